This is an optimization exercise on Yosys and OpenROAD, whose aim is small area, not a production implementation. RTL that was checked went through simulation tests only; none was proved equivalent to the original. Order is by start time. A run may have started before the one above it ended, and the first run may already hold edits. Some runs may be left out. An edit can pass the tests and still lose a function that they never use. For runs 1 to 3, 15 and 17, only the layout was checked, not whether the RTL still works. No activity file was given, so power comes from the tool's default toggle rates. No driver is modelled on the clock port, so clocking that relies on it looks cheaper here than on a real chip.

==> flow/design.v <==
module sort #(
	parameter DATA_W = 32
)(
	input i_clk,
	input i_rst_n,
	input  [DATA_W*8-1:0] i_input,
	output [DATA_W*8-1:0] o_output
);
	wire [DATA_W-1:0] i_input_ [0:7];
	wire [DATA_W-1:0] stage_1  [0:7];
	wire [DATA_W-1:0] stage_2  [0:7];
	wire [DATA_W-1:0] stage_3  [0:7];
	wire [DATA_W-1:0] stage_4  [0:7];
	wire [DATA_W-1:0] stage_5  [0:7];
	wire [DATA_W-1:0] stage_6  [0:7];
	genvar i;
	for(i = 0; i < 8; i=i+1) begin
		assign i_input_[i] = i_input[(i+1)*DATA_W-1:i*DATA_W];
	end
	for(i = 0; i < 4; i=i+1) begin : t1
		if (i % 2 == 0) begin
			comparator #(
				.DATA_W(DATA_W)
			) u1 (
				.i_clk(i_clk),
				.i_rst_n(i_rst_n),
				.i_input_1(i_input_[2*i]),
				.i_input_2(i_input_[2*i+1]),
				.o_output_1(stage_1[2*i]),
				.o_output_2(stage_1[2*i+1])
			);
		end else begin
			comparator #(
				.DATA_W(DATA_W)
			) u1 (
				.i_clk(i_clk),
				.i_rst_n(i_rst_n),
				.i_input_1(i_input_[2*i]),
				.i_input_2(i_input_[2*i+1]),
				.o_output_1(stage_1[2*i+1]),
				.o_output_2(stage_1[2*i])
			);
		end
	end
	for(i = 0; i < 2; i=i+1) begin : t2
		comparator #(
			.DATA_W(DATA_W)
		) u2 (
			.i_clk(i_clk),
			.i_rst_n(i_rst_n),
			.i_input_1(stage_1[i]),
			.i_input_2(stage_1[i+2]),
			.o_output_1(stage_2[i]),
			.o_output_2(stage_2[i+2])
		);
	end
	for(i = 4; i < 6; i=i+1) begin : t3
		comparator #(
			.DATA_W(DATA_W)
		) u2 (
			.i_clk(i_clk),
			.i_rst_n(i_rst_n),
			.i_input_1(stage_1[i]),
			.i_input_2(stage_1[i+2]),
			.o_output_1(stage_2[i+2]),
			.o_output_2(stage_2[i])
		);
	end
	for(i = 0; i < 2; i=i+1) begin : t4
		comparator #(
			.DATA_W(DATA_W)
		) u3 (
			.i_clk(i_clk),
			.i_rst_n(i_rst_n),
			.i_input_1(stage_2[2*i]),
			.i_input_2(stage_2[2*i+1]),
			.o_output_1(stage_3[2*i]),
			.o_output_2(stage_3[2*i+1])
		);
	end
	for(i = 0; i < 2; i=i+1) begin : t5
		comparator #(
			.DATA_W(DATA_W)
		) u3 (
			.i_clk(i_clk),
			.i_rst_n(i_rst_n),
			.i_input_1(stage_2[4+2*i]),
			.i_input_2(stage_2[4+2*i+1]),
			.o_output_1(stage_3[4+2*i+1]),
			.o_output_2(stage_3[4+2*i])
		);
	end
	for(i = 0; i < 4; i=i+1) begin : t6
		comparator #(
			.DATA_W(DATA_W)
		) u4 (
			.i_clk(i_clk),
			.i_rst_n(i_rst_n),
			.i_input_1(stage_3[i]),
			.i_input_2(stage_3[i+4]),
			.o_output_1(stage_4[i]),
			.o_output_2(stage_4[i+4])
		);
	end
	for(i = 0; i < 2; i=i+1) begin : t7
		comparator #(
			.DATA_W(DATA_W)
		) u5 (
			.i_clk(i_clk),
			.i_rst_n(i_rst_n),
			.i_input_1(stage_4[i]),
			.i_input_2(stage_4[i+2]),
			.o_output_1(stage_5[i]),
			.o_output_2(stage_5[i+2])
		);
	end
	for(i = 4; i < 6; i=i+1) begin : t8
		comparator #(
			.DATA_W(DATA_W)
		) u5 (
			.i_clk(i_clk),
			.i_rst_n(i_rst_n),
			.i_input_1(stage_4[i]),
			.i_input_2(stage_4[i+2]),
			.o_output_1(stage_5[i]),
			.o_output_2(stage_5[i+2])
		);
	end
	for(i = 0; i < 8; i=i+2) begin : t9
		comparator #(
			.DATA_W(DATA_W)
		) u6 (
			.i_clk(i_clk),
			.i_rst_n(i_rst_n),
			.i_input_1(stage_5[i]),
			.i_input_2(stage_5[i+1]),
			.o_output_1(stage_6[i]),
			.o_output_2(stage_6[i+1])
		);
	end
	for(i = 0; i < 8; i=i+1)
		assign o_output[(i+1)*DATA_W-1:i*DATA_W] = stage_6[i];
endmodule
module comparator #(
	parameter DATA_W = 32
)(
	input               i_clk,
	input               i_rst_n,
	input  [DATA_W-1:0] i_input_1,
	input  [DATA_W-1:0] i_input_2,
	output [DATA_W-1:0] o_output_1,
	output [DATA_W-1:0] o_output_2
);
	reg [DATA_W-1:0] o_output_1_r, o_output_2_r;
	reg [DATA_W-1:0] o_output_1_w, o_output_2_w;
	assign o_output_1 = o_output_1_r;
	assign o_output_2 = o_output_2_r;
	always @(*) begin
		if (i_input_1 > i_input_2) begin
			o_output_1_w = i_input_2;
			o_output_2_w = i_input_1;
		end else begin
			o_output_1_w = i_input_1;
			o_output_2_w = i_input_2;
		end
	end
	always @(posedge i_clk or negedge i_rst_n) begin
		if (~i_rst_n) begin
			o_output_1_r <= 0;
			o_output_2_r <= 0;
		end else begin
			o_output_1_r <= o_output_1_w;
			o_output_2_r <= o_output_2_w;
		end
	end
endmodule
==> flow/run.sh <==
#!/bin/bash
# synth_recipe.tcl (not shown) runs the flow's synth.tcl, then flattens the netlist and writes it again
# the make line also repeats each setting of config.mk as NAME=value (left out here)
make -C /OpenROAD-flow-scripts/flow DESIGN_CONFIG=/design/flow/config.mk WORK_HOME=/design/flow/orfs CLKGATE_MAP_FILE= SYNTH_SCRIPT=/design/flow/synth_recipe.tcl finish
==> flow/config.mk <==
export PLATFORM = sky130hd
export DESIGN_NAME = sort
export DESIGN_NICKNAME = sort
export VERILOG_FILES = /design/flow/design.v
export SDC_FILE = /design/flow/constraint.sdc
export NUM_CORES = 4
export LEC_CHECK = 0
export CAP_MARGIN = 20
export CORE_MARGIN = 2
export CORE_UTILIZATION = 40
export SLEW_MARGIN = 20
==> flow/constraint.sdc <==
create_clock -name core_clock -period 4.0 [get_ports {i_clk}]
set_input_delay 0.8000 -clock core_clock [delete_from_list [all_inputs] [get_ports {i_clk}]]
set_output_delay 0.8000 -clock core_clock [all_outputs]
set_load 0.01 [all_outputs]
==> results.ini, run 1 <==
[routing]
wl_met2_um = 105000
routed_wirelength_um = 230000
wl_per_cell_um = 24.8
detail_route.vias_per_cell = 5.24
num_vias = 48500
postRouteAntennaNets = 0
remaining_design_rule_violation_count = 0
drt_pass1_iterations = 5
met3WireLength_um = 10600
route.layer.met1.wl_um = 108000
1st_iter_drt_viols = 3263
dr.max_layer_used = met4

[synthesis]
syn-cell-area_mm2 = 0.0766
synthesis.nets = 6958
synth_ff_type = dfrtp_1
syn-instance-count = 5932
ys_top_cells_by_area = dfrtp_1 (50%), mux2_2 (22%), ha_1 (13%), inv_1 (3.8%), a21oi_1 (2.0%)
synth-seq-cells = 1536
post-synth-top-count-cell = dfrtp_1
synthDominantAreaCellType = dfrtp_1
synth_seq_area_share_pct = 50.2
synth_top_cell_area_share_pct = 50.2
number_of_synthesized_flops_with_an_enable_pin = 0
async_sr_flop_fraction_pct = 100
yosys_warnings = 2
synth.cells.most_frequent = dfrtp_1 (1536), mux2_2 (1517), inv_1 (773)
synth.avg_cell_area_um2 = 12.9
yosys.cell_types.count = 40

[timing]
maxClockFrequency_ghz = 0.287
setup_repair_after_global_routing_missed_its_margin = false
finalClockSkew_ps = 34.7
final_max_slew_viol_count = 0
timing.final.crit_share_pct = 87.2
clock_period_minus_worst_slack_ps = 3490
worstMarginPinSlew_ps = 948
timing.slew.headroom_pct = 35.9
timing.setup.tns_ps = 0
report.final.setup_viol = 0
hold_viol = 0

[clock_tree]
clock_path_buffers = 3
htree_num_levels = 4
cts_sinks = 1536
clk-insertion-delay-late_ps = 820
cts_made_buffers = 169
cts_tree = done
clk_root_buffer_cell = clkbuf_16
clk_pin_slew_ps = 60
cts_post_setup_buffers_inserted = 0

[global_routing]
grt_remaining_overflow = 0
grtUsageTotal_pct = 23.7
wire_length_of_the_first_global_routing_pass_um = 336000
grt_pass1_vias = 49900
antenna_found_initial = 30
largest_net_degree_at_the_start_of_global_routing = 119

[power_and_ir_drop]
power.leakage_nw = 41.9
fin_total_pwr_mw = 86.2
power_switching_mw = 33.4
share_seq_of_total_power_pct = 33.7
cellPowerDensity_mw_per_mm2 = 948
pwr-share-clk_pct = 18.9
internal_power_mw = 52.8
comb_power_share_pct = 47.4
vdd_drop_max_mv = 0.632
sw_frac_of_total_pct = 38.7

[floorplan]
ioPinCount = 514
dieHeight_um = 442
fp-row-count = 160
floorplan.die.width_um = 442
std_cell_core_area_mm2 = 0.190
floorplan.die_area_mm2 = 0.195
floorplan.initialDensity_pct = 40.3

[setup_path]
r2r_end = t6[2].u4.o_output_1_r[25]$_DFF_PN0_
crit_start = t5[1].u3.o_output_2_r[7]$_DFF_PN0_
worst_setup_path_end_kind = flop
worstReg2RegStart = t5[1].u3.o_output_2_r[7]$_DFF_PN0_
reg2reg_setup_slack_ps = 510
crit_fanout = 64
cp_data_required_time_ps = 4660
worst_r2r_path_depth = 8
worst_ep_arrival_time_ps = 4150
startpoint_type = flop
setup.worst_path.class = flop to flop

[min_path]
hold_path.startpoint = t6[3].u4.o_output_2_r[5]$_DFF_PN0_
min_path_cells = 1
worst_hold_path.endpoint = t8[5].u5.o_output_2_r[5]$_DFF_PN0_
min-delay-path-class = flop to flop

[cells_and_area]
drive_above_1_share_pct = 29.1
syn2layout_area_growth_pct = 18.7
final.fill_count = 16900
num-nets-final = 7623

[placed_design]
finalWeightedCongestion = 0.950
buffer_ports.inserted = 513
hpwlAfterDp_um = 188000

[run_status]
run_status = no timing/DRC/antenna violations

[flow_run]
max_cap_violations = 0

-- placed cells by master, fill, tap and decap left out, types with 17 or more instances in the layout --
cell type	synthesis	routed
a211oi_1	36	36
a21boi_0	35	35
a21o_1	77	77
a21oi_1	313	313
and4_1	17	17
buf_12	0	32
buf_4	12	93
bufinv_16	0	20
clkbuf_1	0	17
clkbuf_16	0	170
clkbuf_8	0	28
clkdlybuf4s50_1	0	512
clkinv_2	0	31
clkinvlp_4	0	21
dfrtp_1	1536	1536
ha_1	768	768
inv_1	773	773
mux2_1	19	19
mux2_2	1517	1517
nand2_1	103	103
nand3_1	96	96
nand4_1	169	169
nor2_1	19	19
nor2b_1	21	21
nor3_1	41	41
nor4_1	36	34
o211ai_1	22	22
o21ai_0	91	91
-- power groups by stage --
stage	Combinational [mW]	Clock [mW]	Sequential, mW
3_5_place_dp	40.4	0	29.2
4_1_cts	40.9	16.7	28.9
5_1_grt	44.3	17.3	29.7
3_3_place_gp	39.8	0	29.1
6_report	40.8	16.3	29.0
2_1_floorplan	27.5	0	26.3
-- worst max-delay path by stage --
stage,endpoint,slack [ps],cells after the start
floorplan,t1[0].genblk1.u1.o_output_1_r[10]$_DFF_PN0_,1010,9
global placement,t1[2].genblk1.u1.o_output_2_r[30]$_DFF_PN0_,80,10
detailed placement,t1[2].genblk1.u1.o_output_1_r[4]$_DFF_PN0_,70,10
CTS,t6[2].u4.o_output_1_r[22]$_DFF_PN0_,620,8
global route,t6[2].u4.o_output_1_r[22]$_DFF_PN0_,510,8
finish,t6[2].u4.o_output_1_r[25]$_DFF_PN0_,510,8
-- cell families after synthesis --
| kind of cell | share of synthesized area [%] |
|---|---|
| multiplexers | 22.6 |
| flip-flops | 50.2 |
| buffers and inverters | 5.56 |
| adder cells (fa/ha/maj) | 12.5 |
| AO/OA/AOI/OAI | 5.32 |
| AND/OR/NAND/NOR | 3.79 |
-- metal layers --
layer	GRT usage, %	vias to the layer above
met5	0	-
met4	7.18	0
met3	3.22	338
met2	37.5	1171
met1	33.9	24800
li1	-	22300
-- area by class of cell --
class	count	area, um2	area share, %
repair buffers	639	6500	7.15
clock inverters	96	1200	1.32
flip-flops and latches	1536	38400	42.3
inverters	773	2900	3.19
clock buffers	215	4700	5.17
diodes	11	27.5	0.0303
multi-input cells	3478	34000	37.4
well taps	2511	3140	3.46
-- state kept, by name, indices dropped and copies added, names as in the netlist --
signal	cells
t2.u2.o_output_1_r	64
t1.genblk1.u1.o_output_1_r	128
t7.u5.o_output_1_r	64
t3.u2.o_output_1_r	64
t3.u2.o_output_2_r	64
t5.u3.o_output_2_r	64
t2.u2.o_output_2_r	64
t8.u5.o_output_2_r	64
t9.u6.o_output_2_r	128
t7.u5.o_output_2_r	64
t4.u3.o_output_1_r	64
t4.u3.o_output_2_r	64
t1.genblk1.u1.o_output_2_r	128
t9.u6.o_output_1_r	128
t6.u4.o_output_2_r	128
t5.u3.o_output_1_r	64
t6.u4.o_output_1_r	128
t8.u5.o_output_1_r	64
-- what timing repair did --
action / in CTS / in global routing
setup endpoints to repair: 0 / 0
hold endpoints to repair: 13 / 0
hold buffers: 1 / 0
gates resized for setup: 0 / 0
-- critical path, stage by stage (launching register included) --
cell,delay (ps)
dfrtp_1,570
inv_1,100
ha_1,320
a21oi_1,270
a211oi_1,130
or4_1,520
a22oi_2,140
buf_4,690
mux2_2,510
-- stage by stage --
stage          setup WS, ps  utilization, %  cells  cell area [um2]  hold WS, ps
2_1_floorplan          1010               -   5932            76600          475
6_report                512            47.8   9259            90900          528
5_1_grt                 513            47.8   9253            90900          543
3_5_place_dp           71.8            44.7   8936            85000          513
3_3_place_gp           77.7            44.7   8936            85000          512
4_1_cts                 615            47.8   9248            90900          531
==> inputs of run 2 (changes only) <==
==> flow/design.v (replaced) <==
module sort #(
	parameter DATA_W = 32
)(
	input i_clk,
	input i_rst_n,
	input  [DATA_W*8-1:0] i_input,
	output [DATA_W*8-1:0] o_output
);
	reg [6:1] vld;
	always @(posedge i_clk or negedge i_rst_n) begin
		if (~i_rst_n) vld <= 6'd0;
		else         vld <= {vld[5:1], 1'b1};
	end
	wire [31:0] c1_0_a = i_input[0 +: 32];
	wire [31:0] c1_0_b = i_input[32 +: 32];
	wire c1_0_gt = c1_0_a > c1_0_b;
	wire [31:0] c1_1_a = i_input[64 +: 32];
	wire [31:0] c1_1_b = i_input[96 +: 32];
	wire c1_1_gt = c1_1_a > c1_1_b;
	wire [31:0] c1_2_a = i_input[128 +: 32];
	wire [31:0] c1_2_b = i_input[160 +: 32];
	wire c1_2_gt = c1_2_a > c1_2_b;
	wire [31:0] c1_3_a = i_input[192 +: 32];
	wire [31:0] c1_3_b = i_input[224 +: 32];
	wire c1_3_gt = c1_3_a > c1_3_b;
	reg [31:0] r1 [0:7];
	reg [3:0] s1, ns1;
	always @(posedge i_clk) begin
		r1[0] <= i_input[0 +: 32];
		r1[1] <= i_input[32 +: 32];
		r1[2] <= i_input[64 +: 32];
		r1[3] <= i_input[96 +: 32];
		r1[4] <= i_input[128 +: 32];
		r1[5] <= i_input[160 +: 32];
		r1[6] <= i_input[192 +: 32];
		r1[7] <= i_input[224 +: 32];
		s1[0]  <= c1_0_gt;
		ns1[0] <= ~c1_0_gt;
		s1[1]  <= c1_1_gt;
		ns1[1] <= ~c1_1_gt;
		s1[2]  <= c1_2_gt;
		ns1[2] <= ~c1_2_gt;
		s1[3]  <= c1_3_gt;
		ns1[3] <= ~c1_3_gt;
	end
	wire [31:0] y1_0 = ~((r1[0] | {32{s1[0]}}) & (r1[1] | {32{ns1[0]}}));
	wire [31:0] y1_1 = ~((r1[1] | {32{s1[0]}}) & (r1[0] | {32{ns1[0]}}));
	wire [31:0] y1_2 = ~((r1[2] | {32{s1[1]}}) & (r1[3] | {32{ns1[1]}}));
	wire [31:0] y1_3 = ~((r1[3] | {32{s1[1]}}) & (r1[2] | {32{ns1[1]}}));
	wire [31:0] y1_4 = ~((r1[4] | {32{s1[2]}}) & (r1[5] | {32{ns1[2]}}));
	wire [31:0] y1_5 = ~((r1[5] | {32{s1[2]}}) & (r1[4] | {32{ns1[2]}}));
	wire [31:0] y1_6 = ~((r1[6] | {32{s1[3]}}) & (r1[7] | {32{ns1[3]}}));
	wire [31:0] y1_7 = ~((r1[7] | {32{s1[3]}}) & (r1[6] | {32{ns1[3]}}));
	wire [31:0] c2_0_a = ~y1_0;
	wire [31:0] c2_0_b = ~y1_2;
	wire c2_0_gt = c2_0_a > c2_0_b;
	wire [31:0] c2_1_a = ~y1_1;
	wire [31:0] c2_1_b = ~y1_3;
	wire c2_1_gt = c2_1_a > c2_1_b;
	wire [31:0] c2_2_a = ~y1_4;
	wire [31:0] c2_2_b = ~y1_6;
	wire c2_2_gt = c2_2_a > c2_2_b;
	wire [31:0] c2_3_a = ~y1_5;
	wire [31:0] c2_3_b = ~y1_7;
	wire c2_3_gt = c2_3_a > c2_3_b;
	reg [31:0] r2 [0:7];
	reg [3:0] s2, ns2;
	always @(posedge i_clk) begin
		r2[0] <= y1_0;
		r2[1] <= y1_1;
		r2[2] <= y1_2;
		r2[3] <= y1_3;
		r2[4] <= y1_4;
		r2[5] <= y1_5;
		r2[6] <= y1_6;
		r2[7] <= y1_7;
		s2[0]  <= c2_0_gt;
		ns2[0] <= ~c2_0_gt;
		s2[1]  <= c2_1_gt;
		ns2[1] <= ~c2_1_gt;
		s2[2]  <= c2_2_gt;
		ns2[2] <= ~c2_2_gt;
		s2[3]  <= c2_3_gt;
		ns2[3] <= ~c2_3_gt;
	end
	wire [31:0] y2_0 = ~((r2[0] | {32{s2[0]}}) & (r2[2] | {32{ns2[0]}}));
	wire [31:0] y2_2 = ~((r2[2] | {32{s2[0]}}) & (r2[0] | {32{ns2[0]}}));
	wire [31:0] y2_1 = ~((r2[1] | {32{s2[1]}}) & (r2[3] | {32{ns2[1]}}));
	wire [31:0] y2_3 = ~((r2[3] | {32{s2[1]}}) & (r2[1] | {32{ns2[1]}}));
	wire [31:0] y2_4 = ~((r2[4] | {32{s2[2]}}) & (r2[6] | {32{ns2[2]}}));
	wire [31:0] y2_6 = ~((r2[6] | {32{s2[2]}}) & (r2[4] | {32{ns2[2]}}));
	wire [31:0] y2_5 = ~((r2[5] | {32{s2[3]}}) & (r2[7] | {32{ns2[3]}}));
	wire [31:0] y2_7 = ~((r2[7] | {32{s2[3]}}) & (r2[5] | {32{ns2[3]}}));
	wire [31:0] c3_0_a = y2_1;
	wire [31:0] c3_0_b = y2_2;
	wire c3_0_gt = c3_0_a > c3_0_b;
	wire [31:0] c3_1_a = y2_5;
	wire [31:0] c3_1_b = y2_6;
	wire c3_1_gt = c3_1_a > c3_1_b;
	reg [31:0] r3 [0:7];
	reg [1:0] s3, ns3;
	always @(posedge i_clk) begin
		r3[0] <= y2_0;
		r3[1] <= y2_1;
		r3[2] <= y2_2;
		r3[3] <= y2_3;
		r3[4] <= y2_4;
		r3[5] <= y2_5;
		r3[6] <= y2_6;
		r3[7] <= y2_7;
		s3[0]  <= c3_0_gt;
		ns3[0] <= ~c3_0_gt;
		s3[1]  <= c3_1_gt;
		ns3[1] <= ~c3_1_gt;
	end
	wire [31:0] y3_1 = ~((r3[1] | {32{s3[0]}}) & (r3[2] | {32{ns3[0]}}));
	wire [31:0] y3_2 = ~((r3[2] | {32{s3[0]}}) & (r3[1] | {32{ns3[0]}}));
	wire [31:0] y3_5 = ~((r3[5] | {32{s3[1]}}) & (r3[6] | {32{ns3[1]}}));
	wire [31:0] y3_6 = ~((r3[6] | {32{s3[1]}}) & (r3[5] | {32{ns3[1]}}));
	wire [31:0] c4_0_a = r3[0];
	wire [31:0] c4_0_b = r3[4];
	wire c4_0_gt = c4_0_a > c4_0_b;
	wire [31:0] c4_1_a = ~y3_1;
	wire [31:0] c4_1_b = ~y3_5;
	wire c4_1_gt = c4_1_a > c4_1_b;
	wire [31:0] c4_2_a = ~y3_2;
	wire [31:0] c4_2_b = ~y3_6;
	wire c4_2_gt = c4_2_a > c4_2_b;
	wire [31:0] c4_3_a = r3[3];
	wire [31:0] c4_3_b = r3[7];
	wire c4_3_gt = c4_3_a > c4_3_b;
	reg [31:0] r4 [0:7];
	reg [3:0] s4, ns4;
	always @(posedge i_clk) begin
		r4[0] <= r3[0];
		r4[1] <= y3_1;
		r4[2] <= y3_2;
		r4[3] <= r3[3];
		r4[4] <= r3[4];
		r4[5] <= y3_5;
		r4[6] <= y3_6;
		r4[7] <= r3[7];
		s4[0]  <= c4_0_gt;
		ns4[0] <= ~c4_0_gt;
		s4[1]  <= c4_1_gt;
		ns4[1] <= ~c4_1_gt;
		s4[2]  <= c4_2_gt;
		ns4[2] <= ~c4_2_gt;
		s4[3]  <= c4_3_gt;
		ns4[3] <= ~c4_3_gt;
	end
	wire [31:0] y4_0 = ~((r4[0] | {32{s4[0]}}) & (r4[4] | {32{ns4[0]}}));
	wire [31:0] y4_4 = ~((r4[4] | {32{s4[0]}}) & (r4[0] | {32{ns4[0]}}));
	wire [31:0] y4_1 = ~((r4[1] | {32{s4[1]}}) & (r4[5] | {32{ns4[1]}}));
	wire [31:0] y4_5 = ~((r4[5] | {32{s4[1]}}) & (r4[1] | {32{ns4[1]}}));
	wire [31:0] y4_2 = ~((r4[2] | {32{s4[2]}}) & (r4[6] | {32{ns4[2]}}));
	wire [31:0] y4_6 = ~((r4[6] | {32{s4[2]}}) & (r4[2] | {32{ns4[2]}}));
	wire [31:0] y4_3 = ~((r4[3] | {32{s4[3]}}) & (r4[7] | {32{ns4[3]}}));
	wire [31:0] y4_7 = ~((r4[7] | {32{s4[3]}}) & (r4[3] | {32{ns4[3]}}));
	wire [31:0] c5_0_a = y4_2;
	wire [31:0] c5_0_b = ~y4_4;
	wire c5_0_gt = c5_0_a > c5_0_b;
	wire [31:0] c5_1_a = ~y4_3;
	wire [31:0] c5_1_b = y4_5;
	wire c5_1_gt = c5_1_a > c5_1_b;
	reg [31:0] r5 [0:7];
	reg [1:0] s5, ns5;
	always @(posedge i_clk) begin
		r5[0] <= y4_0;
		r5[1] <= y4_1;
		r5[2] <= y4_2;
		r5[3] <= y4_3;
		r5[4] <= y4_4;
		r5[5] <= y4_5;
		r5[6] <= y4_6;
		r5[7] <= y4_7;
		s5[0]  <= c5_0_gt;
		ns5[0] <= ~c5_0_gt;
		s5[1]  <= c5_1_gt;
		ns5[1] <= ~c5_1_gt;
	end
	wire [31:0] y5_2 = ~((r5[2] | {32{s5[0]}}) & ((~r5[4]) | {32{ns5[0]}}));
	wire [31:0] y5_4 = ~(((~r5[4]) | {32{s5[0]}}) & (r5[2] | {32{ns5[0]}}));
	wire [31:0] y5_3 = ~((r5[3] | {32{s5[1]}}) & ((~r5[5]) | {32{ns5[1]}}));
	wire [31:0] y5_5 = ~(((~r5[5]) | {32{s5[1]}}) & (r5[3] | {32{ns5[1]}}));
	wire [31:0] c6_0_a = r5[1];
	wire [31:0] c6_0_b = ~y5_2;
	wire c6_0_gt = c6_0_a > c6_0_b;
	wire [31:0] c6_1_a = y5_3;
	wire [31:0] c6_1_b = ~y5_4;
	wire c6_1_gt = c6_1_a > c6_1_b;
	wire [31:0] c6_2_a = y5_5;
	wire [31:0] c6_2_b = r5[6];
	wire c6_2_gt = c6_2_a > c6_2_b;
	reg [31:0] r6 [0:7];
	reg [2:0] s6, ns6;
	always @(posedge i_clk) begin
		r6[0] <= r5[0];
		r6[1] <= r5[1];
		r6[2] <= y5_2;
		r6[3] <= y5_3;
		r6[4] <= y5_4;
		r6[5] <= y5_5;
		r6[6] <= r5[6];
		r6[7] <= r5[7];
		s6[0]  <= c6_0_gt;
		ns6[0] <= ~c6_0_gt;
		s6[1]  <= c6_1_gt;
		ns6[1] <= ~c6_1_gt;
		s6[2]  <= c6_2_gt;
		ns6[2] <= ~c6_2_gt;
	end
	wire [2:0] sg6 = s6 | {3{~vld[6]}};
	wire [2:0] nsg6 = ns6 | {3{~vld[6]}};
	wire [2:0] sa6 = s6 & {3{vld[6]}};
	wire [2:0] nsa6 = ns6 & {3{vld[6]}};
	wire [31:0] y6_1 = ((~r6[2]) & {32{sa6[0]}}) | (r6[1] & {32{nsa6[0]}});
	wire [31:0] y6_2 = (r6[1] & {32{sa6[0]}}) | ((~r6[2]) & {32{nsa6[0]}});
	wire [31:0] y6_3 = ((~r6[4]) & {32{sa6[1]}}) | (r6[3] & {32{nsa6[1]}});
	wire [31:0] y6_4 = (r6[3] & {32{sa6[1]}}) | ((~r6[4]) & {32{nsa6[1]}});
	wire [31:0] y6_5 = (r6[6] & {32{sa6[2]}}) | (r6[5] & {32{nsa6[2]}});
	wire [31:0] y6_6 = (r6[5] & {32{sa6[2]}}) | (r6[6] & {32{nsa6[2]}});
	wire [31:0] y6_0 = ~(r6[0] | {32{~vld[6]}});
	wire [31:0] y6_7 = ~(r6[7] | {32{~vld[6]}});
	assign o_output[0 +: 32] = y6_0;
	assign o_output[32 +: 32] = y6_1;
	assign o_output[64 +: 32] = y6_2;
	assign o_output[96 +: 32] = y6_3;
	assign o_output[128 +: 32] = y6_4;
	assign o_output[160 +: 32] = y6_5;
	assign o_output[192 +: 32] = y6_6;
	assign o_output[224 +: 32] = y6_7;
endmodule
--- a/flow/config.mk
+++ b/flow/config.mk
@@ -5,6 +5,7 @@
 export SDC_FILE = /design/flow/constraint.sdc
 export NUM_CORES = 4
 export LEC_CHECK = 0
+export ABC_AREA = 1
 export CAP_MARGIN = 20
 export CORE_MARGIN = 2
 export CORE_UTILIZATION = 40
==> results.ini, run 2 <==
[floorplan]
dieHeight_um = 384
floorplan.initialDensity_pct = 40.2
fp-row-count = 139
floorplan.die_area_mm2 = 0.147
std_cell_core_area_mm2 = 0.143
ioPinCount = 514
floorplan.die.width_um = 384

[routing]
wl_per_cell_um = 22.8
routed_wirelength_um = 194000
num_vias = 44700
postRouteAntennaNets = 0
drt_pass1_iterations = 6
1st_iter_drt_viols = 3891
remaining_design_rule_violation_count = 0
detail_route.vias_per_cell = 5.24

[timing]
timing.slew.headroom_pct = 30.4
final_max_slew_viol_count = 0
hold_viol = 0
setup_repair_after_global_routing_missed_its_margin = false
layout_setup_ws_ps = 287
worstMarginPinSlew_ps = 1040
clock_period_minus_worst_slack_ps = 3710
maxClockFrequency_ghz = 0.269
hold-worst-slack_ps = 259
timing.final.crit_share_pct = 92.8
report.final.setup_viol = 0
timing.setup.tns_ps = 0
finalClockSkew_ps = 26.9

[clock_tree]
clk_root_buffer_cell = clkbuf_16
clock_path_buffers = 3
cts-hold-fix-buffers = 0
cts_tree = done
clk_pin_slew_ps = 60
cts_made_buffers = 161
htree_num_levels = 4
cts_sinks = 1580
clk-insertion-delay-late_ps = 800

[synthesis]
yosys.cell_types.count = 27
yosys_warnings = 7
post-synth-top-count-cell = dfxtp_1
synthesis.nets = 6894
synth.avg_cell_area_um2 = 9.58
number_of_synthesized_flops_with_an_enable_pin = 0
synthDominantAreaCellType = dfxtp_1
synth_top_cell_area_share_pct = 54.6
synth-seq-cells = 1580
syn-instance-count = 6028
synth.cells.most_frequent = dfxtp_1 (1574), o22ai_1 (1216), inv_1 (948)
ys_top_cells_by_area = dfxtp_1 (55%), ha_1 (13%), o22ai_1 (13%), inv_1 (6.2%), nand2_1 (4.4%)
synth_seq_area_share_pct = 54.8
async_sr_flop_fraction_pct = 0.380
synth_ff_type = dfxtp_1
syn-cell-area_mm2 = 0.0577

[cells_and_area]
num-nets-final = 7356
syn2layout_area_growth_pct = 21.4
layout_common_cells = dfxtp_1 (1542), o22ai_1 (1216), inv_1 (948)
post_layout_nonfiller_instances = 8538
most_common_cell_after_layout_fill_and_taps_aside = dfxtp_1
drive_above_1_share_pct = 5.42
utilization_pct = 48.9
final_cell_area_mm2 = 0.0701

[power_and_ir_drop]
vdd_drop_max_mv = 0.443
fin_total_pwr_mw = 67.0
sw_frac_of_total_pct = 39.8
share_seq_of_total_power_pct = 38.8
power.leakage_nw = 32.2
power_switching_mw = 26.7
pwr-share-clk_pct = 22.9
cellPowerDensity_mw_per_mm2 = 955
internal_power_mw = 40.3
comb_power_share_pct = 38.3

[placed_design]
placed_cell_area_mm2 = 0.0646
pre_cts_ws_ps = 760
hpwlAfterDp_um = 164000
finalWeightedCongestion = 0.985
buffer_ports.inserted = 513
place.detailed.instances = 8230

[min_path]
min-delay-path-class = primary input to async pin

[global_routing]
antenna_found_initial = 16
grtUsageTotal_pct = 25.8
grt_pass1_vias = 41200
wire_length_of_the_first_global_routing_pass_um = 276000
grt_remaining_overflow = 0
largest_net_degree_at_the_start_of_global_routing = 65

[setup_path]
crit_fanout = 40
list_of_cells_traversed_by_the_critical_path = nand2_2 > buf_4 > o22ai_1 > clkdlybuf4s50_1
worst_ep_arrival_time_ps = 2910
cp_data_required_time_ps = 3200
worst_setup_path_end_kind = primary output
cp.buffers_inverters = 2
startpoint_type = flop
worst_path_largest_cell_delay_ps = 570
setup.worst_path.class = flop to primary output
slowest_stage = dfrtp_2
cp_top_family = buffers and inverters

[flow_run]
max_cap_violations = 0

[run_status]
run_status = no timing/DRC/antenna violations

run 2: worst reg2reg max path: cells and delay by family, from the launching register on:
kind | cells | cell delay (ps)
AO/OA/AOI/OAI | 2 | 950
adder cells (fa/ha/maj) | 1 | 310
AND/OR/NAND/NOR | 4 | 840
flip-flops | 1 | 520
buffers and inverters | 1 | 110
run 2: cell type report:
type	count	area, um2
Tap cell	1903	2380
Timing Repair Buffer	566	5570
Clock inverter	70	875
Sequential cell	1580	31700
Multi-Input combinational cell	3232	21400
Antenna cell	15	37.5
Fill cell	13100	73400
Inverter	949	3560
Clock buffer	223	4610
run 2: worst paths after layout:
path                       cells after the start  slack (ps)              from                to
setup / recovery                               4         290  vld[6]$_DFF_PN0_      o_output[95]
hold / removal                                 1         260           i_rst_n  vld[5]$_DFF_PN0_
setup reg to reg                               8        1130    ns4[3]$_DFF_P_     s5[1]$_DFF_P_
hold reg to reg                                0         320  r5[0][9]$_DFF_P_  r6[0][9]$_DFF_P_
max in group asynchronous                      1        3500           i_rst_n  vld[6]$_DFF_PN0_
min in group core_clock                        0         320  r5[0][9]$_DFF_P_  r6[0][9]$_DFF_P_
run 2: kinds of logic after synthesis:
family	count (synthesis)	share of synthesized area (%)
AOI/OAI and AO/OA	1577	16.6
adders and majority gates	608	13.2
other	1	0.00649
DFF	1580	54.8
buffers and inverters	1216	8.20
and+or+nand+nor	1046	7.24
run 2: power groups by stage:
stage	clock, mW	combinational [mW]	sequential, mW
2_1_floorplan	0	15.9	23.5
3_3_place_gp	0	24.7	26.1
3_5_place_dp	0	25.2	26.2
4_1_cts	15.5	25.4	25.9
5_1_grt	16.2	28.1	26.6
6_report	15.3	25.6	26.0
run 2: what timing repair did:
action / in CTS / in global routing
cloned: 0 / 0
resized for setup: 0 / 6
setup buffers: 0 / 0
setup endpoints to repair: 49 / 129
run 2: layer usage:
| layer | vias up | global-route usage [%] | wire (um) |
|---|---|---|---|
| met1 | 21000 | 36.3 | 89800 |
| li1 | 21700 | - | - |
| met3 | 307 | 3.41 | 12900 |
| met4 | 2 | 10.5 | 8610 |
| met5 | - | 0 | 11 |
| met2 | 1681 | 39.8 | 83100 |
==> inputs of run 3 (changes only) <==
--- a/flow/design.v
+++ b/flow/design.v
@@ -6,6 +6,20 @@
 	input  [DATA_W*8-1:0] i_input,
 	output [DATA_W*8-1:0] o_output
 );
+	function gt32(input [31:0] a, input [31:0] b);
+		reg [31:0] g, e;
+		integer k, n;
+		begin
+			g = a & ~b;
+			e = a | ~b;
+			for (n = 16; n >= 1; n = n / 2)
+				for (k = 0; k < n; k = k + 1) begin
+					g[k] = g[2*k+1] | (e[2*k+1] & g[2*k]);
+					e[k] = e[2*k+1] & e[2*k];
+				end
+			gt32 = g[0];
+		end
+	endfunction
 	reg [6:1] vld;
 	always @(posedge i_clk or negedge i_rst_n) begin
 		if (~i_rst_n) vld <= 6'd0;
@@ -13,16 +27,16 @@
 	end
 	wire [31:0] c1_0_a = i_input[0 +: 32];
 	wire [31:0] c1_0_b = i_input[32 +: 32];
-	wire c1_0_gt = c1_0_a > c1_0_b;
+	wire c1_0_gt = gt32(c1_0_a, c1_0_b);
 	wire [31:0] c1_1_a = i_input[64 +: 32];
 	wire [31:0] c1_1_b = i_input[96 +: 32];
-	wire c1_1_gt = c1_1_a > c1_1_b;
+	wire c1_1_gt = gt32(c1_1_a, c1_1_b);
 	wire [31:0] c1_2_a = i_input[128 +: 32];
 	wire [31:0] c1_2_b = i_input[160 +: 32];
-	wire c1_2_gt = c1_2_a > c1_2_b;
+	wire c1_2_gt = gt32(c1_2_a, c1_2_b);
 	wire [31:0] c1_3_a = i_input[192 +: 32];
 	wire [31:0] c1_3_b = i_input[224 +: 32];
-	wire c1_3_gt = c1_3_a > c1_3_b;
+	wire c1_3_gt = gt32(c1_3_a, c1_3_b);
 	reg [31:0] r1 [0:7];
 	reg [3:0] s1, ns1;
 	always @(posedge i_clk) begin
@@ -53,16 +67,16 @@
 	wire [31:0] y1_7 = ~((r1[7] | {32{s1[3]}}) & (r1[6] | {32{ns1[3]}}));
 	wire [31:0] c2_0_a = ~y1_0;
 	wire [31:0] c2_0_b = ~y1_2;
-	wire c2_0_gt = c2_0_a > c2_0_b;
+	wire c2_0_gt = gt32(c2_0_a, c2_0_b);
 	wire [31:0] c2_1_a = ~y1_1;
 	wire [31:0] c2_1_b = ~y1_3;
-	wire c2_1_gt = c2_1_a > c2_1_b;
+	wire c2_1_gt = gt32(c2_1_a, c2_1_b);
 	wire [31:0] c2_2_a = ~y1_4;
 	wire [31:0] c2_2_b = ~y1_6;
-	wire c2_2_gt = c2_2_a > c2_2_b;
+	wire c2_2_gt = gt32(c2_2_a, c2_2_b);
 	wire [31:0] c2_3_a = ~y1_5;
 	wire [31:0] c2_3_b = ~y1_7;
-	wire c2_3_gt = c2_3_a > c2_3_b;
+	wire c2_3_gt = gt32(c2_3_a, c2_3_b);
 	reg [31:0] r2 [0:7];
 	reg [3:0] s2, ns2;
 	always @(posedge i_clk) begin
@@ -93,10 +107,10 @@
 	wire [31:0] y2_7 = ~((r2[7] | {32{s2[3]}}) & (r2[5] | {32{ns2[3]}}));
 	wire [31:0] c3_0_a = y2_1;
 	wire [31:0] c3_0_b = y2_2;
-	wire c3_0_gt = c3_0_a > c3_0_b;
+	wire c3_0_gt = gt32(c3_0_a, c3_0_b);
 	wire [31:0] c3_1_a = y2_5;
 	wire [31:0] c3_1_b = y2_6;
-	wire c3_1_gt = c3_1_a > c3_1_b;
+	wire c3_1_gt = gt32(c3_1_a, c3_1_b);
 	reg [31:0] r3 [0:7];
 	reg [1:0] s3, ns3;
 	always @(posedge i_clk) begin
@@ -119,16 +133,16 @@
 	wire [31:0] y3_6 = ~((r3[6] | {32{s3[1]}}) & (r3[5] | {32{ns3[1]}}));
 	wire [31:0] c4_0_a = r3[0];
 	wire [31:0] c4_0_b = r3[4];
-	wire c4_0_gt = c4_0_a > c4_0_b;
+	wire c4_0_gt = gt32(c4_0_a, c4_0_b);
 	wire [31:0] c4_1_a = ~y3_1;
 	wire [31:0] c4_1_b = ~y3_5;
-	wire c4_1_gt = c4_1_a > c4_1_b;
+	wire c4_1_gt = gt32(c4_1_a, c4_1_b);
 	wire [31:0] c4_2_a = ~y3_2;
 	wire [31:0] c4_2_b = ~y3_6;
-	wire c4_2_gt = c4_2_a > c4_2_b;
+	wire c4_2_gt = gt32(c4_2_a, c4_2_b);
 	wire [31:0] c4_3_a = r3[3];
 	wire [31:0] c4_3_b = r3[7];
-	wire c4_3_gt = c4_3_a > c4_3_b;
+	wire c4_3_gt = gt32(c4_3_a, c4_3_b);
 	reg [31:0] r4 [0:7];
 	reg [3:0] s4, ns4;
 	always @(posedge i_clk) begin
@@ -159,10 +173,10 @@
 	wire [31:0] y4_7 = ~((r4[7] | {32{s4[3]}}) & (r4[3] | {32{ns4[3]}}));
 	wire [31:0] c5_0_a = y4_2;
 	wire [31:0] c5_0_b = ~y4_4;
-	wire c5_0_gt = c5_0_a > c5_0_b;
+	wire c5_0_gt = gt32(c5_0_a, c5_0_b);
 	wire [31:0] c5_1_a = ~y4_3;
 	wire [31:0] c5_1_b = y4_5;
-	wire c5_1_gt = c5_1_a > c5_1_b;
+	wire c5_1_gt = gt32(c5_1_a, c5_1_b);
 	reg [31:0] r5 [0:7];
 	reg [1:0] s5, ns5;
 	always @(posedge i_clk) begin
@@ -185,13 +199,13 @@
 	wire [31:0] y5_5 = ~(((~r5[5]) | {32{s5[1]}}) & (r5[3] | {32{ns5[1]}}));
 	wire [31:0] c6_0_a = r5[1];
 	wire [31:0] c6_0_b = ~y5_2;
-	wire c6_0_gt = c6_0_a > c6_0_b;
+	wire c6_0_gt = gt32(c6_0_a, c6_0_b);
 	wire [31:0] c6_1_a = y5_3;
 	wire [31:0] c6_1_b = ~y5_4;
-	wire c6_1_gt = c6_1_a > c6_1_b;
+	wire c6_1_gt = gt32(c6_1_a, c6_1_b);
 	wire [31:0] c6_2_a = y5_5;
 	wire [31:0] c6_2_b = r5[6];
-	wire c6_2_gt = c6_2_a > c6_2_b;
+	wire c6_2_gt = gt32(c6_2_a, c6_2_b);
 	reg [31:0] r6 [0:7];
 	reg [2:0] s6, ns6;
 	always @(posedge i_clk) begin
==> flow/flow/run.sh (new file) <==
#!/bin/bash
# Own layout flow: the standard ORFS flow (standard.sh) with three changes:
#  - synthesis maps the logic with an area-oriented ABC script (flow/area.abc);
#    everything else in the synthesis, registers included, is the standard flow's own
#    (synth_recipe.tcl),
#  - port buffers use the smallest buffer cell,
#  - clock tree synthesis uses smaller clock buffers.
# Each tool's output is in orfs/logs/; make's output is in run_make.log.
set -euo pipefail
W=$(pwd)
cat > "$W/own_synth.tcl" <<EOT
# The standard flow's synthesis, with ABC's mapping script replaced
proc abc {args} {
  set i [lsearch -exact \$args -script]
  if {\$i >= 0} { lset args [expr {\$i + 1}] $W/flow/area.abc }
  yosys abc {*}\$args
}
source $W/synth_recipe.tcl
EOT
bash "$W/standard.sh" \
  "SYNTH_SCRIPT=$W/own_synth.tcl" \
  "BUFFER_PORTS_ARGS=-buffer_cell sky130_fd_sc_hd__buf_1" \
  finish > "$W/run_make.log" 2>&1
==> flow/flow/area.abc (new file) <==
strash
dch -f
amap
topo
==> flow/standard.sh (new file) <==
#!/bin/bash
# synth_recipe.tcl (not shown) runs the flow's synth.tcl, then flattens the netlist and writes it again
# the make line also repeats each setting of config.mk as NAME=value (left out here)
make -C /OpenROAD-flow-scripts/flow DESIGN_CONFIG=/design/flow/config.mk WORK_HOME=/design/flow/orfs CLKGATE_MAP_FILE= SYNTH_SCRIPT=/design/flow/synth_recipe.tcl "${@:-finish}"
--- a/flow/config.mk
+++ b/flow/config.mk
@@ -5,8 +5,8 @@
 export SDC_FILE = /design/flow/constraint.sdc
 export NUM_CORES = 4
 export LEC_CHECK = 0
-export ABC_AREA = 1
 export CAP_MARGIN = 20
 export CORE_MARGIN = 2
 export CORE_UTILIZATION = 40
+export CTS_BUF_LIST = sky130_fd_sc_hd__clkbuf_4 sky130_fd_sc_hd__clkbuf_8
 export SLEW_MARGIN = 20
removed: flow/run.sh
==> results.ini, run 3 <==
[power_and_ir_drop]
vdd_drop_max_mv = 0.449
cellPowerDensity_mw_per_mm2 = 988
power.leakage_nw = 23.7
fin_total_pwr_mw = 62.1

[clock_tree]
cts_sinks = 1580
htree_num_levels = 4
clk_root_buffer_cell = clkbuf_8
clk_pin_slew_ps = 60
cts_post_setup_buffers_inserted = 0
clock_path_buffers = 3
cts_made_buffers = 237
clk-insertion-delay-late_ps = 950
cts_tree = done

[min_path]
min-delay-path-class = primary input to flop
min_path_cells = 1
worst_hold_path.endpoint = r1[2][20]$_DFF_P_
hold_path.startpoint = i_input[84]

[synthesis]
synth_top_cell_area_share_pct = 62.9
async_sr_flop_fraction_pct = 0.380
post-synth-top-count-cell = dfxtp_1
synth_seq_area_share_pct = 63.2
syn-cell-area_mm2 = 0.0501
synth.avg_cell_area_um2 = 10.2
yosys_warnings = 7
synth_ff_type = dfxtp_1
ys_top_cells_by_area = dfxtp_1 (63%), o22ai_1 (16%), clkinv_1 (5.2%), nor2_1 (2.6%), o21ai_0 (1.0%)
number_of_synthesized_flops_with_an_enable_pin = 0
synthDominantAreaCellType = dfxtp_1
synth.cells.most_frequent = dfxtp_1 (1574), o22ai_1 (1244), clkinv_1 (691)
synth-seq-cells = 1580
yosys.cell_types.count = 49
synthesis.nets = 5151
syn-instance-count = 4893

[cells_and_area]
num-nets-final = 6228
drive_above_1_share_pct = 8.96
layout_common_cells = dfxtp_1 (1542), o22ai_1 (1244), clkinv_1 (690)
syn2layout_area_growth_pct = 25.5
final.fill_count = 11300
post_layout_nonfiller_instances = 7822
final_cell_area_mm2 = 0.0628
utilization_pct = 50.7
most_common_cell_after_layout_fill_and_taps_aside = dfxtp_1
multi_input_comb_area_mm2 = 0.0159
sequential_cell_area_mm2 = 0.0317

[timing]
maxClockFrequency_ghz = 0.264
setup_repair_after_global_routing_missed_its_margin = false
finalClockSkew_ps = 42.5
report.final.setup_viol = 0
final_max_slew_viol_count = 0
timing.slew.headroom_pct = 28.4
layout_setup_ws_ps = 214
hold_viol = 0
worstMarginPinSlew_ps = 1070
timing.final.crit_share_pct = 94.6
hold-worst-slack_ps = 70.8
clock_period_minus_worst_slack_ps = 3790
timing.setup.tns_ps = 0

[floorplan]
fp-row-count = 129
dieHeight_um = 358
floorplan.initialDensity_pct = 40.4
floorplan.die_area_mm2 = 0.128
ioPinCount = 514
floorplan.die.width_um = 358
std_cell_core_area_mm2 = 0.124

[setup_path]
worstReg2RegStart = ns2[3]$_DFF_P_
reg2reg_setup_slack_ps = 770
startpoint_type = flop
r2r_end = s3[1]$_DFF_P_
worst_setup_path_end_kind = primary output
worst_r2r_path_depth = 8
cp_data_required_time_ps = 3200
setup.worst_path.class = flop to primary output
crit_fanout = 37
worst_ep_arrival_time_ps = 2990

[routing]
detail_route.vias_per_cell = 5.41
num_vias = 42300
postRouteAntennaNets = 0
1st_iter_drt_viols = 3615
wl_per_cell_um = 21.1
routed_wirelength_um = 165000
drt_pass1_iterations = 7
remaining_design_rule_violation_count = 0

[placed_design]
pre_cts_ws_ps = 616
placed_cell_area_mm2 = 0.0548
finalWeightedCongestion = 0.944
place.detailed.instances = 7118
buffer_ports.inserted = 513
hpwlAfterDp_um = 130000

[run_status]
run_status = no timing/DRC/antenna violations

[global_routing]
grt_pass1_vias = 38800
largest_net_degree_at_the_start_of_global_routing = 65
grt_remaining_overflow = 0
wire_length_of_the_first_global_routing_pass_um = 237000
grtUsageTotal_pct = 24.8
antenna_found_initial = 28

[flow_run]
max_cap_violations = 0

==> run 3: cell count changes after synthesis, sizes merged, moves of 43 or more <==
cell | previous run | this run
a21oi | 266 | 95
buf | 214 | 0
clkbuf | 53 | 0
clkinv | 0 | 691
ha | 608 | 0
inv | 949 | 0
nand2 | 688 | 130
nand4 | 56 | 0
nor2 | 243 | 348
nor3 | 14 | 65
o21ai | 38 | 102
o22a | 0 | 43
or2 | 1 | 50
==> run 3: logic make-up after synthesis <==
| kind of cell | after synthesis | share of synthesized area, % |
|---|---|---|
| compound gates | 1868 | 24.7 |
| buf+inv | 691 | 5.18 |
| flops | 1580 | 63.2 |
| other cells | 1 | 0.00749 |
| simple gates | 753 | 6.85 |
==> run 3: power breakdown <==
| part | internal (mW) | switching, mW |
|---|---|---|
| Sequential | 22.0 | 4.31 |
| Clock | 8.44 | 6.21 |
| Combinational | 7.57 | 13.5 |
| Total | 38.1 | 24.1 |
==> run 3: cell type report <==
| cell class | instances | area share (%) |
|---|---|---|
| well taps | 1637 | 3.26 |
| inverters | 691 | 4.13 |
| clock inverters | 69 | 1.30 |
| diodes | 15 | 0.0597 |
| multi-input cells | 2622 | 25.2 |
| flip-flops and latches | 1580 | 50.4 |
| clock buffers | 370 | 7.45 |
| repair buffers | 838 | 8.14 |
==> run 3: worst max-delay path by stage <==
stage,start,to,slack (ps),cells after the start
6_report,vld[6]$_DFF_PN0_,o_output[93],210,4
5_1_grt,vld[6]$_DFF_PN0_,o_output[61],3,4
4_1_cts,vld[6]$_DFF_PN0_,o_output[97],100,4
3_5_place_dp,i_input[163],s1[2]$_DFF_P_,620,12
3_3_place_gp,i_input[163],s1[2]$_DFF_P_,610,12
2_1_floorplan,s4[1]$_DFF_P_,ns5[1]$_DFF_P_,880,10
==> run 3: what timing repair did <==
item / CTS / global route
resized for setup: 0 / 2
endpoints found under the hold margin: 255 / 0
hold buffers: 250 / 0
endpoints found under the setup margin: 0 / 1
==> run 3: metal layers <==
metal  vias to the layer above  global-route usage [%]  wire (um)
met5                         -                       0         18
met4                         4                    9.31       5400
met3                       313                    3.93      10700
met2                      1634                    38.1      71700
met1                     19800                    35.1      76900
li1                      20600                       -          -
==> run 3: worst max-delay path, stage by stage, from the launching register on <==
cell and delay (ps):
dfrtp_1 650, nand2_2 540, buf_4 420, o22ai_1 240, buf_1 180
==> inputs of run 4 (changes only) <==
==> flow/design.v (replaced) <==
module sort #(
	parameter DATA_W = 32
)(
	input i_clk,
	input i_rst_n,
	input  [DATA_W*8-1:0] i_input,
	output [DATA_W*8-1:0] o_output
);
	function gt32(input [31:0] a, input [31:0] b);
		reg [31:0] g, e;
		integer k, n;
		begin
			g = a & ~b;
			e = a | ~b;
			for (n = 16; n >= 1; n = n / 2)
				for (k = 0; k < n; k = k + 1) begin
					g[k] = g[2*k+1] | (e[2*k+1] & g[2*k]);
					e[k] = e[2*k+1] & e[2*k];
				end
			gt32 = g[0];
		end
	endfunction
	reg [6:1] vld;
	always @(posedge i_clk or negedge i_rst_n) begin
		if (~i_rst_n) vld <= 6'd0;
		else         vld <= {vld[5:1], 1'b1};
	end
	wire c1_0_gt = gt32(i_input[0 +: 32], i_input[32 +: 32]);   
	wire c1_1_gt = gt32(i_input[64 +: 32], i_input[96 +: 32]);   
	wire c1_2_gt = gt32(i_input[128 +: 32], i_input[160 +: 32]);   
	wire c1_3_gt = gt32(i_input[192 +: 32], i_input[224 +: 32]);   
	wire [31:0] y1_0 = ~((i_input[0 +: 32] | {32{c1_0_gt}}) & (i_input[32 +: 32] | {32{~c1_0_gt}}));
	wire [31:0] y1_1 = ~((i_input[32 +: 32] | {32{c1_0_gt}}) & (i_input[0 +: 32] | {32{~c1_0_gt}}));
	wire [31:0] y1_2 = ~((i_input[64 +: 32] | {32{c1_1_gt}}) & (i_input[96 +: 32] | {32{~c1_1_gt}}));
	wire [31:0] y1_3 = ~((i_input[96 +: 32] | {32{c1_1_gt}}) & (i_input[64 +: 32] | {32{~c1_1_gt}}));
	wire [31:0] y1_4 = ~((i_input[128 +: 32] | {32{c1_2_gt}}) & (i_input[160 +: 32] | {32{~c1_2_gt}}));
	wire [31:0] y1_5 = ~((i_input[160 +: 32] | {32{c1_2_gt}}) & (i_input[128 +: 32] | {32{~c1_2_gt}}));
	wire [31:0] y1_6 = ~((i_input[192 +: 32] | {32{c1_3_gt}}) & (i_input[224 +: 32] | {32{~c1_3_gt}}));
	wire [31:0] y1_7 = ~((i_input[224 +: 32] | {32{c1_3_gt}}) & (i_input[192 +: 32] | {32{~c1_3_gt}}));
	reg [31:0] r1 [0:7];
	always @(posedge i_clk) begin
		r1[0] <= y1_0;
		r1[1] <= y1_1;
		r1[2] <= y1_2;
		r1[3] <= y1_3;
		r1[4] <= y1_4;
		r1[5] <= y1_5;
		r1[6] <= y1_6;
		r1[7] <= y1_7;
	end
	wire c2_0_gt = gt32(~r1[0], ~r1[2]);   
	wire c2_1_gt = gt32(~r1[1], ~r1[3]);   
	wire c2_2_gt = gt32(~r1[4], ~r1[6]);   
	wire c2_3_gt = gt32(~r1[5], ~r1[7]);   
	wire [31:0] y2_0 = ~((r1[0] | {32{c2_0_gt}}) & (r1[2] | {32{~c2_0_gt}}));
	wire [31:0] y2_2 = ~((r1[2] | {32{c2_0_gt}}) & (r1[0] | {32{~c2_0_gt}}));
	wire [31:0] y2_1 = ~((r1[1] | {32{c2_1_gt}}) & (r1[3] | {32{~c2_1_gt}}));
	wire [31:0] y2_3 = ~((r1[3] | {32{c2_1_gt}}) & (r1[1] | {32{~c2_1_gt}}));
	wire [31:0] y2_4 = ~((r1[4] | {32{c2_2_gt}}) & (r1[6] | {32{~c2_2_gt}}));
	wire [31:0] y2_6 = ~((r1[6] | {32{c2_2_gt}}) & (r1[4] | {32{~c2_2_gt}}));
	wire [31:0] y2_5 = ~((r1[5] | {32{c2_3_gt}}) & (r1[7] | {32{~c2_3_gt}}));
	wire [31:0] y2_7 = ~((r1[7] | {32{c2_3_gt}}) & (r1[5] | {32{~c2_3_gt}}));
	reg [31:0] r2 [0:7];
	always @(posedge i_clk) begin
		r2[0] <= y2_0;
		r2[1] <= y2_1;
		r2[2] <= y2_2;
		r2[3] <= y2_3;
		r2[4] <= y2_4;
		r2[5] <= y2_5;
		r2[6] <= y2_6;
		r2[7] <= y2_7;
	end
	wire c3_0_gt = gt32(r2[1], r2[2]);   
	wire c3_1_gt = gt32(r2[5], r2[6]);   
	wire [31:0] y3_1 = ~((r2[1] | {32{c3_0_gt}}) & (r2[2] | {32{~c3_0_gt}}));
	wire [31:0] y3_2 = ~((r2[2] | {32{c3_0_gt}}) & (r2[1] | {32{~c3_0_gt}}));
	wire [31:0] y3_5 = ~((r2[5] | {32{c3_1_gt}}) & (r2[6] | {32{~c3_1_gt}}));
	wire [31:0] y3_6 = ~((r2[6] | {32{c3_1_gt}}) & (r2[5] | {32{~c3_1_gt}}));
	reg [31:0] r3 [0:7];
	always @(posedge i_clk) begin
		r3[0] <= r2[0];
		r3[1] <= y3_1;
		r3[2] <= y3_2;
		r3[3] <= r2[3];
		r3[4] <= r2[4];
		r3[5] <= y3_5;
		r3[6] <= y3_6;
		r3[7] <= r2[7];
	end
	wire c4_0_gt = gt32(r3[0], r3[4]);   
	wire c4_1_gt = gt32(~r3[1], ~r3[5]);   
	wire c4_2_gt = gt32(~r3[2], ~r3[6]);   
	wire c4_3_gt = gt32(r3[3], r3[7]);   
	wire [31:0] y4_0 = ~((r3[0] | {32{c4_0_gt}}) & (r3[4] | {32{~c4_0_gt}}));
	wire [31:0] y4_4 = ~((r3[4] | {32{c4_0_gt}}) & (r3[0] | {32{~c4_0_gt}}));
	wire [31:0] y4_1 = ~((r3[1] | {32{c4_1_gt}}) & (r3[5] | {32{~c4_1_gt}}));
	wire [31:0] y4_5 = ~((r3[5] | {32{c4_1_gt}}) & (r3[1] | {32{~c4_1_gt}}));
	wire [31:0] y4_2 = ~((r3[2] | {32{c4_2_gt}}) & (r3[6] | {32{~c4_2_gt}}));
	wire [31:0] y4_6 = ~((r3[6] | {32{c4_2_gt}}) & (r3[2] | {32{~c4_2_gt}}));
	wire [31:0] y4_3 = ~((r3[3] | {32{c4_3_gt}}) & (r3[7] | {32{~c4_3_gt}}));
	wire [31:0] y4_7 = ~((r3[7] | {32{c4_3_gt}}) & (r3[3] | {32{~c4_3_gt}}));
	reg [31:0] r4 [0:7];
	always @(posedge i_clk) begin
		r4[0] <= y4_0;
		r4[1] <= y4_1;
		r4[2] <= y4_2;
		r4[3] <= y4_3;
		r4[4] <= y4_4;
		r4[5] <= y4_5;
		r4[6] <= y4_6;
		r4[7] <= y4_7;
	end
	wire c5_0_gt = gt32(r4[2], ~r4[4]);   
	wire c5_1_gt = gt32(~r4[3], r4[5]);   
	wire [31:0] y5_2 = ~((r4[2] | {32{c5_0_gt}}) & ((~r4[4]) | {32{~c5_0_gt}}));
	wire [31:0] y5_4 = ~(((~r4[4]) | {32{c5_0_gt}}) & (r4[2] | {32{~c5_0_gt}}));
	wire [31:0] y5_3 = ~((r4[3] | {32{c5_1_gt}}) & ((~r4[5]) | {32{~c5_1_gt}}));
	wire [31:0] y5_5 = ~(((~r4[5]) | {32{c5_1_gt}}) & (r4[3] | {32{~c5_1_gt}}));
	reg [31:0] r5 [0:7];
	always @(posedge i_clk) begin
		r5[0] <= r4[0];
		r5[1] <= r4[1];
		r5[2] <= y5_2;
		r5[3] <= y5_3;
		r5[4] <= y5_4;
		r5[5] <= y5_5;
		r5[6] <= r4[6];
		r5[7] <= r4[7];
	end
	wire c6_0_gt = gt32(r5[1], ~r5[2]);   
	wire c6_1_gt = gt32(r5[3], ~r5[4]);   
	wire c6_2_gt = gt32(r5[5], r5[6]);   
	reg [31:0] r6 [0:7];
	always @(posedge i_clk) begin
		r6[0] <= r5[0];
		r6[1] <= r5[1];
		r6[2] <= r5[2];
		r6[3] <= r5[3];
		r6[4] <= r5[4];
		r6[5] <= r5[5];
		r6[6] <= r5[6];
		r6[7] <= r5[7];
	end
	reg [2:0] s6, ns6;
	always @(posedge i_clk or negedge i_rst_n) begin
		if (~i_rst_n) begin
			s6[0]  <= 1'b0;
			ns6[0] <= 1'b0;
			s6[1]  <= 1'b0;
			ns6[1] <= 1'b0;
			s6[2]  <= 1'b0;
			ns6[2] <= 1'b0;
		end else begin
			s6[0]  <= c6_0_gt & vld[5];
			ns6[0] <= ~c6_0_gt & vld[5];
			s6[1]  <= c6_1_gt & vld[5];
			ns6[1] <= ~c6_1_gt & vld[5];
			s6[2]  <= c6_2_gt & vld[5];
			ns6[2] <= ~c6_2_gt & vld[5];
		end
	end
	wire [31:0] y6_1 = ((~r6[2]) & {32{s6[0]}}) | (r6[1] & {32{ns6[0]}});
	wire [31:0] y6_2 = (r6[1] & {32{s6[0]}}) | ((~r6[2]) & {32{ns6[0]}});
	wire [31:0] y6_3 = ((~r6[4]) & {32{s6[1]}}) | (r6[3] & {32{ns6[1]}});
	wire [31:0] y6_4 = (r6[3] & {32{s6[1]}}) | ((~r6[4]) & {32{ns6[1]}});
	wire [31:0] y6_5 = (r6[6] & {32{s6[2]}}) | (r6[5] & {32{ns6[2]}});
	wire [31:0] y6_6 = (r6[5] & {32{s6[2]}}) | (r6[6] & {32{ns6[2]}});
	wire [31:0] y6_0 = ~(r6[0] | {32{~vld[6]}});
	wire [31:0] y6_7 = ~(r6[7] | {32{~vld[6]}});
	assign o_output[0 +: 32] = y6_0;
	assign o_output[32 +: 32] = y6_1;
	assign o_output[64 +: 32] = y6_2;
	assign o_output[96 +: 32] = y6_3;
	assign o_output[128 +: 32] = y6_4;
	assign o_output[160 +: 32] = y6_5;
	assign o_output[192 +: 32] = y6_6;
	assign o_output[224 +: 32] = y6_7;
endmodule
--- a/flow/flow/run.sh
+++ b/flow/flow/run.sh
@@ -4,7 +4,8 @@
 #    everything else in the synthesis, registers included, is the standard flow's own
 #    (synth_recipe.tcl),
 #  - port buffers use the smallest buffer cell,
-#  - clock tree synthesis uses smaller clock buffers.
+#  - clock tree synthesis clusters more sinks per leaf buffer and inserts no
+#    dummy loads.
 # Each tool's output is in orfs/logs/; make's output is in run_make.log.
 set -euo pipefail
 W=$(pwd)
@@ -20,4 +21,5 @@
 bash "$W/standard.sh" \
   "SYNTH_SCRIPT=$W/own_synth.tcl" \
   "BUFFER_PORTS_ARGS=-buffer_cell sky130_fd_sc_hd__buf_1" \
+  "CTS_ARGS=-sink_clustering_enable -repair_clock_nets -dont_use_dummy_load -buf_list sky130_fd_sc_hd__clkbuf_16 -sink_clustering_size 30 -sink_clustering_max_diameter 80" \
   finish > "$W/run_make.log" 2>&1
--- a/flow/config.mk
+++ b/flow/config.mk
@@ -8,5 +8,4 @@
 export CAP_MARGIN = 20
 export CORE_MARGIN = 2
 export CORE_UTILIZATION = 40
-export CTS_BUF_LIST = sky130_fd_sc_hd__clkbuf_4 sky130_fd_sc_hd__clkbuf_8
 export SLEW_MARGIN = 20
==> results.ini, run 4 <==
[setup_path]
startpoint_type = flop
slowest_stage = o31ai_1
crit_top_cell = clkinv_1
worst_path_largest_cell_delay_ps = 520
cp_top_family = compound AO/OA/AOI/OAI gates
crit_fanout = 43
setup.worst_path.class = flop to flop
worst_setup_path_end_kind = flop
cp_data_required_time_ps = 4480
list_of_cells_traversed_by_the_critical_path = clkinv_1 > a2111oi_0 > a211oi_1 > o31ai_1 > a31oi_1 > o21ai_4 > clkinv_1 > buf_12 > o22ai_1
cp.buffers_inverters = 3
reg2reg_setup_slack_ps = 390
worst_ep_arrival_time_ps = 4090

[synthesis]
synth_seq_area_share_pct = 63.0
synth_ff_type = dfxtp_1
synth-seq-cells = 1548
yosys_warnings = 7
combinational_family_with_the_most_area_after_synthesis = compound AO/OA/AOI/OAI gates
synth_simple_gate_area_share_pct = 6.98
ys_top_cells_by_area = dfxtp_1 (62%), o22ai_1 (15%), clkinv_1 (5.2%), nor2_1 (3.1%), a21oi_1 (1.6%)
synth.avg_cell_area_um2 = 10.2
number_of_synthesized_flops_with_an_enable_pin = 0
post_synthesis_share_of_cell_area_spent_on_full_adders_half_adders_and_majority_gates_pct = 0
synthXorXnorAreaFrac_pct = 0
syn-cell-area_mm2 = 0.0493
async_sr_flop_fraction_pct = 0.775
yosys.cell_types.count = 48
post_synth_mux_area_share_pct = 0
synthDominantAreaCellType = dfxtp_1
synthesis.nets = 5106
synth_top_cell_area_share_pct = 62.4
synth_compound_area_share_pct = 24.8
syn-instance-count = 4848
synth.cells.most_frequent = dfxtp_1 (1536), o22ai_1 (1182), clkinv_1 (679)
post-synth-top-count-cell = dfxtp_1

[placed_design]
finalWeightedCongestion = 0.966
place.detailed.instances = 7064
hpwlAfterDp_um = 136000
buffer_ports.inserted = 513
placed_cell_area_mm2 = 0.0546

[cells_and_area]
most_common_cell_after_layout_fill_and_taps_aside = dfxtp_1
syn2layout_area_growth_pct = 14.3
num-nets-final = 5766
layout_common_cells = dfxtp_1 (1514), o22ai_1 (1182), clkinv_1 (646)
post_layout_nonfiller_instances = 7145
final_cell_area_mm2 = 0.0563
utilization_pct = 46.2
drive_above_1_share_pct = 4.36

[global_routing]
grt_remaining_overflow = 0
wire_length_of_the_first_global_routing_pass_um = 239000
antenna_found_initial = 30
largest_net_degree_at_the_start_of_global_routing = 65
grt_pass1_vias = 36300
grtUsageTotal_pct = 25.7

[floorplan]
floorplan.die.width_um = 355
std_cell_core_area_mm2 = 0.122
fp-row-count = 128
floorplan.initialDensity_pct = 40.4
floorplan.die_area_mm2 = 0.126
dieHeight_um = 355
ioPinCount = 514

[timing]
final_max_slew_viol_count = 0
timing.setup.tns_ps = 0
clock_period_minus_worst_slack_ps = 3610
timing.final.crit_share_pct = 90.2
maxClockFrequency_ghz = 0.277
finalClockSkew_ps = 93.8
report.final.setup_viol = 0
hold_viol = 0
worstMarginPinSlew_ps = 1050
setup_repair_after_global_routing_missed_its_margin = false
hold-worst-slack_ps = 226
timing.slew.headroom_pct = 29.7

[clock_tree]
clk_pin_slew_ps = 110
htree_num_levels = 3
cts-hold-fix-buffers = 0
cts_post_setup_buffers_inserted = 0
postCtsResizedCells = 0
clk_root_buffer_cell = clkbuf_16
clock_path_buffers = 3
clk-insertion-delay-late_ps = 700
cts_sinks = 1548
cts_tree = done
cts_made_buffers = 67

[power_and_ir_drop]
vdd_drop_max_mv = 0.755
cellPowerDensity_mw_per_mm2 = 1110
power.leakage_nw = 20.4

[flow_run]
max_cap_violations = 0

[routing]
postRouteAntennaNets = 0
wl_per_cell_um = 23.6
drt_pass1_iterations = 7
num_vias = 40500
remaining_design_rule_violation_count = 0
routed_wirelength_um = 169000
detail_route.vias_per_cell = 5.66
1st_iter_drt_viols = 3908

[run_status]
run_status = no timing/DRC/antenna violations

[min_path]
min-delay-path-class = primary input to async pin

run 4: cell type report:
type                    count  area, um2
fillers                 11600      65700
clock buffers              67       1680
repair buffers            591       2810
diodes                     14       35.0
inverters                 679       2650
well taps                1625       2030
multi-input cells        2621      16000
flip-flops and latches   1548      31100
run 4: logic make-up after synthesis:
kind of cell	Yosys count
AO/OA/AOI/OAI	1858
buffers and inverters	679
flip-flops	1548
other	1
AND/OR/NAND/NOR	762
run 4: worst register-to-register path: cells and delay by family (launching register included):
| family | cells | cell delay (ps) |
|---|---|---|
| AOI/OAI and AO/OA | 6 | 2360 |
| buffers and inverters | 3 | 690 |
| DFF | 1 | 380 |
run 4: final timing paths:
kind                                         from                end  depth (start not counted)
max in group asynchronous                 i_rst_n    s6[2]$_DFF_PN0_                          1
worst min register to register  r5[7][19]$_DFF_P_  r6[7][19]$_DFF_P_                          0
worst min-delay path                      i_rst_n   vld[3]$_DFF_PN0_                          1
min in group core_clock         r5[7][19]$_DFF_P_  r6[7][19]$_DFF_P_                          0
worst max register to register   r3[0][2]$_DFF_P_   r4[4][7]$_DFF_P_                          9
worst max-delay path             r3[0][2]$_DFF_P_   r4[4][7]$_DFF_P_                          9
run 4: where the power goes:
group	leakage, nW	switching [mW]	internal [mW]	total (mW)
combinational	6.43	16.6	8.84	25.5
clock	0.826	4.57	3.03	7.59
sequential	13.1	6.18	23.0	29.2
run 4: per-layer routing:
| layer | routed length [um] | track usage, % | vias to the layer above |
|---|---|---|---|
| met4 | 6340 | 9.57 | 18 |
| li1 | - | - | 19400 |
| met1 | 74400 | 35.3 | 19200 |
| met2 | 76100 | 41.1 | 1574 |
| met5 | 118 | 0 | - |
| met3 | 11700 | 3.42 | 246 |
run 4: metrics by stage:
step	power (mW)	setup slack, ps
final	62.3	392
after global routing	65.5	272
after CTS	62.0	476
after detailed placement	54.5	-53.7
after global placement	54.2	-29.6
after floorplan	41.9	-1700
==> inputs of run 5 (changes only) <==
==> flow/flow/area.abc (replaced) <==
strash
&get -n
&syn2
&put
dc2
dch -f
amap
topo
--- a/flow/config.mk
+++ b/flow/config.mk
@@ -7,5 +7,6 @@
 export LEC_CHECK = 0
 export CAP_MARGIN = 20
 export CORE_MARGIN = 2
-export CORE_UTILIZATION = 40
+export CORE_UTILIZATION = 70
+export PLACE_DENSITY = 0.8
 export SLEW_MARGIN = 20
==> results.ini, run 5 <==
[synthesis]
syn-cell-area_mm2 = 0.0487
synthDominantAreaCellType = dfxtp_1
post-synth-top-count-cell = dfxtp_1
async_sr_flop_fraction_pct = 0.775
synth_seq_area_share_pct = 63.8
synth.avg_cell_area_um2 = 10.1
synth-seq-cells = 1548
ys_top_cells_by_area = dfxtp_1 (63%), o22ai_1 (16%), clkinv_1 (5.3%), nor2_1 (3.4%), a21oi_1 (1.3%)
synth_top_cell_area_share_pct = 63.1
synth_ff_type = dfxtp_1
yosys_warnings = 7
synth.cells.most_frequent = dfxtp_1 (1536), o22ai_1 (1242), clkinv_1 (690)
yosys.cell_types.count = 43
synthesis.nets = 5059
syn-instance-count = 4801
number_of_synthesized_flops_with_an_enable_pin = 0

[floorplan]
fp-row-count = 96
floorplan.die.width_um = 268
ioPinCount = 514
floorplan.initialDensity_pct = 70.9
dieHeight_um = 268

[run_status]
run_status = aborted with a tool error
last_flow_stage_reached = 5_1_grt
error = [ERROR GRT-0232] Routing congestion too high. Check the congestion heatmap in the GUI.

[timing]
repair-timing-grt-worst-ep = r1[1][4]$_DFF_P_/D
worstEndpointType = register input

[clock_tree]
clk_root_buffer_cell = clkbuf_16
clock_path_buffers = 3
cts_made_buffers = 58
cts_sinks = 1548
htree_num_levels = 2

[global_routing]
grtUsageTotal_pct = 85.7
grt_remaining_overflow = 313
largest_net_degree_at_the_start_of_global_routing = 65
antenna_found_initial = 90

[placed_design]
hpwlAfterDp_um = 106000
buffer_ports.inserted = 513
finalWeightedCongestion = 0.994
placed_cell_area_mm2 = 0.0540

-- run 5: changes by cell type after synthesis, moves of 24 or more --
cell and change:
a2111oi_0 -24, a211oi_1 +28, a21oi_1 -26, a221oi_1 -36, nand2_1 +43, nor2_1 +32
nor3_1 -48, o21a_1 +24, o22ai_1 +60
-- run 5: power groups by stage --
stage | clock [mW] | sequential (mW) | combinational [mW]
after floorplan | 0 | 25.5 | 12.9
after detailed placement | 0 | 27.5 | 20.0
after global placement | 0 | 27.2 | 19.4
after CTS | 6.89 | 27.4 | 23.2
-- run 5: repair_timing --
action / in CTS
endpoints found under the setup margin: 707
gates cloned: 33
hold buffers: 0
resized for setup: 307
buffers inserted: 30
pin swaps: 41
-- run 5: cells by family after synthesis --
| family | count (synthesis) | share of synthesized area (%) |
|---|---|---|
| AOI/OAI and AO/OA | 1841 | 24.6 |
| buffers and inverters | 690 | 5.32 |
| DFF | 1548 | 63.8 |
| other | 1 | 0.00770 |
| and+or+nand+nor | 721 | 6.29 |
-- run 5: metal layers --
layer,GRT usage [%],GRT overflow
met4,86.7,121
met3,77.3,24
met2,97.2,153
met5,52.6,6
met1,84.0,9
-- run 5: through the flow --
step | setup slack (ps) | std cells
after floorplan | -1240 | 4801
after global placement | -920 | 6450
after detailed placement | -1050 | 6450
after CTS | -175 | 6571
-- run 5: worst min path at each step --
stage                            from           endpoint
floorplan            r2[3][1]$_DFF_P_   r3[3][1]$_DFF_P_
global placement     r2[7][3]$_DFF_P_   r3[7][3]$_DFF_P_
detailed placement  r2[0][16]$_DFF_P_  r3[0][16]$_DFF_P_
CTS                           i_rst_n    s6[1]$_DFF_PN0_
==> inputs of run 6 (changes only) <==
--- a/flow/config.mk
+++ b/flow/config.mk
@@ -7,6 +7,5 @@
 export LEC_CHECK = 0
 export CAP_MARGIN = 20
 export CORE_MARGIN = 2
-export CORE_UTILIZATION = 70
-export PLACE_DENSITY = 0.8
+export CORE_UTILIZATION = 60
 export SLEW_MARGIN = 20
==> results.ini, run 6 <==
[run_status]
run_status = complete, but fails checks
failed_layout_checks = negative setup slack

[timing]
hold_viol = 0
setup_repair_after_global_routing_missed_its_margin = true
report.final.setup_viol = 578
hold-worst-slack_ps = 114
finalClockSkew_ps = 34.4
layout_setup_ws_ps = -350
timing.final.crit_share_pct = 109
timing.slew.headroom_pct = 27.7
clock_period_minus_worst_slack_ps = 4350
maxClockFrequency_ghz = 0.230
final_max_slew_viol_count = 0
worstMarginPinSlew_ps = 1080

[setup_path]
crit_fanout = 8
setup.worst_path.class = flop to flop
startpoint_type = flop
cp_data_required_time_ps = 4560
reg2reg_setup_slack_ps = -350
worst_setup_path_end_kind = flop
worst_ep_arrival_time_ps = 4910

[routing]
routed_wirelength_um = 173000
detail_route.vias_per_cell = 6.39
num_vias = 43900
1st_iter_drt_viols = 5412
drt_pass1_iterations = 10
wl_per_cell_um = 25.1
postRouteAntennaNets = 0
remaining_design_rule_violation_count = 0

[synthesis]
combinational_family_with_the_most_area_after_synthesis = compound AO/OA/AOI/OAI gates
synthXorXnorAreaFrac_pct = 0
synthDominantAreaCellType = dfxtp_1
synth-seq-cells = 1548
synth_ff_type = dfxtp_1
syn-instance-count = 4801
post-synth-top-count-cell = dfxtp_1
synth_top_cell_area_share_pct = 63.1
post_synth_mux_area_share_pct = 0
yosys.cell_types.count = 43
synth_simple_gate_area_share_pct = 6.29
synth.avg_cell_area_um2 = 10.1
number_of_synthesized_flops_with_an_enable_pin = 0
syn-cell-area_mm2 = 0.0487
async_sr_flop_fraction_pct = 0.775
yosys_warnings = 7
synth_compound_area_share_pct = 24.6
post_synthesis_share_of_cell_area_spent_on_full_adders_half_adders_and_majority_gates_pct = 0
synthesis.nets = 5059
synth.cells.most_frequent = dfxtp_1 (1536), o22ai_1 (1242), clkinv_1 (690)
synth_seq_area_share_pct = 63.8
ys_top_cells_by_area = dfxtp_1 (63%), o22ai_1 (16%), clkinv_1 (5.3%), nor2_1 (3.4%), a21oi_1 (1.3%)

[cells_and_area]
final.fill_count = 4863
syn2layout_area_growth_pct = 32.6
drive_above_1_share_pct = 19.0
most_common_cell_after_layout_fill_and_taps_aside = dfxtp_1
utilization_pct = 80.3
num-nets-final = 6060
layout_common_cells = dfxtp_1 (1516), o22ai_1 (818), clkinv_1 (655)

[placed_design]
buffer_ports.inserted = 513
hpwlAfterDp_um = 107000
pre_cts_ws_ps = -1070
finalWeightedCongestion = 0.997

[clock_tree]
htree_num_levels = 2
cts_made_buffers = 58
clk_pin_slew_ps = 110
clk_root_buffer_cell = clkbuf_16
clk-insertion-delay-late_ps = 690
cts_tree = done
clock_path_buffers = 3
cts_sinks = 1548
cts-hold-fix-buffers = 0

[floorplan]
floorplan.die_area_mm2 = 0.0835
std_cell_core_area_mm2 = 0.0804
floorplan.initialDensity_pct = 60.6
floorplan.die.width_um = 289
ioPinCount = 514
fp-row-count = 104
dieHeight_um = 289

[global_routing]
largest_net_degree_at_the_start_of_global_routing = 65
grt_pass1_vias = 36500
antenna_found_initial = 31
grt_remaining_overflow = 0
grtUsageTotal_pct = 33.7
wire_length_of_the_first_global_routing_pass_um = 213000

[flow_run]
max_cap_violations = 0

[power_and_ir_drop]
sw_frac_of_total_pct = 41.6
vdd_drop_max_mv = 0.717
share_seq_of_total_power_pct = 41.8
power_switching_mw = 28.2
cellPowerDensity_mw_per_mm2 = 1050
fin_total_pwr_mw = 67.7
comb_power_share_pct = 47.8
power.leakage_nw = 24.1
pwr-share-clk_pct = 10.4
internal_power_mw = 39.5

[min_path]
min-delay-path-class = primary input to async pin

-- run 6: cell counts after synthesis --
Identical to the previous run, type by type.
-- run 6: metal layers --
| layer | vias up | wire length (um) | GRT usage (%) |
|---|---|---|---|
| met2 | 2712 | 77500 | 52.1 |
| met5 | - | 197 | 0 |
| li1 | 19700 | - | - |
| met1 | 20800 | 66000 | 47.8 |
| met4 | 28 | 10400 | 11.2 |
| met3 | 627 | 18600 | 6.13 |
-- run 6: area by class of cell --
class	instances	area [um2]	area share, %
flip-flops and latches	1548	31100	48.1
multi-input cells	2563	19800	30.7
repair buffers	925	7760	12.0
inverters	690	2770	4.29
clock buffers	58	1450	2.25
well taps	1060	1330	2.05
repair inverters	16	314	0.486
diodes	10	25.0	0.0388
-- run 6: final timing paths --
kind / startpoint / end / cells after the start
max: r3[5][1]$_DFF_P_ / r4[1][6]$_DFF_P_ / 27
min: i_rst_n / s6[1]$_DFF_PN0_ / 1
max reg2reg: r3[5][1]$_DFF_P_ / r4[1][6]$_DFF_P_ / 27
min reg2reg: r2[7][17]$_DFF_P_ / r3[7][17]$_DFF_P_ / 0
max in group asynchronous: i_rst_n / s6[0]$_DFF_PN0_ / 1
min in group core_clock: r2[7][17]$_DFF_P_ / r3[7][17]$_DFF_P_ / 0
-- run 6: what timing repair did --
item                       CTS  global route
gates cloned                38            59
pin swaps                   63           115
setup endpoints to repair  558           980
resized for setup          338           676
setup buffers               35            56
-- run 6: power by group through the flow --
stage / Sequential, mW / Combinational [mW] / Clock [mW]
global placement: 27.3 / 20.3 / 0
finish: 28.3 / 32.3 / 7.06
floorplan: 25.5 / 12.9 / 0
global route: 28.8 / 33.8 / 7.59
detailed placement: 27.4 / 20.6 / 0
CTS: 27.3 / 24.7 / 7.00
-- run 6: logic make-up (layout without fill, tap and decap cells) --
| logic type | Yosys count | count (layout) |
|---|---|---|
| AO/OA/AOI/OAI | 1841 | 1841 |
| flip-flops | 1548 | 1548 |
| AND/OR/NAND/NOR | 721 | 721 |
| buffers and inverters | 690 | 1689 |
| other | 1 | 11 |
-- run 6: critical path: stages (launching register included) --
cell and delay (ps):
dfxtp_2 350, inv_2 40, nor2_1 80, a21oi_1 60, a211oi_2 190, a211oi_2 70
a21oi_1 140, o21ai_1 110, a221oi_2 280, a221oi_2 60, nor3_2 200, a221o_1 160
o221ai_2 110, o211a_1 180, nor3b_2 160, o211ai_1 130, o21a_1 170, a2111oi_4 320
buf_4 180, nand2_2 50, o21a_1 120, nor3_2 180, nand2_1 140, o21ai_4 110
buf_6 170, buf_12 140, clkbuf_16 200, o22ai_1 110
-- run 6: through the flow --
step | std cells | instance area [um2] | TNS, ps
after floorplan | 4801 | 49000 | -879280
after global placement | 6636 | 54700 | -190670
after detailed placement | 6636 | 54700 | -219500
after CTS | 6766 | 59300 | -7830
after global routing | 6862 | 64500 | -231290
final | 6870 | 64600 | -72530
==> inputs of run 7 (changes only) <==
--- a/flow/config.mk
+++ b/flow/config.mk
@@ -5,7 +5,7 @@
 export SDC_FILE = /design/flow/constraint.sdc
 export NUM_CORES = 4
 export LEC_CHECK = 0
-export CAP_MARGIN = 20
+export CAP_MARGIN = 5
 export CORE_MARGIN = 2
 export CORE_UTILIZATION = 60
-export SLEW_MARGIN = 20
+export SLEW_MARGIN = 5
==> results.ini, run 7 <==
[run_status]
run_status = complete, but fails checks
failed_layout_checks = negative setup slack

[global_routing]
grtUsageTotal_pct = 33.7
antenna_found_initial = 31
largest_net_degree_at_the_start_of_global_routing = 65
grt_pass1_vias = 36500
wire_length_of_the_first_global_routing_pass_um = 213000
grt_remaining_overflow = 0

[routing]
routed_wirelength_um = 173000
route.layer.met1.wl_um = 66200
remaining_design_rule_violation_count = 0
drt_pass1_iterations = 10
wl_per_cell_um = 25.1
postRouteAntennaNets = 0
wl_met2_um = 77600
detail_route.vias_per_cell = 6.38
met3WireLength_um = 18500
num_vias = 43800
1st_iter_drt_viols = 5517
dr.max_layer_used = met5

[synthesis]
yosys.cell_types.count = 43
syn-cell-area_mm2 = 0.0487
ys_top_cells_by_area = dfxtp_1 (63%), o22ai_1 (16%), clkinv_1 (5.3%), nor2_1 (3.4%), a21oi_1 (1.3%)
synth_top_cell_area_share_pct = 63.1
synthesis.nets = 5059
synth_ff_type = dfxtp_1
syn-instance-count = 4801
yosys_warnings = 7
synth.cells.most_frequent = dfxtp_1 (1536), o22ai_1 (1242), clkinv_1 (690)
post-synth-top-count-cell = dfxtp_1
synth_seq_area_share_pct = 63.8
synth.avg_cell_area_um2 = 10.1
synth-seq-cells = 1548
async_sr_flop_fraction_pct = 0.775
synthDominantAreaCellType = dfxtp_1
number_of_synthesized_flops_with_an_enable_pin = 0

[placed_design]
pre_cts_ws_ps = -1070
hpwlAfterDp_um = 107000
buffer_ports.inserted = 513
finalWeightedCongestion = 0.997

[timing]
setup_repair_after_global_routing_missed_its_margin = true
timing.final.crit_share_pct = 108
clock_period_minus_worst_slack_ps = 4330
report.final.setup_viol = 567
worstMarginPinSlew_ps = 1160
finalClockSkew_ps = 37.6
timing.slew.headroom_pct = 23.0
hold_viol = 0
maxClockFrequency_ghz = 0.231
layout_setup_ws_ps = -331
final_max_slew_viol_count = 0

[clock_tree]
clock_path_buffers = 3
clk_root_buffer_cell = clkbuf_16
cts_sinks = 1548
clk_pin_slew_ps = 110
cts_made_buffers = 58
cts_tree = done
clk-insertion-delay-late_ps = 690
htree_num_levels = 2
cts-hold-fix-buffers = 0

[floorplan]
ioPinCount = 514
fp-row-count = 104
dieHeight_um = 289
floorplan.initialDensity_pct = 60.6
std_cell_core_area_mm2 = 0.0804
floorplan.die_area_mm2 = 0.0835
floorplan.die.width_um = 289

[setup_path]
cp_data_required_time_ps = 4560
slowest_stage = dfxtp_2
worst_path_largest_cell_delay_ps = 350
worst_ep_arrival_time_ps = 4890
setup.worst_path.class = flop to flop
startpoint_type = flop
reg2reg_setup_slack_ps = -330
crit_fanout = 8
worst_setup_path_end_kind = flop

[cells_and_area]
drive_above_1_share_pct = 19.0
num-nets-final = 6059
most_common_cell_after_layout_fill_and_taps_aside = dfxtp_1
final.fill_count = 4866
utilization_pct = 80.3
syn2layout_area_growth_pct = 32.5
layout_common_cells = dfxtp_1 (1516), o22ai_1 (818), clkinv_1 (655)

[flow_run]
max_cap_violations = 0

[min_path]
min-delay-path-class = primary input to async pin

[power_and_ir_drop]
cellPowerDensity_mw_per_mm2 = 1050
power.leakage_nw = 24.1
vdd_drop_max_mv = 0.720

==> run 7: power by group <==
part | leakage (nW) | internal, mW | switching, mW
Sequential | 13.1 | 22.3 | 5.97
Combinational | 10.3 | 14.6 | 17.8
Clock | 0.715 | 2.61 | 4.46
Total | 24.1 | 39.5 | 28.2
==> run 7: what timing repair did <==
item	in CTS	in global routing
gates cloned	38	59
gates resized for setup	338	676
endpoints found under the setup margin	558	980
endpoints found under the hold margin	0	0
buffers inserted	35	56
pin swaps	63	115
==> run 7: through the flow <==
stage                     hold slack [ps]  setup TNS, ps  instance area [um2]  total power, mW  cells
after global routing                  158        -231290                64500             70.1   6861
final                                 107         -73470                64500             67.7   6869
after CTS                             103          -7830                59300             59.0   6766
after global placement                310        -190670                54700             47.6   6636
after floorplan                       310        -879280                49000             38.4   4801
after detailed placement              312        -219500                54700             48.1   6636
==> run 7: final timing paths <==
path	startpoint	cells after the start	end
min reg2reg	r2[7][17]$_DFF_P_	0	r3[7][17]$_DFF_P_
max reg2reg	r3[5][1]$_DFF_P_	27	r4[1][6]$_DFF_P_
max in group asynchronous	i_rst_n	1	s6[0]$_DFF_PN0_
min in group core_clock	r2[7][17]$_DFF_P_	0	r3[7][17]$_DFF_P_
min	i_rst_n	1	ns6[1]$_DFF_PN0_
max	r3[5][1]$_DFF_P_	27	r4[1][6]$_DFF_P_
==> run 7: layout make-up <==
class / count / area, um2 / area share [%]
Sequential cell: 1548 / 31100 / 48.2
Multi-Input combinational cell: 2563 / 19800 / 30.7
Timing Repair Buffer: 924 / 7740 / 12.0
Inverter: 690 / 2770 / 4.29
Clock buffer: 58 / 1450 / 2.25
Tap cell: 1060 / 1330 / 2.05
Timing Repair inverter: 16 / 314 / 0.487
Antenna cell: 10 / 25.0 / 0.0388
==> run 7: per-layer routing <==
metal / global-route usage [%] / up-vias
li1: - / 19700
met1: 47.8 / 20800
met2: 52.1 / 2669
met3: 6.13 / 608
met4: 11.2 / 28
met5: 0 / -
==> run 7: critical path: cells and delay by family (launching register included) <==
family	cells	cell delay [ps]
and+or+nand+nor	6	820
DFF	1	350
AOI/OAI and AO/OA	16	2330
buffers and inverters	5	730
==> run 7: logic make-up (layout without fill, tap and decap cells) <==
| family | count (synthesis) | in the layout | synth area share, % |
|---|---|---|---|
| flip-flops | 1548 | 1548 | 63.8 |
| other | 1 | 11 | 0.00770 |
| AND/OR/NAND/NOR | 721 | 721 | 6.29 |
| buffers and inverters | 690 | 1688 | 5.32 |
| AO/OA/AOI/OAI | 1841 | 1841 | 24.6 |
==> inputs of run 8 (changes only) <==
==> flow/flow/area.abc (replaced) <==
strash
dch -f
amap
topo
--- a/flow/config.mk
+++ b/flow/config.mk
@@ -5,7 +5,7 @@
 export SDC_FILE = /design/flow/constraint.sdc
 export NUM_CORES = 4
 export LEC_CHECK = 0
-export CAP_MARGIN = 5
+export CAP_MARGIN = 20
 export CORE_MARGIN = 2
 export CORE_UTILIZATION = 60
-export SLEW_MARGIN = 5
+export SLEW_MARGIN = 20
==> results.ini, run 8 <==
[run_status]
run_status = no timing/DRC/antenna violations

[synthesis]
syn-instance-count = 4848
yosys_warnings = 7
syn-cell-area_mm2 = 0.0493
synthDominantAreaCellType = dfxtp_1
yosys.cell_types.count = 48
async_sr_flop_fraction_pct = 0.775
ys_top_cells_by_area = dfxtp_1 (62%), o22ai_1 (15%), clkinv_1 (5.2%), nor2_1 (3.1%), a21oi_1 (1.6%)
post-synth-top-count-cell = dfxtp_1
synth.avg_cell_area_um2 = 10.2
synth.cells.most_frequent = dfxtp_1 (1536), o22ai_1 (1182), clkinv_1 (679)
synthesis.nets = 5106
synth_seq_area_share_pct = 63.0
number_of_synthesized_flops_with_an_enable_pin = 0
synth_top_cell_area_share_pct = 62.4
synth-seq-cells = 1548
synth_ff_type = dfxtp_1

[timing]
setup_repair_after_global_routing_missed_its_margin = false
timing.final.crit_share_pct = 88.4
hold-worst-slack_ps = 153
clock_period_minus_worst_slack_ps = 3540
timing.slew.headroom_pct = 30.5
layout_setup_ws_ps = 464
final_max_slew_viol_count = 0
hold_viol = 0
maxClockFrequency_ghz = 0.283
finalClockSkew_ps = 50.0
worstMarginPinSlew_ps = 1030
report.final.setup_viol = 0

[global_routing]
wire_length_of_the_first_global_routing_pass_um = 228000
antenna_found_initial = 30
grtUsageTotal_pct = 35.9
largest_net_degree_at_the_start_of_global_routing = 65
grt_pass1_vias = 36000
grt_remaining_overflow = 0

[setup_path]
crit_fanout = 27
worst_setup_path_end_kind = flop
worst_r2r_path_depth = 8
startpoint_type = flop
worst_path_largest_cell_delay_ps = 690
worstSetupEndpoint = r2[6][13]$_DFF_P_
cp_data_required_time_ps = 4530
crit_start = r1[6][29]$_DFF_P_
setup.worst_path.class = flop to flop
worst_ep_arrival_time_ps = 4060
worstReg2RegStart = r1[6][29]$_DFF_P_
slowest_stage = o22ai_1
r2r_end = r2[6][13]$_DFF_P_
reg2reg_setup_slack_ps = 460
list_of_cells_traversed_by_the_critical_path = clkinv_1 > a221oi_1 > o21ai_0 > a2111o_1 > a2111o_1 > o221ai_4 > clkinv_1 > o22ai_1

[power_and_ir_drop]
cellPowerDensity_mw_per_mm2 = 1110
sw_frac_of_total_pct = 44.4
pwr-share-clk_pct = 11.3
share_seq_of_total_power_pct = 47.7
comb_power_share_pct = 41.0
internal_power_mw = 34.2
fin_total_pwr_mw = 61.4
power_switching_mw = 27.3
power.leakage_nw = 20.1
vdd_drop_max_mv = 1.01

[routing]
drt_pass1_iterations = 8
wl_per_cell_um = 24.1
num_vias = 40900
1st_iter_drt_viols = 4116
postRouteAntennaNets = 0
routed_wirelength_um = 158000
remaining_design_rule_violation_count = 0
detail_route.vias_per_cell = 6.22

[floorplan]
ioPinCount = 514
std_cell_core_area_mm2 = 0.0817
dieHeight_um = 291
fp-row-count = 105
floorplan.die.width_um = 291
floorplan.die_area_mm2 = 0.0845
floorplan.initialDensity_pct = 60.3

[cells_and_area]
num-nets-final = 5745
utilization_pct = 67.5
layout_common_cells = dfxtp_1 (1514), o22ai_1 (1182), clkinv_1 (653)
syn2layout_area_growth_pct = 11.9
final_cell_area_mm2 = 0.0552
drive_above_1_share_pct = 3.83
most_common_cell_after_layout_fill_and_taps_aside = dfxtp_1

[clock_tree]
clk_root_buffer_cell = clkbuf_16
cts_sinks = 1548
clock_path_buffers = 3
clk-insertion-delay-late_ps = 700
postCtsResizedCells = 0
clk_pin_slew_ps = 110
cts-hold-fix-buffers = 0
cts_tree = done
cts_post_setup_buffers_inserted = 0
cts_made_buffers = 58
htree_num_levels = 2

[placed_design]
finalWeightedCongestion = 1.02
hpwlAfterDp_um = 127000
pre_cts_ws_ps = -28.3
buffer_ports.inserted = 513
placed_cell_area_mm2 = 0.0537

[flow_run]
max_cap_violations = 0

[min_path]
min-delay-path-class = primary input to async pin

[run 8: cell families (layout without fill, tap and decap cells)]
kind of cell	count (synthesis)	in the layout	share of synthesized area (%)
AO/OA/AOI/OAI	1858	1858	24.8
AND/OR/NAND/NOR	762	762	6.98
buffers and inverters	679	1316	5.17
flip-flops	1548	1548	63.0
other	1	15	0.00761
[run 8: stage by stage]
stage / TNS, ps / std cells
5_1_grt: 0 / 6562
2_1_floorplan: -774910 / 4848
3_5_place_dp: -56.9 / 6497
3_3_place_gp: 0 / 6497
4_1_cts: 0 / 6555
6_report: 0 / 6569
[run 8: worst min path at each step]
stage | start | to | slack (ps) | cells past startpoint
after floorplan | r2[3][6]$_DFF_P_ | r3[3][6]$_DFF_P_ | 310 | 0
after global placement | r5[7][15]$_DFF_P_ | r6[7][15]$_DFF_P_ | 310 | 0
after detailed placement | r2[3][24]$_DFF_P_ | r3[3][24]$_DFF_P_ | 310 | 0
after CTS | i_rst_n | s6[0]$_DFF_PN0_ | 160 | 1
after global routing | i_rst_n | s6[0]$_DFF_PN0_ | 200 | 1
final | i_rst_n | s6[0]$_DFF_PN0_ | 150 | 1
[run 8: worst max-delay path, delay by kind of cell (launching register included)]
| family | cells | cell delay (ps) |
|---|---|---|
| compound gates | 6 | 2200 |
| buf+inv | 2 | 780 |
| flops | 1 | 400 |
[run 8: power groups by stage]
stage	Clock [mW]	Sequential (mW)	Combinational, mW
5_1_grt	7.50	29.8	26.9
4_1_cts	6.98	29.0	24.6
2_1_floorplan	0	26.4	15.5
3_3_place_gp	0	29.3	24.2
3_5_place_dp	0	29.4	24.5
6_report	6.94	29.3	25.2
[run 8: layout make-up]
| type | count | area [um2] |
|---|---|---|
| Antenna cell | 14 | 35.0 |
| Clock buffer | 58 | 1450 |
| Fill cell | 6510 | 26600 |
| Inverter | 679 | 2650 |
| Multi-Input combinational cell | 2621 | 16000 |
| Sequential cell | 1548 | 31100 |
| Tap cell | 1070 | 1340 |
| Timing Repair Buffer | 579 | 2580 |
[run 8: metal layers]
layer | vias to the layer above | GRT usage, % | wire length [um] | part of all wire, %
li1 | 19300 | - | - | -
met1 | 19300 | 47.9 | 65300 | 41
met2 | 1880 | 58.2 | 71600 | 45
met3 | 356 | 6.27 | 13800 | 8.7
met4 | 26 | 14.5 | 7490 | 4.7
met5 | - | 0 | 154 | 0.097
==> inputs of run 9 (changes only) <==
--- a/flow/config.mk
+++ b/flow/config.mk
@@ -5,7 +5,7 @@
 export SDC_FILE = /design/flow/constraint.sdc
 export NUM_CORES = 4
 export LEC_CHECK = 0
-export CAP_MARGIN = 20
+export CAP_MARGIN = 5
 export CORE_MARGIN = 2
 export CORE_UTILIZATION = 60
-export SLEW_MARGIN = 20
+export SLEW_MARGIN = 5
==> results.ini, run 9 <==
[run_status]
run_status = no timing/DRC/antenna violations

[placed_design]
place.detailed.instances = 6497
placed_cell_area_mm2 = 0.0537
finalWeightedCongestion = 1.02
buffer_ports.inserted = 513
hpwlAfterDp_um = 127000

[clock_tree]
cts_sinks = 1548
cts-hold-fix-buffers = 0
clk_pin_slew_ps = 110
cts_post_setup_buffers_inserted = 0
clock_path_buffers = 3
cts_tree = done
clk_root_buffer_cell = clkbuf_16
htree_num_levels = 2
clk-insertion-delay-late_ps = 700
cts_made_buffers = 58
postCtsResizedCells = 0

[power_and_ir_drop]
fin_total_pwr_mw = 61.5
cellPowerDensity_mw_per_mm2 = 1110
power.leakage_nw = 20.1
vdd_drop_max_mv = 1.01

[cells_and_area]
most_common_cell_after_layout_fill_and_taps_aside = dfxtp_1
drive_above_1_share_pct = 3.83
num-nets-final = 5745
final_cell_area_mm2 = 0.0552
multi_input_comb_area_mm2 = 0.0160
final.fill_count = 6511
syn2layout_area_growth_pct = 11.9
layout_common_cells = dfxtp_1 (1514), o22ai_1 (1182), clkinv_1 (653)
post_layout_nonfiller_instances = 6569
sequential_cell_area_mm2 = 0.0311

[timing]
timing.slew.headroom_pct = 25.1
setup_repair_after_global_routing_missed_its_margin = false
report.final.setup_viol = 0
hold_viol = 0
finalClockSkew_ps = 49.7
maxClockFrequency_ghz = 0.282
final_max_slew_viol_count = 0
clock_period_minus_worst_slack_ps = 3540
worstMarginPinSlew_ps = 1120
timing.final.crit_share_pct = 88.5

[synthesis]
yosys_warnings = 7
synth.avg_cell_area_um2 = 10.2
synth.cells.most_frequent = dfxtp_1 (1536), o22ai_1 (1182), clkinv_1 (679)
yosys.cell_types.count = 48
synthDominantAreaCellType = dfxtp_1
syn-cell-area_mm2 = 0.0493
synth_top_cell_area_share_pct = 62.4
synth-seq-cells = 1548
async_sr_flop_fraction_pct = 0.775
synth_ff_type = dfxtp_1
synthesis.nets = 5106
synth_seq_area_share_pct = 63.0
ys_top_cells_by_area = dfxtp_1 (62%), o22ai_1 (15%), clkinv_1 (5.2%), nor2_1 (3.1%), a21oi_1 (1.6%)
syn-instance-count = 4848
post-synth-top-count-cell = dfxtp_1
number_of_synthesized_flops_with_an_enable_pin = 0

[routing]
detail_route.vias_per_cell = 6.22
num_vias = 40900
wl_per_cell_um = 24.1
1st_iter_drt_viols = 4116
drt_pass1_iterations = 6
routed_wirelength_um = 158000
remaining_design_rule_violation_count = 0
postRouteAntennaNets = 0

[setup_path]
setup.worst_path.class = flop to flop
startpoint_type = flop
worst_r2r_path_depth = 8
reg2reg_setup_slack_ps = 460
worst_ep_arrival_time_ps = 4070
crit_fanout = 27
cp_data_required_time_ps = 4530
worst_setup_path_end_kind = flop

[floorplan]
floorplan.die.width_um = 291
fp-row-count = 105
std_cell_core_area_mm2 = 0.0817
dieHeight_um = 291
floorplan.die_area_mm2 = 0.0845
ioPinCount = 514
floorplan.initialDensity_pct = 60.3

[global_routing]
wire_length_of_the_first_global_routing_pass_um = 228000
grt_remaining_overflow = 0
largest_net_degree_at_the_start_of_global_routing = 65
grtUsageTotal_pct = 35.9
antenna_found_initial = 30
grt_pass1_vias = 36000

[min_path]
min-delay-path-class = primary input to async pin

[flow_run]
max_cap_violations = 0

==> run 9: changes by cell type in the layout (fill, tap and decap cells not counted) <==
cell | before | now
inv_2 | 3 | 4
clkinv_2 | 18 | 17
==> run 9: logic make-up (layout without fill, tap and decap cells) <==
group	count (synthesis)	count (layout)	share of synthesized area, %
AO/OA/AOI/OAI	1858	1858	24.8
flip-flops	1548	1548	63.0
AND/OR/NAND/NOR	762	762	6.98
buffers and inverters	679	1316	5.17
other	1	15	0.00761
==> run 9: metrics by stage <==
| stage | hold WS [ps] | worst slack, ps | utilization [%] | TNS [ps] |
|---|---|---|---|---|
| after global placement | 309 | 46.6 | 65.7 | 0 |
| final | 154 | 459 | 67.5 | 0 |
| after detailed placement | 312 | -28.3 | 65.7 | -56.9 |
| after CTS | 164 | 505 | 67.5 | 0 |
| after floorplan | 310 | -1700 | - | -774910 |
| after global routing | 196 | 286 | 67.5 | 0 |
==> run 9: power breakdown <==
part | switching, mW | internal, mW
registers | 6.28 | 23.0
clock network | 4.34 | 2.61
logic | 16.7 | 8.52
==> run 9: area by class of cell <==
class	instances	share of cell area, %
flip-flops and latches	1548	56.3
well taps	1070	2.43
diodes	14	0.0635
inverters	679	4.80
clock buffers	58	2.63
multi-input cells	2621	29.1
repair buffers	579	4.68
==> run 9: final timing paths <==
kind,start,end
max,r1[6][29]$_DFF_P_,r2[6][13]$_DFF_P_
min,i_rst_n,s6[0]$_DFF_PN0_
max reg2reg,r1[6][29]$_DFF_P_,r2[6][13]$_DFF_P_
min reg2reg,r5[0][21]$_DFF_P_,r6[0][21]$_DFF_P_
max in group asynchronous,i_rst_n,s6[1]$_DFF_PN0_
min in group core_clock,r5[0][21]$_DFF_P_,r6[0][21]$_DFF_P_
==> run 9: per-layer routing <==
metal	global-route usage [%]	up-vias	share of wire, %
li1	-	19300	-
met1	47.9	19200	41
met2	58.2	1898	45
met3	6.27	367	8.7
met4	14.5	26	4.7
met5	0	-	0.097
==> run 9: worst max-delay path, cell delays in order, from the launching register on <==
cell and delay (ps):
dfxtp_1 400, clkinv_1 100, a221oi_1 330, o21ai_0 180, a2111o_1 430, a2111o_1 410
o221ai_4 160, clkinv_1 690, o22ai_1 690
==> inputs of run 10 (changes only) <==
--- a/flow/config.mk
+++ b/flow/config.mk
@@ -5,7 +5,8 @@
 export SDC_FILE = /design/flow/constraint.sdc
 export NUM_CORES = 4
 export LEC_CHECK = 0
-export CAP_MARGIN = 5
+export CAP_MARGIN = 20
 export CORE_MARGIN = 2
 export CORE_UTILIZATION = 60
-export SLEW_MARGIN = 5
+export GPL_TIMING_DRIVEN = 0
+export SLEW_MARGIN = 20
==> results.ini, run 10 <==
[run_status]
run_status = no timing/DRC/antenna violations

[floorplan]
floorplan.die_area_mm2 = 0.0845
floorplan.die.width_um = 291
fp-row-count = 105
dieHeight_um = 291
std_cell_core_area_mm2 = 0.0817
ioPinCount = 514
floorplan.initialDensity_pct = 60.3

[setup_path]
startpoint_type = flop
setup.worst_path.class = flop to flop
cp_data_required_time_ps = 4490
r2r_end = r4[6][9]$_DFF_P_
crit_fanout = 48
worst_r2r_path_depth = 14
worst_ep_arrival_time_ps = 4440
worstReg2RegStart = r3[2][7]$_DFF_P_
worst_setup_path_end_kind = flop
reg2reg_setup_slack_ps = 50

[cells_and_area]
num-nets-final = 5756
final_cell_area_mm2 = 0.0558
final.fill_count = 6419
multi_input_comb_area_mm2 = 0.0161
drive_above_1_share_pct = 4.55
layout_common_cells = dfxtp_1 (1514), o22ai_1 (1173), clkinv_1 (637)
utilization_pct = 68.3
sequential_cell_area_mm2 = 0.0311
most_common_cell_after_layout_fill_and_taps_aside = dfxtp_1
syn2layout_area_growth_pct = 13.2
post_layout_nonfiller_instances = 6580

[clock_tree]
cts_sinks = 1548
clk-insertion-delay-late_ps = 670
cts_tree = done
cts-hold-fix-buffers = 0
htree_num_levels = 2
clk_pin_slew_ps = 100
clock_path_buffers = 3
cts_made_buffers = 58
clk_root_buffer_cell = clkbuf_16

[routing]
routed_wirelength_um = 155000
remaining_design_rule_violation_count = 0
wl_per_cell_um = 23.6
num_vias = 40900
1st_iter_drt_viols = 4040
postRouteAntennaNets = 0
drt_pass1_iterations = 7
detail_route.vias_per_cell = 6.22

[placed_design]
buffer_ports.inserted = 513
place.detailed.instances = 6497
placed_cell_area_mm2 = 0.0541
finalWeightedCongestion = 1.01
hpwlAfterDp_um = 125000

[synthesis]
post_synth_mux_area_share_pct = 0
synthesis.nets = 5106
post-synth-top-count-cell = dfxtp_1
ys_top_cells_by_area = dfxtp_1 (62%), o22ai_1 (15%), clkinv_1 (5.2%), nor2_1 (3.1%), a21oi_1 (1.6%)
synth_ff_type = dfxtp_1
synth_simple_gate_area_share_pct = 6.98
synth_seq_area_share_pct = 63.0
synthDominantAreaCellType = dfxtp_1
number_of_synthesized_flops_with_an_enable_pin = 0
synth-seq-cells = 1548
yosys.cell_types.count = 48
synth.avg_cell_area_um2 = 10.2
syn-cell-area_mm2 = 0.0493
combinational_family_with_the_most_area_after_synthesis = compound AO/OA/AOI/OAI gates
synth.cells.most_frequent = dfxtp_1 (1536), o22ai_1 (1182), clkinv_1 (679)
async_sr_flop_fraction_pct = 0.775
post_synthesis_share_of_cell_area_spent_on_full_adders_half_adders_and_majority_gates_pct = 0
synth_top_cell_area_share_pct = 62.4
synthXorXnorAreaFrac_pct = 0
syn-instance-count = 4848
yosys_warnings = 7
synth_compound_area_share_pct = 24.8

[global_routing]
grt_remaining_overflow = 0
grt_pass1_vias = 35500
largest_net_degree_at_the_start_of_global_routing = 65
wire_length_of_the_first_global_routing_pass_um = 222000
grtUsageTotal_pct = 35.0
antenna_found_initial = 36

[timing]
final_max_slew_viol_count = 0
setup_repair_after_global_routing_missed_its_margin = false
finalClockSkew_ps = 24.0
timing.slew.headroom_pct = 24.1
maxClockFrequency_ghz = 0.253
worstMarginPinSlew_ps = 1120
report.final.setup_viol = 0
timing.final.crit_share_pct = 98.7
hold_viol = 0
clock_period_minus_worst_slack_ps = 3950

[power_and_ir_drop]
cellPowerDensity_mw_per_mm2 = 1120
power.leakage_nw = 20.4
vdd_drop_max_mv = 0.897

[min_path]
min-delay-path-class = primary input to async pin

[flow_run]
max_cap_violations = 0

## run 10: cell counts after synthesis
Identical to the previous run, type by type.
## run 10: timing repair
action	4_1_cts	5_1_grt
cloned	0	4
pin swaps	2	5
gates resized for setup	10	13
endpoints found under the setup margin	212	139
setup buffers	2	5
## run 10: metal layers
| layer | GRT usage (%) | vias to the layer above | share of wire [%] | wire [um] |
|---|---|---|---|---|
| met2 | 56.3 | 1926 | 46 | 70800 |
| met5 | 0 | - | 0.099 | 154 |
| met3 | 5.22 | 326 | 8.5 | 13100 |
| met1 | 47.0 | 19300 | 41 | 63600 |
| li1 | - | 19400 | - | - |
| met4 | 15.4 | 24 | 4.7 | 7260 |
## run 10: metrics by stage
step	setup TNS (ps)	hold WS [ps]	total power, mW	worst slack, ps
floorplan	-774910	310	41.9	-1700
global route	0	190	65.4	5.07
finish	0	161	62.8	52.9
CTS	0	158	61.7	35.0
detailed placement	-120120	312	54.9	-896
global placement	-2812500	310	52.5	-4780
## run 10: power breakdown
group / total (mW) / internal (mW) / switching (mW)
combinational: 26.9 / 9.31 / 17.6
clock: 6.92 / 2.61 / 4.32
sequential: 28.9 / 23.0 / 5.87
total: 62.8 / 35.0 / 27.8
## run 10: worst max path at each step
stage	endpoint	from	cells after the start	slack [ps]
after floorplan	r1[2][12]$_DFF_P_	i_input[109]	9	-1700
after global placement	r4[3][13]$_DFF_P_	r3[3][7]$_DFF_P_	8	-4780
after detailed placement	r1[2][7]$_DFF_P_	i_input[71]	13	-900
after CTS	r2[1][13]$_DFF_P_	r1[1][1]$_DFF_P_	10	30
after global routing	r2[5][13]$_DFF_P_	r1[5][1]$_DFF_P_	13	5
final	r4[6][9]$_DFF_P_	r3[2][7]$_DFF_P_	14	50
## run 10: cell type report
class,count,share of cell area [%]
Clock buffer,58,2.60
Inverter,679,4.82
Antenna cell,14,0.0628
Sequential cell,1548,55.7
Tap cell,1070,2.40
Timing Repair Buffer,586,5.49
Multi-Input combinational cell,2625,28.9
## run 10: critical path, stage by stage (launching register included)
cell and delay [ps]:
dfxtp_1 410, clkinv_1 120, nor2_1 150, a21oi_1 50
o21ai_0 110, nor2_1 90, a2111oi_2 520, or4_1 210
a311oi_2 160, nor3_4 410, buf_8 250, buf_8 200
clkinv_2 250, buf_12 270, o22ai_1 520
## run 10: kinds of logic after synthesis
family / Yosys count
compound gates: 1858
buf+inv: 679
flops: 1548
other cells: 1
simple gates: 762
==> inputs of run 11 (changes only) <==
--- a/flow/flow/run.sh
+++ b/flow/flow/run.sh
@@ -21,5 +21,5 @@
 bash "$W/standard.sh" \
   "SYNTH_SCRIPT=$W/own_synth.tcl" \
   "BUFFER_PORTS_ARGS=-buffer_cell sky130_fd_sc_hd__buf_1" \
-  "CTS_ARGS=-sink_clustering_enable -repair_clock_nets -dont_use_dummy_load -buf_list sky130_fd_sc_hd__clkbuf_16 -sink_clustering_size 30 -sink_clustering_max_diameter 80" \
+  "CTS_ARGS=-sink_clustering_enable -repair_clock_nets -dont_use_dummy_load -buf_list sky130_fd_sc_hd__clkbuf_16 -sink_clustering_size 32 -sink_clustering_max_diameter 100" \
   finish > "$W/run_make.log" 2>&1
--- a/flow/config.mk
+++ b/flow/config.mk
@@ -7,6 +7,5 @@
 export LEC_CHECK = 0
 export CAP_MARGIN = 20
 export CORE_MARGIN = 2
-export CORE_UTILIZATION = 60
-export GPL_TIMING_DRIVEN = 0
+export CORE_UTILIZATION = 65
 export SLEW_MARGIN = 20
==> results.ini, run 11 <==
[placed_design]
hpwlAfterDp_um = 124000
finalWeightedCongestion = 1.05
placed_cell_area_mm2 = 0.0535
pre_cts_ws_ps = 344
buffer_ports.inserted = 513

[timing]
timing.final.crit_share_pct = 88.1
hold-worst-slack_ps = 113
finalClockSkew_ps = 59.4
setup_repair_after_global_routing_missed_its_margin = false
worstMarginPinSlew_ps = 952
timing.slew.headroom_pct = 34.9
report.final.setup_viol = 0
hold_viol = 0
clock_period_minus_worst_slack_ps = 3520
layout_setup_ws_ps = 477
maxClockFrequency_ghz = 0.284
final_max_slew_viol_count = 0

[global_routing]
wire_length_of_the_first_global_routing_pass_um = 223000
antenna_found_initial = 26
grtUsageTotal_pct = 38.3
grt_pass1_vias = 36300
grt_remaining_overflow = 0
largest_net_degree_at_the_start_of_global_routing = 65

[min_path]
min-delay-path-class = primary input to async pin

[clock_tree]
postCtsResizedCells = 0
cts_tree = done
cts_post_setup_buffers_inserted = 0
cts_made_buffers = 54
cts-hold-fix-buffers = 0
clk_pin_slew_ps = 120
htree_num_levels = 2
clk_root_buffer_cell = clkbuf_16
clock_path_buffers = 3
cts_sinks = 1548
clk-insertion-delay-late_ps = 670

[synthesis]
synth.avg_cell_area_um2 = 10.2
ys_top_cells_by_area = dfxtp_1 (62%), o22ai_1 (15%), clkinv_1 (5.2%), nor2_1 (3.1%), a21oi_1 (1.6%)
synth-seq-cells = 1548
async_sr_flop_fraction_pct = 0.775
syn-instance-count = 4848
yosys.cell_types.count = 48
yosys_warnings = 7
synthesis.nets = 5106
synthDominantAreaCellType = dfxtp_1
synth_seq_area_share_pct = 63.0
post-synth-top-count-cell = dfxtp_1
syn-cell-area_mm2 = 0.0493
number_of_synthesized_flops_with_an_enable_pin = 0
synth_ff_type = dfxtp_1
synth.cells.most_frequent = dfxtp_1 (1536), o22ai_1 (1182), clkinv_1 (679)
synth_top_cell_area_share_pct = 62.4

[floorplan]
ioPinCount = 514
dieHeight_um = 279
floorplan.die_area_mm2 = 0.0780
fp-row-count = 100
std_cell_core_area_mm2 = 0.0747
floorplan.initialDensity_pct = 66.0
floorplan.die.width_um = 279

[setup_path]
worst_ep_arrival_time_ps = 4060
worst_path_largest_cell_delay_ps = 480
crit_top_cell = a2111oi_0
list_of_cells_traversed_by_the_critical_path = clkinv_1 > a21oi_1 > a21oi_1 > a2111oi_0 > a2111oi_0 > buf_4 > a2111oi_0 > nor4b_1 > o21ai_4 > clkinv_2 > buf_4 > o22ai_1
startpoint_type = flop
setup.worst_path.class = flop to flop
crit_fanout = 27
slowest_stage = dfxtp_1
worst_setup_path_end_kind = flop
cp_data_required_time_ps = 4540

[routing]
routed_wirelength_um = 155000
postRouteAntennaNets = 0
num_vias = 41500
detail_route.vias_per_cell = 6.42
1st_iter_drt_viols = 4729
wl_per_cell_um = 24.0
remaining_design_rule_violation_count = 0
drt_pass1_iterations = 7

[power_and_ir_drop]
pwr-share-clk_pct = 11.0
share_seq_of_total_power_pct = 47.5
power.leakage_nw = 20.0
cellPowerDensity_mw_per_mm2 = 1120
fin_total_pwr_mw = 61.3
sw_frac_of_total_pct = 44.7
vdd_drop_max_mv = 0.871
power_switching_mw = 27.4
comb_power_share_pct = 41.5
internal_power_mw = 33.9

[cells_and_area]
most_common_cell_after_layout_fill_and_taps_aside = dfxtp_1
final.fill_count = 5435
drive_above_1_share_pct = 3.67
utilization_pct = 73.5
syn2layout_area_growth_pct = 11.4
num-nets-final = 5736
layout_common_cells = dfxtp_1 (1514), o22ai_1 (1182), clkinv_1 (653)
final_cell_area_mm2 = 0.0549

[run_status]
run_status = no timing/DRC/antenna violations

[flow_run]
max_cap_violations = 0

-- run 11: worst paths after layout --
kind | to | slack [ps] | depth (start not counted) | start
max reg2reg | r3[6][27]$_DFF_P_ | 480 | 12 | r2[5][7]$_DFF_P_
min | s6[2]$_DFF_PN0_ | 110 | 1 | i_rst_n
max in group asynchronous | vld[3]$_DFF_PN0_ | 3490 | 1 | i_rst_n
min in group core_clock | r3[4][3]$_DFF_P_ | 330 | 0 | r2[4][3]$_DFF_P_
max | r3[6][27]$_DFF_P_ | 480 | 12 | r2[5][7]$_DFF_P_
min reg2reg | r3[4][3]$_DFF_P_ | 330 | 0 | r2[4][3]$_DFF_P_
-- run 11: cell families after synthesis --
| kind of cell | after synthesis | synth area share [%] |
|---|---|---|
| buf+inv | 679 | 5.17 |
| flops | 1548 | 63.0 |
| other cells | 1 | 0.00761 |
| compound gates | 1858 | 24.8 |
| simple gates | 762 | 6.98 |
-- run 11: power by group through the flow --
stage | combinational [mW] | clock, mW | sequential (mW)
5_1_grt | 27.1 | 7.28 | 29.6
2_1_floorplan | 15.5 | 0 | 26.4
3_3_place_gp | 24.2 | 0 | 28.9
6_report | 25.5 | 6.75 | 29.1
3_5_place_dp | 24.6 | 0 | 29.1
4_1_cts | 24.8 | 6.76 | 28.8
-- run 11: worst max-delay path, delay by kind of cell, from the launching register on --
kind / cells / cell delay, ps
AOI/OAI and AO/OA: 7 / 1750
buffers and inverters: 4 / 1000
DFF: 1 / 480
and+or+nand+nor: 1 / 170
-- run 11: final cells by class --
type	instances	area (um2)	area share, %
diodes	13	32.5	0.0593
inverters	679	2650	4.82
clock buffers	54	1350	2.46
multi-input cells	2621	16000	29.2
well taps	969	1210	2.21
repair buffers	574	2520	4.59
flip-flops and latches	1548	31100	56.6
-- run 11: per-layer routing --
metal  vias to the layer above  GRT usage, %  part of all wire, %
met5                         -             0                0.057
met4                        12          20.7                  6.1
met3                       384          5.43                  9.9
met2                      2286          60.9                   45
met1                     19500          50.9                   39
li1                      19300             -                    -
-- run 11: stage by stage --
| step | TNS [ps] | std cells |
|---|---|---|
| 5_1_grt | 0 | 6456 |
| 3_5_place_dp | 0 | 6391 |
| 4_1_cts | 0 | 6445 |
| 3_3_place_gp | 0 | 6391 |
| 6_report | 0 | 6458 |
| 2_1_floorplan | -774910 | 4848 |
==> inputs of run 12 (changes only) <==
--- a/flow/flow/run.sh
+++ b/flow/flow/run.sh
@@ -21,5 +21,5 @@
 bash "$W/standard.sh" \
   "SYNTH_SCRIPT=$W/own_synth.tcl" \
   "BUFFER_PORTS_ARGS=-buffer_cell sky130_fd_sc_hd__buf_1" \
-  "CTS_ARGS=-sink_clustering_enable -repair_clock_nets -dont_use_dummy_load -buf_list sky130_fd_sc_hd__clkbuf_16 -sink_clustering_size 32 -sink_clustering_max_diameter 100" \
+  "CTS_ARGS=-sink_clustering_enable -repair_clock_nets -dont_use_dummy_load -buf_list sky130_fd_sc_hd__clkbuf_16 -sink_clustering_size 30 -sink_clustering_max_diameter 80" \
   finish > "$W/run_make.log" 2>&1
==> flow/flow/area.abc (replaced) <==
strash
dc2 -b -l
dch -f
amap
topo
--- a/flow/config.mk
+++ b/flow/config.mk
@@ -7,5 +7,5 @@
 export LEC_CHECK = 0
 export CAP_MARGIN = 20
 export CORE_MARGIN = 2
-export CORE_UTILIZATION = 65
+export CORE_UTILIZATION = 60
 export SLEW_MARGIN = 20
==> results.ini, run 12 <==
[setup_path]
worstReg2RegStart = r2[1][13]$_DFF_P_
worst_setup_path_end_kind = flop
slowest_stage = clkinv_1
crit_top_cell = clkinv_1
cp_data_required_time_ps = 4580
worst_ep_arrival_time_ps = 4110
crit_start = r2[1][13]$_DFF_P_
startpoint_type = flop
setup.worst_path.class = flop to flop
worst_path_largest_cell_delay_ps = 560
crit_fanout = 40
list_of_cells_traversed_by_the_critical_path = clkinv_1 > a222oi_1 > nand2_1 > a221oi_1 > clkinv_1 > o21ai_0 > a31oi_1 > o221ai_4 > clkinv_1 > buf_12 > o22ai_1

[synthesis]
yosys.cell_types.count = 40
synth_seq_area_share_pct = 63.4
synth_ff_type = dfxtp_1
yosys_warnings = 7
syn-instance-count = 4728
post-synth-top-count-cell = dfxtp_1
synthesis.nets = 4986
async_sr_flop_fraction_pct = 0.775
synth-seq-cells = 1548
synth_top_cell_area_share_pct = 62.7
syn-cell-area_mm2 = 0.0490
ys_top_cells_by_area = dfxtp_1 (63%), o22ai_1 (17%), clkinv_1 (5.9%), nor2_1 (2.3%), a222oi_1 (2.1%)
number_of_synthesized_flops_with_an_enable_pin = 0
synth.avg_cell_area_um2 = 10.4
synthDominantAreaCellType = dfxtp_1
synth.cells.most_frequent = dfxtp_1 (1536), o22ai_1 (1361), clkinv_1 (771)

[placed_design]
finalWeightedCongestion = 0.953
hpwlAfterDp_um = 108000
buffer_ports.inserted = 513
placed_cell_area_mm2 = 0.0531

[timing]
clock_period_minus_worst_slack_ps = 3530
final_max_slew_viol_count = 0
hold_viol = 0
timing.slew.headroom_pct = 28.9
timing.final.crit_share_pct = 88.2
finalClockSkew_ps = 31.5
worstMarginPinSlew_ps = 1070
maxClockFrequency_ghz = 0.283
report.final.setup_viol = 0
timing.setup.tns_ps = 0
setup_repair_after_global_routing_missed_its_margin = false

[floorplan]
fp-row-count = 104
floorplan.die.width_um = 290
floorplan.initialDensity_pct = 60.7
dieHeight_um = 290
ioPinCount = 514
floorplan.die_area_mm2 = 0.0840
std_cell_core_area_mm2 = 0.0807

[cells_and_area]
final.fill_count = 6448
sequential_cell_area_mm2 = 0.0311
syn2layout_area_growth_pct = 11.5
num-nets-final = 5612
most_common_cell_after_layout_fill_and_taps_aside = dfxtp_1
utilization_pct = 67.7
layout_common_cells = dfxtp_1 (1532), o22ai_1 (1361), clkinv_1 (753)
multi_input_comb_area_mm2 = 0.0154
drive_above_1_share_pct = 2.90
final_cell_area_mm2 = 0.0546

[routing]
drt_pass1_iterations = 7
routed_wirelength_um = 137000
num_vias = 39300
detail_route.vias_per_cell = 6.12
postRouteAntennaNets = 0
wl_per_cell_um = 21.3
1st_iter_drt_viols = 4181
remaining_design_rule_violation_count = 0

[global_routing]
grt_remaining_overflow = 0
wire_length_of_the_first_global_routing_pass_um = 198000
grt_pass1_vias = 34000
grtUsageTotal_pct = 31.0
antenna_found_initial = 42
largest_net_degree_at_the_start_of_global_routing = 65

[power_and_ir_drop]
cellPowerDensity_mw_per_mm2 = 1120
power.leakage_nw = 20.0
vdd_drop_max_mv = 0.872

[clock_tree]
htree_num_levels = 2
clk-insertion-delay-late_ps = 670
clk_root_buffer_cell = clkbuf_16
cts_sinks = 1548
clock_path_buffers = 3
cts_made_buffers = 58
clk_pin_slew_ps = 110
cts_tree = done
cts_post_setup_buffers_inserted = 0
postCtsResizedCells = 0
cts-hold-fix-buffers = 0

[min_path]
min-delay-path-class = primary input to async pin

[flow_run]
max_cap_violations = 0

[run_status]
run_status = no timing/DRC/antenna violations

run 12: path summary, 6_finish.rpt:
kind,end,slack (ps),depth (start not counted)
max in group asynchronous,s6[0]$_DFF_PN0_,3470,1
setup / recovery,r3[2][1]$_DFF_P_,470,11
setup reg to reg,r3[2][1]$_DFF_P_,470,11
min in group core_clock,r5[7][26]$_DFF_P_,310,0
hold reg to reg,r5[7][26]$_DFF_P_,310,0
hold / removal,ns6[1]$_DFF_PN0_,120,1
run 12: power by group:
group | switching [mW] | internal [mW] | leakage, nW
sequential | 5.60 | 23.3 | 13.1
clock | 4.30 | 2.61 | 0.715
combinational | 16.3 | 9.09 | 6.19
run 12: final cells by class:
class                           count  area share [%]
Inverter                          771            5.40
Tap cell                         1060            2.43
Clock buffer                       58            2.66
Antenna cell                       15          0.0687
Sequential cell                  1548            56.8
Multi-Input combinational cell   2409            28.1
Timing Repair Buffer              566            4.48
run 12: metrics by stage:
step	total power, mW	std cells	hold slack, ps	worst slack, ps
5_1_grt	64.7	6421	145	152
3_5_place_dp	53.9	6353	312	512
3_3_place_gp	53.4	6353	310	578
6_report	61.2	6427	117	470
4_1_cts	60.7	6411	79.8	620
2_1_floorplan	43.6	4728	310	-1690
run 12: worst max-delay path, delay by kind of cell, from the launching register on:
family / cells / cell delay [ps]
buf+inv: 4 / 1230
simple gates: 1 / 160
compound gates: 6 / 1510
flops: 1 / 520
run 12: logic make-up (layout without fill, tap and decap cells):
logic type,after synthesis,count (layout),synth area share (%)
buffers and inverters,771,1395,5.91
AND/OR/NAND/NOR,467,467,3.83
other,1,16,0.00765
AO/OA/AOI/OAI,1941,1941,26.9
flip-flops,1548,1548,63.4
run 12: per-layer routing:
layer	global-route usage [%]	vias to the layer above	part of all wire (%)
met4	7.33	30	2.1
met5	0	-	0.15
met1	46.2	18500	46
met2	46.1	1508	42
li1	-	19100	-
met3	6.49	177	9.4
==> inputs of run 13 (changes only) <==
--- a/flow/flow/run.sh
+++ b/flow/flow/run.sh
@@ -21,5 +21,5 @@
 bash "$W/standard.sh" \
   "SYNTH_SCRIPT=$W/own_synth.tcl" \
   "BUFFER_PORTS_ARGS=-buffer_cell sky130_fd_sc_hd__buf_1" \
-  "CTS_ARGS=-sink_clustering_enable -repair_clock_nets -dont_use_dummy_load -buf_list sky130_fd_sc_hd__clkbuf_16 -sink_clustering_size 30 -sink_clustering_max_diameter 80" \
+  "CTS_ARGS=-sink_clustering_enable -repair_clock_nets -dont_use_dummy_load -buf_list sky130_fd_sc_hd__clkbuf_16 -sink_clustering_size 32 -sink_clustering_max_diameter 100" \
   finish > "$W/run_make.log" 2>&1
--- a/flow/config.mk
+++ b/flow/config.mk
@@ -7,5 +7,5 @@
 export LEC_CHECK = 0
 export CAP_MARGIN = 20
 export CORE_MARGIN = 2
-export CORE_UTILIZATION = 60
+export CORE_UTILIZATION = 65
 export SLEW_MARGIN = 20
==> results.ini, run 13 <==
[setup_path]
crit_fanout = 48
cp_data_required_time_ps = 4540
worst_setup_path_end_kind = flop
worst_ep_arrival_time_ps = 4010
setup.worst_path.class = flop to flop
startpoint_type = flop

[synthesis]
syn-instance-count = 4728
synth.cells.most_frequent = dfxtp_1 (1536), o22ai_1 (1361), clkinv_1 (771)
synth.avg_cell_area_um2 = 10.4
post-synth-top-count-cell = dfxtp_1
synthesis.nets = 4986
synth-seq-cells = 1548
number_of_synthesized_flops_with_an_enable_pin = 0
syn-cell-area_mm2 = 0.0490
synth_seq_area_share_pct = 63.4
yosys.cell_types.count = 40
synth_ff_type = dfxtp_1
async_sr_flop_fraction_pct = 0.775
ys_top_cells_by_area = dfxtp_1 (63%), o22ai_1 (17%), clkinv_1 (5.9%), nor2_1 (2.3%), a222oi_1 (2.1%)
synthDominantAreaCellType = dfxtp_1
yosys_warnings = 7
synth_top_cell_area_share_pct = 62.7

[cells_and_area]
final.fill_count = 5552
drive_above_1_share_pct = 2.64
post_layout_nonfiller_instances = 6323
most_common_cell_after_layout_fill_and_taps_aside = dfxtp_1
layout_common_cells = dfxtp_1 (1532), o22ai_1 (1361), clkinv_1 (753)
syn2layout_area_growth_pct = 10.9
num-nets-final = 5598

[power_and_ir_drop]
fin_total_pwr_mw = 60.8
cellPowerDensity_mw_per_mm2 = 1120
vdd_drop_max_mv = 1.77
power.leakage_nw = 19.9

[timing]
timing.setup.tns_ps = 0
timing.slew.headroom_pct = 28.6
finalClockSkew_ps = 50.2
hold-worst-slack_ps = 135
hold_viol = 0
worstMarginPinSlew_ps = 1070
timing.final.crit_share_pct = 86.6
final_max_slew_viol_count = 0
layout_setup_ws_ps = 537
report.final.setup_viol = 0
clock_period_minus_worst_slack_ps = 3460
setup_repair_after_global_routing_missed_its_margin = false
maxClockFrequency_ghz = 0.289

[clock_tree]
clk_root_buffer_cell = clkbuf_16
cts_tree = done
cts-hold-fix-buffers = 0
cts_made_buffers = 54
clk_pin_slew_ps = 120
cts_post_setup_buffers_inserted = 0
htree_num_levels = 2
clk-insertion-delay-late_ps = 660
clock_path_buffers = 3
cts_sinks = 1548
postCtsResizedCells = 0

[global_routing]
grtUsageTotal_pct = 33.1
grt_remaining_overflow = 0
antenna_found_initial = 49
grt_pass1_vias = 34300
wire_length_of_the_first_global_routing_pass_um = 197000
largest_net_degree_at_the_start_of_global_routing = 65

[floorplan]
floorplan.die.width_um = 279
std_cell_core_area_mm2 = 0.0746
dieHeight_um = 279
fp-row-count = 100
floorplan.die_area_mm2 = 0.0776
floorplan.initialDensity_pct = 65.7
ioPinCount = 514

[routing]
1st_iter_drt_viols = 4478
routed_wirelength_um = 135000
postRouteAntennaNets = 0
remaining_design_rule_violation_count = 0
num_vias = 39600
drt_pass1_iterations = 9
detail_route.vias_per_cell = 6.25
wl_per_cell_um = 21.3

[flow_run]
max_cap_violations = 0

[min_path]
min-delay-path-class = primary input to async pin

[run_status]
run_status = no timing/DRC/antenna violations

[placed_design]
hpwlAfterDp_um = 106000
finalWeightedCongestion = 0.950
buffer_ports.inserted = 513
pre_cts_ws_ps = 223
place.detailed.instances = 6251

run 13: worst max-delay path, cell delays in order (launching register included):
cell and delay [ps]:
dfxtp_1 440, clkinv_1 120, a22oi_1 190, a2111o_1 120, o21ai_0 110, a222oi_1 270, clkinv_1 190, a31oi_1 310
nor4b_1 100, buf_4 160, nor4_4 150, clkinv_1 480, buf_12 370, o22ai_1 310
run 13: report_power, final:
group	leakage [nW]	internal (mW)	switching, mW
clock network	0.666	2.44	4.25
registers	13.1	23.3	5.56
logic	6.15	9.03	16.2
run 13: cell families (layout without fill, tap and decap cells):
logic type             count (synthesis)  in the layout  synth area share, %
other                                  1             17              0.00765
and+or+nand+nor                      467            467                 3.83
buffers and inverters                771           1381                 5.91
DFF                                 1548           1548                 63.4
AOI/OAI and AO/OA                   1941           1941                 26.9
run 13: worst paths after layout:
check                                  start                 to  slack [ps]  cells past startpoint
min in group core_clock    r2[3][16]$_DFF_P_  r3[3][16]$_DFF_P_         320                      0
setup reg to reg            r1[4][1]$_DFF_P_   r2[6][5]$_DFF_P_         540                     13
setup / recovery            r1[4][1]$_DFF_P_   r2[6][5]$_DFF_P_         540                     13
hold / removal                       i_rst_n   vld[6]$_DFF_PN0_         130                      1
max in group asynchronous            i_rst_n   vld[4]$_DFF_PN0_        3440                      1
hold reg to reg            r2[3][16]$_DFF_P_  r3[3][16]$_DFF_P_         320                      0
run 13: layout make-up:
class	count	area, um2	area share (%)
tap	969	1210	2.23
sequential	1548	31100	57.1
inverter	771	2950	5.43
antenna	16	40.0	0.0736
clock buffer	54	1350	2.49
timing repair buffer	556	2390	4.39
multi-input combinational	2409	15400	28.3
run 13: layer usage:
layer  global-route usage [%]  vias up  wire length [um]
met3                     5.46      185             13900
met4                     8.17       22              3420
li1                         -    19100                 -
met1                     50.0    18500             60400
met5                        0        -               153
met2                     49.5     1799             56700
run 13: through the flow:
step | util [%] | instance area, um2
after detailed placement | 71.0 | 52900
after global placement | 71.0 | 52900
after CTS | 72.8 | 54300
after global routing | 72.9 | 54300
final | 72.9 | 54400
after floorplan | - | 49300
==> inputs of run 14 (changes only) <==
--- a/flow/flow/run.sh
+++ b/flow/flow/run.sh
@@ -21,5 +21,5 @@
 bash "$W/standard.sh" \
   "SYNTH_SCRIPT=$W/own_synth.tcl" \
   "BUFFER_PORTS_ARGS=-buffer_cell sky130_fd_sc_hd__buf_1" \
-  "CTS_ARGS=-sink_clustering_enable -repair_clock_nets -dont_use_dummy_load -buf_list sky130_fd_sc_hd__clkbuf_16 -sink_clustering_size 32 -sink_clustering_max_diameter 100" \
+  "CTS_ARGS=-sink_clustering_enable -repair_clock_nets -dont_use_dummy_load -buf_list sky130_fd_sc_hd__clkbuf_16 -sink_clustering_size 30 -sink_clustering_max_diameter 80" \
   finish > "$W/run_make.log" 2>&1
==> flow/flow/area.abc (replaced) <==
strash
dc2 -b -l
dc2 -b -l
dc2 -b -l
dch -f
amap
topo
--- a/flow/config.mk
+++ b/flow/config.mk
@@ -7,5 +7,5 @@
 export LEC_CHECK = 0
 export CAP_MARGIN = 20
 export CORE_MARGIN = 2
-export CORE_UTILIZATION = 65
+export CORE_UTILIZATION = 60
 export SLEW_MARGIN = 20
==> results.ini, run 14 <==
[run_status]
run_status = no timing/DRC/antenna violations

[cells_and_area]
num-nets-final = 5566
multi_input_comb_area_mm2 = 0.0152
sequential_cell_area_mm2 = 0.0311
drive_above_1_share_pct = 3.13
utilization_pct = 67.6
most_common_cell_after_layout_fill_and_taps_aside = dfxtp_1
final.fill_count = 6500
layout_common_cells = dfxtp_1 (1528), o22ai_1 (1366), clkinv_1 (760)
syn2layout_area_growth_pct = 11.4

[clock_tree]
cts_made_buffers = 58
postCtsResizedCells = 0
cts-hold-fix-buffers = 0
cts_post_setup_buffers_inserted = 0
cts_sinks = 1548
clk-insertion-delay-late_ps = 690
htree_num_levels = 2
clock_path_buffers = 3
cts_tree = done
clk_pin_slew_ps = 100
clk_root_buffer_cell = clkbuf_16

[global_routing]
antenna_found_initial = 38
grt_pass1_vias = 33700
grtUsageTotal_pct = 31.1
largest_net_degree_at_the_start_of_global_routing = 65
grt_remaining_overflow = 0
wire_length_of_the_first_global_routing_pass_um = 198000

[power_and_ir_drop]
power.leakage_nw = 19.9
vdd_drop_max_mv = 0.918
cellPowerDensity_mw_per_mm2 = 1110

[synthesis]
post-synth-top-count-cell = dfxtp_1
number_of_synthesized_flops_with_an_enable_pin = 0
synthesis.nets = 4942
synth.cells.most_frequent = dfxtp_1 (1536), o22ai_1 (1366), clkinv_1 (783)
synth-seq-cells = 1548
yosys.cell_types.count = 38
syn-instance-count = 4684
synth_ff_type = dfxtp_1
syn-cell-area_mm2 = 0.0488
synth_top_cell_area_share_pct = 63.0
yosys_warnings = 7
ys_top_cells_by_area = dfxtp_1 (63%), o22ai_1 (17%), clkinv_1 (6.0%), a222oi_1 (2.3%), nor2_1 (1.8%)
async_sr_flop_fraction_pct = 0.775
synthDominantAreaCellType = dfxtp_1
synth.avg_cell_area_um2 = 10.4
synth_seq_area_share_pct = 63.6

[routing]
routed_wirelength_um = 137000
postRouteAntennaNets = 0
num_vias = 39100
1st_iter_drt_viols = 4422
wl_per_cell_um = 21.4
remaining_design_rule_violation_count = 0
detail_route.vias_per_cell = 6.13
drt_pass1_iterations = 8

[timing]
hold-worst-slack_ps = 125
final_max_slew_viol_count = 0
report.final.setup_viol = 0
setup_repair_after_global_routing_missed_its_margin = false
worstMarginPinSlew_ps = 1070
timing.final.crit_share_pct = 86.4
maxClockFrequency_ghz = 0.289
clock_period_minus_worst_slack_ps = 3450
hold_viol = 0
finalClockSkew_ps = 43.5
timing.slew.headroom_pct = 28.5

[setup_path]
r2r_end = r5[4][0]$_DFF_P_
setup.worst_path.class = flop to flop
worst_setup_path_end_kind = flop
reg2reg_setup_slack_ps = 550
crit_start = r4[4][7]$_DFF_P_
worstReg2RegStart = r4[4][7]$_DFF_P_
worstSetupEndpoint = r5[4][0]$_DFF_P_
list_of_cells_traversed_by_the_critical_path = or2_0 > o21ai_0 > a21oi_1 > o21a_1 > a222oi_1 > clkinv_1 > a31oi_1 > nor4_1 > a2111oi_4 > clkinv_1 > buf_12 > o22ai_1
worst_ep_arrival_time_ps = 3990
startpoint_type = flop
worst_path_largest_cell_delay_ps = 490
worst_r2r_path_depth = 12
cp_data_required_time_ps = 4540
crit_top_cell = clkinv_1
slowest_stage = clkinv_1
crit_fanout = 48

[floorplan]
std_cell_core_area_mm2 = 0.0805
floorplan.die_area_mm2 = 0.0837
ioPinCount = 514
floorplan.die.width_um = 289
fp-row-count = 104
floorplan.initialDensity_pct = 60.6
dieHeight_um = 289

[placed_design]
buffer_ports.inserted = 513
finalWeightedCongestion = 0.967
hpwlAfterDp_um = 108000

[flow_run]
max_cap_violations = 0

[min_path]
min-delay-path-class = primary input to async pin

==> run 14: cell types whose count changed after synthesis, sizes merged, moves of 13 or more <==
cell	previous run	this run
nand2	121	142
a221oi	18	33
nor2	294	234
a21boi	20	7
o221ai	13	27
a21oi	66	53
==> run 14: cells by family (layout without fill, tap and decap cells) <==
logic type	Yosys count	count (layout)	synth area share, %
AOI/OAI and AO/OA	1929	1929	26.9
DFF	1548	1548	63.6
buffers and inverters	783	1405	6.02
and+or+nand+nor	423	423	3.49
other	1	15	0.00768
==> run 14: where the power goes <==
| part | internal [mW] | switching [mW] |
|---|---|---|
| Sequential | 23.3 | 6.04 |
| Clock | 2.60 | 4.30 |
| Combinational | 8.95 | 15.3 |
| Total | 34.8 | 25.6 |
==> run 14: how the worst min path moves through the flow <==
stage / from / end / cells past startpoint
floorplan: r2[4][1]$_DFF_P_ / r3[4][1]$_DFF_P_ / 0
global route: i_rst_n / vld[1]$_DFF_PN0_ / 1
CTS: i_rst_n / vld[5]$_DFF_PN0_ / 1
finish: i_rst_n / vld[2]$_DFF_PN0_ / 1
detailed placement: r2[0][22]$_DFF_P_ / r3[0][22]$_DFF_P_ / 0
global placement: r5[0][20]$_DFF_P_ / r6[0][20]$_DFF_P_ / 0
==> run 14: metrics by stage <==
stage,total power [mW],cells,setup WS (ps),area (um2),TNS [ps]
2_1_floorplan,43.5,4684,-1710,49100,-1209180
3_3_place_gp,52.7,6308,545,52900,0
3_5_place_dp,53.2,6308,489,52900,0
4_1_cts,60.0,6366,614,54400,0
5_1_grt,63.9,6374,274,54400,0
6_report,60.5,6380,546,54400,0
==> run 14: per-layer routing <==
layer	track usage, %	vias up	share of wire [%]
li1	-	18900	-
met1	46.3	18400	46
met2	46.9	1527	43
met3	6.39	176	9.7
met4	6.10	40	1.9
met5	0	-	0.19
==> run 14: cell type report <==
type                    count  share of cell area, %
well taps                1060                   2.44
diodes                     14                 0.0644
clock buffers              58                   2.67
multi-input cells        2353                   27.9
repair buffers            564                   4.40
inverters                 783                   5.43
flip-flops and latches   1548                   57.1
==> run 14: critical path: cells and delay by family (launching register included) <==
| kind | cells | cell delay [ps] |
|---|---|---|
| AO/OA/AOI/OAI | 7 | 1450 |
| buffers and inverters | 3 | 1040 |
| AND/OR/NAND/NOR | 2 | 420 |
| flip-flops | 1 | 380 |
==> inputs of run 15 (changes only) <==
--- a/flow/design.v
+++ b/flow/design.v
@@ -7,12 +7,18 @@
 	output [DATA_W*8-1:0] o_output
 );
 	function gt32(input [31:0] a, input [31:0] b);
-		reg [31:0] g, e;
+		reg [7:0] g, e;
+		reg c;
 		integer k, n;
 		begin
-			g = a & ~b;
-			e = a | ~b;
-			for (n = 16; n >= 1; n = n / 2)
+			for (k = 0; k < 8; k = k + 1) begin
+				c = 1'b0;
+				for (n = 0; n < 4; n = n + 1)
+					c = (a[4*k+n] & ~b[4*k+n]) | ((a[4*k+n] | ~b[4*k+n]) & c);
+				g[k] = c;
+				e[k] = &(a[4*k +: 4] | ~b[4*k +: 4]);
+			end
+			for (n = 4; n >= 1; n = n / 2)
 				for (k = 0; k < n; k = k + 1) begin
 					g[k] = g[2*k+1] | (e[2*k+1] & g[2*k]);
 					e[k] = e[2*k+1] & e[2*k];
==> flow/flow/area.abc (replaced) <==
strash
dc2 -b -l
dch -f
dc2 -b -l
dch -f
amap
topo
==> results.ini, run 15 <==
[cells_and_area]
syn2layout_area_growth_pct = 11.4
most_common_cell_after_layout_fill_and_taps_aside = dfxtp_1
layout_common_cells = dfxtp_1 (1527), o22ai_1 (1286), clkinv_1 (715)
num-nets-final = 5616
post_layout_nonfiller_instances = 6425
final_cell_area_mm2 = 0.0543
drive_above_1_share_pct = 3.02
final.fill_count = 6430

[timing]
clock_period_minus_worst_slack_ps = 3510
worstMarginPinSlew_ps = 1030
maxClockFrequency_ghz = 0.285
timing.setup.tns_ps = 0
report.final.setup_viol = 0
hold_viol = 0
timing.slew.headroom_pct = 31.0
final_max_slew_viol_count = 0
finalClockSkew_ps = 62.6
timing.final.crit_share_pct = 87.7
setup_repair_after_global_routing_missed_its_margin = false
hold-worst-slack_ps = 119

[setup_path]
worstReg2RegStart = r1[1][15]$_DFF_P_
crit_top_cell = clkinv_1
crit_start = r1[1][15]$_DFF_P_
worst_path_largest_cell_delay_ps = 610
worst_setup_path_end_kind = flop
cp_top_family = compound AO/OA/AOI/OAI gates
worst_ep_arrival_time_ps = 4020
cp_data_required_time_ps = 4510
crit_fanout = 33
list_of_cells_traversed_by_the_critical_path = clkinv_1 > o21ai_0 > clkinv_1 > a222oi_1 > o221ai_1 > a221oi_1 > a2111oi_0 > buf_4 > a21oi_4 > clkinv_2 > o22ai_1
slowest_stage = o22ai_1
cp.buffers_inverters = 4
startpoint_type = flop
setup.worst_path.class = flop to flop

[synthesis]
ys_top_cells_by_area = dfxtp_1 (63%), o22ai_1 (17%), clkinv_1 (5.7%), nor2_1 (2.2%), a222oi_1 (2.0%)
synth_seq_area_share_pct = 63.8
synth.cells.most_frequent = dfxtp_1 (1536), o22ai_1 (1288), clkinv_1 (739)
synth_ff_type = dfxtp_1
synth.avg_cell_area_um2 = 10.3
synth-seq-cells = 1548
yosys_warnings = 7
async_sr_flop_fraction_pct = 0.775
post-synth-top-count-cell = dfxtp_1
synthDominantAreaCellType = dfxtp_1
syn-instance-count = 4738
number_of_synthesized_flops_with_an_enable_pin = 0
syn-cell-area_mm2 = 0.0487
synthesis.nets = 4996
yosys.cell_types.count = 56
synth_top_cell_area_share_pct = 63.1

[clock_tree]
cts_made_buffers = 59
cts_post_setup_buffers_inserted = 0
clk-insertion-delay-late_ps = 680
cts-hold-fix-buffers = 0
cts_tree = done
htree_num_levels = 2
clk_pin_slew_ps = 100
clock_path_buffers = 3
cts_sinks = 1548
postCtsResizedCells = 0
clk_root_buffer_cell = clkbuf_16

[min_path]
min-delay-path-class = primary input to async pin

[placed_design]
finalWeightedCongestion = 0.984
hpwlAfterDp_um = 110000
place.detailed.instances = 6357
placed_cell_area_mm2 = 0.0528
buffer_ports.inserted = 513

[floorplan]
std_cell_core_area_mm2 = 0.0804
floorplan.die.width_um = 289
dieHeight_um = 289
ioPinCount = 514
floorplan.die_area_mm2 = 0.0835
fp-row-count = 104
floorplan.initialDensity_pct = 60.6

[routing]
postRouteAntennaNets = 0
num_vias = 39600
drt_pass1_iterations = 6
routed_wirelength_um = 139000
remaining_design_rule_violation_count = 0
1st_iter_drt_viols = 5004
detail_route.vias_per_cell = 6.17
wl_per_cell_um = 21.7

[power_and_ir_drop]
power.leakage_nw = 19.8
cellPowerDensity_mw_per_mm2 = 1070
vdd_drop_max_mv = 0.666

[global_routing]
grtUsageTotal_pct = 31.7
antenna_found_initial = 12
grt_pass1_vias = 33400
wire_length_of_the_first_global_routing_pass_um = 200000
grt_remaining_overflow = 0
largest_net_degree_at_the_start_of_global_routing = 66

[flow_run]
max_cap_violations = 0

[run_status]
run_status = no timing/DRC/antenna violations

-- run 15: cell count changes after synthesis, sizes merged, moves of 15 or more --
| cell | previous run | this run |
|---|---|---|
| a21o | 21 | 5 |
| a21oi | 53 | 90 |
| a221o | 43 | 10 |
| a221oi | 33 | 8 |
| clkinv | 783 | 739 |
| nand3 | 0 | 15 |
| nor2 | 234 | 290 |
| nor3 | 8 | 26 |
| o211ai | 12 | 31 |
| o21ai | 57 | 140 |
| o22a | 80 | 30 |
| o22ai | 1366 | 1288 |
| or2 | 12 | 27 |
-- run 15: worst paths after layout --
path,end,slack [ps],cells past startpoint
setup reg to reg,r2[1][1]$_DFF_P_,490,11
hold / removal,s6[1]$_DFF_PN0_,120,1
hold reg to reg,r5[0][28]$_DFF_P_,290,0
max in group asynchronous,ns6[0]$_DFF_PN0_,3460,1
setup / recovery,r2[1][1]$_DFF_P_,490,11
min in group core_clock,r5[0][28]$_DFF_P_,290,0
-- run 15: routing by layer --
layer | share of wire [%] | vias to the layer above | GRT usage, %
met5 | 0 | - | 0
met4 | 2.5 | 0 | 8.25
met3 | 9.2 | 179 | 3.49
met2 | 41 | 1856 | 46.0
met1 | 47 | 18600 | 50.1
li1 | - | 19000 | -
-- run 15: through the flow --
stage	setup WS (ps)	power, mW	utilization [%]
after detailed placement	260	50.5	65.6
after global routing	234	60.9	67.5
after floorplan	-1710	41.2	-
final	492	57.8	67.5
after global placement	249	50.1	65.6
after CTS	526	57.3	67.4
-- run 15: worst register-to-register path, cell delays in order (launching register included) --
cell       delay (ps)
dfxtp_1           380
clkinv_1           90
o21ai_0           250
clkinv_1          100
a222oi_1          340
o221ai_1          350
a221oi_1          430
a2111oi_0         110
buf_4             170
a21oi_4           120
clkinv_2          370
o22ai_1           640
-- run 15: cells by family (layout without fill, tap and decap cells) --
kind of cell / after synthesis / after routing / synth area share (%)
flip-flops: 1548 / 1548 / 63.8
AND/OR/NAND/NOR: 553 / 553 / 4.85
other: 1 / 10 / 0.00770
buffers and inverters: 739 / 1357 / 5.70
AO/OA/AOI/OAI: 1897 / 1897 / 25.7
-- run 15: where the power goes --
part	internal [mW]	total, mW	switching, mW
registers	22.9	28.6	5.69
logic	8.09	22.2	14.1
clock network	2.65	6.95	4.31
total	33.7	57.8	24.1
-- run 15: final cells by class --
cell class | count | area [um2] | share of cell area [%]
tap | 1060 | 1330 | 2.44
clock buffer | 59 | 1480 | 2.72
multi-input combinational | 2451 | 15100 | 27.9
timing repair buffer | 559 | 2410 | 4.44
antenna | 9 | 22.5 | 0.0415
sequential | 1548 | 31100 | 57.3
inverter | 739 | 2810 | 5.18
==> inputs of run 16 (changes only) <==
--- a/flow/design.v
+++ b/flow/design.v
@@ -7,18 +7,12 @@
 	output [DATA_W*8-1:0] o_output
 );
 	function gt32(input [31:0] a, input [31:0] b);
-		reg [7:0] g, e;
-		reg c;
+		reg [31:0] g, e;
 		integer k, n;
 		begin
-			for (k = 0; k < 8; k = k + 1) begin
-				c = 1'b0;
-				for (n = 0; n < 4; n = n + 1)
-					c = (a[4*k+n] & ~b[4*k+n]) | ((a[4*k+n] | ~b[4*k+n]) & c);
-				g[k] = c;
-				e[k] = &(a[4*k +: 4] | ~b[4*k +: 4]);
-			end
-			for (n = 4; n >= 1; n = n / 2)
+			g = a & ~b;
+			e = a | ~b;
+			for (n = 16; n >= 1; n = n / 2)
 				for (k = 0; k < n; k = k + 1) begin
 					g[k] = g[2*k+1] | (e[2*k+1] & g[2*k]);
 					e[k] = e[2*k+1] & e[2*k];
==> results.ini, run 16 <==
[min_path]
min-delay-path-class = primary input to async pin

[synthesis]
synth_top_cell_area_share_pct = 62.9
synth_seq_area_share_pct = 63.5
post-synth-top-count-cell = dfxtp_1
synthXorXnorAreaFrac_pct = 0
synth_compound_area_share_pct = 27.2
combinational_family_with_the_most_area_after_synthesis = compound AO/OA/AOI/OAI gates
post_synth_mux_area_share_pct = 0
async_sr_flop_fraction_pct = 0.775
synthDominantAreaCellType = dfxtp_1
synth.avg_cell_area_um2 = 10.5
number_of_synthesized_flops_with_an_enable_pin = 0
yosys_warnings = 7
ys_top_cells_by_area = dfxtp_1 (63%), o22ai_1 (17%), clkinv_1 (5.8%), a222oi_1 (2.1%), nor2_1 (2.0%)
synth.cells.most_frequent = dfxtp_1 (1536), o22ai_1 (1346), clkinv_1 (750)
synth_ff_type = dfxtp_1
synthesis.nets = 4915
yosys.cell_types.count = 39
synth_simple_gate_area_share_pct = 3.51
synth-seq-cells = 1548
syn-instance-count = 4657
syn-cell-area_mm2 = 0.0489
post_synthesis_share_of_cell_area_spent_on_full_adders_half_adders_and_majority_gates_pct = 0

[routing]
remaining_design_rule_violation_count = 0
routed_wirelength_um = 138000
wl_per_cell_um = 21.8
detail_route.vias_per_cell = 6.18
postRouteAntennaNets = 0
1st_iter_drt_viols = 4873
drt_pass1_iterations = 9
num_vias = 39100

[timing]
hold_viol = 0
clock_period_minus_worst_slack_ps = 3340
report.final.setup_viol = 0
finalClockSkew_ps = 35.3
timing.slew.headroom_pct = 32.3
worstMarginPinSlew_ps = 1020
final_max_slew_viol_count = 0
timing.final.crit_share_pct = 83.6
setup_repair_after_global_routing_missed_its_margin = false
maxClockFrequency_ghz = 0.299

[power_and_ir_drop]
comb_power_share_pct = 41.7
sw_frac_of_total_pct = 42.9
pwr-share-clk_pct = 11.3
internal_power_mw = 34.9
share_seq_of_total_power_pct = 47.0
power.leakage_nw = 19.9
power_switching_mw = 26.3
cellPowerDensity_mw_per_mm2 = 1130
vdd_drop_max_mv = 0.993

[floorplan]
ioPinCount = 514
std_cell_core_area_mm2 = 0.0805
dieHeight_um = 289
floorplan.die_area_mm2 = 0.0838
floorplan.initialDensity_pct = 60.7
floorplan.die.width_um = 289
fp-row-count = 104

[cells_and_area]
final.fill_count = 6362
drive_above_1_share_pct = 2.90
utilization_pct = 67.5
most_common_cell_after_layout_fill_and_taps_aside = dfxtp_1
final_cell_area_mm2 = 0.0543
syn2layout_area_growth_pct = 11.1
num-nets-final = 5531
layout_common_cells = dfxtp_1 (1529), o22ai_1 (1346), clkinv_1 (723)

[global_routing]
grt_pass1_vias = 33200
grtUsageTotal_pct = 31.6
antenna_found_initial = 15
grt_remaining_overflow = 0
wire_length_of_the_first_global_routing_pass_um = 200000
largest_net_degree_at_the_start_of_global_routing = 65

[placed_design]
buffer_ports.inserted = 513
placed_cell_area_mm2 = 0.0529
finalWeightedCongestion = 0.937
hpwlAfterDp_um = 110000

[setup_path]
worst_setup_path_end_kind = flop
crit_top_cell = o221a_1
startpoint_type = flop
reg2reg_setup_slack_ps = 660
setup.worst_path.class = flop to flop
worst_ep_arrival_time_ps = 3870
slowest_stage = clkinv_2
worst_path_largest_cell_delay_ps = 450
crit_fanout = 37
cp_data_required_time_ps = 4530
list_of_cells_traversed_by_the_critical_path = or2_0 > o221a_1 > o21ai_0 > a21oi_1 > o221ai_1 > o21bai_1 > o221a_1 > o221ai_4 > clkinv_2 > buf_4 > o22ai_1

[clock_tree]
postCtsResizedCells = 0
cts_tree = done
cts_made_buffers = 58
cts-hold-fix-buffers = 0
cts_sinks = 1548
clock_path_buffers = 3
clk_root_buffer_cell = clkbuf_16
cts_post_setup_buffers_inserted = 0
htree_num_levels = 2
clk-insertion-delay-late_ps = 670
clk_pin_slew_ps = 100

[run_status]
run_status = no timing/DRC/antenna violations

[flow_run]
max_cap_violations = 0

[run 16: cell count changes after synthesis, moves of 17 or more]
cell,before,now
nor2_1,290,262
a21o_1,5,38
o221a_1,3,20
o211ai_1,31,10
o22a_1,30,82
a221o_1,10,68
o21ai_0,140,44
a21oi_1,90,57
nand2_1,145,117
a31oi_1,24,3
o22ai_1,1288,1346
[run 16: logic make-up (layout without fill, tap and decap cells)]
family / Yosys count / in the layout
flops: 1548 / 1548
buf+inv: 750 / 1364
compound gates: 1930 / 1930
other cells: 1 / 3
simple gates: 428 / 428
[run 16: worst max-delay path: cells and delay by family, from the launching register on]
| kind | cells | cell delay [ps] |
|---|---|---|
| buf+inv | 2 | 830 |
| compound gates | 8 | 1750 |
| simple gates | 1 | 200 |
| flops | 1 | 410 |
[run 16: stage by stage]
stage | setup TNS [ps] | hold WS [ps] | std cells | setup slack [ps] | power [mW]
global placement | 0 | 310 | 6273 | 468 | 53.5
floorplan | -503610 | 310 | 4657 | -1800 | 43.7
CTS | 0 | 78.1 | 6331 | 707 | 60.7
global route | 0 | 133 | 6332 | 471 | 64.7
finish | 0 | 110 | 6333 | 655 | 61.2
detailed placement | 0 | 312 | 6273 | 420 | 54.0
[run 16: area by class of cell]
type	instances	area, um2	share of cell area [%]
Multi-Input combinational cell	2359	15300	28.2
Timing Repair Buffer	556	2300	4.23
Inverter	750	2880	5.30
Antenna cell	2	5.00	0.00921
Clock buffer	58	1450	2.67
Sequential cell	1548	31100	57.2
Tap cell	1060	1330	2.44
[run 16: metal layers]
layer	wire [um]	GRT usage [%]	vias up	part of all wire (%)
met2	57700	46.4	1807	42
met4	2970	7.22	0	2.2
met1	64600	49.5	18300	47
li1	-	-	18900	-
met5	0	0	-	0
met3	12900	3.85	150	9.3
[run 16: worst paths after layout]
check                                       start                 to  cells past startpoint
worst min-delay path                      i_rst_n   vld[5]$_DFF_PN0_                      1
worst max-delay path            r4[2][15]$_DFF_P_  r5[4][18]$_DFF_P_                     11
worst min register to register  r5[0][10]$_DFF_P_  r6[0][10]$_DFF_P_                      0
max in group asynchronous                 i_rst_n   ns6[0]$_DFF_PN0_                      1
min in group core_clock         r5[0][10]$_DFF_P_  r6[0][10]$_DFF_P_                      0
worst max register to register  r4[2][15]$_DFF_P_  r5[4][18]$_DFF_P_                     11
[run 16: power by group through the flow]
stage	sequential [mW]	clock [mW]	combinational, mW
floorplan	26.8	0	16.8
detailed placement	29.0	0	25.0
finish	28.8	6.91	25.5
global placement	28.8	0	24.6
CTS	28.6	7.00	25.1
global route	29.5	7.52	27.7
==> inputs of run 17 (changes only) <==
--- a/flow/design.v
+++ b/flow/design.v
@@ -7,12 +7,18 @@
 	output [DATA_W*8-1:0] o_output
 );
 	function gt32(input [31:0] a, input [31:0] b);
-		reg [31:0] g, e;
+		reg [7:0] g, e;
+		reg c;
 		integer k, n;
 		begin
-			g = a & ~b;
-			e = a | ~b;
-			for (n = 16; n >= 1; n = n / 2)
+			for (k = 0; k < 8; k = k + 1) begin
+				c = 1'b0;
+				for (n = 0; n < 4; n = n + 1)
+					c = (a[4*k+n] & ~b[4*k+n]) | ((a[4*k+n] | ~b[4*k+n]) & c);
+				g[k] = c;
+				e[k] = &(a[4*k +: 4] | ~b[4*k +: 4]);
+			end
+			for (n = 4; n >= 1; n = n / 2)
 				for (k = 0; k < n; k = k + 1) begin
 					g[k] = g[2*k+1] | (e[2*k+1] & g[2*k]);
 					e[k] = e[2*k+1] & e[2*k];
--- a/flow/config.mk
+++ b/flow/config.mk
@@ -7,5 +7,5 @@
 export LEC_CHECK = 0
 export CAP_MARGIN = 20
 export CORE_MARGIN = 2
-export CORE_UTILIZATION = 60
+export CORE_UTILIZATION = 65
 export SLEW_MARGIN = 20
==> results.ini, run 17 <==
[setup_path]
crit_fanout = 64
cp_data_required_time_ps = 4500
slowest_stage = a222oi_1
r2r_end = r2[6][3]$_DFF_P_
worst_setup_path_end_kind = flop
worst_path_largest_cell_delay_ps = 610
list_of_cells_traversed_by_the_critical_path = clkinv_1 > o22a_1 > a222oi_1 > clkinv_1 > a222oi_1 > nor2_1 > o211ai_1 > o21a_1 > o221ai_4 > clkinv_2 > o22ai_1
reg2reg_setup_slack_ps = 390
worstReg2RegStart = r1[4][2]$_DFF_P_
worst_ep_arrival_time_ps = 4110
startpoint_type = flop
setup.worst_path.class = flop to flop
worst_r2r_path_depth = 11

[global_routing]
wire_length_of_the_first_global_routing_pass_um = 201000
largest_net_degree_at_the_start_of_global_routing = 65
grt_pass1_vias = 34400
grt_remaining_overflow = 0
antenna_found_initial = 20
grtUsageTotal_pct = 33.9

[timing]
timing.slew.headroom_pct = 31.9
setup_repair_after_global_routing_missed_its_margin = false
report.final.setup_viol = 0
worstMarginPinSlew_ps = 1020
hold_viol = 0
maxClockFrequency_ghz = 0.277
final_max_slew_viol_count = 0
timing.final.crit_share_pct = 90.3
finalClockSkew_ps = 34.7
clock_period_minus_worst_slack_ps = 3610

[clock_tree]
clock_path_buffers = 3
htree_num_levels = 2
postCtsResizedCells = 0
cts_made_buffers = 58
clk-insertion-delay-late_ps = 670
clk_root_buffer_cell = clkbuf_16
cts_sinks = 1548
cts_post_setup_buffers_inserted = 0
cts_tree = done
cts-hold-fix-buffers = 0
clk_pin_slew_ps = 100

[power_and_ir_drop]
sw_frac_of_total_pct = 41.9
vdd_drop_max_mv = 0.884
cellPowerDensity_mw_per_mm2 = 1070
comb_power_share_pct = 39.2
pwr-share-clk_pct = 11.8
share_seq_of_total_power_pct = 49.0
power.leakage_nw = 19.8
internal_power_mw = 33.7
power_switching_mw = 24.3

[cells_and_area]
drive_above_1_share_pct = 3.01
num-nets-final = 5615
utilization_pct = 72.8
most_common_cell_after_layout_fill_and_taps_aside = dfxtp_1
final_cell_area_mm2 = 0.0541
layout_common_cells = dfxtp_1 (1527), o22ai_1 (1286), clkinv_1 (715)
syn2layout_area_growth_pct = 11.1

[run_status]
run_status = no timing/DRC/antenna violations

[placed_design]
finalWeightedCongestion = 1.04
buffer_ports.inserted = 513
placed_cell_area_mm2 = 0.0526
hpwlAfterDp_um = 108000

[floorplan]
dieHeight_um = 278
floorplan.initialDensity_pct = 65.5
ioPinCount = 514
floorplan.die.width_um = 278
fp-row-count = 100
floorplan.die_area_mm2 = 0.0771
std_cell_core_area_mm2 = 0.0743

[synthesis]
synth-seq-cells = 1548
synth_seq_area_share_pct = 63.8
syn-cell-area_mm2 = 0.0487
post-synth-top-count-cell = dfxtp_1
synthesis.nets = 4996
synth_top_cell_area_share_pct = 63.1
async_sr_flop_fraction_pct = 0.775
synth_ff_type = dfxtp_1
synthDominantAreaCellType = dfxtp_1
ys_top_cells_by_area = dfxtp_1 (63%), o22ai_1 (17%), clkinv_1 (5.7%), nor2_1 (2.2%), a222oi_1 (2.0%)
synth.avg_cell_area_um2 = 10.3
syn-instance-count = 4738
yosys_warnings = 7
synth.cells.most_frequent = dfxtp_1 (1536), o22ai_1 (1288), clkinv_1 (739)
yosys.cell_types.count = 56
number_of_synthesized_flops_with_an_enable_pin = 0

[flow_run]
max_cap_violations = 0

[routing]
1st_iter_drt_viols = 5193
routed_wirelength_um = 137000
drt_pass1_iterations = 6
postRouteAntennaNets = 0
remaining_design_rule_violation_count = 0
wl_per_cell_um = 21.6
detail_route.vias_per_cell = 6.28
num_vias = 39800

[min_path]
min-delay-path-class = primary input to async pin

run 17: cell count changes after synthesis, moves of 15 or more:
cell / delta
nand3_1: +15
nor2_1: +28
o22ai_1: -58
a31oi_1: +21
nor3_1: +15
a21oi_1: +33
o21ai_0: +96
a221o_1: -58
o221a_1: -17
o22a_1: -52
nand2_1: +28
a21o_1: -33
o211ai_1: +21
run 17: logic make-up after synthesis:
logic type | synth area share (%)
flip-flops | 63.8
other | 0.00770
AO/OA/AOI/OAI | 25.7
AND/OR/NAND/NOR | 4.85
buffers and inverters | 5.70
run 17: area by class of cell:
type | instances | area, um2
Clock buffer | 58 | 1450
Antenna cell | 9 | 22.5
Fill cell | 5474 | 20200
Timing Repair Buffer | 559 | 2390
Multi-Input combinational cell | 2451 | 15100
Inverter | 739 | 2810
Tap cell | 969 | 1210
Sequential cell | 1548 | 31100
run 17: critical path, delay by kind of cell (launching register included):
kind                   cells  cell delay, ps
AOI/OAI and AO/OA          7            2000
buffers and inverters      3             830
DFF                        1             460
and+or+nand+nor            1             120
run 17: power by group through the flow:
stage | Combinational (mW) | Clock [mW] | Sequential (mW)
after floorplan | 14.9 | 0 | 26.3
after global placement | 21.7 | 0 | 28.4
after detailed placement | 22.1 | 0 | 28.5
after CTS | 22.3 | 6.91 | 28.2
after global routing | 24.5 | 7.41 | 29.0
final | 22.8 | 6.85 | 28.4
run 17: worst max path at each step:
stage / startpoint / endpoint / slack, ps / cells past startpoint
finish: r1[4][2]$_DFF_P_ / r2[6][3]$_DFF_P_ / 390 / 11
CTS: r1[4][2]$_DFF_P_ / r2[6][3]$_DFF_P_ / 530 / 11
detailed placement: i_input[70] / r1[2][8]$_DFF_P_ / -40 / 10
floorplan: i_input[34] / r1[0][31]$_DFF_P_ / -1710 / 11
global route: r1[2][6]$_DFF_P_ / r2[0][18]$_DFF_P_ / 290 / 12
global placement: i_input[70] / r1[3][4]$_DFF_P_ / 170 / 10
run 17: layer usage:
metal | up-vias | wire length, um | global-route usage (%)
li1 | 19000 | - | -
met1 | 18500 | 60700 | 51.2
met2 | 2077 | 58400 | 51.3
met3 | 176 | 14600 | 5.01
met4 | 0 | 3340 | 8.25
met5 | - | 0 | 0
run 17: stage by stage:
| step | hold slack (ps) | cells | TNS (ps) | power (mW) | setup WS, ps |
|---|---|---|---|---|---|
| after floorplan | 310 | 4738 | -373510 | 41.2 | -1710 |
| after global placement | 310 | 6265 | 0 | 50.0 | 171 |
| after detailed placement | 312 | 6265 | -40.5 | 50.7 | -40.5 |
| after CTS | 120 | 6323 | 0 | 57.4 | 531 |
| after global routing | 161 | 6330 | 0 | 61.0 | 295 |
| final | 146 | 6333 | 0 | 58.0 | 389 |
==> inputs of run 18 (changes only) <==
--- a/flow/design.v
+++ b/flow/design.v
@@ -7,18 +7,18 @@
 	output [DATA_W*8-1:0] o_output
 );
 	function gt32(input [31:0] a, input [31:0] b);
-		reg [7:0] g, e;
+		reg [3:0] g, e;
 		reg c;
 		integer k, n;
 		begin
-			for (k = 0; k < 8; k = k + 1) begin
+			for (k = 0; k < 4; k = k + 1) begin
 				c = 1'b0;
-				for (n = 0; n < 4; n = n + 1)
-					c = (a[4*k+n] & ~b[4*k+n]) | ((a[4*k+n] | ~b[4*k+n]) & c);
+				for (n = 0; n < 8; n = n + 1)
+					c = (a[8*k+n] & ~b[8*k+n]) | ((a[8*k+n] | ~b[8*k+n]) & c);
 				g[k] = c;
-				e[k] = &(a[4*k +: 4] | ~b[4*k +: 4]);
+				e[k] = &(a[8*k +: 8] | ~b[8*k +: 8]);
 			end
-			for (n = 4; n >= 1; n = n / 2)
+			for (n = 2; n >= 1; n = n / 2)
 				for (k = 0; k < n; k = k + 1) begin
 					g[k] = g[2*k+1] | (e[2*k+1] & g[2*k]);
 					e[k] = e[2*k+1] & e[2*k];
--- a/flow/config.mk
+++ b/flow/config.mk
@@ -7,5 +7,5 @@
 export LEC_CHECK = 0
 export CAP_MARGIN = 20
 export CORE_MARGIN = 2
-export CORE_UTILIZATION = 65
+export CORE_UTILIZATION = 60
 export SLEW_MARGIN = 20
==> results.ini, run 18 <==
[timing]
layout_setup_ws_ps = 204
report.final.setup_viol = 0
clock_period_minus_worst_slack_ps = 3800
timing.final.crit_share_pct = 94.9
maxClockFrequency_ghz = 0.263
hold_viol = 0
final_max_slew_viol_count = 0
worstMarginPinSlew_ps = 1100
setup_repair_after_global_routing_missed_its_margin = false
timing.slew.headroom_pct = 26.8
finalClockSkew_ps = 38.6
hold-worst-slack_ps = 121

[power_and_ir_drop]
cellPowerDensity_mw_per_mm2 = 1020
internal_power_mw = 32.8
comb_power_share_pct = 37.5
vdd_drop_max_mv = 1.13
sw_frac_of_total_pct = 40.5
power_switching_mw = 22.3
fin_total_pwr_mw = 55.1
share_seq_of_total_power_pct = 50.0
pwr-share-clk_pct = 12.5
power.leakage_nw = 19.8

[floorplan]
floorplan.initialDensity_pct = 60.3
std_cell_core_area_mm2 = 0.0803
dieHeight_um = 288
floorplan.die.width_um = 288
fp-row-count = 104
floorplan.die_area_mm2 = 0.0830
ioPinCount = 514

[setup_path]
crit_start = r1[3][0]$_DFF_P_
worst_ep_arrival_time_ps = 4350
worstReg2RegStart = r1[3][0]$_DFF_P_
startpoint_type = flop
worst_setup_path_end_kind = flop
crit_fanout = 64
setup.worst_path.class = flop to flop
cp_data_required_time_ps = 4560

[routing]
dr.max_layer_used = met5
num_vias = 38500
route.layer.met1.wl_um = 60000
met3WireLength_um = 12600
postRouteAntennaNets = 0
drt_pass1_iterations = 8
detail_route.vias_per_cell = 6.02
1st_iter_drt_viols = 3670
wl_met2_um = 56800
routed_wirelength_um = 132000
wl_per_cell_um = 20.7
remaining_design_rule_violation_count = 0

[cells_and_area]
utilization_pct = 67.4
final.fill_count = 6507
post_layout_nonfiller_instances = 6393
num-nets-final = 5574
most_common_cell_after_layout_fill_and_taps_aside = dfxtp_1
layout_common_cells = dfxtp_1 (1536), o22ai_1 (1320), clkinv_1 (691)
syn2layout_area_growth_pct = 11.7
drive_above_1_share_pct = 3.03

[clock_tree]
clk_pin_slew_ps = 110
clock_path_buffers = 3
postCtsResizedCells = 0
cts-hold-fix-buffers = 0
cts_made_buffers = 58
cts_tree = done
cts_sinks = 1548
htree_num_levels = 2
clk-insertion-delay-late_ps = 670
clk_root_buffer_cell = clkbuf_16
cts_post_setup_buffers_inserted = 0

[synthesis]
synthDominantAreaCellType = dfxtp_1
combinational_family_with_the_most_area_after_synthesis = compound AO/OA/AOI/OAI gates
synth-seq-cells = 1548
synth_seq_area_share_pct = 64.1
syn-instance-count = 4679
synth_top_cell_area_share_pct = 63.5
number_of_synthesized_flops_with_an_enable_pin = 0
synth_ff_type = dfxtp_1
synth.cells.most_frequent = dfxtp_1 (1536), o22ai_1 (1320), clkinv_1 (712)
post-synth-top-count-cell = dfxtp_1
post_synth_mux_area_share_pct = 0
synthesis.nets = 4937
synth_simple_gate_area_share_pct = 5.00
yosys.cell_types.count = 51
yosys_warnings = 7
async_sr_flop_fraction_pct = 0.775
synth.avg_cell_area_um2 = 10.4
ys_top_cells_by_area = dfxtp_1 (63%), o22ai_1 (17%), clkinv_1 (5.5%), nor2_1 (2.6%), a222oi_1 (1.8%)
synth_compound_area_share_pct = 25.4
post_synthesis_share_of_cell_area_spent_on_full_adders_half_adders_and_majority_gates_pct = 0
synthXorXnorAreaFrac_pct = 0
syn-cell-area_mm2 = 0.0484

[global_routing]
grt_remaining_overflow = 0
antenna_found_initial = 52
wire_length_of_the_first_global_routing_pass_um = 192000
largest_net_degree_at_the_start_of_global_routing = 65
grtUsageTotal_pct = 30.5
grt_pass1_vias = 33600

[placed_design]
hpwlAfterDp_um = 106000
buffer_ports.inserted = 513
place.detailed.instances = 6314
pre_cts_ws_ps = -250
finalWeightedCongestion = 0.941

[min_path]
min-delay-path-class = primary input to async pin

[run_status]
run_status = no timing/DRC/antenna violations

[flow_run]
max_cap_violations = 0

## run 18: changes by cell type after synthesis, sizes merged, moves of 22 or more
cell / previous run / this run
a221oi: 8 / 37
nor2: 290 / 332
o21ai: 140 / 115
o211ai: 31 / 9
a21oi: 90 / 65
clkinv: 739 / 712
nand2: 145 / 96
o22ai: 1288 / 1320
## run 18: per-stage QoR
stage          cell area [um2]  TNS, ps
6_report                 54100        0
3_5_place_dp             52600   -14650
4_1_cts                  54000        0
3_3_place_gp             52600   -13240
2_1_floorplan            48600    -1840
5_1_grt                  54100        0
## run 18: per-layer routing
layer / vias to the layer above / track usage (%)
met1: 18000 / 45.1
met2: 1444 / 46.7
met3: 181 / 5.79
li1: 18800 / -
met4: 44 / 6.63
met5: - / 0
## run 18: final timing paths
path | to | slack, ps | cells after the start
max | r2[1][20]$_DFF_P_ | 200 | 16
max reg2reg | r2[1][20]$_DFF_P_ | 200 | 16
max in group asynchronous | ns6[2]$_DFF_PN0_ | 3470 | 1
min in group core_clock | r3[7][18]$_DFF_P_ | 310 | 0
min | s6[1]$_DFF_PN0_ | 120 | 1
min reg2reg | r3[7][18]$_DFF_P_ | 310 | 0
## run 18: cells by family (layout without fill, tap and decap cells)
logic type             Yosys count  after routing
and+or+nand+nor                556            557
AOI/OAI and AO/OA             1862           1862
other                            1             20
buffers and inverters          712           1346
DFF                           1548           1548
## run 18: cell type report
| type | count | area [um2] | share of cell area (%) |
|---|---|---|---|
| Sequential cell | 1548 | 31000 | 57.4 |
| Multi-Input combinational cell | 2420 | 14900 | 27.5 |
| Inverter | 712 | 2730 | 5.04 |
| Timing Repair Buffer | 576 | 2640 | 4.87 |
| Clock buffer | 58 | 1450 | 2.68 |
| Tap cell | 1060 | 1330 | 2.45 |
| Antenna cell | 19 | 47.5 | 0.0879 |
## run 18: power groups by stage
| stage | Clock, mW | Sequential, mW | Combinational, mW |
|---|---|---|---|
| 4_1_cts | 6.99 | 27.4 | 20.4 |
| 5_1_grt | 7.53 | 28.2 | 22.6 |
| 3_5_place_dp | 0 | 27.8 | 20.3 |
| 3_3_place_gp | 0 | 27.6 | 20.0 |
| 2_1_floorplan | 0 | 25.8 | 13.5 |
| 6_report | 6.90 | 27.6 | 20.7 |
## run 18: critical path, cell delays in order, from the launching register on
cell and delay, ps:
dfxtp_1 420, clkinv_1 80, o21ai_0 190, a222oi_1 100
nor3_1 150, a221o_1 130, o21ai_0 70, a21boi_0 130
o22a_1 210, or4b_1 540, o21a_1 160, nor4b_1 400
a211oi_1 140, nor3_1 300, nor2_4 50, buf_4 310
o22ai_1 290
==> inputs of run 19 (changes only) <==
--- a/flow/config.mk
+++ b/flow/config.mk
@@ -7,5 +7,5 @@
 export LEC_CHECK = 0
 export CAP_MARGIN = 20
 export CORE_MARGIN = 2
-export CORE_UTILIZATION = 60
+export CORE_UTILIZATION = 65
 export SLEW_MARGIN = 20
==> results.ini, run 19 <==
[clock_tree]
cts-hold-fix-buffers = 0
htree_num_levels = 2
cts_sinks = 1548
cts_tree = done
clock_path_buffers = 3
clk_pin_slew_ps = 100
clk-insertion-delay-late_ps = 680
cts_made_buffers = 58
clk_root_buffer_cell = clkbuf_16

[cells_and_area]
drive_above_1_share_pct = 3.01
layout_common_cells = dfxtp_1 (1536), o22ai_1 (1320), clkinv_1 (692)
most_common_cell_after_layout_fill_and_taps_aside = dfxtp_1
post_layout_nonfiller_instances = 6293
syn2layout_area_growth_pct = 11.4
num-nets-final = 5570
final.fill_count = 5530

[setup_path]
cp_data_required_time_ps = 4500
slowest_stage = o22ai_1
worst_ep_arrival_time_ps = 4290
cp_top_family = compound AO/OA/AOI/OAI gates
setup.worst_path.class = flop to flop
worstSetupEndpoint = r4[4][1]$_DFF_P_
startpoint_type = flop
cp.buffers_inverters = 3
worst_path_largest_cell_delay_ps = 560
crit_top_cell = a211oi_1
number_of_cells_on_the_critical_path = 16
r2r_end = r4[4][1]$_DFF_P_
worst_setup_path_end_kind = flop
crit_start = r3[4][1]$_DFF_P_
worst_r2r_path_depth = 16
reg2reg_setup_slack_ps = 210
worstReg2RegStart = r3[4][1]$_DFF_P_
crit_fanout = 64
list_of_cells_traversed_by_the_critical_path = clkinv_1 > or2_0 > a222oi_1 > a211oi_1 > a211oi_1 > a211oi_1 > o21ai_0 > o211ai_1 > a31oi_1 > nor4bb_1 > nor4_1 > a211oi_1 > nor2b_4 > clkinv_2 > buf_12 > o22ai_1

[synthesis]
yosys_warnings = 7
syn-cell-area_mm2 = 0.0484
ys_top_cells_by_area = dfxtp_1 (63%), o22ai_1 (17%), clkinv_1 (5.5%), nor2_1 (2.6%), a222oi_1 (1.8%)
synthDominantAreaCellType = dfxtp_1
synth_top_cell_area_share_pct = 63.5
synth-seq-cells = 1548
synth_ff_type = dfxtp_1
yosys.cell_types.count = 51
syn-instance-count = 4679
synth.avg_cell_area_um2 = 10.4
number_of_synthesized_flops_with_an_enable_pin = 0
async_sr_flop_fraction_pct = 0.775
synth_seq_area_share_pct = 64.1
post-synth-top-count-cell = dfxtp_1
synth.cells.most_frequent = dfxtp_1 (1536), o22ai_1 (1320), clkinv_1 (712)
synthesis.nets = 4937

[power_and_ir_drop]
power_switching_mw = 22.6
cellPowerDensity_mw_per_mm2 = 1030
vdd_drop_max_mv = 1.16
pwr-share-clk_pct = 12.5
comb_power_share_pct = 37.5
internal_power_mw = 32.8
share_seq_of_total_power_pct = 50.0
sw_frac_of_total_pct = 40.8
power.leakage_nw = 19.8

[global_routing]
grt_pass1_vias = 35000
grtUsageTotal_pct = 33.4
wire_length_of_the_first_global_routing_pass_um = 199000
grt_remaining_overflow = 0
largest_net_degree_at_the_start_of_global_routing = 65
antenna_found_initial = 38

[placed_design]
pre_cts_ws_ps = -390
finalWeightedCongestion = 0.955
hpwlAfterDp_um = 105000
buffer_ports.inserted = 513
place.detailed.instances = 6218

[timing]
final_max_slew_viol_count = 0
clock_period_minus_worst_slack_ps = 3790
layout_setup_ws_ps = 207
finalClockSkew_ps = 44.2
timing.slew.headroom_pct = 29.1
timing.setup.tns_ps = 0
maxClockFrequency_ghz = 0.264
report.final.setup_viol = 0
hold_viol = 0
worstMarginPinSlew_ps = 1060
timing.final.crit_share_pct = 94.8
setup_repair_after_global_routing_missed_its_margin = false
hold-worst-slack_ps = 118

[run_status]
run_status = no timing/DRC/antenna violations

[floorplan]
dieHeight_um = 277
fp-row-count = 100
std_cell_core_area_mm2 = 0.0741
floorplan.die.width_um = 277
floorplan.initialDensity_pct = 65.4
ioPinCount = 514
floorplan.die_area_mm2 = 0.0767

[routing]
1st_iter_drt_viols = 4268
postRouteAntennaNets = 0
wl_per_cell_um = 21.3
detail_route.vias_per_cell = 6.27
routed_wirelength_um = 134000
remaining_design_rule_violation_count = 0
num_vias = 39500
drt_pass1_iterations = 8

[min_path]
min-delay-path-class = primary input to async pin

[flow_run]
max_cap_violations = 0

==> run 19: metrics by stage <==
stage,utilization [%],total power [mW],instance area [um2]
floorplan,-,39.4,48600
global placement,70.7,47.3,52400
detailed placement,70.7,47.9,52400
CTS,72.7,54.7,53800
global route,72.8,58.3,53900
finish,72.8,55.3,54000
==> run 19: worst register-to-register path, cell delays in order, from the launching register on <==
cell,delay (ps)
dfxtp_1,380
clkinv_1,90
or2_0,210
a222oi_1,230
a211oi_1,80
a211oi_1,210
a211oi_1,70
o21ai_0,170
o211ai_1,140
a31oi_1,330
nor4bb_1,150
nor4_1,280
a211oi_1,130
nor2b_4,240
clkinv_2,110
buf_12,220
o22ai_1,590
==> run 19: layout make-up <==
| type | instances | area (um2) | area share (%) |
|---|---|---|---|
| well taps | 969 | 1210 | 2.25 |
| flip-flops and latches | 1548 | 31000 | 57.5 |
| inverters | 712 | 2730 | 5.05 |
| clock buffers | 58 | 1450 | 2.69 |
| diodes | 14 | 35.0 | 0.0649 |
| repair buffers | 572 | 2610 | 4.83 |
| multi-input cells | 2420 | 14900 | 27.6 |
==> run 19: cell families (layout without fill, tap and decap cells) <==
| kind of cell | Yosys count | count (layout) | share of synthesized area (%) |
|---|---|---|---|
| other | 1 | 15 | 0.00774 |
| and+or+nand+nor | 556 | 557 | 5.00 |
| buffers and inverters | 712 | 1342 | 5.52 |
| AOI/OAI and AO/OA | 1862 | 1862 | 25.4 |
| DFF | 1548 | 1548 | 64.1 |
==> run 19: power by group through the flow <==
stage	Sequential, mW	Clock [mW]	Combinational [mW]
2_1_floorplan	25.8	0	13.5
3_3_place_gp	27.6	0	19.8
3_5_place_dp	27.8	0	20.1
4_1_cts	27.4	6.97	20.3
5_1_grt	28.3	7.49	22.6
6_report	27.7	6.91	20.8
==> run 19: metal layers <==
layer	track usage [%]	up-vias	routed length, um
met3	7.30	222	15400
met5	0	-	168
met1	49.0	18500	58000
met4	9.00	28	3860
li1	-	18800	-
met2	50.1	1915	56600
==> run 19: worst min-delay path by stage <==
stage	startpoint	to	cells past startpoint
after floorplan	r2[0][0]$_DFF_P_	r3[0][0]$_DFF_P_	0
after global placement	r4[0][17]$_DFF_P_	r5[0][17]$_DFF_P_	0
after detailed placement	r2[0][9]$_DFF_P_	r3[0][9]$_DFF_P_	0
after CTS	i_rst_n	vld[3]$_DFF_PN0_	1
after global routing	i_rst_n	vld[3]$_DFF_PN0_	1
final	i_rst_n	ns6[1]$_DFF_PN0_	1
==> run 19: repair_timing <==
| item | CTS | global route |
|---|---|---|
| setup buffers | 0 | 0 |
| endpoints found under the setup margin | 0 | 239 |
| gates resized for setup | 0 | 6 |
==> inputs of run 20 (changes only) <==
--- a/flow/flow/run.sh
+++ b/flow/flow/run.sh
@@ -21,5 +21,5 @@
 bash "$W/standard.sh" \
   "SYNTH_SCRIPT=$W/own_synth.tcl" \
   "BUFFER_PORTS_ARGS=-buffer_cell sky130_fd_sc_hd__buf_1" \
-  "CTS_ARGS=-sink_clustering_enable -repair_clock_nets -dont_use_dummy_load -buf_list sky130_fd_sc_hd__clkbuf_16 -sink_clustering_size 30 -sink_clustering_max_diameter 80" \
+  "CTS_ARGS=-sink_clustering_enable -repair_clock_nets -dont_use_dummy_load -buf_list sky130_fd_sc_hd__clkbuf_8 -sink_clustering_size 19 -sink_clustering_max_diameter 150" \
   finish > "$W/run_make.log" 2>&1
--- a/flow/config.mk
+++ b/flow/config.mk
@@ -7,5 +7,5 @@
 export LEC_CHECK = 0
 export CAP_MARGIN = 20
 export CORE_MARGIN = 2
-export CORE_UTILIZATION = 65
+export CORE_UTILIZATION = 60
 export SLEW_MARGIN = 20
==> results.ini, run 20 <==
[global_routing]
wire_length_of_the_first_global_routing_pass_um = 194000
grt_pass1_vias = 34000
grt_remaining_overflow = 0
grtUsageTotal_pct = 30.8
antenna_found_initial = 53
largest_net_degree_at_the_start_of_global_routing = 65

[routing]
routed_wirelength_um = 133000
dr.max_layer_used = met5
postRouteAntennaNets = 0
wl_met2_um = 57300
remaining_design_rule_violation_count = 0
drt_pass1_iterations = 8
detail_route.vias_per_cell = 6.03
wl_per_cell_um = 20.7
route.layer.met1.wl_um = 59900
met3WireLength_um = 13200
num_vias = 38700
1st_iter_drt_viols = 3818

[synthesis]
synthDominantAreaCellType = dfxtp_1
synthXorXnorAreaFrac_pct = 0
syn-cell-area_mm2 = 0.0484
async_sr_flop_fraction_pct = 0.775
synth-seq-cells = 1548
synthesis.nets = 4937
number_of_synthesized_flops_with_an_enable_pin = 0
synth.cells.most_frequent = dfxtp_1 (1536), o22ai_1 (1320), clkinv_1 (712)
synth.avg_cell_area_um2 = 10.4
post-synth-top-count-cell = dfxtp_1
ys_top_cells_by_area = dfxtp_1 (63%), o22ai_1 (17%), clkinv_1 (5.5%), nor2_1 (2.6%), a222oi_1 (1.8%)
synth_ff_type = dfxtp_1
yosys.cell_types.count = 51
post_synth_mux_area_share_pct = 0
syn-instance-count = 4679
combinational_family_with_the_most_area_after_synthesis = compound AO/OA/AOI/OAI gates
synth_seq_area_share_pct = 64.1
synth_simple_gate_area_share_pct = 5.00
yosys_warnings = 7
post_synthesis_share_of_cell_area_spent_on_full_adders_half_adders_and_majority_gates_pct = 0
synth_compound_area_share_pct = 25.4
synth_top_cell_area_share_pct = 63.5

[floorplan]
floorplan.die.width_um = 288
ioPinCount = 514
std_cell_core_area_mm2 = 0.0803
dieHeight_um = 288
floorplan.die_area_mm2 = 0.0830
floorplan.initialDensity_pct = 60.3
fp-row-count = 104

[timing]
setup_repair_after_global_routing_missed_its_margin = false
timing.slew.headroom_pct = 27.9
final_max_slew_viol_count = 0
hold_viol = 0
finalClockSkew_ps = 60.9
report.final.setup_viol = 0
worstMarginPinSlew_ps = 1080
timing.final.crit_share_pct = 95.5
layout_setup_ws_ps = 181
clock_period_minus_worst_slack_ps = 3820
timing.setup.tns_ps = 0
maxClockFrequency_ghz = 0.262

[clock_tree]
clk_pin_slew_ps = 120
clk-insertion-delay-late_ps = 750
cts_tree = done
clock_path_buffers = 3
htree_num_levels = 3
cts_sinks = 1548
cts_made_buffers = 91
cts_post_setup_buffers_inserted = 0
postCtsResizedCells = 0
cts-hold-fix-buffers = 0
clk_root_buffer_cell = clkbuf_8

[setup_path]
worst_setup_path_end_kind = flop
crit_fanout = 64
reg2reg_setup_slack_ps = 180
startpoint_type = flop
worst_r2r_path_depth = 16
crit_start = r1[3][0]$_DFF_P_
worstReg2RegStart = r1[3][0]$_DFF_P_
setup.worst_path.class = flop to flop
worstSetupEndpoint = r2[1][15]$_DFF_P_
worst_ep_arrival_time_ps = 4450
cp_data_required_time_ps = 4630
r2r_end = r2[1][15]$_DFF_P_

[power_and_ir_drop]
vdd_drop_max_mv = 1.05
cellPowerDensity_mw_per_mm2 = 1010
power.leakage_nw = 19.7

[cells_and_area]
drive_above_1_share_pct = 3.61
syn2layout_area_growth_pct = 11.2
final_cell_area_mm2 = 0.0539
num-nets-final = 5607
final.fill_count = 6568
layout_common_cells = dfxtp_1 (1536), o22ai_1 (1320), clkinv_1 (691)
post_layout_nonfiller_instances = 6424
most_common_cell_after_layout_fill_and_taps_aside = dfxtp_1

[run_status]
run_status = no timing/DRC/antenna violations

[placed_design]
hpwlAfterDp_um = 106000
buffer_ports.inserted = 513
finalWeightedCongestion = 0.941
placed_cell_area_mm2 = 0.0526
pre_cts_ws_ps = -250
place.detailed.instances = 6314

[flow_run]
max_cap_violations = 0

[min_path]
min-delay-path-class = primary input to async pin

==> run 20: worst min path at each step <==
| stage | from | to | slack (ps) | cells after the start |
|---|---|---|---|---|
| 2_1_floorplan | r2[0][0]$_DFF_P_ | r3[0][0]$_DFF_P_ | 310 | 0 |
| 3_3_place_gp | r5[7][24]$_DFF_P_ | r6[7][24]$_DFF_P_ | 310 | 0 |
| 3_5_place_dp | r2[0][16]$_DFF_P_ | r3[0][16]$_DFF_P_ | 310 | 0 |
| 4_1_cts | i_rst_n | s6[0]$_DFF_PN0_ | 20 | 1 |
| 5_1_grt | i_rst_n | vld[1]$_DFF_PN0_ | 70 | 1 |
| 6_report | i_rst_n | s6[0]$_DFF_PN0_ | 50 | 1 |
==> run 20: stage by stage <==
step	hold WS (ps)	power, mW	utilization (%)
final	45.3	54.6	67.1
after global routing	68.5	57.9	67.1
after CTS	18.1	54.2	67.0
after detailed placement	312	48.0	65.5
after global placement	310	47.6	65.5
after floorplan	310	39.4	-
==> run 20: critical path, stage by stage, from the launching register on <==
cell and delay [ps]:
dfxtp_1 410, clkinv_1 80, o21ai_0 180, a222oi_1 100, nor3_1 150, a221o_1 130
o21ai_0 70, a21boi_0 140, o22a_1 200, or4b_1 540, o21a_1 160, nor4b_1 420
a211oi_1 150, nor3_1 290, nor2_4 60, buf_4 310, o22ai_1 290
==> run 20: report_power, final <==
part | switching, mW | internal [mW]
clock network | 4.35 | 2.06
logic | 13.1 | 7.59
registers | 4.96 | 22.6
==> run 20: cell type report <==
| type | count | area (um2) | share of cell area [%] |
|---|---|---|---|
| multi-input combinational | 2420 | 14900 | 27.6 |
| antenna | 17 | 42.5 | 0.0790 |
| timing repair buffer | 576 | 2640 | 4.89 |
| inverter | 712 | 2730 | 5.06 |
| clock buffer | 91 | 1250 | 2.32 |
| sequential | 1548 | 31000 | 57.6 |
| tap | 1060 | 1330 | 2.46 |
==> run 20: cells by family (layout without fill, tap and decap cells) <==
kind of cell / after synthesis / count (layout)
AOI/OAI and AO/OA: 1862 / 1862
and+or+nand+nor: 556 / 557
other: 1 / 18
DFF: 1548 / 1548
buffers and inverters: 712 / 1379
==> run 20: routing by layer <==
metal  up-vias  track usage (%)
met5         -                0
met4        46             7.84
met1     18200             44.8
met3       199             6.60
li1      18900                -
met2      1432             46.8
==> inputs of run 21 (changes only) <==
--- a/flow/flow/run.sh
+++ b/flow/flow/run.sh
@@ -21,5 +21,5 @@
 bash "$W/standard.sh" \
   "SYNTH_SCRIPT=$W/own_synth.tcl" \
   "BUFFER_PORTS_ARGS=-buffer_cell sky130_fd_sc_hd__buf_1" \
-  "CTS_ARGS=-sink_clustering_enable -repair_clock_nets -dont_use_dummy_load -buf_list sky130_fd_sc_hd__clkbuf_8 -sink_clustering_size 19 -sink_clustering_max_diameter 150" \
+  "CTS_ARGS=-sink_clustering_enable -repair_clock_nets -dont_use_dummy_load -buf_list sky130_fd_sc_hd__clkbuf_16 -sink_clustering_size 33 -sink_clustering_max_diameter 120" \
   finish > "$W/run_make.log" 2>&1
==> results.ini, run 21 <==
[cells_and_area]
utilization_pct = 67.2
num-nets-final = 5568
final_cell_area_mm2 = 0.0539
drive_above_1_share_pct = 2.90
layout_common_cells = dfxtp_1 (1536), o22ai_1 (1320), clkinv_1 (691)
most_common_cell_after_layout_fill_and_taps_aside = dfxtp_1
final.fill_count = 6542
syn2layout_area_growth_pct = 11.4

[clock_tree]
cts_post_setup_buffers_inserted = 0
clk-insertion-delay-late_ps = 670
postCtsResizedCells = 0
clock_path_buffers = 3
cts_made_buffers = 52
cts_tree = done
clk_pin_slew_ps = 120
cts_sinks = 1548
htree_num_levels = 2
clk_root_buffer_cell = clkbuf_16
cts-hold-fix-buffers = 0

[setup_path]
worst_ep_arrival_time_ps = 4370
startpoint_type = flop
worstReg2RegStart = r1[3][0]$_DFF_P_
worst_setup_path_end_kind = flop
setup.worst_path.class = flop to flop
crit_fanout = 64
worst_r2r_path_depth = 16
r2r_end = r2[1][6]$_DFF_P_
cp_data_required_time_ps = 4580
reg2reg_setup_slack_ps = 210
crit_start = r1[3][0]$_DFF_P_

[floorplan]
dieHeight_um = 288
floorplan.die.width_um = 288
floorplan.initialDensity_pct = 60.3
ioPinCount = 514
floorplan.die_area_mm2 = 0.0830
fp-row-count = 104
std_cell_core_area_mm2 = 0.0803

[run_status]
run_status = no timing/DRC/antenna violations

[placed_design]
buffer_ports.inserted = 513
finalWeightedCongestion = 0.941
placed_cell_area_mm2 = 0.0526
hpwlAfterDp_um = 106000

[timing]
timing.final.crit_share_pct = 94.7
hold_viol = 0
clock_period_minus_worst_slack_ps = 3790
timing.slew.headroom_pct = 26.4
final_max_slew_viol_count = 0
setup_repair_after_global_routing_missed_its_margin = false
hold-worst-slack_ps = 146
finalClockSkew_ps = 45.5
worstMarginPinSlew_ps = 1100
maxClockFrequency_ghz = 0.264
report.final.setup_viol = 0

[min_path]
min-delay-path-class = primary input to async pin

[synthesis]
synth.cells.most_frequent = dfxtp_1 (1536), o22ai_1 (1320), clkinv_1 (712)
synth_top_cell_area_share_pct = 63.5
post-synth-top-count-cell = dfxtp_1
synth.avg_cell_area_um2 = 10.4
number_of_synthesized_flops_with_an_enable_pin = 0
syn-cell-area_mm2 = 0.0484
synthesis.nets = 4937
ys_top_cells_by_area = dfxtp_1 (63%), o22ai_1 (17%), clkinv_1 (5.5%), nor2_1 (2.6%), a222oi_1 (1.8%)
syn-instance-count = 4679
synthDominantAreaCellType = dfxtp_1
async_sr_flop_fraction_pct = 0.775
yosys_warnings = 7
synth_seq_area_share_pct = 64.1
synth-seq-cells = 1548
synth_ff_type = dfxtp_1
yosys.cell_types.count = 51

[global_routing]
grtUsageTotal_pct = 30.5
antenna_found_initial = 53
largest_net_degree_at_the_start_of_global_routing = 65
grt_pass1_vias = 33600
wire_length_of_the_first_global_routing_pass_um = 192000
grt_remaining_overflow = 0

[routing]
remaining_design_rule_violation_count = 0
drt_pass1_iterations = 6
postRouteAntennaNets = 0
num_vias = 38400
1st_iter_drt_viols = 3508
detail_route.vias_per_cell = 6.01
routed_wirelength_um = 133000
wl_per_cell_um = 20.7

[power_and_ir_drop]
fin_total_pwr_mw = 54.8
vdd_drop_max_mv = 1.03
power.leakage_nw = 19.7
cellPowerDensity_mw_per_mm2 = 1020

[flow_run]
max_cap_violations = 0

## run 21: cell counts after synthesis
No cell type changed its count.
## run 21: layout make-up
| class | count | area, um2 | share of cell area [%] |
|---|---|---|---|
| multi-input combinational | 2420 | 14900 | 27.5 |
| sequential | 1548 | 31000 | 57.6 |
| tap | 1060 | 1330 | 2.46 |
| antenna | 20 | 50.0 | 0.0928 |
| timing repair buffer | 576 | 2640 | 4.89 |
| inverter | 712 | 2730 | 5.05 |
| clock buffer | 52 | 1300 | 2.41 |
## run 21: critical path: stages (launching register included)
cell and delay (ps):
dfxtp_1 420, clkinv_1 80, o21ai_0 180, a222oi_1 100
nor3_1 150, a221o_1 130, o21ai_0 70, a21boi_0 130
o22a_1 200, or4b_1 540, o21a_1 160, nor4b_1 400
a211oi_1 140, nor3_1 290, nor2_4 50, buf_4 310
o22ai_1 310
## run 21: cell families (layout without fill, tap and decap cells)
| group | count (synthesis) | count (layout) | synth area share (%) |
|---|---|---|---|
| DFF | 1548 | 1548 | 64.1 |
| and+or+nand+nor | 556 | 557 | 5.00 |
| other | 1 | 21 | 0.00774 |
| AOI/OAI and AO/OA | 1862 | 1862 | 25.4 |
| buffers and inverters | 712 | 1340 | 5.52 |
## run 21: layer usage
metal | vias up | track usage, % | share of wire, %
met3 | 198 | 6.45 | 9.4
met4 | 50 | 7.09 | 2.1
met2 | 1387 | 46.5 | 43
met5 | - | 0 | 0.24
met1 | 17900 | 44.6 | 45
li1 | 18900 | - | -
## run 21: worst max path at each step
stage                              endpoint  slack (ps)  cells after the start
after global routing      r4[6][28]$_DFF_P_           5                     16
after detailed placement   r1[5][6]$_DFF_P_        -250                     20
final                      r2[1][6]$_DFF_P_         210                     16
after CTS                 r2[5][29]$_DFF_P_         230                     15
after global placement    r1[4][10]$_DFF_P_        -210                     20
after floorplan           r1[4][10]$_DFF_P_         -30                     15
## run 21: report_power, final
group | internal, mW | switching [mW] | total [mW]
combinational | 7.59 | 13.1 | 20.7
sequential | 22.6 | 4.95 | 27.6
clock | 2.36 | 4.24 | 6.60
total | 32.5 | 22.3 | 54.8
## run 21: through the flow
stage / setup TNS [ps] / instances / setup slack (ps)
final: 0 / 6388 / 214
after detailed placement: -14650 / 6314 / -250
after floorplan: -1840 / 4679 / -30.0
after global routing: 0 / 6383 / 5.43
after CTS: 0 / 6366 / 228
after global placement: -13240 / 6314 / -214
==> inputs of run 22 (changes only) <==
--- a/flow/flow/run.sh
+++ b/flow/flow/run.sh
@@ -21,5 +21,5 @@
 bash "$W/standard.sh" \
   "SYNTH_SCRIPT=$W/own_synth.tcl" \
   "BUFFER_PORTS_ARGS=-buffer_cell sky130_fd_sc_hd__buf_1" \
-  "CTS_ARGS=-sink_clustering_enable -repair_clock_nets -dont_use_dummy_load -buf_list sky130_fd_sc_hd__clkbuf_16 -sink_clustering_size 33 -sink_clustering_max_diameter 120" \
+  "CTS_ARGS=-sink_clustering_enable -repair_clock_nets -dont_use_dummy_load -buf_list sky130_fd_sc_hd__clkbuf_16 -sink_clustering_size 30 -sink_clustering_max_diameter 80" \
   finish > "$W/run_make.log" 2>&1
==> flow/flow/area.abc (replaced) <==
strash
dc2 -b -l
dc2 -b -l
dc2 -b -l
dch -f
amap
topo
==> results.ini, run 22 <==
[synthesis]
syn-cell-area_mm2 = 0.0483
synthDominantAreaCellType = dfxtp_1
synth_top_cell_area_share_pct = 63.6
number_of_synthesized_flops_with_an_enable_pin = 0
yosys_warnings = 7
syn-instance-count = 4651
synth-seq-cells = 1548
synth_ff_type = dfxtp_1
post-synth-top-count-cell = dfxtp_1
yosys.cell_types.count = 49
synth.avg_cell_area_um2 = 10.4
synth_seq_area_share_pct = 64.2
async_sr_flop_fraction_pct = 0.775
ys_top_cells_by_area = dfxtp_1 (64%), o22ai_1 (17%), clkinv_1 (5.5%), nor2_1 (2.3%), a222oi_1 (2.1%)
synth.cells.most_frequent = dfxtp_1 (1536), o22ai_1 (1341), clkinv_1 (714)
synthesis.nets = 4909

[timing]
worstMarginPinSlew_ps = 1050
hold_viol = 0
setup_repair_after_global_routing_missed_its_margin = true
timing.final.crit_share_pct = 101
hold-worst-slack_ps = 146
timing.slew.headroom_pct = 30.3
clock_period_minus_worst_slack_ps = 4030
report.final.setup_viol = 24
finalClockSkew_ps = 38.5
maxClockFrequency_ghz = 0.248
layout_setup_ws_ps = -34.0
final_max_slew_viol_count = 0

[clock_tree]
cts-hold-fix-buffers = 0
clk-insertion-delay-late_ps = 670
cts_tree = done
clk_pin_slew_ps = 100
cts_made_buffers = 58
clock_path_buffers = 3
cts_sinks = 1548
clk_root_buffer_cell = clkbuf_16
htree_num_levels = 2

[routing]
postRouteAntennaNets = 0
routed_wirelength_um = 139000
remaining_design_rule_violation_count = 0
detail_route.vias_per_cell = 6.09
wl_per_cell_um = 21.8
num_vias = 38800
drt_pass1_iterations = 9
1st_iter_drt_viols = 4495

[floorplan]
dieHeight_um = 288
fp-row-count = 104
ioPinCount = 514
floorplan.die_area_mm2 = 0.0828
std_cell_core_area_mm2 = 0.0802
floorplan.initialDensity_pct = 60.3
floorplan.die.width_um = 288

[setup_path]
cp_data_required_time_ps = 4580
slowest_stage = or4b_4
startpoint_type = flop
setup.worst_path.class = flop to flop
reg2reg_setup_slack_ps = -30
r2r_end = r2[7][27]$_DFF_P_
worst_r2r_path_depth = 17
worst_setup_path_end_kind = flop
crit_fanout = 8
worst_ep_arrival_time_ps = 4620
worstReg2RegStart = r1[7][2]$_DFF_P_
list_of_cells_traversed_by_the_critical_path = clkinv_2 > o22a_1 > a222oi_1 > clkinv_1 > a222oi_1 > o22ai_1 > a21boi_2 > or4b_4 > o21a_1 > or4_1 > o21a_1 > or4b_4 > o21ai_4 > buf_12 > buf_12 > inv_8 > o22ai_2
worst_path_largest_cell_delay_ps = 530

[run_status]
failed_layout_checks = negative setup slack
run_status = complete, but fails checks

[power_and_ir_drop]
fin_total_pwr_mw = 56.1
power.leakage_nw = 20.1
vdd_drop_max_mv = 0.916
cellPowerDensity_mw_per_mm2 = 1030

[placed_design]
buffer_ports.inserted = 513
hpwlAfterDp_um = 109000
finalWeightedCongestion = 0.983

[cells_and_area]
num-nets-final = 5561
drive_above_1_share_pct = 4.36
most_common_cell_after_layout_fill_and_taps_aside = dfxtp_1
layout_common_cells = dfxtp_1 (1532), o22ai_1 (1290), clkinv_1 (694)
syn2layout_area_growth_pct = 13.1

[global_routing]
grtUsageTotal_pct = 31.5
grt_remaining_overflow = 0
wire_length_of_the_first_global_routing_pass_um = 198000
antenna_found_initial = 28
grt_pass1_vias = 33800
largest_net_degree_at_the_start_of_global_routing = 65

[min_path]
min-delay-path-class = primary input to async pin

[flow_run]
max_cap_violations = 0

==> run 22: metal layers <==
metal  vias up  GRT usage [%]  part of all wire, %
met4        18           6.74                  2.6
met3       224           5.40                  9.5
li1      18800              -                    -
met1     18200           47.1                   45
met5         -              0                0.083
met2      1586           48.1                   43
==> run 22: cell type report <==
class,instances,area (um2)
Sequential cell,1548,31100
Clock buffer,58,1450
Antenna cell,8,20.0
Timing Repair inverter,5,75.1
Tap cell,1060,1330
Multi-Input combinational cell,2389,15100
Timing Repair Buffer,587,2900
Fill cell,6328,25500
Inverter,714,2720
==> run 22: how the worst max path moves through the flow <==
stage / start / end / slack, ps
3_5_place_dp: r1[7][2]$_DFF_P_ / r2[5][17]$_DFF_P_ / -100
2_1_floorplan: r2[1][25]$_DFF_P_ / r3[1][0]$_DFF_P_ / -1740
5_1_grt: r1[7][2]$_DFF_P_ / r2[7][24]$_DFF_P_ / -220
4_1_cts: r1[7][2]$_DFF_P_ / r2[7][1]$_DFF_P_ / -40
3_3_place_gp: r1[7][2]$_DFF_P_ / r2[7][2]$_DFF_P_ / 30
6_report: r1[7][2]$_DFF_P_ / r2[7][27]$_DFF_P_ / -30
==> run 22: logic make-up after synthesis <==
group	share of synthesized area, %
buf+inv	5.55
compound gates	25.6
simple gates	4.58
flops	64.2
other cells	0.00776
==> run 22: worst max-delay path, delay by kind of cell (launching register included) <==
| kind | cells | cell delay (ps) |
|---|---|---|
| flip-flops | 1 | 350 |
| AND/OR/NAND/NOR | 3 | 1430 |
| buffers and inverters | 5 | 590 |
| AO/OA/AOI/OAI | 9 | 1580 |
==> run 22: what timing repair did <==
item | in CTS | in global routing
cloned | 4 | 8
buffers inserted | 10 | 1
setup endpoints to repair | 64 | 64
pin swaps | 6 | 12
gates resized for setup | 25 | 54
==> run 22: power breakdown <==
group / internal [mW] / switching, mW
combinational: 7.80 / 13.7
sequential: 22.6 / 5.05
clock: 2.60 / 4.32
==> run 22: metrics by stage <==
step | instances | instance area (um2) | setup WS, ps | setup TNS [ps] | utilization [%]
6_report | 6369 | 54700 | -34.0 | -282 | 68.2
2_1_floorplan | 4651 | 48500 | -1740 | -113520 | -
3_5_place_dp | 6280 | 52400 | -104 | -3280 | 65.4
5_1_grt | 6366 | 54700 | -216 | -10170 | 68.2
4_1_cts | 6352 | 54100 | -36.0 | -633 | 67.5
3_3_place_gp | 6280 | 52400 | 34.1 | 0 | 65.4

[separate check: timing with driven ports]
How much do the figures lean on ideal ports? The routed layouts below were timed once more, with nothing changed but the port constraints. Step 1: set_driving_cell puts a clkbuf_16 on i_clk and a buf_2 on each other input, an assumption about the parent block. Step 2 times the ports against the registers' clock, not the clock port: input delays grow and output delays shrink by t, the midpoint of the rising clock arrivals with the driver on. Slacks: no drivers / after step 1 / after step 2; pairs: no drivers / after step 1.
run	t (ns)	setup slack, ns	clock arrival spread, ns	cell pins on the clock port's net
run 1	0.897	0.512 / 0.512 / 0.132	0.035 / 0.035	1
run 2	0.867	0.287 / 0.204 / 1.072	0.029 / 0.029	1
run 3	0.992	0.214 / 0.149 / 0.103	0.048 / 0.047	1
run 4	0.735	0.392 / 0.392 / -0.175	0.108 / 0.109	1
run 6	0.742	-0.350 / -0.350 / -0.936	0.039 / 0.038	1
run 7	0.743	-0.331 / -0.331 / -0.952	0.040 / 0.040	1
run 8	0.744	0.464 / 0.464 / -0.158	0.052 / 0.053	1
run 9	0.744	0.459 / 0.459 / -0.153	0.052 / 0.052	1
run 10	0.732	0.053 / 0.053 / -0.571	0.027 / 0.027	1
run 11	0.718	0.477 / 0.437 / 0.164	0.059 / 0.060	1
run 12	0.722	0.470 / 0.470 / 0.439	0.033 / 0.033	1
run 13	0.704	0.537 / 0.537 / 0.255	0.050 / 0.050	1
run 14	0.738	0.546 / 0.546 / 0.412	0.045 / 0.045	1
run 15	0.718	0.492 / 0.492 / 0.233	0.063 / 0.063	1
run 16	0.731	0.655 / 0.655 / 0.346	0.036 / 0.036	1
run 17	0.720	0.389 / 0.389 / -0.053	0.036 / 0.037	1
run 18	0.724	0.204 / 0.204 / -0.297	0.039 / 0.039	1
run 19	0.728	0.207 / 0.207 / -0.243	0.049 / 0.049	1
run 20	0.782	0.181 / 0.181 / -0.286	0.061 / 0.061	1
run 21	0.716	0.214 / 0.214 / -0.277	0.047 / 0.047	1
run 22	0.726	-0.034 / -0.034 / -0.034	0.040 / 0.040	1
Met with ideal ports but missed after step 2: setup timing in 9 of these runs. The setup slack of run 10, which loses most, moves by 0.000 ns with the drivers and by -0.624 ns with both steps.
